Source: an optimization exercise on an open RTL-to-GDS flow (aim: small area). Production flows keep margins and buffers that such runs may drop. Where RTL was checked, it was by simulation tests only, not by an equivalence proof against the original. Runs are listed by start time; runs that overlapped did not see each other's results, and the first one shown may already differ from the original design. Not every run is shown, and edits may drop behaviour that the tests do not exercise. The RTL of runs 1 to 4 and 7 was laid out without a check of its function. Power and IR drop assume default switching activity.

$ cat flow/run.sh
#!/bin/bash
# synth_recipe.tcl (not shown) runs the flow's synth.tcl, then flattens the netlist and writes it again
# the make line also repeats each setting of config.mk as NAME=value (left out here)
make -C /OpenROAD-flow-scripts/flow DESIGN_CONFIG=/design/flow/config.mk WORK_HOME=/design/flow/orfs CLKGATE_MAP_FILE= SYNTH_SCRIPT=/design/flow/synth_recipe.tcl finish
$ cat flow/design.v
`timescale 1ns / 1ps
module FIFO_shift_reg_beh
#(
    parameter FIFO_width = 32,
    parameter FIFO_depth = 10
 )
(
    output reg [FIFO_width - 1 : 0] dataOut,
    output empty, full,
    input readEnable, writeEnable,
    input [FIFO_width - 1 : 0] dataIn,
    input enable, reset, clk
    );
    reg [FIFO_width - 1 : 0] slot [0 : FIFO_depth - 1];
    reg [FIFO_depth : 0] level;                  
    assign empty = level[0];
    assign full  = level[FIFO_depth];
    wire doRead  = readEnable & ~empty;
    wire doWrite = writeEnable & ~full & ~doRead;
    integer i;
    always @(posedge clk)
        if (enable & ~reset & doWrite) begin
            slot[0] <= dataIn;
            for (i = 1; i < FIFO_depth; i = i + 1)
                slot[i] <= slot[i-1];
        end
    reg [FIFO_width - 1 : 0] oldest;
    always @(*) begin
        oldest = {FIFO_width{1'b0}};
        for (i = 0; i < FIFO_depth; i = i + 1)
            oldest = oldest | (slot[i] & {FIFO_width{level[i+1]}});
    end
    always @(posedge clk)
        if (enable) begin
            if (reset) begin
                level <= 1;
                dataOut <= {FIFO_width{1'b0}};
            end else if (doRead) begin
                level <= level >> 1;
                dataOut <= oldest;
            end else if (doWrite)
                level <= level << 1;
        end
endmodule
$ cat flow/constraint.sdc
create_clock -name core_clock -period 5.0 [get_ports {clk}]
set_input_delay 1.0000 -clock core_clock [delete_from_list [all_inputs] [get_ports {clk}]]
set_output_delay 1.0000 -clock core_clock [all_outputs]
set_load 0.01 [all_outputs]
$ cat flow/config.mk
export PLATFORM = sky130hd
export DESIGN_NAME = FIFO_shift_reg_beh
export DESIGN_NICKNAME = FIFO_shift_reg_beh
export VERILOG_FILES = /design/flow/design.v
export SDC_FILE = /design/flow/constraint.sdc
export NUM_CORES = 4
export LEC_CHECK = 0
export CAP_MARGIN = 20
export CORE_MARGIN = 2
export CORE_UTILIZATION = 40
export PLACE_DENSITY = 0.6
export SLEW_MARGIN = 20
==> results by group, run 1 <==
Global route
  • GRT Total Usage: 16.6%
  • Largest net degree at the start of global routing: 148
  • Initial antenna violation count: 1
  • Total grt overflow: 0
  • Vias in the first global route: 6897
  • First-pass GRT wire length: approximately 43 mm

Clocking
  • CTS HTree Levels: 2
  • Max Root-Sink Buffers: 3
  • CTS tree: yes
  • Clk root buf: clkbuf_16
  • Worst-path clk slew: 0.06 ns
  • Setup Buffers After CTS: 0
  • Clk sinks: 363
  • TritonCTS Buffers: 38
  • Post-cts hold buffer count: 0
  • Post_cts resized: 0
  • Clock Latency Late Sink: between 0.5 and 0.6 ns

Setup path
  • Crit end category: output port
  • Arrival @ worst endpoint: 1.92 ns
  • CP required: 4.00 ns
  • Buffers & Inverters on Critical Path: 1
  • CP top delay family: flip-flops
  • Kind of critical path: reg2out
  • CP Cell Sequence: clkdlybuf4s50_1
  • Slowest CP cell: edfxtp_1
  • Critical Path Source Type: flop
  • Critical path's largest stage delay: 0.75 ns
  • Crit-path max FO: 12

Die
  • Initial Util: around 40%
  • Die area: about 34000 µm²
  • Core ar.: 32300 µm²
  • I/O pin count: 71
  • Die Ht: 185 µm
  • Die Wd: 185 µm
  • Cell Rows: 66

Route
  • Post-DRT Antenna Nets: 0
  • TritonRoute pass-1 iters: 5
  • DR DRC count: 0
  • Vias per Instance: 5.79
  • Via count: 6868
  • Total wire length: 28.5 mm
  • Drt initial violations: 642
  • DR WL/cell: roughly 24 µm

STA
  • Tightest Pin Transition: approximately 1.1 ns
  • Tmin final: 2.92 ns
  • Slew HR: 29.0%
  • Final Slew Violations: 0
  • Unrepaired setup endpoints after global routing: no
  • Tcrit/Tclk final: 58.4%
  • Final setup violation count: 0
  • WHS: 0.448 ns
  • Hold Fails Final Rpt: 0
  • Max frequency: approximately 340 MHz
  • Clock Skews: around 0.017 ns

Job
  • Max Cap Viol: 0

Synth
  • Area contributors post-synth: edfxtp_1 (84%), a22o_1 (4.0%), a221oi_1 (3.6%), a22oi_1 (1.8%), a31oi_1 (1.5%)
  • Net Count, Synth: 674
  • Synth top area share: 83.6%
  • Number of synthesized register bits: 363
  • Syn Area/Cell: 20.5 µm²
  • Largest area contributor in the netlist: edfxtp_1
  • Synthesized instance count: 637
  • Seq/Total Area, Yosys: 83.6%
  • Cell Area, Synth: 13000 µm²
  • Distinct cells, synth: 21
  • Ys Warns: 2

Cells and area
  • Synth-to-layout area growth: 17.2%
  • Fin nets: around 750
  • Cell area after layout: 15300 µm²
  • Final core occ: 47.3%
  • Share of post-route cells with drive strength above 1: 11.6%
  • Ant. Diodes: 0

Pwr
  • LEAKAGE: 4.84 nW
  • Maximum VDD drop: 0.258 mV
  • Overall power: 6.43 mW
  • Cell Pwr Density: ~420 nW/µm²

Place
  • IO buf count: 70
  • Post-DP HPWL: 14.7 mm
  • Placed cell areas: 14100 µm²
  • Routability cong.: 0.774

Status
  • Status: timing/DRC/antenna clean

Worst hold path
  • Hold WC Path Type: reg2reg
-- per-stage QoR --
| stage | setup slack [ns] | cells | setup TNS (ns) |
|---|---|---|---|
| 2_1_floorplan | -6.78 | 637 | -2169.10 |
| 5_1_grt | 2.04 | 1186 | 0 |
| 3_3_place_gp | 1.60 | 1118 | 0 |
| 6_report | 2.08 | 1186 | 0 |
| 4_1_cts | 2.07 | 1186 | 0 |
| 3_5_place_dp | 1.55 | 1118 | 0 |
-- cell usage in the layout, fill, tap and decap left out, types with 3 or more instances in the layout --
cell / synthesis / layout
clkinv_1: 0 / 9
clkbuf_1: 12 / 9
clkinv_2: 0 / 6
buf_4: 4 / 14
a22o_2: 5 / 5
clkbuf_16: 0 / 39
clkdlybuf4s50_1: 0 / 69
a21oi_1: 9 / 9
a221oi_1: 53 / 53
inv_6: 0 / 3
nand2_1: 16 / 16
a22o_1: 59 / 59
a31oi_1: 32 / 32
a22oi_1: 32 / 32
a221oi_2: 11 / 11
edfxtp_1: 363 / 363
-- cell families (layout without fill, tap and decap cells) --
logic type | count (synthesis) | after routing | share of synthesized area (%)
buf+inv | 47 | 154 | 2.57
simple gates | 24 | 24 | 0.825
compound gates | 203 | 203 | 13.0
flops | 363 | 363 | 83.6
-- power breakdown --
group	total (mW)	internal, mW	switching (mW)
Clock	2.67	1.54	1.13
Combinational	0.282	0.125	0.156
Sequential	3.48	3.41	0.0726
-- cell type report --
| cell class | count | area [µm²] |
|---|---|---|
| Fill cell | 2645 | 17000 |
| Sequential cell | 363 | 10900 |
| Timing Repair Buffer | 86 | 841 |
| Tap cell | 442 | 553 |
| Clock buffer | 48 | 1010 |
| Multi-Input combinational cell | 227 | 1830 |
| Clock inverter | 20 | 150 |
-- cell usage after synthesis, drive strengths merged --
cell and n:
a21boi 1, a21o 1, a21oi 9, a221oi 64
a22o 64, a22oi 32, a31oi 32, and2 1
buf 35, clkbuf 12, edfxtp 363, nand2 16
nand2b 2, nor2 2, nor2b 2, nor4b 1
-- sequential cells by signal, indices dropped and copies added, names as in the netlist --
| register | cells |
|---|---|
| level | 11 |
| slot | 320 |
| dataOut | 32 |
-- per-layer routing --
| layer | part of all wire [%] | global-route usage [%] |
|---|---|---|
| met1 | 43 | 23.6 |
| met5 | 0.046 | 0 |
| met4 | 1.9 | 4.51 |
| met3 | 7.7 | 3.02 |
| met2 | 47 | 26.3 |
-- path summary, 6_finish.rpt --
path / to / startpoint / cells past startpoint / slack [ns]
setup reg to reg: slot[0][5]$_DFFE_PP_ / level[10]$_SDFFCE_PN0P_ / 3 / 2.44
hold reg to reg: slot[3][15]$_DFFE_PP_ / slot[2][15]$_DFFE_PP_ / 0 / 0.45
setup / recovery: full / level[10]$_SDFFCE_PN0P_ / 1 / 2.08
hold / removal: slot[3][15]$_DFFE_PP_ / slot[2][15]$_DFFE_PP_ / 0 / 0.45
==> inputs of run 2 (changes only) <==
--- a/flow/config.mk
+++ b/flow/config.mk
@@ -9,4 +9,7 @@
 export CORE_MARGIN = 2
 export CORE_UTILIZATION = 40
+export CTS_BUF_LIST = sky130_fd_sc_hd__clkbuf_16
+export CTS_CLUSTER_DIAMETER = 80
+export CTS_CLUSTER_SIZE = 30
 export PLACE_DENSITY = 0.6
 export SLEW_MARGIN = 20
==> results by group, run 2 <==
Cells and area
  • Finished Layout Cells: 1139 (was 1186)
  • Largest Register: slot (unchanged)
  • Commonest cells after routing, fill and taps aside: edfxtp_1 (363), clkdlybuf4s50_1 (69), a22o_1 (59) (unchanged)
  • Max reg flops: 320 (unchanged)
  • Fin nets: 731 (was 753)
  • Ant. Diodes: 0 (unchanged)
  • Fill cell count: 2709 (was 2645)
  • Multi-input gate area: 1830 µm² (unchanged)
  • Share of post-route cells with drive strength above 1: 7.89% (was 11.6%)
  • Cell area after layout: 14600 µm² (was 15300 µm²)
  • Register area: 10900 µm² (unchanged)
  • Largest registers: slot (320), dataOut (32), level (11) (unchanged)
  • Synth-to-layout area growth: 11.9% (was 17.2%)
  • Commonest non-fill, non-tap cell in the layout: edfxtp_1 (unchanged)

Route
  • TritonRoute pass-1 iters: 5 (unchanged)
  • DR WL/cell: 24.2 µm (was 24.0 µm)
  • Vias per Instance: 5.84 (was 5.79)
  • Post-DRT Antenna Nets: 0 (unchanged)
  • Via count: 6651 (was 6868)
  • Drt initial violations: 630 (was 642)
  • Total wire length: 27.5 mm (was 28.5 mm)
  • DR DRC count: 0 (unchanged)

Job
  • Max Cap Viol: 0 (unchanged)

Synth
  • Distinct cells, synth: 21 (unchanged)
  • XOR/XNOR Fraction of Synth Area: 0% (unchanged)
  • Most common cell in the synthesized netlist: edfxtp_1 (unchanged)
  • Seq/Total Area, Yosys: 83.6% (unchanged)
  • Post-synthesis mux area share: 0% (unchanged)
  • Post-synthesis adder-cell area fraction: 0% (unchanged)
  • Largest area contributor in the netlist: edfxtp_1 (unchanged)
  • Ys Warns: 2 (unchanged)
  • Cell Area, Synth: 13000 µm² (unchanged)
  • Simple-gate share of the synthesized area: 0.825% (unchanged)
  • Post-synth EDFFs: 363 (unchanged)
  • Synth Flop Type: edfxtp_1 (unchanged)
  • Ys async rst share: 0% (unchanged)
  • Syn Area/Cell: 20.5 µm² (unchanged)
  • Synth top area share: 83.6% (unchanged)
  • Main combinational cell family by area after synthesis: compound AO/OA/AOI/OAI gates (unchanged)
  • Area contributors post-synth: edfxtp_1 (84%), a22o_1 (4.0%), a221oi_1 (3.6%), a22oi_1 (1.8%), a31oi_1 (1.5%) (unchanged)
  • Net Count, Synth: 674 (unchanged)
  • Number of synthesized register bits: 363 (unchanged)
  • Complex-gate fraction of the synthesized area: 13.0% (unchanged)
  • Top cells by count, synth: edfxtp_1 (363), a22o_1 (59), a221oi_1 (53) (unchanged)
  • Synthesized instance count: 637 (unchanged)

Setup path
  • CP Cell Sequence: clkdlybuf4s50_1 (unchanged)
  • Arrival @ worst endpoint: 1.93 ns (was 1.92 ns)
  • R2R Path End: slot[6][2]$_DFFE_PP_ (was slot[0][5]$_DFFE_PP_)
  • Kind of critical path: reg2out (unchanged)
  • CP top delay family: flip-flops (unchanged)
  • Crit end category: output port (unchanged)
  • Critical path's largest stage delay: 0.77 ns (was 0.75 ns)
  • CP required: 4.00 ns (about the same)
  • Buffers & Inverters on Critical Path: 1 (unchanged)
  • Worst-case reg-to-reg path depth: 3 (unchanged)
  • Crit-path max FO: 12 (unchanged)
  • Reg2reg start: level[10]$_SDFFCE_PN0P_ (unchanged)
  • Critical Path Source Type: flop (unchanged)
  • Slowest CP cell: edfxtp_1 (unchanged)
  • Flop2flop setup slack: 2.45 ns (was 2.44 ns)

Global route
  • First-pass GRT wire length: 41.0 mm (was 42.5 mm)
  • GRT met1 Usage: 22.8% (was 23.6%)
  • Vias in the first global route: 6637 (was 6897)
  • Largest net degree at the start of global routing: 148 (unchanged)
  • Global-route met2 utilization: 26.2% (was 26.3%)
  • Total grt overflow: 0 (unchanged)
  • Met3 usage: 2.23% (was 3.02%)
  • GRT Total Usage: 16.0% (was 16.6%)
  • Initial antenna violation count: 1 (unchanged)
  • GRT busiest layer: met2 (unchanged)

Clocking
  • Max Root-Sink Buffers: 3 (unchanged)
  • Clk sinks: 363 (unchanged)
  • Clk root buf: clkbuf_16 (unchanged)
  • Post-cts hold buffer count: 0 (unchanged)
  • CTS tree: yes (unchanged)
  • CTS HTree Levels: 1 (was 2)
  • TritonCTS Buffers: 16 (was 38)
  • Worst-path clk slew: 0.10 ns (was 0.06 ns)
  • Setup Buffers After CTS: 0 (unchanged)
  • Post_cts resized: 0 (unchanged)
  • Clock Latency Late Sink: 0.51 ns (was 0.52 ns)

Place
  • Placed cells: 1118 (unchanged)
  • Placed cell areas: 14100 µm² (unchanged)
  • Post-DP HPWL: 14.7 mm (unchanged)
  • IO buf count: 70 (unchanged)
  • Routability cong.: 0.774 (unchanged)

STA
  • Clock Skews: 0.0199 ns (was 0.0168 ns)
  • Hold Fails Final Rpt: 0 (unchanged)
  • Tmin final: 2.93 ns (was 2.92 ns)
  • Final Slew Violations: 0 (unchanged)
  • Tcrit/Tclk final: 58.7% (was 58.4%)
  • Slew HR: 27.1% (was 29.0%)
  • Max frequency: 341 MHz (was 342 MHz)
  • Unrepaired setup endpoints after global routing: no (unchanged)
  • Tightest Pin Transition: 1.09 ns (was 1.07 ns)
  • Final setup violation count: 0 (unchanged)

Die
  • I/O pin count: 71 (unchanged)
  • Die Wd: 185 µm (unchanged)
  • Core ar.: 32300 µm² (unchanged)
  • Initial Util: 40.4% (unchanged)
  • Die area: 34100 µm² (unchanged)
  • Cell Rows: 66 (unchanged)
  • Die Ht: 185 µm (unchanged)

Status
  • Status: timing/DRC/antenna clean (unchanged)

Worst hold path
  • Hold WC Path Type: reg2reg (unchanged)
  • Hold depth: 0 (unchanged)
  • Hold Startpoint: slot[4][29]$_DFFE_PP_ (was slot[2][15]$_DFFE_PP_)
  • WHS Endpoint: slot[5][29]$_DFFE_PP_ (was slot[3][15]$_DFFE_PP_)

Pwr
  • LEAKAGE: 4.50 nW (was 4.84 nW)
  • Maximum VDD drop: 0.227 mV (was 0.258 mV)
  • Overall power: 5.26 mW (was 6.43 mW)
  • Cell Pwr Density: 361 nW/µm² (was 420 nW/µm²)
run 2: cell counts after synthesis:
No cell type changed its count.
run 2: cells by family after synthesis:
logic type | after synthesis
AO/OA/AOI/OAI | 203
buffers and inverters | 47
flip-flops | 363
AND/OR/NAND/NOR | 24
run 2: cell type report:
class | instances | area share, %
flip-flops and latches | 363 | 74.7
multi-input cells | 227 | 12.6
well taps | 442 | 3.79
clock inverters | 4 | 0.223
clock buffers | 17 | 2.92
repair buffers | 86 | 5.76
run 2: routing by layer:
layer / share of wire (%) / wire, µm
met4: 1.3 / 355
met3: 6.7 / 1860
met1: 44 / 12100
met5: 0.047 / 13
met2: 48 / 13200
run 2: power by group:
part / internal (mW) / leakage [nW] / switching (mW)
Sequential: 3.40 / 3.32 / 0.0719
Combinational: 0.125 / 0.955 / 0.156
Clock: 0.630 / 0.228 / 0.876
run 2: per-stage QoR:
step / util (%) / TNS [ns] / hold WS [ns] / setup WS (ns)
after global placement: 43.8 / 0 / 0.431 / 1.60
after global routing: 45.2 / 0 / 0.440 / 2.03
final: 45.2 / 0 / 0.443 / 2.07
after floorplan: - / -2169.10 / 0.427 / -6.78
after detailed placement: 43.8 / 0 / 0.434 / 1.55
after CTS: 45.2 / 0 / 0.444 / 2.06
run 2: worst max path at each step:
stage / start / to / slack (ns) / cells after the start
floorplan: readEnable / slot[0][0]$_DFFE_PP_ / -6.78 / 3
global placement: readEnable / dataOut[14]$_SDFFCE_PP0P_ / 1.60 / 5
detailed placement: readEnable / dataOut[14]$_SDFFCE_PP0P_ / 1.55 / 5
CTS: level[10]$_SDFFCE_PN0P_ / full / 2.06 / 1
global route: level[10]$_SDFFCE_PN0P_ / full / 2.03 / 1
finish: level[10]$_SDFFCE_PN0P_ / full / 2.07 / 1
run 2: worst register-to-register path: cells and delay by family (launching register included):
kind	cells	cell delay, ns
buffers and inverters	1	0.68
DFF	1	0.68
and+or+nand+nor	2	0.79
==> inputs of run 3 (changes only) <==
--- a/flow/config.mk
+++ b/flow/config.mk
@@ -9,7 +9,7 @@
 export CORE_MARGIN = 2
 export CORE_UTILIZATION = 40
-export CTS_BUF_LIST = sky130_fd_sc_hd__clkbuf_16
-export CTS_CLUSTER_DIAMETER = 80
-export CTS_CLUSTER_SIZE = 30
+export CTS_BUF_LIST = sky130_fd_sc_hd__clkbuf_8
+export CTS_CLUSTER_DIAMETER = 50
+export CTS_CLUSTER_SIZE = 18
 export PLACE_DENSITY = 0.6
 export SLEW_MARGIN = 20
==> results by group, run 3 <==
Status
  • Status: timing/DRC/antenna clean (unchanged)

Setup path
  • Buffers & Inverters on Critical Path: 1 (unchanged)
  • Critical Path Source Type: flop (unchanged)
  • Critical path's largest stage delay: 0.76 ns (was 0.77 ns)
  • CP Cell Sequence: clkdlybuf4s50_1 (unchanged)
  • Kind of critical path: reg2out (unchanged)
  • Crit end category: output port (unchanged)
  • CP top delay family: flip-flops (unchanged)
  • Slowest CP cell: edfxtp_1 (unchanged)
  • Arrival @ worst endpoint: 2.02 ns (was 1.93 ns)
  • CP required: 4.00 ns (about the same)
  • Crit-path max FO: 12 (unchanged)

Place
  • Placed cell areas: 14100 µm² (unchanged)
  • Post-DP HPWL: 14.7 mm (unchanged)
  • Placed cells: 1118 (unchanged)
  • Routability cong.: 0.774 (unchanged)
  • IO buf count: 70 (unchanged)

Pwr
  • Logic pwr share: 5.1% (was 5.3%)
  • Maximum VDD drop: 0.214 mV (was 0.227 mV)
  • Clock network power share: 32.5% (was 28.6%)
  • Internal power: 4.30 mW (was 4.16 mW)
  • Overall power: 5.57 mW (was 5.26 mW)
  • Cell Pwr Density: 376 nW/µm² (was 361 nW/µm²)
  • LEAKAGE: 4.61 nW (was 4.50 nW)
  • Switching Fraction: 22.8% (was 21.0%)
  • Sequential Power Share: 62.4% (was 66.0%)
  • Switch Pwr: 1.27 mW (was 1.10 mW)

Clocking
  • Clk root buf: clkbuf_8 (was clkbuf_16)
  • Worst-path clk slew: 0.10 ns (about the same)
  • Post-cts hold buffer count: 0 (unchanged)
  • Setup Buffers After CTS: 0 (unchanged)
  • Max Root-Sink Buffers: 3 (unchanged)
  • Clock Latency Late Sink: 0.62 ns (was 0.51 ns)
  • Clk sinks: 363 (unchanged)
  • CTS tree: yes (unchanged)
  • CTS HTree Levels: 1 (unchanged)
  • Post_cts resized: 0 (unchanged)
  • TritonCTS Buffers: 30 (was 16)

Synth
  • Synth Flop Type: edfxtp_1 (unchanged)
  • Ys Warns: 2 (unchanged)
  • Distinct cells, synth: 21 (unchanged)
  • Simple-gate share of the synthesized area: 0.825% (unchanged)
  • Synth top area share: 83.6% (unchanged)
  • Largest area contributor in the netlist: edfxtp_1 (unchanged)
  • Top cells by count, synth: edfxtp_1 (363), a22o_1 (59), a221oi_1 (53) (unchanged)
  • Area contributors post-synth: edfxtp_1 (84%), a22o_1 (4.0%), a221oi_1 (3.6%), a22oi_1 (1.8%), a31oi_1 (1.5%) (unchanged)
  • Post-synthesis adder-cell area fraction: 0% (unchanged)
  • Synthesized instance count: 637 (unchanged)
  • Main combinational cell family by area after synthesis: compound AO/OA/AOI/OAI gates (unchanged)
  • Seq/Total Area, Yosys: 83.6% (unchanged)
  • Complex-gate fraction of the synthesized area: 13.0% (unchanged)
  • Most common cell in the synthesized netlist: edfxtp_1 (unchanged)
  • Net Count, Synth: 674 (unchanged)
  • Ys async rst share: 0% (unchanged)
  • Post-synth EDFFs: 363 (unchanged)
  • Cell Area, Synth: 13000 µm² (unchanged)
  • XOR/XNOR Fraction of Synth Area: 0% (unchanged)
  • Syn Area/Cell: 20.5 µm² (unchanged)
  • Number of synthesized register bits: 363 (unchanged)
  • Post-synthesis mux area share: 0% (unchanged)

STA
  • Hold Fails Final Rpt: 0 (unchanged)
  • Final Slew Violations: 0 (unchanged)
  • Clock Skews: 0.0398 ns (was 0.0199 ns)
  • WHS: 0.447 ns (was 0.443 ns)
  • Tcrit/Tclk final: 60.4% (was 58.7%)
  • Final setup violation count: 0 (unchanged)
  • Tmin final: 3.02 ns (was 2.93 ns)
  • Tightest Pin Transition: 1.07 ns (was 1.09 ns)
  • Unrepaired setup endpoints after global routing: no (unchanged)
  • Slew HR: 28.6% (was 27.1%)
  • Max frequency: 331 MHz (was 341 MHz)

Global route
  • Total grt overflow: 0 (unchanged)
  • Initial antenna violation count: 1 (unchanged)
  • Largest net degree at the start of global routing: 148 (unchanged)
  • GRT Total Usage: 16.3% (was 16.0%)
  • Vias in the first global route: 6733 (was 6637)
  • First-pass GRT wire length: 41.7 mm (was 41.0 mm)

Die
  • Core ar.: 32300 µm² (unchanged)
  • Die Wd: 185 µm (unchanged)
  • Die Ht: 185 µm (unchanged)
  • Die area: 34100 µm² (unchanged)
  • Initial Util: 40.4% (unchanged)
  • I/O pin count: 71 (unchanged)
  • Cell Rows: 66 (unchanged)

Cells and area
  • Commonest cells after routing, fill and taps aside: edfxtp_1 (363), clkdlybuf4s50_1 (69), a22o_1 (59) (unchanged)
  • Max reg flops: 320 (unchanged)
  • Finished Layout Cells: 1172 (was 1139)
  • Largest registers: slot (320), dataOut (32), level (11) (unchanged)
  • Share of post-route cells with drive strength above 1: 11.6% (was 7.89%)
  • Ant. Diodes: 0 (unchanged)
  • Final core occ: 45.8% (was 45.2%)
  • Fin nets: 745 (was 731)
  • Largest Register: slot (unchanged)
  • Cell area after layout: 14800 µm² (was 14600 µm²)
  • Synth-to-layout area growth: 13.4% (was 11.9%)
  • Commonest non-fill, non-tap cell in the layout: edfxtp_1 (unchanged)
  • Fill cell count: 2708 (was 2709)

Route
  • TritonRoute pass-1 iters: 5 (unchanged)
  • Vias per Instance: 5.75 (was 5.84)
  • DR WL/cell: 24.0 µm (was 24.2 µm)
  • Post-DRT Antenna Nets: 0 (unchanged)
  • DR DRC count: 0 (unchanged)
  • Via count: 6739 (was 6651)
  • Total wire length: 28.1 mm (was 27.5 mm)
  • Drt initial violations: 562 (was 630)

Worst hold path
  • Hold WC Path Type: reg2reg (unchanged)

Job
  • Max Cap Viol: 0 (unchanged)
-- run 3: cell types whose count changed in the layout (fill, tap and decap cells not counted), sizes merged --
cell / before / now
bufinv: 0 / 3
clkinvlp: 0 / 5
clkbuf: 17 / 31
clkinv: 1 / 3
inv: 3 / 12
-- run 3: final timing paths --
| path | from | end | slack, ns | cells past startpoint |
|---|---|---|---|---|
| max | level[10]$_SDFFCE_PN0P_ | full | 1.98 | 1 |
| min | slot[3][1]$_DFFE_PP_ | slot[4][1]$_DFFE_PP_ | 0.45 | 0 |
| max reg2reg | level[10]$_SDFFCE_PN0P_ | slot[2][9]$_DFFE_PP_ | 2.43 | 3 |
| min reg2reg | slot[3][1]$_DFFE_PP_ | slot[4][1]$_DFFE_PP_ | 0.45 | 0 |
-- run 3: cell type report --
| type | instances | area (µm²) | share of cell area (%) |
|---|---|---|---|
| Timing Repair Buffer | 86 | 841 | 5.68 |
| Sequential cell | 363 | 10900 | 73.7 |
| Tap cell | 442 | 553 | 3.74 |
| Clock inverter | 23 | 238 | 1.61 |
| Clock buffer | 31 | 427 | 2.88 |
| Multi-Input combinational cell | 227 | 1830 | 12.4 |
-- run 3: worst reg2reg max path: cells and delay by family (launching register included) --
kind | cells | cell delay (ns)
and+or+nand+nor | 2 | 0.79
buffers and inverters | 1 | 0.60
DFF | 1 | 0.67
-- run 3: metrics by stage --
| stage | TNS (ns) | setup slack, ns |
|---|---|---|
| after floorplan | -2169.10 | -6.78 |
| after global placement | 0 | 1.60 |
| after detailed placement | 0 | 1.55 |
| after CTS | 0 | 1.95 |
| after global routing | 0 | 1.93 |
| final | 0 | 1.98 |
-- run 3: cell families after synthesis --
logic type             count (synthesis)
flip-flops                           363
AO/OA/AOI/OAI                        203
buffers and inverters                 47
AND/OR/NAND/NOR                       24
-- run 3: power by group through the flow --
stage / Sequential (mW) / Combinational [mW] / Clock [mW]
3_3_place_gp: 3.54 / 0.278 / 0
3_5_place_dp: 3.54 / 0.284 / 0
5_1_grt: 3.48 / 0.302 / 1.97
2_1_floorplan: 3.51 / 0.187 / 0
4_1_cts: 3.47 / 0.284 / 1.85
6_report: 3.47 / 0.282 / 1.81
-- run 3: per-layer routing --
metal / track usage (%) / vias to the layer above / wire, µm
met5: 0 / - / 13
met4: 3.71 / 2 / 565
met3: 2.25 / 45 / 2100
met2: 26.7 / 325 / 13300
met1: 23.2 / 3501 / 12100
li1: - / 2866 / -
==> inputs of run 4 (changes only) <==
==> flow/flow/run.sh (new file) <==
#!/bin/bash
# The standard layout, with the smallest buffer on every input and output port
# instead of the one buffer_ports picks by itself.
set -euo pipefail
export BUFFER_PORTS_ARGS="-buffer_cell sky130_fd_sc_hd__buf_1"
bash standard.sh finish > standard.log 2>&1
==> flow/standard.sh (new file) <==
#!/bin/bash
# synth_recipe.tcl (not shown) runs the flow's synth.tcl, then flattens the netlist and writes it again
# the make line also repeats each setting of config.mk as NAME=value (left out here)
make -C /OpenROAD-flow-scripts/flow DESIGN_CONFIG=/design/flow/config.mk WORK_HOME=/design/flow/orfs CLKGATE_MAP_FILE= SYNTH_SCRIPT=/design/flow/synth_recipe.tcl "${@:-finish}"
removed: flow/run.sh
==> results by group, run 4 <==
STA
  • Final Slew Violations: 0 (unchanged)
  • Slew HR: 35.5% (was 28.6%)
  • Total negative slack: 0 ns (unchanged)
  • Hold Fails Final Rpt: 0 (unchanged)
  • Unrepaired setup endpoints after global routing: no (unchanged)
  • Tmin final: 2.70 ns (was 3.02 ns)
  • Tightest Pin Transition: 0.968 ns (was 1.07 ns)
  • Max frequency: 371 MHz (was 331 MHz)
  • Clock Skews: 0.0333 ns (was 0.0398 ns)
  • Tcrit/Tclk final: 53.9% (was 60.4%)
  • Final setup violation count: 0 (unchanged)

Cells and area
  • Share of post-route cells with drive strength above 1: 11.9% (was 11.6%)
  • Max reg flops: 320 (unchanged)
  • Fin nets: 745 (unchanged)
  • Multi-input gate area: 1830 µm² (unchanged)
  • Commonest cells after routing, fill and taps aside: edfxtp_1 (363), buf_1 (69), a22o_1 (59) (was edfxtp_1 (363), clkdlybuf4s50_1 (69), a22o_1 (59))
  • Commonest non-fill, non-tap cell in the layout: edfxtp_1 (unchanged)
  • Register area: 10900 µm² (unchanged)
  • Largest Register: slot (unchanged)
  • Ant. Diodes: 0 (unchanged)
  • Fill cell count: 2761 (was 2708)
  • Final core occ: 44.4% (was 45.8%)
  • Synth-to-layout area growth: 10.0% (was 13.4%)
  • Largest registers: slot (320), dataOut (32), level (11) (unchanged)

Pwr
  • Overall power: 5.49 mW (was 5.57 mW)
  • Maximum VDD drop: 0.247 mV (was 0.214 mV)
  • Cell Pwr Density: 383 nW/µm² (was 376 nW/µm²)
  • LEAKAGE: 4.41 nW (was 4.61 nW)

Worst hold path
  • Hold WC Path Type: reg2reg (unchanged)

Global route
  • First-pass GRT wire length: 41.6 mm (was 41.7 mm)
  • GRT Total Usage: 16.1% (was 16.3%)
  • Total grt overflow: 0 (unchanged)
  • Vias in the first global route: 6767 (was 6733)
  • Largest net degree at the start of global routing: 190 (was 148)
  • Initial antenna violation count: 0 (was 1)

Synth
  • Synth Flop Type: edfxtp_1 (unchanged)
  • Net Count, Synth: 674 (unchanged)
  • Number of synthesized register bits: 363 (unchanged)
  • Area contributors post-synth: edfxtp_1 (84%), a22o_1 (4.0%), a221oi_1 (3.6%), a22oi_1 (1.8%), a31oi_1 (1.5%) (unchanged)
  • Distinct cells, synth: 21 (unchanged)
  • Largest area contributor in the netlist: edfxtp_1 (unchanged)
  • Ys Warns: 2 (unchanged)
  • Cell Area, Synth: 13000 µm² (unchanged)
  • Ys async rst share: 0% (unchanged)
  • Top cells by count, synth: edfxtp_1 (363), a22o_1 (59), a221oi_1 (53) (unchanged)
  • Synthesized instance count: 637 (unchanged)
  • Syn Area/Cell: 20.5 µm² (unchanged)
  • Most common cell in the synthesized netlist: edfxtp_1 (unchanged)
  • Synth top area share: 83.6% (unchanged)
  • Post-synth EDFFs: 363 (unchanged)
  • Seq/Total Area, Yosys: 83.6% (unchanged)

Route
  • Via count: 6609 (was 6739)
  • TritonRoute pass-1 iters: 5 (unchanged)
  • Drt initial violations: 574 (was 562)
  • Metal-1 WL: 12.0 mm (was 12.1 mm)
  • Total wire length: 27.7 mm (was 28.1 mm)
  • DR WL/cell: 23.6 µm (was 24.0 µm)
  • Top Layer Used: met4 (was met5)
  • Post-DRT Antenna Nets: 0 (unchanged)
  • Met3 WL: 2.03 mm (was 2.10 mm)
  • DR DRC count: 0 (unchanged)
  • Vias per Instance: 5.64 (was 5.75)
  • Met2 routed WL: 13.1 mm (was 13.3 mm)

Clocking
  • Post_cts resized: 0 (unchanged)
  • CTS tree: yes (unchanged)
  • Clk root buf: clkbuf_8 (unchanged)
  • Setup Buffers After CTS: 0 (unchanged)
  • Clock Latency Late Sink: 0.63 ns (was 0.62 ns)
  • Max Root-Sink Buffers: 3 (unchanged)
  • TritonCTS Buffers: 30 (unchanged)
  • Worst-path clk slew: 0.10 ns (about the same)
  • Post-cts hold buffer count: 0 (unchanged)
  • CTS HTree Levels: 1 (unchanged)
  • Clk sinks: 363 (unchanged)

Setup path
  • Crit-path max FO: 34 (was 12)
  • Flop2flop setup slack: 2.67 ns (was 2.43 ns)
  • CP required: 4.00 ns (about the same)
  • Critical Path Source Type: flop (unchanged)
  • Kind of critical path: reg2out (unchanged)
  • Arrival @ worst endpoint: 1.70 ns (was 2.02 ns)
  • Crit end category: output port (unchanged)

Place
  • Post-DP HPWL: 13.8 mm (was 14.7 mm)
  • Routability cong.: 0.726 (was 0.774)
  • IO buf count: 70 (unchanged)

Die
  • Die Ht: 185 µm (unchanged)
  • I/O pin count: 71 (unchanged)
  • Cell Rows: 66 (unchanged)
  • Die area: 34100 µm² (unchanged)
  • Core ar.: 32300 µm² (unchanged)
  • Initial Util: 40.4% (unchanged)
  • Die Wd: 185 µm (unchanged)

Status
  • Status: timing/DRC/antenna clean (unchanged)

Job
  • Max Cap Viol: 0 (unchanged)
-- run 4: cell count changes in the layout (fill, tap and decap cells not counted), sizes merged --
cell / delta
buf: +68
bufinv: -1
clkbuf: +1
clkdlybuf4s50: -69
clkinv: +5
inv: -4
-- run 4: per-stage QoR --
step | std cells | area, µm² | worst slack, ns | hold slack (ns)
2_1_floorplan | 637 | 13100 | -6.78 | 0.427
3_3_place_gp | 1118 | 13700 | 1.98 | 0.432
3_5_place_dp | 1118 | 13700 | 1.98 | 0.435
4_1_cts | 1172 | 14300 | 2.25 | 0.440
5_1_grt | 1172 | 14300 | 2.22 | 0.450
6_report | 1172 | 14300 | 2.30 | 0.442
-- run 4: area by class of cell --
type	count	share of cell area [%]
Sequential cell	363	76.0
Multi-Input combinational cell	227	12.8
Tap cell	442	3.86
Clock buffer	31	2.97
Timing Repair Buffer	86	2.85
Clock inverter	23	1.54
-- run 4: worst paths after layout --
check	startpoint	endpoint	cells after the start
worst max-delay path	level[10]$_SDFFCE_PN0P_	full	2
worst max register to register	level[0]$_SDFFCE_PP1P_	dataOut[5]$_SDFFCE_PP0P_	4
worst min-delay path	slot[7][24]$_DFFE_PP_	slot[8][24]$_DFFE_PP_	0
worst min register to register	slot[7][24]$_DFFE_PP_	slot[8][24]$_DFFE_PP_	0
-- run 4: cell families after synthesis --
family	count (synthesis)	synth area share (%)
AO/OA/AOI/OAI	203	13.0
buffers and inverters	47	2.57
flip-flops	363	83.6
AND/OR/NAND/NOR	24	0.825
-- run 4: per-layer routing --
metal  global-route usage (%)  vias up
met5                        0        -
met4                     4.00        0
met3                     3.30       43
met2                     26.2      275
met1                     22.4     3423
li1                         -     2868
-- run 4: report_power, final --
group | internal, mW | switching [mW] | leakage, nW
clock network | 0.725 | 1.05 | 0.325
registers | 3.40 | 0.0368 | 3.32
logic | 0.0888 | 0.187 | 0.767
total | 4.21 | 1.27 | 4.41
-- run 4: worst max-delay path, stage by stage (launching register included) --
cell and delay [ns]:
edfxtp_1 0.36, buf_4 0.50, buf_1 0.21
==> inputs of run 5 (changes only) <==
--- a/flow/design.v
+++ b/flow/design.v
@@ -3,5 +3,5 @@
 #(
     parameter FIFO_width = 32,
-    parameter FIFO_depth = 10
+    parameter FIFO_depth = 10                    
  )
 (
@@ -13,7 +13,19 @@
     );
     reg [FIFO_width - 1 : 0] slot [0 : FIFO_depth - 1];
-    reg [FIFO_depth : 0] level;                  
-    assign empty = level[0];
-    assign full  = level[FIFO_depth];
+    reg [5:0] count;
+    wire [FIFO_depth : 0] at;
+    assign at[0]  = ~count[5] & ~count[0];
+    assign at[1]  =  count[0] & ~count[1];
+    assign at[2]  =  count[1] & ~count[2];
+    assign at[3]  =  count[2] & ~count[3];
+    assign at[4]  =  count[3] & ~count[4];
+    assign at[5]  =  count[4] & ~count[5];
+    assign at[6]  =  count[5] &  count[0];
+    assign at[7]  = ~count[0] &  count[1];
+    assign at[8]  = ~count[1] &  count[2];
+    assign at[9]  = ~count[2] &  count[3];
+    assign at[10] = ~count[3] &  count[4];
+    assign empty = at[0];
+    assign full  = at[FIFO_depth];
     wire doRead  = readEnable & ~empty;
     wire doWrite = writeEnable & ~full & ~doRead;
@@ -29,16 +41,16 @@
         oldest = {FIFO_width{1'b0}};
         for (i = 0; i < FIFO_depth; i = i + 1)
-            oldest = oldest | (slot[i] & {FIFO_width{level[i+1]}});
+            oldest = oldest | (slot[i] & {FIFO_width{at[i+1]}});
     end
     always @(posedge clk)
         if (enable) begin
             if (reset) begin
-                level <= 1;
+                count <= 6'b000000;
                 dataOut <= {FIFO_width{1'b0}};
             end else if (doRead) begin
-                level <= level >> 1;
+                count <= {~count[0], count[5:1]};
                 dataOut <= oldest;
             end else if (doWrite)
-                level <= level << 1;
+                count <= {count[4:0], ~count[5]};
         end
 endmodule
==> flow/flow/run.sh (replaced) <==
#!/bin/bash
# The standard layout, with two changes:
#  - after the standard synthesis, the logic between its registers is replaced by the
#    hand-mapped netlist gen_netlist.py writes (the registers stay as synthesis made them);
#  - every input and output port gets the smallest buffer, sky130_fd_sc_hd__buf_1.
# Each tool's output goes to a log of its own in this folder.
set -euo pipefail
R=orfs/results/${FLOW_PLATFORM}/FIFO_shift_reg_beh/base
export BUFFER_PORTS_ARGS="-buffer_cell sky130_fd_sc_hd__buf_1"
bash standard.sh synth > synth.log 2>&1
cp $R/1_2_yosys.v standard_1_2_yosys.v
if python3 flow/gen_netlist.py standard_1_2_yosys.v $R/1_2_yosys.v > gen_netlist.log 2>&1; then
  rm -f $R/1_synth.odb $R/1_synth.sdc
fi
bash standard.sh finish > layout.log 2>&1
==> flow/flow/gen_netlist.py (new file) <==
#!/usr/bin/env python3
"""Write the gate netlist of FIFO_shift_reg_beh (32 x 10, Johnson-coded count) by hand.

usage: gen_netlist.py STANDARD_NETLIST OUT_NETLIST

The registers are the standard synthesis's: the same instances, names and cell types, read
from STANDARD_NETLIST. Only the logic between them is written here, as the RTL states it:
dataOut's sum of products over the ten slots becomes three a222oi, a nand2 and a nand4 per bit.
If the standard netlist's registers are not the ones expected, OUT_NETLIST is left as it is.
"""
import re
import sys

W, D = 32, 10
P = "sky130_fd_sc_hd__"


def main():
    std, out = sys.argv[1], sys.argv[2]
    text = open(std).read()
    regs = {}
    for m in re.finditer(r"\b" + P + r"(\w+)\s+(\\\S+|\w+)\s*\(", text):
        cell, name = m.group(1), m.group(2).lstrip("\\")
        if "df" in cell:
            stem = name.rpartition("$")[0] if "$_" in name else name
            regs[stem] = (name, cell)
    want = [f"count[{k}]" for k in range(6)] + [f"dataOut[{b}]" for b in range(W)] + [
        f"slot[{i}][{b}]" for i in range(D) for b in range(W)
    ]
    if sorted(regs) != sorted(want) or any(c != "edfxtp_1" for _, c in regs.values()):
        print("standard registers differ from the expected ones; netlist left unchanged")
        print(sorted(set(regs) ^ set(want))[:10], {c for _, c in regs.values()})
        return 1

    cells = []
    wires = []

    def cell(typ, pins):
        cells.append((typ, pins))

    def inst_name(n):
        return "\\" + n + " "

    def flop(reg, d, de, q):
        cells.append(("edfxtp_1", dict(CLK="clk", D=d, DE=de, Q=q), inst_name(regs[reg][0])))

    def wire(n):
        wires.append(n)
        return n

    cq = [wire(f"cq{k}") for k in range(6)]
    for n in ["doRead", "doWrite", "shiftEn", "outEn", "cntEn", "ncq0", "ncq5"]:
        wire(n)
    cell("nor2_1", dict(A=cq[5], B=cq[0], Y="empty"))
    cell("nor2b_1", dict(A=cq[3], B_N=cq[4], Y="full"))
    cell("o21a_1", dict(A1=cq[5], A2=cq[0], B1="readEnable", X="doRead"))
    cell("nor3b_1", dict(A="full", B="doRead", C_N="writeEnable", Y="doWrite"))
    cell("and3b_1", dict(A_N="reset", B="enable", C="doWrite", X="shiftEn"))
    cell("o21a_1", dict(A1="reset", A2="doRead", B1="enable", X="outEn"))
    cell("o31a_1", dict(A1="reset", A2="doRead", A3="doWrite", B1="enable", X="cntEn"))
    cell("inv_1", dict(A=cq[0], Y="ncq0"))
    cell("inv_1", dict(A=cq[5], Y="ncq5"))
    for k in range(6):
        up = "ncq5" if k == 0 else cq[k - 1]
        down = "ncq0" if k == 5 else cq[k + 1]
        m, d = wire(f"cm{k}"), wire(f"cd{k}")
        cell("mux2i_1", dict(A0=up, A1=down, S="doRead", Y=m))
        cell("nor2_1", dict(A=m, B="reset", Y=d))
        flop(f"count[{k}]", d, "cntEn", cq[k])

    # s[k]: count == k and no reset, k = 1 .. 10
    s = [None] + [wire(f"sel{k}") for k in range(1, D + 1)]
    for k in range(1, 6):
        cell("nor3b_1", dict(A=cq[k], B="reset", C_N=cq[k - 1], Y=s[k]))
    cell("and3b_1", dict(A_N="reset", B=cq[5], C=cq[0], X=s[6]))
    for k in range(7, 11):
        cell("nor3b_1", dict(A=cq[k - 7], B="reset", C_N=cq[k - 6], Y=s[k]))

    sq = [[wire(f"sq{i}_{b}") for b in range(W)] for i in range(D)]
    for i in range(D):
        for b in range(W):
            flop(f"slot[{i}][{b}]", f"dataIn[{b}]" if i == 0 else sq[i - 1][b], "shiftEn", sq[i][b])

    for b in range(W):
        g = [wire(f"g{j}_{b}") for j in range(4)]
        d = wire(f"od{b}")
        cell("a222oi_1", dict(A1=s[1], A2=sq[0][b], B1=s[2], B2=sq[1][b], C1=s[3], C2=sq[2][b], Y=g[0]))
        cell("a222oi_1", dict(A1=s[4], A2=sq[3][b], B1=s[5], B2=sq[4][b], C1=s[6], C2=sq[5][b], Y=g[1]))
        cell("a222oi_1", dict(A1=s[7], A2=sq[6][b], B1=s[8], B2=sq[7][b], C1=s[9], C2=sq[8][b], Y=g[2]))
        cell("nand2_1", dict(A=s[10], B=sq[9][b], Y=g[3]))
        cell("nand4_1", dict(A=g[0], B=g[1], C=g[2], D=g[3], Y=d))
        flop(f"dataOut[{b}]", d, "outEn", f"dataOut[{b}]")

    o = []
    o.append("module FIFO_shift_reg_beh(dataOut, empty, full, readEnable, writeEnable, dataIn, enable, reset, clk);")
    o.append("  output [31:0] dataOut;\n  output empty;\n  output full;\n  input readEnable;\n  input writeEnable;")
    o.append("  input [31:0] dataIn;\n  input enable;\n  input reset;\n  input clk;")
    o.append("  wire [31:0] dataOut;\n  wire empty;\n  wire full;\n  wire readEnable;\n  wire writeEnable;")
    o.append("  wire [31:0] dataIn;\n  wire enable;\n  wire reset;\n  wire clk;")
    for w in wires:
        o.append(f"  wire {w};")
    n = 0
    for c in cells:
        typ, pins = c[0], c[1]
        name = c[2] if len(c) > 2 else f"g_{n}"
        n += 1
        conn = ", ".join(f".{p}({v})" for p, v in pins.items())
        o.append(f"  {P}{typ} {name}({conn});")
    o.append("endmodule")
    open(out, "w").write("\n".join(o) + "\n")
    print(f"wrote {out}: {len(cells)} cells")
    return 0


if __name__ == "__main__":
    sys.exit(main())
--- a/flow/config.mk
+++ b/flow/config.mk
@@ -9,7 +9,7 @@
 export CORE_MARGIN = 2
 export CORE_UTILIZATION = 40
-export CTS_BUF_LIST = sky130_fd_sc_hd__clkbuf_8
-export CTS_CLUSTER_DIAMETER = 50
-export CTS_CLUSTER_SIZE = 18
+export CTS_BUF_LIST = sky130_fd_sc_hd__clkbuf_16
+export CTS_CLUSTER_DIAMETER = 80
+export CTS_CLUSTER_SIZE = 30
 export PLACE_DENSITY = 0.6
 export SLEW_MARGIN = 20
==> results by group, run 5 <==
Place
  • Routability cong.: 0.723 (was 0.726)
  • Place WS: 1.66 ns (was 1.98 ns)
  • IO buf count: 70 (unchanged)
  • Placed cells: 1031 (was 1118)
  • Post-DP HPWL: 13.4 mm (was 13.8 mm)

Clocking
  • Clk root buf: clkbuf_16 (was clkbuf_8)
  • CTS HTree Levels: 1 (unchanged)
  • Setup Buffers After CTS: 0 (unchanged)
  • Post_cts resized: 0 (unchanged)
  • CTS tree: yes (unchanged)
  • Clock Latency Late Sink: 0.51 ns (was 0.63 ns)
  • Max Root-Sink Buffers: 3 (unchanged)
  • Clk sinks: 358 (was 363)
  • Worst-path clk slew: 0.12 ns (was 0.10 ns)
  • TritonCTS Buffers: 16 (was 30)
  • Post-cts hold buffer count: 0 (unchanged)

Route
  • DR DRC count: 0 (unchanged)
  • Via count: 6353 (was 6609)
  • DR WL/cell: 24.2 µm (was 23.6 µm)
  • TritonRoute pass-1 iters: 7 (was 5)
  • Vias per Instance: 6.04 (was 5.64)
  • Total wire length: 25.4 mm (was 27.7 mm)
  • Post-DRT Antenna Nets: 0 (unchanged)
  • Drt initial violations: 1233 (was 574)

Cells and area
  • Max reg flops: 320 (unchanged)
  • Fin nets: 690 (was 745)
  • Largest Register: slot (unchanged)
  • Final core occ: 45.2% (was 44.4%)
  • Share of post-route cells with drive strength above 1: 7.33% (was 11.9%)
  • Finished Layout Cells: 1051 (was 1172)
  • Synth-to-layout area growth: 12.1% (was 10.0%)
  • Commonest cells after routing, fill and taps aside: edfxtp_1 (358), a222oi_1 (96), buf_1 (70) (was edfxtp_1 (363), buf_1 (69), a22o_1 (59))
  • Largest registers: slot (320), dataOut (32), count (6) (was slot (320), dataOut (32), level (11))
  • Commonest non-fill, non-tap cell in the layout: edfxtp_1 (unchanged)
  • Ant. Diodes: 0 (unchanged)

Setup path
  • Flop2flop setup slack: 2.09 ns (was 2.67 ns)
  • Worst-case reg-to-reg path depth: 4 (unchanged)
  • Kind of critical path: reg2reg (was reg2out)
  • Crit end category: flop (was output port)
  • Arrival @ worst endpoint: 3.08 ns (was 1.70 ns)
  • CP Cell Sequence: o21a_1 -> nor3b_1 -> and3b_4 -> buf_12 (was buf_4 -> buf_1)
  • Slowest CP cell: and3b_4 (was buf_4)
  • Critical path's largest stage delay: 0.79 ns (was 0.50 ns)
  • Reg2reg start: count[5]$_SDFFCE_PP0P_ (was level[0]$_SDFFCE_PP1P_)
  • CP top delay family: simple AND/OR/NAND/NOR gates (was buffers and inverters)
  • R2R Path End: slot[4][23]$_DFFE_PP_ (was dataOut[5]$_SDFFCE_PP0P_)
  • Critical Path Source: count[5]$_SDFFCE_PP0P_ (was level[10]$_SDFFCE_PN0P_)
  • Buffers & Inverters on Critical Path: 1 (was 2)
  • Critical Path Source Type: flop (unchanged)
  • CP required: 5.17 ns (was 4.00 ns)
  • Crit-path max FO: 86 (was 34)

Die
  • Cell Rows: 64 (was 66)
  • Die Wd: 179 µm (was 185 µm)
  • Initial Util: 40.4% (about the same)
  • Core ar.: 30300 µm² (was 32300 µm²)
  • I/O pin count: 71 (unchanged)
  • Die Ht: 179 µm (was 185 µm)
  • Die area: 32000 µm² (was 34100 µm²)

Worst hold path
  • Hold Startpoint: slot[6][18]$_DFFE_PP_ (was slot[7][24]$_DFFE_PP_)
  • Hold depth: 0 (unchanged)
  • WHS Endpoint: slot[7][18]$_DFFE_PP_ (was slot[8][24]$_DFFE_PP_)
  • Hold WC Path Type: reg2reg (unchanged)

STA
  • Tightest Pin Transition: 0.954 ns (was 0.968 ns)
  • Tcrit/Tclk final: 58.2% (was 53.9%)
  • Total negative slack: 0 ns (unchanged)
  • Final Slew Violations: 0 (unchanged)
  • Slew HR: 36.4% (was 35.5%)
  • Max frequency: 344 MHz (was 371 MHz)
  • Final setup violation count: 0 (unchanged)
  • Hold Fails Final Rpt: 0 (unchanged)
  • Unrepaired setup endpoints after global routing: no (unchanged)
  • Tmin final: 2.91 ns (was 2.70 ns)
  • Worst Slack Setup Final: 2.09 ns (was 2.30 ns)
  • Clock Skews: 0.0169 ns (was 0.0333 ns)

Global route
  • GRT Total Usage: 15.6% (was 16.1%)
  • Total grt overflow: 0 (unchanged)
  • Largest net degree at the start of global routing: 87 (was 190)
  • Initial antenna violation count: 0 (unchanged)
  • First-pass GRT wire length: 37.9 mm (was 41.6 mm)
  • Vias in the first global route: 6338 (was 6767)

Synth
  • Syn Area/Cell: 22.3 µm² (was 20.5 µm²)
  • Net Count, Synth: 586 (was 674)
  • Ys Warns: 2 (unchanged)
  • Cell Area, Synth: 12200 µm² (was 13000 µm²)
  • Synthesized instance count: 549 (was 637)

Pwr
  • LEAKAGE: 4.10 nW (was 4.41 nW)
  • Overall power: 5.24 mW (was 5.49 mW)
  • Cell Pwr Density: 382 nW/µm² (was 383 nW/µm²)
  • Maximum VDD drop: 0.193 mV (was 0.247 mV)

Status
  • Status: timing/DRC/antenna clean (unchanged)

Job
  • Max Cap Viol: 0 (unchanged)
-- run 5: layout make-up --
cell class	count	area, µm²
inverter	2	7.51
sequential	358	10800
clock buffer	17	425
tap	396	495
fill	2510	16600
timing repair buffer	86	433
clock inverter	3	66.3
multi-input combinational	189	1550
-- run 5: how the worst max path moves through the flow --
stage / to / slack (ns) / depth (start not counted)
finish: slot[4][23]$_DFFE_PP_ / 2.09 / 4
global placement: dataOut[11]$_SDFFCE_PP0P_ / 1.81 / 4
floorplan: slot[0][0]$_DFFE_PP_ / 0.42 / 3
global route: slot[7][10]$_DFFE_PP_ / 1.92 / 4
CTS: slot[4][20]$_DFFE_PP_ / 2.11 / 4
detailed placement: slot[0][10]$_DFFE_PP_ / 1.66 / 5
-- run 5: layer usage --
| layer | track usage [%] | wire length (µm) | share of wire [%] |
|---|---|---|---|
| met1 | 22.8 | 10900 | 43 |
| met2 | 25.0 | 12100 | 48 |
| met3 | 2.10 | 2040 | 8.0 |
| met4 | 3.39 | 343 | 1.3 |
| met5 | 0 | 0 | 0 |
-- run 5: power by group --
| group | internal, mW | switching, mW |
|---|---|---|
| Clock | 0.685 | 0.873 |
| Combinational | 0.0837 | 0.170 |
| Sequential | 3.38 | 0.0463 |
-- run 5: through the flow --
step	area [µm²]	hold WS (ns)
after detailed placement	13200	0.434
after CTS	13700	0.450
after floorplan	12300	0.426
final	13700	0.450
after global placement	13200	0.431
after global routing	13700	0.456
==> inputs of run 6 (changes only) <==
--- a/flow/flow/run.sh
+++ b/flow/flow/run.sh
@@ -8,4 +8,5 @@
 R=orfs/results/${FLOW_PLATFORM}/FIFO_shift_reg_beh/base
 export BUFFER_PORTS_ARGS="-buffer_cell sky130_fd_sc_hd__buf_1"
+export CTS_ARGS="-sink_clustering_enable -repair_clock_nets -sink_clustering_size 30 -sink_clustering_max_diameter 80 -buf_list {sky130_fd_sc_hd__clkbuf_8 sky130_fd_sc_hd__clkbuf_16} -dont_use_dummy_load"
 bash standard.sh synth > synth.log 2>&1
 cp $R/1_2_yosys.v standard_1_2_yosys.v
==> results by group, run 6 <==
Cells and area
  • Share of post-route cells with drive strength above 1: 6.76% (was 7.33%)
  • Commonest non-fill, non-tap cell in the layout: edfxtp_1 (unchanged)
  • Fin nets: 690 (unchanged)
  • Final core occ: 44.9% (was 45.2%)
  • Largest Register: slot (unchanged)
  • Register area: 10800 µm² (unchanged)
  • Max reg flops: 320 (unchanged)
  • Largest registers: slot (320), dataOut (32), count (6) (unchanged)
  • Commonest cells after routing, fill and taps aside: edfxtp_1 (358), a222oi_1 (96), buf_1 (70) (unchanged)
  • Multi-input gate area: 1550 µm² (unchanged)
  • Fill cell count: 2520 (was 2510)
  • Finished Layout Cells: 1047 (was 1051)
  • Synth-to-layout area growth: 11.3% (was 12.1%)
  • Ant. Diodes: 0 (unchanged)

Setup path
  • CP top delay family: simple AND/OR/NAND/NOR gates (unchanged)
  • Crit path to: slot[5][31]$_DFFE_PP_ (was slot[4][23]$_DFFE_PP_)
  • WP depth: 4 (unchanged)
  • Critical Path Source Type: flop (unchanged)
  • Kind of critical path: reg2reg (unchanged)
  • Reg2reg start: count[5]$_SDFFCE_PP0P_ (unchanged)
  • Crit end category: flop (unchanged)
  • R2R Path End: slot[5][31]$_DFFE_PP_ (was slot[4][23]$_DFFE_PP_)
  • Flop2flop setup slack: 2.10 ns (was 2.09 ns)
  • Critical Path Source: count[5]$_SDFFCE_PP0P_ (unchanged)
  • CP required: 5.16 ns (was 5.17 ns)
  • Arrival @ worst endpoint: 3.05 ns (was 3.08 ns)
  • Worst-case reg-to-reg path depth: 4 (unchanged)
  • Critical path's largest stage delay: 0.79 ns (about the same)
  • Slowest CP cell: and3b_4 (unchanged)
  • Crit-path max FO: 86 (unchanged)
  • Buffers & Inverters on Critical Path: 1 (unchanged)
  • CP Cell Sequence: o21a_1 -> nor3b_1 -> and3b_4 -> buf_12 (unchanged)

Clocking
  • Clock Latency Late Sink: 0.51 ns (about the same)
  • Post_cts resized: 0 (unchanged)
  • TritonCTS Buffers: 16 (unchanged)
  • Setup Buffers After CTS: 0 (unchanged)
  • Clk sinks: 358 (unchanged)
  • Post-cts hold buffer count: 0 (unchanged)
  • Worst-path clk slew: 0.11 ns (was 0.12 ns)
  • Clk root buf: clkbuf_16 (unchanged)
  • Max Root-Sink Buffers: 3 (unchanged)
  • CTS tree: yes (unchanged)
  • CTS HTree Levels: 1 (unchanged)

Synth
  • Cell Area, Synth: 12200 µm² (unchanged)
  • Syn Area/Cell: 22.3 µm² (unchanged)
  • Synthesized instance count: 549 (unchanged)
  • Net Count, Synth: 586 (unchanged)
  • Ys Warns: 2 (unchanged)

Global route
  • Initial antenna violation count: 0 (unchanged)
  • Total grt overflow: 0 (unchanged)
  • GRT Total Usage: 15.5% (was 15.6%)
  • First-pass GRT wire length: 37.8 mm (was 37.9 mm)
  • Vias in the first global route: 6334 (was 6338)
  • Largest net degree at the start of global routing: 87 (unchanged)

Pwr
  • Clock network power share: 27.5% (was 29.7%)
  • Logic pwr share: 5.0% (was 4.8%)
  • Switching Fraction: 20.4% (was 20.8%)
  • LEAKAGE: 4.06 nW (was 4.10 nW)
  • Sequential Power Share: 67.5% (was 65.4%)
  • Switch Pwr: 1.04 mW (was 1.09 mW)
  • Internal power: 4.05 mW (was 4.15 mW)
  • Maximum VDD drop: 0.190 mV (was 0.193 mV)
  • Cell Pwr Density: 373 nW/µm² (was 382 nW/µm²)

Die
  • Die area: 32000 µm² (unchanged)
  • Initial Util: 40.4% (unchanged)
  • Die Wd: 179 µm (unchanged)
  • I/O pin count: 71 (unchanged)
  • Core ar.: 30300 µm² (unchanged)
  • Die Ht: 179 µm (unchanged)
  • Cell Rows: 64 (unchanged)

STA
  • Slew HR: 35.5% (was 36.4%)
  • Final Slew Violations: 0 (unchanged)
  • Max frequency: 345 MHz (was 344 MHz)
  • Hold Fails Final Rpt: 0 (unchanged)
  • Final setup violation count: 0 (unchanged)
  • WHS: 0.417 ns (was 0.450 ns)
  • Unrepaired setup endpoints after global routing: no (unchanged)
  • Tmin final: 2.90 ns (was 2.91 ns)
  • Tightest Pin Transition: 0.967 ns (was 0.954 ns)
  • Clock Skews: 0.0401 ns (was 0.0169 ns)
  • Total negative slack: 0 ns (unchanged)
  • Tcrit/Tclk final: 57.9% (was 58.2%)

Place
  • Routability cong.: 0.723 (unchanged)
  • IO buf count: 70 (unchanged)
  • Placed cells: 1031 (unchanged)
  • Post-DP HPWL: 13.4 mm (unchanged)

Route
  • Total wire length: 25.4 mm (about the same)
  • Vias per Instance: 6.08 (was 6.04)
  • TritonRoute pass-1 iters: 10 (was 7)
  • DR WL/cell: 24.2 µm (about the same)
  • Via count: 6361 (was 6353)
  • DR DRC count: 0 (unchanged)
  • Post-DRT Antenna Nets: 0 (unchanged)
  • Drt initial violations: 1191 (was 1233)

Worst hold path
  • Hold WC Path Type: reg2reg (unchanged)
  • Hold Startpoint: slot[6][18]$_DFFE_PP_ (unchanged)

Job
  • Max Cap Viol: 0 (unchanged)

Status
  • Status: timing/DRC/antenna clean (unchanged)
run 6: metrics by stage:
step / setup WS [ns] / area, µm² / total power, mW
3_5_place_dp: 1.66 / 13200 / 3.75
2_1_floorplan: 0.416 / 12300 / 3.63
4_1_cts: 2.11 / 13600 / 5.14
6_report: 2.10 / 13600 / 5.08
3_3_place_gp: 1.81 / 13200 / 3.74
5_1_grt: 1.93 / 13600 / 5.26
run 6: power by group through the flow:
| stage | Sequential [mW] | Clock, mW | Combinational (mW) |
|---|---|---|---|
| after detailed placement | 3.50 | 0 | 0.257 |
| after CTS | 3.43 | 1.45 | 0.257 |
| after global routing | 3.44 | 1.55 | 0.277 |
| final | 3.43 | 1.40 | 0.254 |
| after global placement | 3.49 | 0 | 0.250 |
| after floorplan | 3.49 | 0 | 0.133 |
run 6: worst min path at each step:
stage,end,slack [ns],cells past startpoint
floorplan,slot[1][0]$_DFFE_PP_,0.43,0
global route,slot[5][9]$_DFFE_PP_,0.42,0
global placement,slot[7][3]$_DFFE_PP_,0.43,0
CTS,slot[7][18]$_DFFE_PP_,0.41,0
detailed placement,slot[7][11]$_DFFE_PP_,0.43,0
finish,slot[7][18]$_DFFE_PP_,0.42,0
run 6: area by class of cell:
cell class,count,share of cell area [%]
Sequential cell,358,78.8
Multi-Input combinational cell,189,11.4
Tap cell,396,3.63
Timing Repair Buffer,86,3.18
Clock buffer,16,2.94
Inverter,2,0.0551
run 6: layer usage:
layer / wire length (µm) / global-route usage, %
met1: 10700 / 22.9
met5: 0 / 0
met2: 12200 / 24.9
met3: 2180 / 2.04
met4: 376 / 3.49
==> inputs of run 7 (changes only) <==
--- a/flow/design.v
+++ b/flow/design.v
@@ -12,5 +12,5 @@
     input enable, reset, clk
     );
-    reg [FIFO_width - 1 : 0] slot [0 : FIFO_depth - 1];
+    reg [FIFO_width * FIFO_depth - 1 : 0] slots;     
     reg [5:0] count;
     wire [FIFO_depth : 0] at;
@@ -31,26 +31,26 @@
     wire doWrite = writeEnable & ~full & ~doRead;
     integer i;
+    wire shift = enable & ~reset & doWrite;
+    wire keep  = ~(enable & doWrite);
+    wire [FIFO_width * FIFO_depth - 1 : 0] slotIn = {slots[FIFO_width * (FIFO_depth - 1) - 1 : 0], dataIn};
     always @(posedge clk)
-        if (enable & ~reset & doWrite) begin
-            slot[0] <= dataIn;
-            for (i = 1; i < FIFO_depth; i = i + 1)
-                slot[i] <= slot[i-1];
-        end
+        slots <= (slotIn & {FIFO_width * FIFO_depth{shift}}) | (slots & {FIFO_width * FIFO_depth{keep}});
     reg [FIFO_width - 1 : 0] oldest;
     always @(*) begin
         oldest = {FIFO_width{1'b0}};
         for (i = 0; i < FIFO_depth; i = i + 1)
-            oldest = oldest | (slot[i] & {FIFO_width{at[i+1]}});
+            oldest = oldest | (slots[FIFO_width * i +: FIFO_width] & {FIFO_width{at[i+1]}});
     end
     always @(posedge clk)
         if (enable) begin
-            if (reset) begin
+            if (reset)
                 count <= 6'b000000;
-                dataOut <= {FIFO_width{1'b0}};
-            end else if (doRead) begin
+            else if (doRead)
                 count <= {~count[0], count[5:1]};
-                dataOut <= oldest;
-            end else if (doWrite)
+            else if (doWrite)
                 count <= {count[4:0], ~count[5]};
         end
+    wire loadOut = enable & (reset | doRead);
+    always @(posedge clk)
+        dataOut <= (oldest & {FIFO_width{loadOut & ~reset}}) | (dataOut & {FIFO_width{~loadOut}});
 endmodule
--- a/flow/flow/run.sh
+++ b/flow/flow/run.sh
@@ -8,5 +8,4 @@
 R=orfs/results/${FLOW_PLATFORM}/FIFO_shift_reg_beh/base
 export BUFFER_PORTS_ARGS="-buffer_cell sky130_fd_sc_hd__buf_1"
-export CTS_ARGS="-sink_clustering_enable -repair_clock_nets -sink_clustering_size 30 -sink_clustering_max_diameter 80 -buf_list {sky130_fd_sc_hd__clkbuf_8 sky130_fd_sc_hd__clkbuf_16} -dont_use_dummy_load"
 bash standard.sh synth > synth.log 2>&1
 cp $R/1_2_yosys.v standard_1_2_yosys.v
--- a/flow/flow/gen_netlist.py
+++ b/flow/flow/gen_netlist.py
@@ -6,5 +6,6 @@
 The registers are the standard synthesis's: the same instances, names and cell types, read
 from STANDARD_NETLIST. Only the logic between them is written here, as the RTL states it:
-dataOut's sum of products over the ten slots becomes three a222oi, a nand2 and a nand4 per bit.
+dataOut's sum of products (ten slots and its own value) becomes three a222oi, an a22oi and
+a nand4 per bit, and each slot's sum of products (the slot below, or its own value) an a22o.
 If the standard netlist's registers are not the ones expected, OUT_NETLIST is left as it is.
 """
@@ -25,8 +26,8 @@
             stem = name.rpartition("$")[0] if "$_" in name else name
             regs[stem] = (name, cell)
-    want = [f"count[{k}]" for k in range(6)] + [f"dataOut[{b}]" for b in range(W)] + [
-        f"slot[{i}][{b}]" for i in range(D) for b in range(W)
-    ]
-    if sorted(regs) != sorted(want) or any(c != "edfxtp_1" for _, c in regs.values()):
+    want = {f"count[{k}]": "edfxtp_1" for k in range(6)}
+    want.update({f"dataOut[{b}]": "dfxtp_1" for b in range(W)})
+    want.update({f"slots[{n}]": "dfxtp_1" for n in range(W * D)})
+    if sorted(regs) != sorted(want) or any(regs[r][1] != want[r] for r in want):
         print("standard registers differ from the expected ones; netlist left unchanged")
         print(sorted(set(regs) ^ set(want))[:10], {c for _, c in regs.values()})
@@ -45,4 +46,7 @@
         cells.append(("edfxtp_1", dict(CLK="clk", D=d, DE=de, Q=q), inst_name(regs[reg][0])))
 
+    def dff(reg, d, q):
+        cells.append(("dfxtp_1", dict(CLK="clk", D=d, Q=q), inst_name(regs[reg][0])))
+
     def wire(n):
         wires.append(n)
@@ -50,5 +54,5 @@
 
     cq = [wire(f"cq{k}") for k in range(6)]
-    for n in ["doRead", "doWrite", "shiftEn", "outEn", "cntEn", "ncq0", "ncq5"]:
+    for n in ["doRead", "doWrite", "shiftEn", "keep", "holdOut", "noLoad", "cntEn", "ncq0", "ncq5"]:
         wire(n)
     cell("nor2_1", dict(A=cq[5], B=cq[0], Y="empty"))
@@ -57,5 +61,7 @@
     cell("nor3b_1", dict(A="full", B="doRead", C_N="writeEnable", Y="doWrite"))
     cell("and3b_1", dict(A_N="reset", B="enable", C="doWrite", X="shiftEn"))
-    cell("o21a_1", dict(A1="reset", A2="doRead", B1="enable", X="outEn"))
+    cell("nand2_1", dict(A="enable", B="doWrite", Y="keep"))
+    cell("o21ai_0", dict(A1="reset", A2="doRead", B1="enable", Y="holdOut"))
+    cell("nand3b_1", dict(A_N="reset", B="enable", C="doRead", Y="noLoad"))
     cell("o31a_1", dict(A1="reset", A2="doRead", A3="doWrite", B1="enable", X="cntEn"))
     cell("inv_1", dict(A=cq[0], Y="ncq0"))
@@ -69,16 +75,19 @@
         flop(f"count[{k}]", d, "cntEn", cq[k])
 
-    # s[k]: count == k and no reset, k = 1 .. 10
+    # s[k]: count == k and dataOut loads the oldest word (a read, enabled, no reset), k = 1 .. 10
     s = [None] + [wire(f"sel{k}") for k in range(1, D + 1)]
     for k in range(1, 6):
-        cell("nor3b_1", dict(A=cq[k], B="reset", C_N=cq[k - 1], Y=s[k]))
-    cell("and3b_1", dict(A_N="reset", B=cq[5], C=cq[0], X=s[6]))
+        cell("nor3b_1", dict(A=cq[k], B="noLoad", C_N=cq[k - 1], Y=s[k]))
+    cell("and3b_1", dict(A_N="noLoad", B=cq[5], C=cq[0], X=s[6]))
     for k in range(7, 11):
-        cell("nor3b_1", dict(A=cq[k - 7], B="reset", C_N=cq[k - 6], Y=s[k]))
+        cell("nor3b_1", dict(A=cq[k - 7], B="noLoad", C_N=cq[k - 6], Y=s[k]))
 
     sq = [[wire(f"sq{i}_{b}") for b in range(W)] for i in range(D)]
     for i in range(D):
         for b in range(W):
-            flop(f"slot[{i}][{b}]", f"dataIn[{b}]" if i == 0 else sq[i - 1][b], "shiftEn", sq[i][b])
+            d = wire(f"sd{i}_{b}")
+            prev = f"dataIn[{b}]" if i == 0 else sq[i - 1][b]
+            cell("a22o_1", dict(A1="shiftEn", A2=prev, B1="keep", B2=sq[i][b], X=d))
+            dff(f"slots[{W * i + b}]", d, sq[i][b])
 
     for b in range(W):
@@ -88,7 +97,7 @@
         cell("a222oi_1", dict(A1=s[4], A2=sq[3][b], B1=s[5], B2=sq[4][b], C1=s[6], C2=sq[5][b], Y=g[1]))
         cell("a222oi_1", dict(A1=s[7], A2=sq[6][b], B1=s[8], B2=sq[7][b], C1=s[9], C2=sq[8][b], Y=g[2]))
-        cell("nand2_1", dict(A=s[10], B=sq[9][b], Y=g[3]))
+        cell("a22oi_1", dict(A1=s[10], A2=sq[9][b], B1="holdOut", B2=f"dataOut[{b}]", Y=g[3]))
         cell("nand4_1", dict(A=g[0], B=g[1], C=g[2], D=g[3], Y=d))
-        flop(f"dataOut[{b}]", d, "outEn", f"dataOut[{b}]")
+        dff(f"dataOut[{b}]", d, f"dataOut[{b}]")
 
     o = []
==> results by group, run 7 <==
Status
  • Status: timing/DRC/antenna clean (unchanged)

STA
  • Final Slew Violations: 0 (unchanged)
  • Tcrit/Tclk final: 63.0% (was 57.9%)
  • Final setup violation count: 0 (unchanged)
  • Total negative slack: 0 ns (unchanged)
  • Hold Fails Final Rpt: 0 (unchanged)
  • Tightest Pin Transition: 0.895 ns (was 0.967 ns)
  • Max frequency: 317 MHz (was 345 MHz)
  • Worst Slack Setup Final: 1.85 ns (was 2.10 ns)
  • Slew HR: 40.3% (was 35.5%)
  • Tmin final: 3.15 ns (was 2.90 ns)
  • WHS: 0.488 ns (was 0.417 ns)
  • Clock Skews: 0.00843 ns (was 0.0401 ns)
  • Unrepaired setup endpoints after global routing: no (unchanged)

Cells and area
  • Largest Register: slots (was slot)
  • Ant. Diodes: 0 (unchanged)
  • Synth-to-layout area growth: 13.0% (was 11.3%)
  • Cell area after layout: 13200 µm² (was 13600 µm²)
  • Commonest non-fill, non-tap cell in the layout: dfxtp_1 (was edfxtp_1)
  • Commonest cells after routing, fill and taps aside: dfxtp_1 (352), a22o_1 (320), a222oi_1 (96) (was edfxtp_1 (358), a222oi_1 (96), buf_1 (70))
  • Largest registers: slots (320), dataOut (32), count (6) (was slot (320), dataOut (32), count (6))
  • Max reg flops: 320 (unchanged)
  • Share of post-route cells with drive strength above 1: 5.28% (was 6.76%)
  • Fin nets: 1016 (was 690)

Setup path
  • CP required: 5.46 ns (was 5.16 ns)
  • Slowest CP cell: and3b_4 (unchanged)
  • Critical Path Source Type: flop (unchanged)
  • Crit-path max FO: 73 (was 86)
  • Crit end category: flop (unchanged)
  • Arrival @ worst endpoint: 3.60 ns (was 3.05 ns)
  • Kind of critical path: reg2reg (unchanged)
  • Critical path's largest stage delay: 0.80 ns (was 0.79 ns)
  • CP Cell Sequence: o21a_1 -> nor3b_1 -> and3b_4 -> buf_12 -> a22o_1 (was o21a_1 -> nor3b_1 -> and3b_4 -> buf_12)
  • Buffers & Inverters on Critical Path: 1 (unchanged)
  • CP top delay family: simple AND/OR/NAND/NOR gates (unchanged)

Global route
  • Met3 usage: 2.20% (was 2.04%)
  • GRT busiest layer: met1 (was met2)
  • First-pass GRT wire length: 46.0 mm (was 37.8 mm)
  • Largest net degree at the start of global routing: 192 (was 87)
  • Vias in the first global route: 7949 (was 6334)
  • GRT met1 Usage: 28.3% (was 22.9%)
  • Total grt overflow: 0 (unchanged)
  • Initial antenna violation count: 0 (unchanged)
  • GRT Total Usage: 18.3% (was 15.5%)
  • Global-route met2 utilization: 27.7% (was 24.9%)

Clocking
  • Clk sinks: 358 (unchanged)
  • Max Root-Sink Buffers: 3 (unchanged)
  • Worst-path clk slew: 0.11 ns (about the same)
  • Post_cts resized: 0 (unchanged)
  • TritonCTS Buffers: 16 (unchanged)
  • Post-cts hold buffer count: 0 (unchanged)
  • Clk root buf: clkbuf_16 (unchanged)
  • Setup Buffers After CTS: 0 (unchanged)
  • CTS HTree Levels: 1 (unchanged)
  • CTS tree: yes (unchanged)
  • Clock Latency Late Sink: 0.51 ns (about the same)

Worst hold path
  • Hold WC Path Type: reg2reg (unchanged)

Synth
  • Synthesized instance count: 871 (was 549)
  • Ys Warns: 1 (was 2)
  • Syn Area/Cell: 13.4 µm² (was 22.3 µm²)
  • Net Count, Synth: 908 (was 586)
  • Cell Area, Synth: 11700 µm² (was 12200 µm²)

Route
  • Post-DRT Antenna Nets: 0 (unchanged)
  • DR DRC count: 0 (unchanged)
  • TritonRoute pass-1 iters: 10 (unchanged)
  • Drt initial violations: 1243 (was 1191)
  • Total wire length: 29.0 mm (was 25.4 mm)
  • Via count: 8678 (was 6361)
  • DR WL/cell: 21.2 µm (was 24.2 µm)
  • Vias per Instance: 6.34 (was 6.08)

Die
  • Core ar.: 28700 µm² (was 30300 µm²)
  • Cell Rows: 62 (was 64)
  • I/O pin count: 71 (unchanged)
  • Die Ht: 175 µm (was 179 µm)
  • Die area: 30500 µm² (was 32000 µm²)
  • Die Wd: 175 µm (was 179 µm)
  • Initial Util: 40.6% (was 40.4%)

Pwr
  • Maximum VDD drop: 0.263 mV (was 0.190 mV)
  • LEAKAGE: 4.77 nW (was 4.06 nW)
  • Cell Pwr Density: 379 nW/µm² (was 373 nW/µm²)

Place
  • Placed cell areas: 12700 µm² (was 13200 µm²)
  • IO buf count: 70 (unchanged)
  • Place WS: 1.46 ns (was 1.66 ns)
  • Routability cong.: 0.701 (was 0.723)
  • Post-DP HPWL: 14.7 mm (was 13.4 mm)

Job
  • Max Cap Viol: 0 (unchanged)
[run 7: changes by cell type in the layout (fill, tap and decap cells not counted), moves of 2 or more]
cell	change
a22o_1	+320
a22oi_1	+32
buf_4	+3
clkinv_1	+2
dfxtp_1	+352
edfxtp_1	-352
nand2_1	-32
[run 7: metal layers]
layer  vias to the layer above  wire length [µm]
li1                       4050                 -
met1                      4350             14200
met2                       251             12800
met3                        27              1610
met4                         0               400
met5                         -                 0
[run 7: final cells by class]
cell class | instances | area, µm²
Clock buffer | 17 | 425
Inverter | 2 | 7.51
Tap cell | 384 | 480
Fill cell | 2625 | 15500
Timing Repair Buffer | 90 | 475
Sequential cell | 358 | 7230
Clock inverter | 6 | 68.8
Multi-Input combinational cell | 511 | 4490
[run 7: path summary, 6_finish.rpt]
check                                          end  cells past startpoint  slack [ns]                   start
worst max register to register   slots[96]$_DFF_P_                      5        1.85  count[5]$_SDFFCE_PP0P_
worst max-delay path             slots[96]$_DFF_P_                      5        1.85  count[5]$_SDFFCE_PP0P_
worst min register to register  slots[316]$_DFF_P_                      1        0.49      slots[316]$_DFF_P_
worst min-delay path            slots[316]$_DFF_P_                      1        0.49      slots[316]$_DFF_P_
[run 7: per-stage QoR]
| step | std cells | total power [mW] | utilization (%) |
|---|---|---|---|
| after floorplan | 871 | 3.37 | - |
| after global placement | 1345 | 3.49 | 44.2 |
| after detailed placement | 1345 | 3.49 | 44.2 |
| after CTS | 1368 | 5.06 | 45.9 |
| after global routing | 1368 | 5.20 | 45.9 |
| final | 1368 | 5.00 | 45.9 |
[run 7: report_power, final]
| group | internal [mW] | switching (mW) |
|---|---|---|
| clock | 0.686 | 0.879 |
| combinational | 0.137 | 0.156 |
| sequential | 3.01 | 0.128 |
| total | 3.84 | 1.16 |
==> inputs of run 8 (changes only) <==
--- a/flow/design.v
+++ b/flow/design.v
@@ -42,13 +42,9 @@
             oldest = oldest | (slots[FIFO_width * i +: FIFO_width] & {FIFO_width{at[i+1]}});
     end
+    wire stepCount = enable & ~reset & (doRead | doWrite);
+    wire keepCount = ~(enable & (reset | doRead | doWrite));
+    wire [5:0] nextCount = doRead ? {~count[0], count[5:1]} : {count[4:0], ~count[5]};
     always @(posedge clk)
-        if (enable) begin
-            if (reset)
-                count <= 6'b000000;
-            else if (doRead)
-                count <= {~count[0], count[5:1]};
-            else if (doWrite)
-                count <= {count[4:0], ~count[5]};
-        end
+        count <= (nextCount & {6{stepCount}}) | (count & {6{keepCount}});
     wire loadOut = enable & (reset | doRead);
     always @(posedge clk)
--- a/flow/flow/gen_netlist.py
+++ b/flow/flow/gen_netlist.py
@@ -7,5 +7,6 @@
 from STANDARD_NETLIST. Only the logic between them is written here, as the RTL states it:
 dataOut's sum of products (ten slots and its own value) becomes three a222oi, an a22oi and
-a nand4 per bit, and each slot's sum of products (the slot below, or its own value) an a22o.
+a nand4 per bit, each slot's sum of products (the slot below, or its own value) an a22o, and
+each count bit's a mux2i and an a2bb2o.
 If the standard netlist's registers are not the ones expected, OUT_NETLIST is left as it is.
 """
@@ -26,5 +27,5 @@
             stem = name.rpartition("$")[0] if "$_" in name else name
             regs[stem] = (name, cell)
-    want = {f"count[{k}]": "edfxtp_1" for k in range(6)}
+    want = {f"count[{k}]": "dfxtp_1" for k in range(6)}
     want.update({f"dataOut[{b}]": "dfxtp_1" for b in range(W)})
     want.update({f"slots[{n}]": "dfxtp_1" for n in range(W * D)})
@@ -43,7 +44,4 @@
         return "\\" + n + " "
 
-    def flop(reg, d, de, q):
-        cells.append(("edfxtp_1", dict(CLK="clk", D=d, DE=de, Q=q), inst_name(regs[reg][0])))
-
     def dff(reg, d, q):
         cells.append(("dfxtp_1", dict(CLK="clk", D=d, Q=q), inst_name(regs[reg][0])))
@@ -54,5 +52,5 @@
 
     cq = [wire(f"cq{k}") for k in range(6)]
-    for n in ["doRead", "doWrite", "shiftEn", "keep", "holdOut", "noLoad", "cntEn", "ncq0", "ncq5"]:
+    for n in ["doRead", "doWrite", "shiftEn", "keep", "holdOut", "noLoad", "rdwr", "noStep", "keepCount", "ncq0", "ncq5"]:
         wire(n)
     cell("nor2_1", dict(A=cq[5], B=cq[0], Y="empty"))
@@ -64,5 +62,7 @@
     cell("o21ai_0", dict(A1="reset", A2="doRead", B1="enable", Y="holdOut"))
     cell("nand3b_1", dict(A_N="reset", B="enable", C="doRead", Y="noLoad"))
-    cell("o31a_1", dict(A1="reset", A2="doRead", A3="doWrite", B1="enable", X="cntEn"))
+    cell("or2_1", dict(A="doRead", B="doWrite", X="rdwr"))
+    cell("nand3b_1", dict(A_N="reset", B="enable", C="rdwr", Y="noStep"))
+    cell("o21ai_0", dict(A1="reset", A2="rdwr", B1="enable", Y="keepCount"))
     cell("inv_1", dict(A=cq[0], Y="ncq0"))
     cell("inv_1", dict(A=cq[5], Y="ncq5"))
@@ -72,6 +72,6 @@
         m, d = wire(f"cm{k}"), wire(f"cd{k}")
         cell("mux2i_1", dict(A0=up, A1=down, S="doRead", Y=m))
-        cell("nor2_1", dict(A=m, B="reset", Y=d))
-        flop(f"count[{k}]", d, "cntEn", cq[k])
+        cell("a2bb2o_1", dict(A1_N=m, A2_N="noStep", B1=cq[k], B2="keepCount", X=d))
+        dff(f"count[{k}]", d, cq[k])
 
     # s[k]: count == k and dataOut loads the oldest word (a read, enabled, no reset), k = 1 .. 10
==> results by group, run 8 <==
Route
  • Vias per Instance: 6.34 (about the same)
  • Drt initial violations: 1384 (was 1243)
  • TritonRoute pass-1 iters: 9 (was 10)
  • Total wire length: 29.4 mm (was 29.0 mm)
  • DR WL/cell: 21.4 µm (was 21.2 µm)
  • DR DRC count: 0 (unchanged)
  • Post-DRT Antenna Nets: 0 (unchanged)
  • Via count: 8699 (was 8678)

Die
  • Die Wd: 175 µm (about the same)
  • Initial Util: 40.6% (about the same)
  • Die area: 30500 µm² (about the same)
  • Core ar.: 28700 µm² (unchanged)
  • I/O pin count: 71 (unchanged)
  • Die Ht: 175 µm (about the same)
  • Cell Rows: 62 (unchanged)

STA
  • Slew HR: 48.0% (was 40.3%)
  • Hold Fails Final Rpt: 0 (unchanged)
  • Worst Slack Setup Final: 1.89 ns (was 1.85 ns)
  • Tmin final: 3.11 ns (was 3.15 ns)
  • Total negative slack: 0 ns (unchanged)
  • Final Slew Violations: 0 (unchanged)
  • Clock Skews: 0.0219 ns (was 0.00843 ns)
  • Tcrit/Tclk final: 62.1% (was 63.0%)
  • Unrepaired setup endpoints after global routing: no (unchanged)
  • Tightest Pin Transition: 0.778 ns (was 0.895 ns)
  • Max frequency: 322 MHz (was 317 MHz)
  • Final setup violation count: 0 (unchanged)

Synth
  • Net Count, Synth: 910 (was 908)
  • Syn Area/Cell: 13.3 µm² (was 13.4 µm²)
  • Ys Warns: 1 (unchanged)
  • Cell Area, Synth: 11600 µm² (was 11700 µm²)
  • Synthesized instance count: 873 (was 871)

Setup path
  • Crit path to: slots[192]$_DFF_P_ (was slots[96]$_DFF_P_)
  • Worst-case reg-to-reg path depth: 5 (unchanged)
  • Arrival @ worst endpoint: 3.52 ns (was 3.60 ns)
  • Kind of critical path: in2reg (was reg2reg)
  • CP required: 5.41 ns (was 5.46 ns)
  • Critical Path Source: readEnable (was count[5]$_SDFFCE_PP0P_)
  • Flop2flop setup slack: 1.93 ns (was 1.85 ns)
  • Reg2reg start: count[5]$_DFF_P_ (was count[5]$_SDFFCE_PP0P_)
  • R2R Path End: slots[192]$_DFF_P_ (was slots[96]$_DFF_P_)
  • Crit-path max FO: 152 (was 73)
  • Crit end category: flop (unchanged)
  • Critical Path Source Type: primary input (was flop)

Clocking
  • Post-cts hold buffer count: 0 (unchanged)
  • Clk root buf: clkbuf_16 (unchanged)
  • Max Root-Sink Buffers: 3 (unchanged)
  • CTS HTree Levels: 1 (unchanged)
  • Post_cts resized: 0 (unchanged)
  • Clock Latency Late Sink: 0.52 ns (was 0.51 ns)
  • Setup Buffers After CTS: 0 (unchanged)
  • Worst-path clk slew: 0.10 ns (was 0.11 ns)
  • TritonCTS Buffers: 16 (unchanged)
  • CTS tree: yes (unchanged)
  • Clk sinks: 358 (unchanged)

Pwr
  • Internal power: 3.84 mW (about the same)
  • Cell Pwr Density: 382 nW/µm² (was 379 nW/µm²)
  • LEAKAGE: 4.77 nW (about the same)
  • Logic pwr share: 6.4% (was 5.8%)
  • Sequential Power Share: 62.4% (was 62.9%)
  • Switch Pwr: 1.20 mW (was 1.16 mW)
  • Maximum VDD drop: 0.224 mV (was 0.263 mV)
  • Clock network power share: 31.3% (about the same)
  • Switching Fraction: 23.8% (was 23.3%)

Cells and area
  • Commonest non-fill, non-tap cell in the layout: dfxtp_1 (unchanged)
  • Share of post-route cells with drive strength above 1: 5.77% (was 5.28%)
  • Synth-to-layout area growth: 13.2% (was 13.0%)
  • Fin nets: 1021 (was 1016)
  • Largest registers: slots (320), dataOut (32), count (6) (unchanged)
  • Commonest cells after routing, fill and taps aside: dfxtp_1 (358), a22o_1 (320), a222oi_1 (96) (was dfxtp_1 (352), a22o_1 (320), a222oi_1 (96))
  • Final core occ: 45.9% (about the same)
  • Max reg flops: 320 (unchanged)
  • Largest Register: slots (unchanged)
  • Ant. Diodes: 0 (unchanged)

Global route
  • Vias in the first global route: 8086 (was 7949)
  • First-pass GRT wire length: 46.8 mm (was 46.0 mm)
  • Total grt overflow: 0 (unchanged)
  • GRT Total Usage: 18.6% (was 18.3%)
  • Largest net degree at the start of global routing: 153 (was 192)
  • Initial antenna violation count: 0 (unchanged)

Place
  • Post-DP HPWL: 14.6 mm (was 14.7 mm)
  • Routability cong.: 0.697 (was 0.701)
  • Place WS: 1.50 ns (was 1.46 ns)
  • IO buf count: 70 (unchanged)

Worst hold path
  • Hold WC Path Type: reg2reg (unchanged)

Job
  • Max Cap Viol: 0 (unchanged)

Status
  • Status: timing/DRC/antenna clean (unchanged)
[run 8: through the flow]
| step | hold WS, ns | instance area, µm² | total power, mW | cells |
|---|---|---|---|---|
| after global placement | 0.456 | 12700 | 3.51 | 1350 |
| after detailed placement | 0.458 | 12700 | 3.52 | 1350 |
| after global routing | 0.500 | 13200 | 5.23 | 1372 |
| final | 0.490 | 13200 | 5.03 | 1372 |
| after floorplan | 0.443 | 11600 | 3.39 | 873 |
| after CTS | 0.489 | 13200 | 5.08 | 1372 |
[run 8: power by group through the flow]
stage	Sequential, mW	Clock (mW)	Combinational [mW]
final	3.14	1.57	0.320
after global routing	3.16	1.71	0.352
after CTS	3.13	1.62	0.320
after detailed placement	3.20	0	0.318
after global placement	3.20	0	0.314
after floorplan	3.16	0	0.230
[run 8: worst min path at each step]
| stage | start | to | slack [ns] | cells after the start |
|---|---|---|---|---|
| after floorplan | slots[288]$_DFF_P_ | slots[288]$_DFF_P_ | 0.44 | 1 |
| after CTS | slots[288]$_DFF_P_ | slots[288]$_DFF_P_ | 0.49 | 1 |
| after detailed placement | slots[305]$_DFF_P_ | slots[305]$_DFF_P_ | 0.46 | 1 |
| after global routing | slots[291]$_DFF_P_ | slots[291]$_DFF_P_ | 0.50 | 1 |
| after global placement | slots[292]$_DFF_P_ | slots[292]$_DFF_P_ | 0.46 | 1 |
| final | slots[290]$_DFF_P_ | slots[290]$_DFF_P_ | 0.49 | 1 |
[run 8: layer usage]
| layer | wire length [µm] | GRT usage (%) | vias to the layer above |
|---|---|---|---|
| li1 | - | - | 4063 |
| met1 | 14900 | 29.6 | 4382 |
| met2 | 12500 | 27.1 | 235 |
| met3 | 1680 | 2.50 | 19 |
| met4 | 279 | 3.09 | 0 |
| met5 | 0 | 0 | - |
[run 8: layout make-up]
| cell class | instances | area, µm² |
|---|---|---|
| Tap cell | 384 | 480 |
| Timing Repair Buffer | 93 | 498 |
| Multi-Input combinational cell | 513 | 4540 |
| Inverter | 2 | 7.51 |
| Clock inverter | 5 | 68.8 |
| Sequential cell | 358 | 7170 |
| Fill cell | 2652 | 15500 |
| Clock buffer | 17 | 425 |
[run 8: critical path, stage by stage]
cell and delay, ns:
buf_1 0.07, o21a_1 0.25, nor3b_1 0.70, nand2_8 0.49, buf_12 0.42, a22o_1 0.33
==> inputs of run 9 (changes only) <==
--- a/flow/flow/run.sh
+++ b/flow/flow/run.sh
@@ -8,4 +8,5 @@
 R=orfs/results/${FLOW_PLATFORM}/FIFO_shift_reg_beh/base
 export BUFFER_PORTS_ARGS="-buffer_cell sky130_fd_sc_hd__buf_1"
+export CTS_ARGS="-sink_clustering_enable -repair_clock_nets -sink_clustering_size 36 -sink_clustering_max_diameter 60 -buf_list sky130_fd_sc_hd__clkbuf_16 -dont_use_dummy_load"
 bash standard.sh synth > synth.log 2>&1
 cp $R/1_2_yosys.v standard_1_2_yosys.v
--- a/flow/config.mk
+++ b/flow/config.mk
@@ -8,8 +8,5 @@
 export CAP_MARGIN = 20
 export CORE_MARGIN = 2
-export CORE_UTILIZATION = 40
-export CTS_BUF_LIST = sky130_fd_sc_hd__clkbuf_16
-export CTS_CLUSTER_DIAMETER = 80
-export CTS_CLUSTER_SIZE = 30
-export PLACE_DENSITY = 0.6
+export CORE_UTILIZATION = 65
+export PLACE_DENSITY = 0.8
 export SLEW_MARGIN = 20
==> results by group, run 9 <==
Status
  • Status: timing/DRC/antenna clean (unchanged)

Setup path
  • Critical path's largest stage delay: 0.70 ns (about the same)
  • Crit end category: flop (unchanged)
  • CP top delay family: simple AND/OR/NAND/NOR gates (unchanged)
  • Buffers & Inverters on Critical Path: 2 (unchanged)
  • Crit-path max FO: 131 (was 152)
  • Kind of critical path: in2reg (unchanged)
  • Critical Path Source Type: primary input (unchanged)
  • Slowest CP cell: nor3b_1 (unchanged)
  • Arrival @ worst endpoint: 3.64 ns (was 3.52 ns)
  • CP required: 5.37 ns (was 5.41 ns)
  • CP Cell Sequence: buf_1 -> o21a_1 -> nor3b_1 -> nand2_8 -> buf_4 -> a22o_1 (was buf_1 -> o21a_1 -> nor3b_1 -> nand2_8 -> buf_12 -> a22o_1)

Cells and area
  • Largest Register: slots (unchanged)
  • Multi-input gate area: 4550 µm² (was 4540 µm²)
  • Largest registers: slots (320), dataOut (32), count (6) (unchanged)
  • Ant. Diodes: 0 (unchanged)
  • Fin nets: 1019 (was 1021)
  • Commonest cells after routing, fill and taps aside: dfxtp_1 (358), a22o_1 (320), a222oi_1 (96) (unchanged)
  • Share of post-route cells with drive strength above 1: 5.10% (was 5.77%)
  • Register area: 7170 µm² (unchanged)
  • Synth-to-layout area growth: 10.8% (was 13.2%)
  • Finished Layout Cells: 1205 (was 1372)
  • Commonest non-fill, non-tap cell in the layout: dfxtp_1 (unchanged)
  • Max reg flops: 320 (unchanged)
  • Fill cell count: 1194 (was 2652)
  • Cell area after layout: 12900 µm² (was 13200 µm²)

Die
  • Initial Util: 66.9% (was 40.6%)
  • I/O pin count: 71 (unchanged)
  • Cell Rows: 48 (was 62)
  • Die Ht: 138 µm (was 175 µm)
  • Die area: 19000 µm² (was 30500 µm²)
  • Die Wd: 138 µm (was 175 µm)
  • Core ar.: 17400 µm² (was 28700 µm²)

Global route
  • Total grt overflow: 0 (unchanged)
  • Largest net degree at the start of global routing: 132 (was 153)
  • Initial antenna violation count: 0 (unchanged)
  • Vias in the first global route: 8466 (was 8086)
  • First-pass GRT wire length: 45.0 mm (was 46.8 mm)
  • GRT Total Usage: 29.4% (was 18.6%)

STA
  • Slew HR: 36.0% (was 48.0%)
  • Final setup violation count: 0 (unchanged)
  • Total negative slack: 0 ns (unchanged)
  • Max frequency: 307 MHz (was 322 MHz)
  • Tightest Pin Transition: 0.959 ns (was 0.778 ns)
  • Unrepaired setup endpoints after global routing: no (unchanged)
  • WHS: 0.474 ns (was 0.490 ns)
  • Clock Skews: 0.0673 ns (was 0.0219 ns)
  • Final Slew Violations: 0 (unchanged)
  • Worst Slack Setup Final: 1.74 ns (was 1.89 ns)
  • Tmin final: 3.26 ns (was 3.11 ns)
  • Hold Fails Final Rpt: 0 (unchanged)
  • Tcrit/Tclk final: 65.2% (was 62.1%)

Clocking
  • Clk sinks: 358 (unchanged)
  • Clock Latency Late Sink: 0.53 ns (was 0.52 ns)
  • Max Root-Sink Buffers: 3 (unchanged)
  • Setup Buffers After CTS: 0 (unchanged)
  • CTS HTree Levels: 1 (unchanged)
  • Worst-path clk slew: 0.08 ns (was 0.10 ns)
  • Post_cts resized: 0 (unchanged)
  • Clk root buf: clkbuf_16 (unchanged)
  • TritonCTS Buffers: 18 (was 16)
  • CTS tree: yes (unchanged)
  • Post-cts hold buffer count: 0 (unchanged)

Place
  • Placed cell areas: 12400 µm² (was 12700 µm²)
  • Placed cells: 1187 (was 1350)
  • Post-DP HPWL: 15.4 mm (was 14.6 mm)
  • Place WS: 1.35 ns (was 1.50 ns)
  • Routability cong.: 0.802 (was 0.697)
  • IO buf count: 70 (unchanged)

Synth
  • Synthesized instance count: 873 (unchanged)
  • Cell Area, Synth: 11600 µm² (unchanged)
  • Ys Warns: 1 (unchanged)
  • Net Count, Synth: 910 (unchanged)
  • Syn Area/Cell: 13.3 µm² (unchanged)

Route
  • Post-DRT Antenna Nets: 0 (unchanged)
  • Drt initial violations: 1289 (was 1384)
  • TritonRoute pass-1 iters: 9 (unchanged)
  • DR DRC count: 0 (unchanged)
  • Via count: 9007 (was 8699)
  • Vias per Instance: 7.47 (was 6.34)
  • Total wire length: 28.7 mm (was 29.4 mm)
  • DR WL/cell: 23.8 µm (was 21.4 µm)

Job
  • Max Cap Viol: 0 (unchanged)

Pwr
  • Maximum VDD drop: 0.319 mV (was 0.224 mV)
  • LEAKAGE: 4.72 nW (was 4.77 nW)
  • Cell Pwr Density: 383 nW/µm² (was 382 nW/µm²)

Worst hold path
  • Hold WC Path Type: reg2reg (unchanged)
## run 9: changes by cell type in the layout (fill, tap and decap cells not counted), sizes merged
cell    previous run  this run
buf               93        89
bufinv             1         0
clkbuf            17        18
clkinv             3         0
inv                3         2
## run 9: final timing paths
path                                    startpoint            endpoint  slack (ns)  cells after the start
worst min-delay path            slots[290]$_DFF_P_  slots[290]$_DFF_P_        0.47                      1
worst max register to register    count[5]$_DFF_P_   slots[73]$_DFF_P_        1.82                      5
worst min register to register  slots[290]$_DFF_P_  slots[290]$_DFF_P_        0.47                      1
worst max-delay path                    readEnable   slots[73]$_DFF_P_        1.74                      6
## run 9: routing by layer
layer,share of wire (%),vias to the layer above,track usage (%)
met5,0,-,0
met4,2.0,0,8.96
met3,7.4,57,4.56
met2,47,400,47.3
met1,43,4494,41.2
li1,-,4056,-
## run 9: final cells by class
class / instances / share of cell area [%]
Clock buffer: 18 / 3.49
Timing Repair Buffer: 89 / 3.43
Multi-Input combinational cell: 513 / 35.3
Tap cell: 225 / 2.18
Inverter: 2 / 0.0582
Sequential cell: 358 / 55.6
## run 9: through the flow
stage                     utilization [%]  power [mW]
after detailed placement             71.5        3.51
after global placement               71.5        3.48
final                                74.0        4.93
after floorplan                         -        3.39
after CTS                            74.0        4.95
after global routing                 74.0        5.10
## run 9: where the power goes
part / total (mW) / internal [mW] / switching (mW)
clock network: 1.48 / 0.647 / 0.829
logic: 0.319 / 0.143 / 0.176
registers: 3.14 / 3.01 / 0.133
==> inputs of run 10 (changes only) <==
--- a/flow/flow/run.sh
+++ b/flow/flow/run.sh
@@ -8,5 +8,5 @@
 R=orfs/results/${FLOW_PLATFORM}/FIFO_shift_reg_beh/base
 export BUFFER_PORTS_ARGS="-buffer_cell sky130_fd_sc_hd__buf_1"
-export CTS_ARGS="-sink_clustering_enable -repair_clock_nets -sink_clustering_size 36 -sink_clustering_max_diameter 60 -buf_list sky130_fd_sc_hd__clkbuf_16 -dont_use_dummy_load"
+export CTS_ARGS="-sink_clustering_enable -repair_clock_nets -sink_clustering_size 30 -sink_clustering_max_diameter 80 -buf_list sky130_fd_sc_hd__clkbuf_16 -dont_use_dummy_load"
 bash standard.sh synth > synth.log 2>&1
 cp $R/1_2_yosys.v standard_1_2_yosys.v
--- a/flow/config.mk
+++ b/flow/config.mk
@@ -6,7 +6,7 @@
 export NUM_CORES = 4
 export LEC_CHECK = 0
-export CAP_MARGIN = 20
+export CAP_MARGIN = 0
 export CORE_MARGIN = 2
 export CORE_UTILIZATION = 65
 export PLACE_DENSITY = 0.8
-export SLEW_MARGIN = 20
+export SLEW_MARGIN = 0
==> results by group, run 10 <==
Status
  • Status: timing/DRC/antenna clean (unchanged)

Route
  • Via count: 9013 (was 9007)
  • DR WL/cell: 23.9 µm (was 23.8 µm)
  • Met3 WL: 2.15 mm (was 2.13 mm)
  • Vias per Instance: 7.50 (was 7.47)
  • Post-DRT Antenna Nets: 0 (unchanged)
  • Top Layer Used: met4 (unchanged)
  • Drt initial violations: 1296 (was 1289)
  • DR DRC count: 0 (unchanged)
  • TritonRoute pass-1 iters: 9 (unchanged)
  • Met2 routed WL: 13.6 mm (was 13.5 mm)
  • Metal-1 WL: 12.5 mm (was 12.4 mm)
  • Total wire length: 28.7 mm (about the same)

Place
  • IO buf count: 70 (unchanged)
  • Routability cong.: 0.802 (unchanged)
  • Placed cell areas: 12400 µm² (unchanged)
  • Post-DP HPWL: 15.4 mm (unchanged)

STA
  • Final Slew Violations: 0 (unchanged)
  • Max frequency: 310 MHz (was 307 MHz)
  • Hold Fails Final Rpt: 0 (unchanged)
  • Tcrit/Tclk final: 64.6% (was 65.2%)
  • Total negative slack: 0 ns (unchanged)
  • Slew HR: 35.0% (was 36.0%)
  • Tmin final: 3.23 ns (was 3.26 ns)
  • Unrepaired setup endpoints after global routing: no (unchanged)
  • Clock Skews: 0.0149 ns (was 0.0673 ns)
  • Tightest Pin Transition: 0.976 ns (was 0.959 ns)
  • WHS: 0.488 ns (was 0.474 ns)
  • Final setup violation count: 0 (unchanged)

Clocking
  • Post_cts resized: 0 (unchanged)
  • Max Root-Sink Buffers: 3 (unchanged)
  • Clock Latency Late Sink: 0.50 ns (was 0.53 ns)
  • CTS tree: yes (unchanged)
  • CTS HTree Levels: 1 (unchanged)
  • TritonCTS Buffers: 15 (was 18)
  • Setup Buffers After CTS: 0 (unchanged)
  • Post-cts hold buffer count: 0 (unchanged)
  • Clk root buf: clkbuf_16 (unchanged)
  • Clk sinks: 358 (unchanged)
  • Worst-path clk slew: 0.11 ns (was 0.08 ns)

Setup path
  • Arrival @ worst endpoint: 3.63 ns (was 3.64 ns)
  • Crit-path max FO: 131 (unchanged)
  • CP top delay family: simple AND/OR/NAND/NOR gates (unchanged)
  • CP required: 5.40 ns (was 5.37 ns)
  • CP Cell Sequence: buf_1 -> o21a_1 -> nor3b_1 -> nand2_8 -> buf_4 -> a22o_1 (unchanged)
  • Crit end category: flop (unchanged)
  • Critical Path Source Type: primary input (unchanged)
  • Critical path's largest stage delay: 0.70 ns (about the same)
  • Slowest CP cell: nor3b_1 (unchanged)
  • Kind of critical path: in2reg (unchanged)
  • Buffers & Inverters on Critical Path: 2 (unchanged)

Cells and area
  • Multi-input gate area: 4550 µm² (unchanged)
  • Commonest non-fill, non-tap cell in the layout: dfxtp_1 (unchanged)
  • Largest registers: slots (320), dataOut (32), count (6) (unchanged)
  • Register area: 7170 µm² (unchanged)
  • Commonest cells after routing, fill and taps aside: dfxtp_1 (358), a22o_1 (320), a222oi_1 (96) (unchanged)
  • Max reg flops: 320 (unchanged)
  • Fill cell count: 1201 (was 1194)
  • Cell area after layout: 12800 µm² (was 12900 µm²)
  • Share of post-route cells with drive strength above 1: 4.81% (was 5.10%)
  • Ant. Diodes: 0 (unchanged)
  • Synth-to-layout area growth: 10.1% (was 10.8%)
  • Largest Register: slots (unchanged)
  • Fin nets: 1016 (was 1019)

Synth
  • Syn Area/Cell: 13.3 µm² (unchanged)
  • Synthesized instance count: 873 (unchanged)
  • Net Count, Synth: 910 (unchanged)
  • Cell Area, Synth: 11600 µm² (unchanged)
  • Ys Warns: 1 (unchanged)

Global route
  • Vias in the first global route: 8505 (was 8466)
  • GRT Total Usage: 29.4% (about the same)
  • Total grt overflow: 0 (unchanged)
  • First-pass GRT wire length: 45.0 mm (about the same)
  • Initial antenna violation count: 0 (unchanged)
  • Largest net degree at the start of global routing: 132 (unchanged)

Pwr
  • Switching Fraction: 23.4% (was 23.1%)
  • Maximum VDD drop: 0.304 mV (was 0.319 mV)
  • Clock network power share: 28.3% (was 29.9%)
  • Internal power: 3.69 mW (was 3.80 mW)
  • Sequential Power Share: 65.1% (was 63.6%)
  • LEAKAGE: 4.68 nW (was 4.72 nW)
  • Switch Pwr: 1.13 mW (was 1.14 mW)
  • Cell Pwr Density: 376 nW/µm² (was 383 nW/µm²)
  • Logic pwr share: 6.6% (was 6.5%)

Die
  • Die area: 19000 µm² (unchanged)
  • Cell Rows: 48 (unchanged)
  • Die Wd: 138 µm (unchanged)
  • Initial Util: 66.9% (unchanged)
  • I/O pin count: 71 (unchanged)
  • Core ar.: 17400 µm² (unchanged)
  • Die Ht: 138 µm (unchanged)

Worst hold path
  • Hold WC Path Type: reg2reg (unchanged)

Job
  • Max Cap Viol: 0 (unchanged)
run 10: power groups by stage:
stage / Combinational [mW] / Clock [mW] / Sequential, mW
after floorplan: 0.230 / 0 / 3.16
after global placement: 0.296 / 0 / 3.18
after detailed placement: 0.315 / 0 / 3.19
after CTS: 0.317 / 1.38 / 3.13
after global routing: 0.347 / 1.47 / 3.16
final: 0.318 / 1.36 / 3.14
run 10: path summary, 6_finish.rpt:
kind,from,to,slack (ns),cells after the start
max,readEnable,slots[9]$_DFF_P_,1.77,6
min,slots[313]$_DFF_P_,slots[313]$_DFF_P_,0.49,1
max reg2reg,count[5]$_DFF_P_,slots[9]$_DFF_P_,1.82,5
min reg2reg,slots[313]$_DFF_P_,slots[313]$_DFF_P_,0.49,1
run 10: routing by layer:
layer	global-route usage, %	vias to the layer above
li1	-	4048
met1	41.3	4528
met2	47.1	394
met3	4.23	43
met4	9.24	0
met5	0	-
run 10: through the flow:
| step | cells | utilization [%] | total power, mW | setup WS, ns |
|---|---|---|---|---|
| 2_1_floorplan | 873 | - | 3.39 | 0.128 |
| 3_3_place_gp | 1187 | 71.5 | 3.48 | 1.48 |
| 3_5_place_dp | 1187 | 71.5 | 3.51 | 1.35 |
| 4_1_cts | 1202 | 73.6 | 4.83 | 1.85 |
| 5_1_grt | 1202 | 73.6 | 4.98 | 1.63 |
| 6_report | 1202 | 73.6 | 4.82 | 1.77 |
run 10: area by class of cell:
cell class	instances	share of cell area [%]
Timing Repair Buffer	89	3.45
Clock buffer	15	2.93
Multi-Input combinational cell	513	35.5
Tap cell	225	2.20
Inverter	2	0.0586
Sequential cell	358	55.9
run 10: worst register-to-register path, delay by kind of cell (launching register included):
kind | cells | cell delay (ns)
AND/OR/NAND/NOR | 2 | 1.25
buffers and inverters | 1 | 0.72
AO/OA/AOI/OAI | 2 | 0.71
flip-flops | 1 | 0.40
==> inputs of run 11 (changes only) <==
--- a/flow/config.mk
+++ b/flow/config.mk
@@ -6,7 +6,7 @@
 export NUM_CORES = 4
 export LEC_CHECK = 0
-export CAP_MARGIN = 0
+export CAP_MARGIN = 20
 export CORE_MARGIN = 2
 export CORE_UTILIZATION = 65
 export PLACE_DENSITY = 0.8
-export SLEW_MARGIN = 0
+export SLEW_MARGIN = 20
==> results by group, run 11 <==
Cells and area
  • Share of post-route cells with drive strength above 1: 4.81% (unchanged)
  • Largest Register: slots (unchanged)
  • Commonest cells after routing, fill and taps aside: dfxtp_1 (358), a22o_1 (320), a222oi_1 (96) (unchanged)
  • Fill cell count: 1201 (unchanged)
  • Register area: 7170 µm² (unchanged)
  • Commonest non-fill, non-tap cell in the layout: dfxtp_1 (unchanged)
  • Ant. Diodes: 0 (unchanged)
  • Fin nets: 1016 (unchanged)
  • Max reg flops: 320 (unchanged)
  • Synth-to-layout area growth: 10.1% (unchanged)
  • Largest registers: slots (320), dataOut (32), count (6) (unchanged)
  • Multi-input gate area: 4550 µm² (unchanged)

Pwr
  • Sequential Power Share: 65.1% (about the same)
  • LEAKAGE: 4.68 nW (unchanged)
  • Logic pwr share: 6.6% (about the same)
  • Overall power: 4.82 mW (unchanged)
  • Switching Fraction: 23.4% (unchanged)
  • Switch Pwr: 1.13 mW (unchanged)
  • Cell Pwr Density: 376 nW/µm² (unchanged)
  • Maximum VDD drop: 0.304 mV (unchanged)
  • Internal power: 3.69 mW (unchanged)
  • Clock network power share: 28.3% (about the same)

Global route
  • Vias in the first global route: 8505 (unchanged)
  • Initial antenna violation count: 0 (unchanged)
  • Total grt overflow: 0 (unchanged)
  • First-pass GRT wire length: 45.0 mm (unchanged)
  • GRT Total Usage: 29.4% (unchanged)
  • Largest net degree at the start of global routing: 132 (unchanged)

Clocking
  • Post_cts resized: 0 (unchanged)
  • CTS tree: yes (unchanged)
  • Setup Buffers After CTS: 0 (unchanged)
  • Worst-path clk slew: 0.11 ns (about the same)
  • Max Root-Sink Buffers: 3 (unchanged)
  • Clock Latency Late Sink: 0.50 ns (about the same)
  • Clk sinks: 358 (unchanged)
  • Clk root buf: clkbuf_16 (unchanged)
  • TritonCTS Buffers: 15 (unchanged)
  • Post-cts hold buffer count: 0 (unchanged)
  • CTS HTree Levels: 1 (unchanged)

Route
  • Drt initial violations: 1296 (unchanged)
  • Total wire length: 28.7 mm (unchanged)
  • DR DRC count: 0 (unchanged)
  • Post-DRT Antenna Nets: 0 (unchanged)
  • DR WL/cell: 23.9 µm (unchanged)
  • Via count: 9013 (unchanged)
  • TritonRoute pass-1 iters: 9 (unchanged)
  • Vias per Instance: 7.50 (unchanged)

Worst hold path
  • Hold WC Path Type: reg2reg (unchanged)
  • Hold depth: 1 (unchanged)
  • WHS Endpoint: slots[313]$_DFF_P_ (unchanged)
  • Hold Startpoint: slots[313]$_DFF_P_ (unchanged)

Die
  • Die area: 19000 µm² (unchanged)
  • Core ar.: 17400 µm² (unchanged)
  • Die Wd: 138 µm (unchanged)
  • Cell Rows: 48 (unchanged)
  • I/O pin count: 71 (unchanged)
  • Initial Util: 66.9% (unchanged)
  • Die Ht: 138 µm (unchanged)

Synth
  • Syn Area/Cell: 13.3 µm² (unchanged)
  • Cell Area, Synth: 11600 µm² (unchanged)
  • Synthesized instance count: 873 (unchanged)
  • Ys Warns: 1 (unchanged)
  • Net Count, Synth: 910 (unchanged)

STA
  • Slew HR: 35.0% (unchanged)
  • Hold Fails Final Rpt: 0 (unchanged)
  • Worst Slack Setup Final: 1.77 ns (unchanged)
  • Final Slew Violations: 0 (unchanged)
  • Tightest Pin Transition: 0.976 ns (unchanged)
  • Clock Skews: 0.0149 ns (unchanged)
  • Tcrit/Tclk final: 64.6% (unchanged)
  • Total negative slack: 0 ns (unchanged)
  • Unrepaired setup endpoints after global routing: no (unchanged)
  • Max frequency: 310 MHz (unchanged)
  • Final setup violation count: 0 (unchanged)
  • Tmin final: 3.23 ns (unchanged)
  • WHS: 0.488 ns (unchanged)

Place
  • IO buf count: 70 (unchanged)
  • Post-DP HPWL: 15.4 mm (unchanged)
  • Place WS: 1.35 ns (unchanged)
  • Routability cong.: 0.802 (unchanged)

Setup path
  • Worst-case reg-to-reg path depth: 5 (unchanged)
  • Crit-path max FO: 131 (unchanged)
  • Crit end category: flop (unchanged)
  • Critical Path Source Type: primary input (unchanged)
  • Arrival @ worst endpoint: 3.63 ns (about the same)
  • Reg2reg start: count[5]$_DFF_P_ (unchanged)
  • Buffers & Inverters on Critical Path: 2 (unchanged)
  • Slowest CP cell: nor3b_1 (unchanged)
  • Critical path's largest stage delay: 0.70 ns (about the same)
  • Kind of critical path: in2reg (unchanged)
  • CP Cell Sequence: buf_1 -> o21a_1 -> nor3b_1 -> nand2_8 -> buf_4 -> a22o_1 (unchanged)
  • R2R Path End: slots[9]$_DFF_P_ (unchanged)
  • CP top delay family: simple AND/OR/NAND/NOR gates (unchanged)
  • CP required: 5.40 ns (about the same)
  • Flop2flop setup slack: 1.82 ns (about the same)

Job
  • Max Cap Viol: 0 (unchanged)

Status
  • Status: timing/DRC/antenna clean (unchanged)
run 11: cell counts in the layout (fill, tap and decap cells not counted):
No cell type changed its count.
run 11: worst reg2reg max path: stages, from the launching register on:
cell and delay, ns:
dfxtp_1 0.40, o21a_1 0.38, nor3b_1 0.70, nand2_8 0.55, buf_4 0.72, a22o_1 0.33
run 11: worst max-delay path by stage:
| stage | start | slack, ns | cells past startpoint | to |
|---|---|---|---|---|
| final | readEnable | 1.77 | 6 | slots[9]$_DFF_P_ |
| after global routing | readEnable | 1.63 | 6 | slots[300]$_DFF_P_ |
| after floorplan | readEnable | 0.13 | 4 | slots[0]$_DFF_P_ |
| after CTS | readEnable | 1.85 | 6 | slots[9]$_DFF_P_ |
| after detailed placement | readEnable | 1.35 | 6 | slots[13]$_DFF_P_ |
| after global placement | readEnable | 1.48 | 6 | slots[97]$_DFF_P_ |
run 11: power by group through the flow:
stage / logic (mW) / clock network, mW / registers (mW)
floorplan: 0.230 / 0 / 3.16
global placement: 0.296 / 0 / 3.18
detailed placement: 0.315 / 0 / 3.19
CTS: 0.317 / 1.38 / 3.13
global route: 0.347 / 1.47 / 3.16
finish: 0.318 / 1.36 / 3.14
run 11: area by class of cell:
cell class                      instances  area share, %
Sequential cell                       358           55.9
Timing Repair Buffer                   89           3.45
Multi-Input combinational cell        513           35.5
Clock buffer                           15           2.93
Tap cell                              225           2.20
Inverter                                2         0.0586
run 11: metal layers:
layer  track usage, %  share of wire (%)
met1             41.3                 44
met4             9.24                1.5
met5                0                  0
met3             4.23                7.5
met2             47.1                 47
run 11: per-stage QoR:
stage / util, % / std cells / cell area [µm²]
4_1_cts: 73.6 / 1202 / 12800
2_1_floorplan: - / 873 / 11600
3_5_place_dp: 71.5 / 1187 / 12400
5_1_grt: 73.6 / 1202 / 12800
6_report: 73.6 / 1202 / 12800
3_3_place_gp: 71.5 / 1187 / 12400
==> inputs of run 12 (changes only) <==
--- a/flow/flow/run.sh
+++ b/flow/flow/run.sh
@@ -8,5 +8,5 @@
 R=orfs/results/${FLOW_PLATFORM}/FIFO_shift_reg_beh/base
 export BUFFER_PORTS_ARGS="-buffer_cell sky130_fd_sc_hd__buf_1"
-export CTS_ARGS="-sink_clustering_enable -repair_clock_nets -sink_clustering_size 30 -sink_clustering_max_diameter 80 -buf_list sky130_fd_sc_hd__clkbuf_16 -dont_use_dummy_load"
+export CTS_ARGS="-sink_clustering_enable -repair_clock_nets -sink_clustering_size 30 -sink_clustering_max_diameter 150 -buf_list sky130_fd_sc_hd__clkbuf_16 -dont_use_dummy_load"
 bash standard.sh synth > synth.log 2>&1
 cp $R/1_2_yosys.v standard_1_2_yosys.v
==> results by group, run 12 <==
Cells and area
  • Share of post-route cells with drive strength above 1: 4.81% (unchanged)
  • Commonest non-fill, non-tap cell in the layout: dfxtp_1 (unchanged)
  • Fin nets: 1016 (unchanged)
  • Commonest cells after routing, fill and taps aside: dfxtp_1 (358), a22o_1 (320), a222oi_1 (96) (unchanged)
  • Finished Layout Cells: 1202 (unchanged)
  • Largest Register: slots (unchanged)
  • Synth-to-layout area growth: 10.1% (unchanged)
  • Ant. Diodes: 0 (unchanged)
  • Largest registers: slots (320), dataOut (32), count (6) (unchanged)
  • Max reg flops: 320 (unchanged)
  • Final core occ: 73.6% (unchanged)

Route
  • Post-DRT Antenna Nets: 0 (unchanged)
  • Vias per Instance: 7.41 (was 7.50)
  • Total wire length: 28.9 mm (was 28.7 mm)
  • Via count: 8910 (was 9013)
  • TritonRoute pass-1 iters: 7 (was 9)
  • Drt initial violations: 1394 (was 1296)
  • DR WL/cell: 24.0 µm (was 23.9 µm)
  • DR DRC count: 0 (unchanged)

STA
  • Final setup violation count: 0 (unchanged)
  • Max frequency: 307 MHz (was 310 MHz)
  • Clock Skews: 0.0375 ns (was 0.0149 ns)
  • Final Slew Violations: 0 (unchanged)
  • Tmin final: 3.26 ns (was 3.23 ns)
  • Slew HR: 35.6% (was 35.0%)
  • Total negative slack: 0 ns (unchanged)
  • Hold Fails Final Rpt: 0 (unchanged)
  • Tcrit/Tclk final: 65.1% (was 64.6%)
  • Unrepaired setup endpoints after global routing: no (unchanged)
  • Tightest Pin Transition: 0.967 ns (was 0.976 ns)

Synth
  • Net Count, Synth: 910 (unchanged)
  • Synthesized instance count: 873 (unchanged)
  • Syn Area/Cell: 13.3 µm² (unchanged)
  • Ys Warns: 1 (unchanged)
  • Cell Area, Synth: 11600 µm² (unchanged)

Clocking
  • Worst-path clk slew: 0.11 ns (about the same)
  • Post_cts resized: 0 (unchanged)
  • Post-cts hold buffer count: 0 (unchanged)
  • Clock Latency Late Sink: 0.51 ns (was 0.50 ns)
  • TritonCTS Buffers: 15 (unchanged)
  • Setup Buffers After CTS: 0 (unchanged)
  • CTS tree: yes (unchanged)
  • Clk sinks: 358 (unchanged)
  • Clk root buf: clkbuf_16 (unchanged)
  • Max Root-Sink Buffers: 3 (unchanged)
  • CTS HTree Levels: 1 (unchanged)

Global route
  • First-pass GRT wire length: 45.4 mm (was 45.0 mm)
  • Total grt overflow: 0 (unchanged)
  • Initial antenna violation count: 0 (unchanged)
  • Vias in the first global route: 8536 (was 8505)
  • Largest net degree at the start of global routing: 132 (unchanged)
  • GRT Total Usage: 29.6% (was 29.4%)

Setup path
  • Flop2flop setup slack: 1.81 ns (was 1.82 ns)
  • Crit end category: flop (unchanged)
  • CP required: 5.38 ns (was 5.40 ns)
  • Kind of critical path: in2reg (unchanged)
  • Crit-path max FO: 131 (unchanged)
  • Critical Path Source Type: primary input (unchanged)
  • Arrival @ worst endpoint: 3.64 ns (was 3.63 ns)

Die
  • Die Wd: 138 µm (unchanged)
  • Die area: 19000 µm² (unchanged)
  • Core ar.: 17400 µm² (unchanged)
  • Cell Rows: 48 (unchanged)
  • I/O pin count: 71 (unchanged)
  • Initial Util: 66.9% (unchanged)
  • Die Ht: 138 µm (unchanged)

Pwr
  • LEAKAGE: 4.68 nW (unchanged)
  • Cell Pwr Density: 376 nW/µm² (about the same)
  • Maximum VDD drop: 0.408 mV (was 0.304 mV)

Place
  • Placed cells: 1187 (unchanged)
  • Routability cong.: 0.802 (unchanged)
  • Post-DP HPWL: 15.4 mm (unchanged)
  • IO buf count: 70 (unchanged)

Worst hold path
  • Hold WC Path Type: reg2reg (unchanged)

Job
  • Max Cap Viol: 0 (unchanged)

Status
  • Status: timing/DRC/antenna clean (unchanged)
## run 12: critical path, cell delays in order
cell     delay [ns]
buf_1          0.07
o21a_1         0.26
nor3b_1        0.70
nand2_8        0.52
buf_4          0.63
a22o_1         0.31
## run 12: layout make-up
cell class              count  area, µm²
clock buffers              15        375
fillers                  1203       4600
inverters                   2       7.51
multi-input cells         513       4550
flip-flops and latches    358       7170
well taps                 225        282
repair buffers             89        443
## run 12: where the power goes
part / switching (mW) / internal [mW]
sequential: 0.134 / 3.01
combinational: 0.176 / 0.143
clock: 0.815 / 0.545
## run 12: through the flow
step | hold WS (ns) | worst slack (ns) | power (mW) | instance area, µm²
after floorplan | 0.443 | 0.128 | 3.39 | 11600
after global placement | 0.457 | 1.48 | 3.48 | 12400
after detailed placement | 0.459 | 1.35 | 3.51 | 12400
after CTS | 0.488 | 1.84 | 4.82 | 12800
after global routing | 0.504 | 1.62 | 4.98 | 12800
final | 0.487 | 1.74 | 4.82 | 12800
## run 12: path summary, 6_finish.rpt
check / start / to / cells after the start
setup reg to reg: count[5]$_DFF_P_ / slots[30]$_DFF_P_ / 5
setup / recovery: readEnable / slots[30]$_DFF_P_ / 6
hold / removal: slots[290]$_DFF_P_ / slots[290]$_DFF_P_ / 1
hold reg to reg: slots[290]$_DFF_P_ / slots[290]$_DFF_P_ / 1
## run 12: per-layer routing
metal,track usage [%],share of wire [%],vias to the layer above
met5,0,0,-
met4,8.50,2.4,0
met3,4.34,6.4,60
met2,48.0,47,339
met1,41.5,44,4460
li1,-,-,4051
==> inputs of run 13 (changes only) <==
--- a/flow/flow/run.sh
+++ b/flow/flow/run.sh
@@ -8,5 +8,5 @@
 R=orfs/results/${FLOW_PLATFORM}/FIFO_shift_reg_beh/base
 export BUFFER_PORTS_ARGS="-buffer_cell sky130_fd_sc_hd__buf_1"
-export CTS_ARGS="-sink_clustering_enable -repair_clock_nets -sink_clustering_size 30 -sink_clustering_max_diameter 150 -buf_list sky130_fd_sc_hd__clkbuf_16 -dont_use_dummy_load"
+export CTS_ARGS="-sink_clustering_enable -repair_clock_nets -sink_clustering_size 32 -sink_clustering_max_diameter 80 -buf_list sky130_fd_sc_hd__clkbuf_16 -dont_use_dummy_load"
 bash standard.sh synth > synth.log 2>&1
 cp $R/1_2_yosys.v standard_1_2_yosys.v
==> results by group, run 13 <==
Die
  • Die Wd: 138 µm (unchanged)
  • Initial Util: 66.9% (unchanged)
  • Die Ht: 138 µm (unchanged)
  • I/O pin count: 71 (unchanged)
  • Core ar.: 17400 µm² (unchanged)
  • Cell Rows: 48 (unchanged)
  • Die area: 19000 µm² (unchanged)

Setup path
  • R2R Path End: slots[154]$_DFF_P_ (was slots[30]$_DFF_P_)
  • CP Cell Sequence: buf_1 -> o21a_1 -> nor3b_1 -> nand2_8 -> buf_4 -> a22o_1 (unchanged)
  • Crit end category: flop (unchanged)
  • CP top delay family: simple AND/OR/NAND/NOR gates (unchanged)
  • Buffers & Inverters on Critical Path: 2 (unchanged)
  • Critical Path Source Type: primary input (unchanged)
  • Arrival @ worst endpoint: 3.63 ns (was 3.64 ns)
  • Critical path's largest stage delay: 0.70 ns (about the same)
  • Critical Path Source: readEnable (unchanged)
  • Flop2flop setup slack: 1.81 ns (about the same)
  • Worst-case reg-to-reg path depth: 5 (unchanged)
  • Slowest CP cell: nor3b_1 (unchanged)
  • Reg2reg start: count[5]$_DFF_P_ (unchanged)
  • Crit-path max FO: 131 (unchanged)
  • Kind of critical path: in2reg (unchanged)
  • CP required: 5.39 ns (was 5.38 ns)

STA
  • Final setup violation count: 0 (unchanged)
  • Hold Fails Final Rpt: 0 (unchanged)
  • Slew HR: 36.6% (was 35.6%)
  • WHS: 0.488 ns (was 0.487 ns)
  • Unrepaired setup endpoints after global routing: no (unchanged)
  • Tmin final: 3.24 ns (was 3.26 ns)
  • Clock Skews: 0.0352 ns (was 0.0375 ns)
  • Tcrit/Tclk final: 64.7% (was 65.1%)
  • Max frequency: 309 MHz (was 307 MHz)
  • Final Slew Violations: 0 (unchanged)
  • Total negative slack: 0 ns (unchanged)
  • Tightest Pin Transition: 0.952 ns (was 0.967 ns)

Worst hold path
  • Hold Startpoint: slots[290]$_DFF_P_ (unchanged)
  • Hold WC Path Type: reg2reg (unchanged)
  • Hold depth: 1 (unchanged)
  • WHS Endpoint: slots[290]$_DFF_P_ (unchanged)

Cells and area
  • Largest registers: slots (320), dataOut (32), count (6) (unchanged)
  • Commonest non-fill, non-tap cell in the layout: dfxtp_1 (unchanged)
  • Synth-to-layout area growth: 10.1% (unchanged)
  • Fill cell count: 1203 (unchanged)
  • Ant. Diodes: 0 (unchanged)
  • Largest Register: slots (unchanged)
  • Cell area after layout: 12800 µm² (unchanged)
  • Fin nets: 1016 (unchanged)
  • Commonest cells after routing, fill and taps aside: dfxtp_1 (358), a22o_1 (320), a222oi_1 (96) (unchanged)
  • Final core occ: 73.6% (unchanged)
  • Share of post-route cells with drive strength above 1: 4.81% (unchanged)
  • Max reg flops: 320 (unchanged)

Route
  • Vias per Instance: 7.48 (was 7.41)
  • TritonRoute pass-1 iters: 8 (was 7)
  • Drt initial violations: 1347 (was 1394)
  • DR DRC count: 0 (unchanged)
  • Total wire length: 28.8 mm (was 28.9 mm)
  • Via count: 8995 (was 8910)
  • DR WL/cell: 24.0 µm (about the same)
  • Post-DRT Antenna Nets: 0 (unchanged)

Global route
  • GRT Total Usage: 29.6% (about the same)
  • First-pass GRT wire length: 45.3 mm (was 45.4 mm)
  • Initial antenna violation count: 0 (unchanged)
  • Largest net degree at the start of global routing: 132 (unchanged)
  • Total grt overflow: 0 (unchanged)
  • Vias in the first global route: 8495 (was 8536)

Place
  • Placed cell areas: 12400 µm² (unchanged)
  • Post-DP HPWL: 15.4 mm (unchanged)
  • Routability cong.: 0.802 (unchanged)
  • IO buf count: 70 (unchanged)

Pwr
  • Switching Fraction: 23.4% (was 23.3%)
  • Maximum VDD drop: 0.469 mV (was 0.408 mV)
  • Internal power: 3.69 mW (about the same)
  • Sequential Power Share: 65.1% (was 65.2%)
  • LEAKAGE: 4.68 nW (unchanged)
  • Cell Pwr Density: 376 nW/µm² (about the same)
  • Clock network power share: 28.3% (was 28.2%)
  • Switch Pwr: 1.13 mW (was 1.12 mW)
  • Overall power: 4.82 mW (about the same)
  • Logic pwr share: 6.6% (about the same)

Clocking
  • Clock Latency Late Sink: 0.50 ns (was 0.51 ns)
  • Clk sinks: 358 (unchanged)
  • Setup Buffers After CTS: 0 (unchanged)
  • Worst-path clk slew: 0.11 ns (about the same)
  • TritonCTS Buffers: 15 (unchanged)
  • CTS tree: yes (unchanged)
  • Max Root-Sink Buffers: 3 (unchanged)
  • CTS HTree Levels: 1 (unchanged)
  • Post-cts hold buffer count: 0 (unchanged)
  • Clk root buf: clkbuf_16 (unchanged)
  • Post_cts resized: 0 (unchanged)

Job
  • Max Cap Viol: 0 (unchanged)

Synth
  • Net Count, Synth: 910 (unchanged)
  • Cell Area, Synth: 11600 µm² (unchanged)
  • Synthesized instance count: 873 (unchanged)
  • Syn Area/Cell: 13.3 µm² (unchanged)
  • Ys Warns: 1 (unchanged)

Status
  • Status: timing/DRC/antenna clean (unchanged)
[run 13: through the flow]
| step | std cells | setup WS, ns |
|---|---|---|
| final | 1202 | 1.76 |
| after detailed placement | 1187 | 1.35 |
| after floorplan | 873 | 0.128 |
| after global placement | 1187 | 1.48 |
| after CTS | 1202 | 1.83 |
| after global routing | 1202 | 1.63 |
[run 13: layout make-up]
type / instances / area [µm²] / share of cell area (%)
Sequential cell: 358 / 7170 / 55.9
Multi-Input combinational cell: 513 / 4550 / 35.5
Timing Repair Buffer: 89 / 443 / 3.45
Clock buffer: 15 / 375 / 2.93
Tap cell: 225 / 282 / 2.20
Inverter: 2 / 7.51 / 0.0586
[run 13: how the worst max path moves through the flow]
stage	endpoint	cells past startpoint	slack, ns
after floorplan	slots[0]$_DFF_P_	4	0.13
after global placement	slots[97]$_DFF_P_	6	1.48
after detailed placement	slots[13]$_DFF_P_	6	1.35
after CTS	slots[154]$_DFF_P_	6	1.83
after global routing	slots[40]$_DFF_P_	6	1.63
final	slots[154]$_DFF_P_	6	1.76
[run 13: layer usage]
layer / share of wire, % / track usage, % / vias up
met3: 7.2 / 3.97 / 55
li1: - / - / 4046
met2: 47 / 47.4 / 399
met4: 2.1 / 8.56 / 0
met1: 44 / 42.2 / 4495
met5: 0 / 0 / -
[run 13: power groups by stage]
stage / logic [mW] / registers, mW / clock network, mW
4_1_cts: 0.317 / 3.13 / 1.38
3_3_place_gp: 0.296 / 3.18 / 0
5_1_grt: 0.347 / 3.16 / 1.48
3_5_place_dp: 0.315 / 3.19 / 0
2_1_floorplan: 0.230 / 3.16 / 0
6_report: 0.319 / 3.14 / 1.36
==> inputs of run 14 (changes only) <==
--- a/flow/flow/run.sh
+++ b/flow/flow/run.sh
@@ -8,5 +8,5 @@
 R=orfs/results/${FLOW_PLATFORM}/FIFO_shift_reg_beh/base
 export BUFFER_PORTS_ARGS="-buffer_cell sky130_fd_sc_hd__buf_1"
-export CTS_ARGS="-sink_clustering_enable -repair_clock_nets -sink_clustering_size 32 -sink_clustering_max_diameter 80 -buf_list sky130_fd_sc_hd__clkbuf_16 -dont_use_dummy_load"
+export CTS_ARGS="-sink_clustering_enable -repair_clock_nets -sink_clustering_size 30 -sink_clustering_max_diameter 80 -buf_list sky130_fd_sc_hd__clkbuf_16 -dont_use_dummy_load"
 bash standard.sh synth > synth.log 2>&1
 cp $R/1_2_yosys.v standard_1_2_yosys.v
--- a/flow/config.mk
+++ b/flow/config.mk
@@ -8,5 +8,5 @@
 export CAP_MARGIN = 20
 export CORE_MARGIN = 2
-export CORE_UTILIZATION = 65
-export PLACE_DENSITY = 0.8
+export CORE_UTILIZATION = 80
+export PLACE_DENSITY = 0.92
 export SLEW_MARGIN = 20
==> results by group, run 14 <==
STA
  • Tightest Pin Transition: 0.997 ns (was 0.952 ns)
  • Final setup violation count: 0 (unchanged)
  • Tmin final: 3.16 ns (was 3.24 ns)
  • Slew HR: 33.3% (was 36.6%)
  • Unrepaired setup endpoints after global routing: no (unchanged)
  • Clock Skews: 0.0231 ns (was 0.0352 ns)
  • Max frequency: 317 MHz (was 309 MHz)
  • Final Slew Violations: 0 (unchanged)
  • Hold Fails Final Rpt: 0 (unchanged)
  • Tcrit/Tclk final: 63.1% (was 64.7%)
  • Total negative slack: 0 ns (unchanged)

Cells and area
  • Largest Register: slots (unchanged)
  • Largest registers: slots (320), dataOut (32), count (6) (unchanged)
  • Share of post-route cells with drive strength above 1: 4.81% (about the same)
  • Fin nets: 1017 (was 1016)
  • Synth-to-layout area growth: 10.2% (was 10.1%)
  • Fill cell count: 604 (was 1203)
  • Commonest cells after routing, fill and taps aside: dfxtp_1 (358), a22o_1 (320), a222oi_1 (96) (unchanged)
  • Commonest non-fill, non-tap cell in the layout: dfxtp_1 (unchanged)
  • Max reg flops: 320 (unchanged)
  • Ant. Diodes: 0 (unchanged)
  • Cell area after layout: 12800 µm² (about the same)

Route
  • TritonRoute pass-1 iters: 8 (unchanged)
  • Total wire length: 31.6 mm (was 28.8 mm)
  • Via count: 9518 (was 8995)
  • DR DRC count: 0 (unchanged)
  • DR WL/cell: 27.2 µm (was 24.0 µm)
  • Drt initial violations: 1755 (was 1347)
  • Post-DRT Antenna Nets: 0 (unchanged)
  • Vias per Instance: 8.19 (was 7.48)

Synth
  • Synthesized instance count: 873 (unchanged)
  • Ys Warns: 1 (unchanged)
  • Syn Area/Cell: 13.3 µm² (unchanged)
  • Net Count, Synth: 910 (unchanged)
  • Cell Area, Synth: 11600 µm² (unchanged)

Global route
  • Total grt overflow: 0 (unchanged)
  • Initial antenna violation count: 0 (unchanged)
  • GRT Total Usage: 38.7% (was 29.6%)
  • Vias in the first global route: 9300 (was 8495)
  • Largest net degree at the start of global routing: 231 (was 132)
  • First-pass GRT wire length: 49.6 mm (was 45.3 mm)

Job
  • Max Cap Viol: 0 (unchanged)

Setup path
  • Reg2reg start: count[0]$_DFF_P_ (was count[5]$_DFF_P_)
  • CP required: 5.44 ns (was 5.39 ns)
  • Crit end category: flop (unchanged)
  • Critical Path Source Type: primary input (unchanged)
  • Worst-case reg-to-reg path depth: 6 (was 5)
  • Kind of critical path: in2reg (unchanged)
  • R2R Path End: dataOut[16]$_DFF_P_ (was slots[154]$_DFF_P_)
  • Flop2flop setup slack: 1.88 ns (was 1.81 ns)
  • Arrival @ worst endpoint: 3.59 ns (was 3.63 ns)
  • Crit-path max FO: 26 (was 131)

Die
  • Die Ht: 125 µm (was 138 µm)
  • I/O pin count: 71 (unchanged)
  • Initial Util: 81.0% (was 66.9%)
  • Cell Rows: 44 (was 48)
  • Die Wd: 125 µm (was 138 µm)
  • Die area: 15500 µm² (was 19000 µm²)
  • Core ar.: 14400 µm² (was 17400 µm²)

Pwr
  • Maximum VDD drop: 0.412 mV (was 0.469 mV)
  • LEAKAGE: 4.71 nW (was 4.68 nW)
  • Cell Pwr Density: 378 nW/µm² (was 376 nW/µm²)

Clocking
  • Post-cts hold buffer count: 0 (unchanged)
  • Clock Latency Late Sink: 0.51 ns (was 0.50 ns)
  • Worst-path clk slew: 0.11 ns (about the same)
  • Max Root-Sink Buffers: 3 (unchanged)
  • TritonCTS Buffers: 15 (unchanged)
  • CTS tree: yes (unchanged)
  • Setup Buffers After CTS: 0 (unchanged)
  • Clk root buf: clkbuf_16 (unchanged)
  • Post_cts resized: 0 (unchanged)
  • Clk sinks: 358 (unchanged)
  • CTS HTree Levels: 1 (unchanged)

Status
  • Status: timing/DRC/antenna clean (unchanged)

Place
  • Routability cong.: 0.783 (was 0.802)
  • Post-DP HPWL: 16.6 mm (was 15.4 mm)
  • IO buf count: 70 (unchanged)
  • Placed cell areas: 12500 µm² (was 12400 µm²)

Worst hold path
  • Hold Startpoint: slots[289]$_DFF_P_ (was slots[290]$_DFF_P_)
  • Hold WC Path Type: reg2reg (unchanged)
  • Hold depth: 1 (unchanged)
  • WHS Endpoint: slots[289]$_DFF_P_ (was slots[290]$_DFF_P_)
-- run 14: worst max-delay path by stage --
stage | startpoint | end | cells after the start
finish | readEnable | dataOut[16]$_DFF_P_ | 7
global route | readEnable | dataOut[10]$_DFF_P_ | 7
CTS | readEnable | dataOut[16]$_DFF_P_ | 7
detailed placement | readEnable | dataOut[11]$_DFF_P_ | 7
global placement | readEnable | slots[172]$_DFF_P_ | 6
floorplan | readEnable | slots[0]$_DFF_P_ | 4
-- run 14: report_power, final --
part | switching [mW] | internal (mW) | total (mW)
Sequential | 0.145 | 3.01 | 3.15
Combinational | 0.183 | 0.145 | 0.327
Clock | 0.827 | 0.546 | 1.37
Total | 1.16 | 3.70 | 4.85
-- run 14: critical path, cell delays in order --
cell      delay (ns)
buf_1           0.07
o21a_1          0.44
nand3b_1        0.49
nor3b_2         0.69
buf_4           0.51
a222oi_1        0.24
nand4_1         0.15
-- run 14: area by class of cell --
class / count / area (µm²) / share of cell area (%)
Multi-Input combinational cell: 513 / 4550 / 35.4
Inverter: 2 / 7.51 / 0.0585
Timing Repair Buffer: 90 / 500 / 3.90
Clock buffer: 15 / 375 / 2.93
Sequential cell: 358 / 7170 / 55.9
Tap cell: 184 / 230 / 1.79
-- run 14: per-stage QoR --
stage | std cells | utilization, % | hold WS, ns | worst slack (ns) | power [mW]
2_1_floorplan | 873 | - | 0.443 | 0.128 | 3.39
3_3_place_gp | 1147 | 86.7 | 0.458 | 1.57 | 3.48
3_5_place_dp | 1147 | 86.7 | 0.457 | 1.43 | 3.52
4_1_cts | 1162 | 89.3 | 0.489 | 1.93 | 4.83
5_1_grt | 1162 | 89.3 | 0.504 | 1.73 | 4.97
6_report | 1162 | 89.3 | 0.495 | 1.84 | 4.85
-- run 14: routing by layer --
layer | GRT usage [%] | vias up | share of wire [%]
met5 | 0 | - | 0
met4 | 20.0 | 0 | 4.3
met3 | 6.40 | 134 | 10
met2 | 61.4 | 725 | 48
met1 | 51.8 | 4607 | 38
li1 | - | 4052 | -
==> inputs of run 15 (changes only) <==
--- a/flow/flow/run.sh
+++ b/flow/flow/run.sh
@@ -8,5 +8,5 @@
 R=orfs/results/${FLOW_PLATFORM}/FIFO_shift_reg_beh/base
 export BUFFER_PORTS_ARGS="-buffer_cell sky130_fd_sc_hd__buf_1"
-export CTS_ARGS="-sink_clustering_enable -repair_clock_nets -sink_clustering_size 30 -sink_clustering_max_diameter 80 -buf_list sky130_fd_sc_hd__clkbuf_16 -dont_use_dummy_load"
+export CTS_ARGS="-sink_clustering_enable -repair_clock_nets -sink_clustering_size 30 -sink_clustering_max_diameter 80 -buf_list sky130_fd_sc_hd__clkbuf_16 -root_buf sky130_fd_sc_hd__clkbuf_8 -tree_buf sky130_fd_sc_hd__clkbuf_8 -sink_clustering_buffer sky130_fd_sc_hd__clkbuf_16 -dont_use_dummy_load"
 bash standard.sh synth > synth.log 2>&1
 cp $R/1_2_yosys.v standard_1_2_yosys.v
--- a/flow/config.mk
+++ b/flow/config.mk
@@ -8,5 +8,5 @@
 export CAP_MARGIN = 20
 export CORE_MARGIN = 2
-export CORE_UTILIZATION = 80
-export PLACE_DENSITY = 0.92
+export CORE_UTILIZATION = 65
+export PLACE_DENSITY = 0.8
 export SLEW_MARGIN = 20
==> results by group, run 15 <==
Clocking
  • Max Root-Sink Buffers: 3 (unchanged)
  • TritonCTS Buffers: 15 (unchanged)
  • Clk root buf: clkbuf_8 (was clkbuf_16)
  • CTS tree: yes (unchanged)
  • Clk sinks: 358 (unchanged)
  • Clock Latency Late Sink: 0.55 ns (was 0.51 ns)
  • Post_cts resized: 0 (unchanged)
  • Post-cts hold buffer count: 0 (unchanged)
  • Worst-path clk slew: 0.10 ns (was 0.11 ns)
  • CTS HTree Levels: 1 (unchanged)
  • Setup Buffers After CTS: 0 (unchanged)

STA
  • Tcrit/Tclk final: 63.9% (was 63.1%)
  • Max frequency: 313 MHz (was 317 MHz)
  • Tightest Pin Transition: 0.970 ns (was 0.997 ns)
  • Hold Fails Final Rpt: 0 (unchanged)
  • WHS: 0.488 ns (was 0.495 ns)
  • Final Slew Violations: 0 (unchanged)
  • Total negative slack: 0 ns (unchanged)
  • Tmin final: 3.20 ns (was 3.16 ns)
  • Unrepaired setup endpoints after global routing: no (unchanged)
  • Slew HR: 35.4% (was 33.3%)
  • Final setup violation count: 0 (unchanged)
  • Clock Skews: 0.0111 ns (was 0.0231 ns)

Route
  • Metal-1 WL: 12.4 mm (was 12.0 mm)
  • DR DRC count: 0 (unchanged)
  • Post-DRT Antenna Nets: 0 (unchanged)
  • TritonRoute pass-1 iters: 8 (unchanged)
  • Via count: 8986 (was 9518)
  • Met3 WL: 2.20 mm (was 3.22 mm)
  • Vias per Instance: 7.48 (was 8.19)
  • Top Layer Used: met4 (unchanged)
  • DR WL/cell: 24.0 µm (was 27.2 µm)
  • Total wire length: 28.8 mm (was 31.6 mm)
  • Met2 routed WL: 13.7 mm (was 15.0 mm)
  • Drt initial violations: 1293 (was 1755)

Global route
  • Initial antenna violation count: 0 (unchanged)
  • Total grt overflow: 0 (unchanged)
  • Vias in the first global route: 8499 (was 9300)
  • First-pass GRT wire length: 44.9 mm (was 49.6 mm)
  • Largest net degree at the start of global routing: 132 (was 231)
  • GRT Total Usage: 29.3% (was 38.7%)

Setup path
  • Crit-path max FO: 131 (was 26)
  • Kind of critical path: in2reg (unchanged)
  • CP required: 5.45 ns (was 5.44 ns)
  • Critical Path Source Type: primary input (unchanged)
  • Arrival @ worst endpoint: 3.64 ns (was 3.59 ns)
  • Crit end category: flop (unchanged)

Cells and area
  • Multi-input gate area: 4550 µm² (about the same)
  • Fill cell count: 1206 (was 604)
  • Largest registers: slots (320), dataOut (32), count (6) (unchanged)
  • Largest Register: slots (unchanged)
  • Commonest cells after routing, fill and taps aside: dfxtp_1 (358), a22o_1 (320), a222oi_1 (96) (unchanged)
  • Register area: 7170 µm² (unchanged)
  • Synth-to-layout area growth: 9.82% (was 10.2%)
  • Share of post-route cells with drive strength above 1: 4.81% (about the same)
  • Max reg flops: 320 (unchanged)
  • Commonest non-fill, non-tap cell in the layout: dfxtp_1 (unchanged)
  • Fin nets: 1016 (was 1017)
  • Ant. Diodes: 0 (unchanged)
  • Finished Layout Cells: 1202 (was 1162)

Die
  • I/O pin count: 71 (unchanged)
  • Die Ht: 138 µm (was 125 µm)
  • Die Wd: 138 µm (was 125 µm)
  • Die area: 19000 µm² (was 15500 µm²)
  • Initial Util: 66.9% (was 81.0%)
  • Core ar.: 17400 µm² (was 14400 µm²)
  • Cell Rows: 48 (was 44)

Pwr
  • Cell Pwr Density: 372 nW/µm² (was 378 nW/µm²)
  • LEAKAGE: 4.67 nW (was 4.71 nW)
  • Maximum VDD drop: 0.302 mV (was 0.412 mV)

Place
  • Post-DP HPWL: 15.4 mm (was 16.6 mm)
  • Placed cells: 1187 (was 1147)
  • IO buf count: 70 (unchanged)
  • Routability cong.: 0.802 (was 0.783)

Synth
  • Net Count, Synth: 910 (unchanged)
  • Cell Area, Synth: 11600 µm² (unchanged)
  • Ys Warns: 1 (unchanged)
  • Synthesized instance count: 873 (unchanged)
  • Syn Area/Cell: 13.3 µm² (unchanged)

Worst hold path
  • Hold WC Path Type: reg2reg (unchanged)

Job
  • Max Cap Viol: 0 (unchanged)

Status
  • Status: timing/DRC/antenna clean (unchanged)
-- run 15: layer usage --
metal	up-vias	global-route usage, %
met5	-	0
met4	0	9.30
met3	48	4.30
met2	389	47.0
met1	4504	41.0
li1	4045	-
-- run 15: layout make-up --
type / count / area share (%)
Timing Repair Buffer: 89 / 3.46
Clock buffer: 15 / 2.67
Sequential cell: 358 / 56.0
Multi-Input combinational cell: 513 / 35.6
Inverter: 2 / 0.0587
Tap cell: 225 / 2.20
-- run 15: where the power goes --
group	total (mW)	switching (mW)	internal [mW]
sequential	3.14	0.133	3.01
clock	1.30	0.806	0.489
combinational	0.319	0.176	0.143
-- run 15: worst paths after layout --
check	cells past startpoint	slack (ns)	end	from
max reg2reg	5	1.80	slots[9]$_DFF_P_	count[5]$_DFF_P_
max	6	1.80	slots[9]$_DFF_P_	readEnable
min	1	0.49	slots[289]$_DFF_P_	slots[289]$_DFF_P_
min reg2reg	1	0.49	slots[289]$_DFF_P_	slots[289]$_DFF_P_
-- run 15: worst max-delay path, cell delays in order --
cell     delay [ns]
buf_1          0.07
o21a_1         0.26
nor3b_1        0.71
nand2_8        0.54
buf_4          0.63
a22o_1         0.31
-- run 15: metrics by stage --
| step | cell area, µm² | power (mW) | util (%) | setup slack (ns) |
|---|---|---|---|---|
| 5_1_grt | 12800 | 4.91 | 73.4 | 1.65 |
| 3_3_place_gp | 12400 | 3.48 | 71.5 | 1.48 |
| 6_report | 12800 | 4.75 | 73.4 | 1.80 |
| 4_1_cts | 12800 | 4.77 | 73.4 | 1.90 |
| 2_1_floorplan | 11600 | 3.39 | - | 0.128 |
| 3_5_place_dp | 12400 | 3.51 | 71.5 | 1.35 |
==> inputs of run 16 (changes only) <==
--- a/flow/config.mk
+++ b/flow/config.mk
@@ -9,4 +9,6 @@
 export CORE_MARGIN = 2
 export CORE_UTILIZATION = 65
+export GPL_ROUTABILITY_DRIVEN = 0
+export GPL_TIMING_DRIVEN = 0
 export PLACE_DENSITY = 0.8
 export SLEW_MARGIN = 20
==> results by group, run 16 <==
Status
  • Status: timing/DRC/antenna clean (unchanged)

Cells and area
  • Commonest cells after routing, fill and taps aside: dfxtp_1 (358), a22o_1 (320), a222oi_1 (96) (unchanged)
  • Largest registers: slots (320), dataOut (32), count (6) (unchanged)
  • Ant. Diodes: 0 (unchanged)
  • Share of post-route cells with drive strength above 1: 6.81% (was 4.81%)
  • Fill cell count: 1162 (was 1206)
  • Synth-to-layout area growth: 12.5% (was 9.82%)
  • Multi-input gate area: 4550 µm² (unchanged)
  • Commonest non-fill, non-tap cell in the layout: dfxtp_1 (unchanged)
  • Cell area after layout: 13100 µm² (was 12800 µm²)
  • Largest Register: slots (unchanged)
  • Max reg flops: 320 (unchanged)
  • Register area: 7170 µm² (unchanged)
  • Fin nets: 1037 (was 1016)
  • Finished Layout Cells: 1223 (was 1202)

Pwr
  • Overall power: 4.77 mW (was 4.75 mW)
  • LEAKAGE: 4.84 nW (was 4.67 nW)
  • Maximum VDD drop: 0.287 mV (was 0.302 mV)
  • Cell Pwr Density: 364 nW/µm² (was 372 nW/µm²)

Die
  • Core ar.: 17400 µm² (unchanged)
  • Die area: 19000 µm² (unchanged)
  • Die Ht: 138 µm (unchanged)
  • Die Wd: 138 µm (unchanged)
  • Initial Util: 66.9% (unchanged)
  • Cell Rows: 48 (unchanged)
  • I/O pin count: 71 (unchanged)

Clocking
  • Clk sinks: 358 (unchanged)
  • Setup Buffers After CTS: 0 (unchanged)
  • Max Root-Sink Buffers: 3 (unchanged)
  • TritonCTS Buffers: 15 (unchanged)
  • Worst-path clk slew: 0.10 ns (about the same)
  • Post_cts resized: 0 (unchanged)
  • CTS HTree Levels: 1 (unchanged)
  • Post-cts hold buffer count: 0 (unchanged)
  • Clk root buf: clkbuf_8 (unchanged)
  • CTS tree: yes (unchanged)
  • Clock Latency Late Sink: 0.55 ns (about the same)

Setup path
  • R2R Path End: slots[259]$_DFF_P_ (was slots[9]$_DFF_P_)
  • Flop2flop setup slack: 1.83 ns (was 1.80 ns)
  • Kind of critical path: in2reg (unchanged)
  • Critical Path Source Type: primary input (unchanged)
  • Reg2reg start: count[0]$_DFF_P_ (was count[5]$_DFF_P_)
  • Arrival @ worst endpoint: 3.69 ns (was 3.64 ns)
  • Crit end category: flop (unchanged)
  • Crit-path max FO: 72 (was 131)
  • CP required: 5.49 ns (was 5.45 ns)
  • Critical Path Source: readEnable (unchanged)
  • Worst-case reg-to-reg path depth: 6 (was 5)
  • Crit path to: slots[259]$_DFF_P_ (was slots[9]$_DFF_P_)

STA
  • Final setup violation count: 0 (unchanged)
  • Max frequency: 313 MHz (about the same)
  • Slew HR: 37.5% (was 35.4%)
  • Unrepaired setup endpoints after global routing: no (unchanged)
  • Hold Fails Final Rpt: 0 (unchanged)
  • Final Slew Violations: 0 (unchanged)
  • Clock Skews: 0.0190 ns (was 0.0111 ns)
  • Tcrit/Tclk final: 63.9% (about the same)
  • Tmin final: 3.20 ns (about the same)
  • Tightest Pin Transition: 0.933 ns (was 0.970 ns)

Job
  • Max Cap Viol: 0 (unchanged)

Place
  • IO buf count: 70 (unchanged)
  • Placed cells: 1208 (was 1187)
  • Placed cell areas: 12800 µm² (was 12400 µm²)
  • Post-DP HPWL: 18.0 mm (was 15.4 mm)

Route
  • Post-DRT Antenna Nets: 0 (unchanged)
  • DR WL/cell: 23.0 µm (was 24.0 µm)
  • Metal-1 WL: 12.3 mm (was 12.4 mm)
  • TritonRoute pass-1 iters: 8 (unchanged)
  • Drt initial violations: 1302 (was 1293)
  • Top Layer Used: met4 (unchanged)
  • DR DRC count: 0 (unchanged)
  • Vias per Instance: 7.36 (was 7.48)
  • Total wire length: 28.2 mm (was 28.8 mm)
  • Met2 routed WL: 13.5 mm (was 13.7 mm)
  • Met3 WL: 1.82 mm (was 2.20 mm)
  • Via count: 9003 (was 8986)

Synth
  • Ys Warns: 1 (unchanged)
  • Synthesized instance count: 873 (unchanged)
  • Net Count, Synth: 910 (unchanged)
  • Cell Area, Synth: 11600 µm² (unchanged)
  • Syn Area/Cell: 13.3 µm² (unchanged)

Global route
  • First-pass GRT wire length: 44.4 mm (was 44.9 mm)
  • Total grt overflow: 0 (unchanged)
  • Vias in the first global route: 8460 (was 8499)
  • GRT Total Usage: 29.0% (was 29.3%)
  • Initial antenna violation count: 0 (unchanged)
  • Largest net degree at the start of global routing: 134 (was 132)

Worst hold path
  • Hold WC Path Type: reg2reg (unchanged)
## run 16: through the flow
| step | setup WS, ns | util (%) | setup TNS [ns] | hold slack, ns |
|---|---|---|---|---|
| 3_5_place_dp | 1.30 | 73.2 | 0 | 0.455 |
| 5_1_grt | 1.61 | 75.2 | 0 | 0.498 |
| 2_1_floorplan | 0.128 | - | 0 | 0.443 |
| 3_3_place_gp | -1.79 | 70.0 | -346.38 | 0.458 |
| 6_report | 1.80 | 75.2 | 0 | 0.491 |
| 4_1_cts | 1.83 | 75.2 | 0 | 0.489 |
## run 16: cell type report
class / count / share of cell area [%]
sequential: 358 / 54.7
multi-input combinational: 513 / 34.7
timing repair buffer: 110 / 5.72
clock buffer: 15 / 2.61
tap: 225 / 2.15
inverter: 2 / 0.0573
## run 16: worst min-delay path by stage
stage | from | end | slack, ns | cells past startpoint
2_1_floorplan | slots[288]$_DFF_P_ | slots[288]$_DFF_P_ | 0.44 | 1
3_3_place_gp | slots[289]$_DFF_P_ | slots[289]$_DFF_P_ | 0.46 | 1
3_5_place_dp | slots[290]$_DFF_P_ | slots[290]$_DFF_P_ | 0.46 | 1
4_1_cts | slots[290]$_DFF_P_ | slots[290]$_DFF_P_ | 0.49 | 1
5_1_grt | slots[290]$_DFF_P_ | slots[290]$_DFF_P_ | 0.50 | 1
6_report | slots[319]$_DFF_P_ | slots[319]$_DFF_P_ | 0.49 | 1
## run 16: power by group
group          internal (mW)  leakage, nW  switching (mW)  total (mW)
sequential              3.01         2.90           0.132        3.14
clock                  0.490        0.169           0.802        1.29
combinational          0.157         1.77           0.179       0.336
total                   3.65         4.84            1.11        4.77
## run 16: layer usage
metal / vias to the layer above / track usage, %
met2: 355 / 47.5
li1: 4100 / -
met3: 53 / 4.23
met5: - / 0
met1: 4495 / 39.8
met4: 0 / 8.84
## run 16: critical path: stages
cell and delay, ns:
buf_1 0.07, o21a_1 0.27, nor3b_1 0.74, and3b_4 0.69
buf_16 0.33, buf_16 0.30, a22o_1 0.21
==> inputs of run 17 (changes only) <==
--- a/flow/flow/run.sh
+++ b/flow/flow/run.sh
@@ -8,5 +8,5 @@
 R=orfs/results/${FLOW_PLATFORM}/FIFO_shift_reg_beh/base
 export BUFFER_PORTS_ARGS="-buffer_cell sky130_fd_sc_hd__buf_1"
-export CTS_ARGS="-sink_clustering_enable -repair_clock_nets -sink_clustering_size 30 -sink_clustering_max_diameter 80 -buf_list sky130_fd_sc_hd__clkbuf_16 -root_buf sky130_fd_sc_hd__clkbuf_8 -tree_buf sky130_fd_sc_hd__clkbuf_8 -sink_clustering_buffer sky130_fd_sc_hd__clkbuf_16 -dont_use_dummy_load"
+export CTS_ARGS="-sink_clustering_enable -repair_clock_nets -sink_clustering_size 30 -sink_clustering_max_diameter 80 -buf_list sky130_fd_sc_hd__clkbuf_16 -root_buf sky130_fd_sc_hd__clkbuf_4 -tree_buf sky130_fd_sc_hd__clkbuf_4 -sink_clustering_buffer sky130_fd_sc_hd__clkbuf_16 -dont_use_dummy_load"
 bash standard.sh synth > synth.log 2>&1
 cp $R/1_2_yosys.v standard_1_2_yosys.v
--- a/flow/config.mk
+++ b/flow/config.mk
@@ -9,6 +9,4 @@
 export CORE_MARGIN = 2
 export CORE_UTILIZATION = 65
-export GPL_ROUTABILITY_DRIVEN = 0
-export GPL_TIMING_DRIVEN = 0
 export PLACE_DENSITY = 0.8
 export SLEW_MARGIN = 20
==> results by group, run 17 <==
Status
  • Status: timing/DRC/antenna clean (unchanged)

Cells and area
  • Max reg flops: 320 (unchanged)
  • Commonest non-fill, non-tap cell in the layout: dfxtp_1 (unchanged)
  • Fill cell count: 1208 (was 1162)
  • Register area: 7170 µm² (unchanged)
  • Largest registers: slots (320), dataOut (32), count (6) (unchanged)
  • Finished Layout Cells: 1203 (was 1223)
  • Synth-to-layout area growth: 9.68% (was 12.5%)
  • Commonest cells after routing, fill and taps aside: dfxtp_1 (358), a22o_1 (320), a222oi_1 (96) (unchanged)
  • Largest Register: slots (unchanged)
  • Cell area after layout: 12800 µm² (was 13100 µm²)
  • Fin nets: 1016 (was 1037)
  • Multi-input gate area: 4550 µm² (unchanged)
  • Share of post-route cells with drive strength above 1: 4.81% (was 6.81%)

Setup path
  • CP top delay family: simple AND/OR/NAND/NOR gates (unchanged)
  • Buffers & Inverters on Critical Path: 1 (was 3)
  • Critical Path Source Type: flop (was primary input)
  • Slowest CP cell: nor3b_1 (unchanged)
  • Critical path's largest stage delay: 0.70 ns (was 0.74 ns)
  • CP required: 5.58 ns (was 5.49 ns)
  • Crit-path max FO: 131 (was 72)
  • Kind of critical path: reg2reg (was in2reg)
  • CP Cell Sequence: o21a_1 -> nor3b_1 -> nand2_8 -> buf_4 -> a22o_1 (was buf_1 -> o21a_1 -> nor3b_1 -> and3b_4 -> buf_16 -> buf_16 -> a22o_1)
  • Arrival @ worst endpoint: 3.78 ns (was 3.69 ns)
  • Crit end category: flop (unchanged)

Pwr
  • Clock network power share: 26.8% (was 27.1%)
  • Switch Pwr: 1.12 mW (was 1.11 mW)
  • Maximum VDD drop: 0.307 mV (was 0.287 mV)
  • Sequential Power Share: 66.5% (was 65.8%)
  • Internal power: 3.60 mW (was 3.65 mW)
  • Logic pwr share: 6.7% (was 7.0%)
  • Switching Fraction: 23.7% (was 23.4%)
  • Cell Pwr Density: 370 nW/µm² (was 364 nW/µm²)
  • Overall power: 4.72 mW (was 4.77 mW)
  • LEAKAGE: 4.66 nW (was 4.84 nW)

Die
  • Cell Rows: 48 (unchanged)
  • I/O pin count: 71 (unchanged)
  • Initial Util: 66.9% (unchanged)
  • Die Ht: 138 µm (unchanged)
  • Core ar.: 17400 µm² (unchanged)
  • Die area: 19000 µm² (unchanged)
  • Die Wd: 138 µm (unchanged)

Place
  • Placed cells: 1187 (was 1208)
  • Post-DP HPWL: 15.4 mm (was 18.0 mm)
  • Placed cell areas: 12400 µm² (was 12800 µm²)
  • Routability cong.: 0.802
  • IO buf count: 70 (unchanged)

STA
  • Total negative slack: 0 ns (unchanged)
  • Final setup violation count: 0 (unchanged)
  • Max frequency: 312 MHz (was 313 MHz)
  • Final Slew Violations: 0 (unchanged)
  • Clock Skews: 0.0138 ns (was 0.0190 ns)
  • Tmin final: 3.20 ns (about the same)
  • Unrepaired setup endpoints after global routing: no (unchanged)
  • WHS: 0.488 ns (was 0.491 ns)
  • Tightest Pin Transition: 0.982 ns (was 0.933 ns)
  • Tcrit/Tclk final: 64.0% (was 63.9%)
  • Hold Fails Final Rpt: 0 (unchanged)
  • Slew HR: 34.5% (was 37.5%)

Route
  • DR WL/cell: 23.8 µm (was 23.0 µm)
  • Via count: 9017 (was 9003)
  • TritonRoute pass-1 iters: 8 (unchanged)
  • Post-DRT Antenna Nets: 0 (unchanged)
  • Total wire length: 28.7 mm (was 28.2 mm)
  • DR DRC count: 0 (unchanged)
  • Drt initial violations: 1329 (was 1302)
  • Vias per Instance: 7.50 (was 7.36)

Clocking
  • Max Root-Sink Buffers: 3 (unchanged)
  • Post_cts resized: 0 (unchanged)
  • TritonCTS Buffers: 15 (unchanged)
  • CTS tree: yes (unchanged)
  • CTS HTree Levels: 1 (unchanged)
  • Worst-path clk slew: 0.11 ns (was 0.10 ns)
  • Clock Latency Late Sink: 0.69 ns (was 0.55 ns)
  • Setup Buffers After CTS: 0 (unchanged)
  • Clk sinks: 358 (unchanged)
  • Post-cts hold buffer count: 0 (unchanged)
  • Clk root buf: clkbuf_4 (was clkbuf_8)

Synth
  • Cell Area, Synth: 11600 µm² (unchanged)
  • Net Count, Synth: 910 (unchanged)
  • Ys Warns: 1 (unchanged)
  • Syn Area/Cell: 13.3 µm² (unchanged)
  • Synthesized instance count: 873 (unchanged)

Global route
  • Largest net degree at the start of global routing: 132 (was 134)
  • First-pass GRT wire length: 45.0 mm (was 44.4 mm)
  • Vias in the first global route: 8513 (was 8460)
  • Initial antenna violation count: 1 (was 0)
  • Total grt overflow: 0 (unchanged)
  • GRT Total Usage: 29.3% (was 29.0%)

Job
  • Max Cap Viol: 0 (unchanged)

Worst hold path
  • Hold WC Path Type: reg2reg (unchanged)
==> run 17: final cells by class <==
cell class                      instances  share of cell area [%]
Antenna cell                            1                  0.0196
Clock buffer                           15                    2.53
Inverter                                2                  0.0588
Multi-Input combinational cell        513                    35.6
Sequential cell                       358                    56.1
Tap cell                              225                    2.20
Timing Repair Buffer                   89                    3.47
==> run 17: power groups by stage <==
stage               registers [mW]  clock network (mW)  logic (mW)
floorplan                     3.16                   0       0.230
global placement              3.18                   0       0.296
detailed placement            3.19                   0       0.315
CTS                           3.13                1.28       0.317
global route                  3.16                1.37       0.347
finish                        3.14                1.26       0.318
==> run 17: worst paths after layout <==
kind                                    startpoint                 end  slack [ns]  depth (start not counted)
worst min register to register  slots[289]$_DFF_P_  slots[289]$_DFF_P_        0.49                          1
worst max-delay path              count[5]$_DFF_P_    slots[9]$_DFF_P_        1.80                          5
worst max register to register    count[5]$_DFF_P_    slots[9]$_DFF_P_        1.80                          5
worst min-delay path            slots[289]$_DFF_P_  slots[289]$_DFF_P_        0.49                          1
==> run 17: per-layer routing <==
layer	share of wire (%)	global-route usage, %	vias to the layer above
met1	43	41.1	4535
met2	48	47.1	382
met4	1.7	9.13	0
met5	0	0	-
met3	7.6	4.27	49
li1	-	-	4051
==> run 17: through the flow <==
stage	setup slack (ns)	util [%]
CTS	1.90	73.3
floorplan	0.128	-
global route	1.65	73.3
detailed placement	1.35	71.5
finish	1.80	73.3
global placement	1.48	71.5

## port drivers added, routing unchanged
No port has a modelled driver above. Below, the same layouts with a new extraction and two added sets of constraints.
Step 1 assumes that a clkbuf_16 drives the clock port and a buf_2 every other input.
Step 2 times the ports against the registers' clock, not the clock port: input delays grow and output delays shrink by t, the midpoint of the rising clock arrivals with the driver on.
Three values: ideal, step 1, step 2; two values: the first two.
run	t (ns)	slack for setup (ns)	worst setup path after step 2
run 1	0.554	2.079 / 2.032 / 1.569	input to register
run 2	0.551	2.066 / 2.018 / 1.569	input to register
run 3	0.641	1.980 / 1.935 / 1.601	input to register
run 4	0.651	2.303 / 2.262 / 1.974	input to register
run 5	0.555	2.092 / 2.092 / 1.661	input to register
run 6	0.536	2.105 / 2.105 / 1.681	input to register
run 7	0.554	1.850 / 1.850 / 1.398	input to register
run 8	0.550	1.895 / 1.925 / 1.375	input to register
run 9	0.549	1.738 / 1.760 / 1.210	input to register
run 10	0.544	1.772 / 1.793 / 1.249	input to register
run 11	0.544	1.772 / 1.793 / 1.249	input to register
run 12	0.542	1.744 / 1.765 / 1.222	input to register
run 13	0.531	1.763 / 1.784 / 1.253	input to register
run 14	0.538	1.843 / 1.862 / 1.323	input to register
run 15	0.589	1.805 / 1.805 / 1.233	input to register
run 16	0.576	1.804 / 1.817 / 1.241	input to register
run 17	0.722	1.800 / 1.800 / 1.226	input to register
After both steps setup and hold are still met in every run listed. The setup slack of run 17, which loses most, moves by 0.000 ns with the drivers and by -0.574 ns with both steps.
